Background: an optimization exercise with open tools, aiming at small area. Do not read the settings as production practice. Where RTL was checked, it was by simulation tests only, not by an equivalence proof against the original. Runs are listed by start time; runs that overlapped did not see each other's results, and the first one shown may already differ from the original design. The series may have gaps, and a smaller design here may also do less where the tests do not look. Function not checked in runs 11 and 18: the RTL went through the layout flow alone. No driver is modelled on the clock port, so clocking that relies on it looks cheaper here than on a real chip.

===== design.v =====
module ALU(
	input logic[2:0] i_op,
	input logic[7:0] i_x,
	input logic[7:0] i_y,
	output logic[7:0] o_result
	);
	always_comb
	begin
		case(i_op)
			0: o_result = i_x + i_y;
			1: o_result = i_x - i_y;
			2: o_result = i_x & i_y;
			3: o_result = ~(i_x | i_y);
			4: o_result = i_x ^ i_y;
			5: o_result = i_x << i_y;
			6: o_result = i_x >> i_y;
			7: o_result = i_x >>> i_y;
		endcase
	end
endmodule
module debounce(
	input i_clk,
	input i_rst,
	input [WIDTH - 1:0] i_btn,
	output [WIDTH - 1:0] o_btn
	);
	parameter WIDTH = 1;
	parameter WAIT = 18;
	logic[WIDTH - 1:0] sync;
	logic[WIDTH - 1:0] cur_state;
	logic[WIDTH - 1:0] prev_state;
	logic[WAIT - 1:0] counter;
	logic[WIDTH - 1:0] debounced;
	always_ff @(posedge i_clk)
		if(i_rst)
			{prev_state, cur_state, sync} <= '0;
		else
			{prev_state, cur_state, sync} <= {cur_state, sync, i_btn};
	always_ff @(posedge i_clk)
		if(i_rst)
		begin
			debounced <= '0;
			counter <= '0;
		end else if(counter == 0)
		begin
			debounced <= cur_state;
			counter <= ~0;
		end else
			counter <= counter - 1'b1;
	assign o_btn = debounced;
endmodule
module top(
	input i_clk,
	input i_rst,
	input [10:0] i_btn,
	output [11:0] o_led
	);
	typedef enum logic[2:0] {S_OP, S_REG_SEL, S_REG_EDIT, S_X_REG_SEL, S_Y_REG_SEL, S_RES_REG_SEL, S_RES} states;
	states state;
	logic[2:0] op;
	logic[7:0] x;
	logic[7:0] y;
	logic[7:0] res;
	logic[2:0] x_reg;
	logic[2:0] y_reg;
	logic[2:0] res_reg;
	logic[2:0] sel_reg;
	logic[7:0] reg0;
	logic[7:0] reg1;
	logic[7:0] reg2;
	logic[7:0] reg3;
	logic[7:0] reg4;
	logic[7:0] reg5;
	logic[7:0] reg6;
	logic[7:0] reg7;
	logic[10:0] prev_btn;
	logic[10:0] button_events;
	wire[10:0] btn_debounced;
	logic[11:0] led_state;
	debounce #(11, 4) debouncer0(i_clk, i_rst, i_btn, btn_debounced);
	ALU alu0(op, x, y, res);
	always_comb begin
		case(x_reg)
			0: x = reg0;
			1: x = reg1;
			2: x = reg2;
			3: x = reg3;
			4: x = reg4;
			5: x = reg5;
			6: x = reg6;
			7: x = reg7;
		endcase
		case(y_reg)
			0: y = reg0;
			1: y = reg1;
			2: y = reg2;
			3: y = reg3;
			4: y = reg4;
			5: y = reg5;
			6: y = reg6;
			7: y = reg7;
		endcase
	end
	always_ff @(posedge i_clk) begin
		if(i_rst) begin
			button_events <= '0;
			prev_btn <= '0;
		end else begin
			button_events <= prev_btn & ~btn_debounced;
			prev_btn <= btn_debounced;
		end
	end
	always_ff @(posedge i_clk)
	begin
		if(i_rst) begin
			state <= S_OP;
			op <= '0;
			x_reg <= '0;
			y_reg <= '0;
			res_reg <= '0;
			sel_reg <= '0;
			{reg0, reg1, reg2, reg3, reg4, reg5, reg6, reg7} <= '0;
			led_state <= '0;
		end else
		case(state)
			S_OP: begin
				op <= op ^ button_events[2:0];
				led_state <= {9'b0, op};
				if(button_events[8])
					state <= S_REG_SEL;
			end
			S_REG_SEL: begin
				sel_reg <= sel_reg ^ button_events[2:0];
				led_state <= {9'b000100000, sel_reg};
				if(button_events[8])
					state <= S_X_REG_SEL;
				if(button_events[9])
					state <= S_REG_EDIT;
			end
			S_REG_EDIT: begin
				case(sel_reg)
					0: {led_state[7:0], reg0} <= {2{reg0 ^ button_events[7:0]}};
					1: {led_state[7:0], reg1} <= {2{reg1 ^ button_events[7:0]}};
					2: {led_state[7:0], reg2} <= {2{reg2 ^ button_events[7:0]}};
					3: {led_state[7:0], reg3} <= {2{reg3 ^ button_events[7:0]}};
					4: {led_state[7:0], reg4} <= {2{reg4 ^ button_events[7:0]}};
					5: {led_state[7:0], reg5} <= {2{reg5 ^ button_events[7:0]}};
					6: {led_state[7:0], reg6} <= {2{reg6 ^ button_events[7:0]}};
					7: {led_state[7:0], reg7} <= {2{reg7 ^ button_events[7:0]}};
				endcase
				led_state[11:8] <= 4'b0010;
				if(button_events[9])
					state <= S_REG_SEL;
			end
			S_X_REG_SEL: begin
				x_reg <= x_reg ^ button_events[2:0];
				led_state <= {9'b001100000, x_reg};
				if(button_events[8])
					state <= S_Y_REG_SEL;
			end
			S_Y_REG_SEL: begin
				y_reg <= y_reg ^ button_events[2:0];
				led_state <= {9'b010000000, y_reg};
				if(button_events[8])
					state <= S_RES_REG_SEL;
			end
			S_RES_REG_SEL: begin
				res_reg <= res_reg ^ button_events[2:0];
				led_state <= {9'b010100000, res_reg};
				if(button_events[8])
					state <= S_RES;
			end
			S_RES: begin
				led_state <= {4'b0110, res};
				if(button_events[10]) begin
					case(res_reg)
						0: reg0 <= res;
						1: reg1 <= res;
						2: reg2 <= res;
						3: reg3 <= res;
						4: reg4 <= res;
						5: reg5 <= res;
						6: reg6 <= res;
						7: reg7 <= res;
					endcase
				end
				if(button_events[8])
					state <= S_OP;
			end
		endcase
	end
	assign o_led = {led_state[11:8], ~led_state[7:0]};
endmodule

===== run.sh =====
#!/bin/bash
# synth_recipe.tcl (not shown) runs the flow's synth.tcl, then flattens the netlist and writes it again
# the make line also repeats each setting of config.mk as NAME=value (left out here)
make -C /OpenROAD-flow-scripts/flow DESIGN_CONFIG=/design/flow/config.mk WORK_HOME=/design/flow/orfs CLKGATE_MAP_FILE= SYNTH_SCRIPT=/design/flow/synth_recipe.tcl finish

===== config.mk =====
export PLATFORM = sky130hd
export DESIGN_NAME = top
export DESIGN_NICKNAME = top
export VERILOG_FILES = /design/flow/design.v
export SDC_FILE = /design/flow/constraint.sdc
export NUM_CORES = 4
export LEC_CHECK = 0
export CAP_MARGIN = 20
export CORE_MARGIN = 2
export CORE_UTILIZATION = 40
export SLEW_MARGIN = 20

===== constraint.sdc =====
create_clock -name core_clock -period 10.0 [get_ports {i_clk}]
set_input_delay 2.0000 -clock core_clock [delete_from_list [all_inputs] [get_ports {i_clk}]]
set_output_delay 2.0000 -clock core_clock [all_outputs]
set_load 0.01 [all_outputs]

==> results by group, run 1 <==
Worst setup path
  – CP max FO: 18
  – Req. time, crit path: 10.33 ns
  – Critical Path Stages: 16
  – CP bufs+invs: 3
  – Critical path class: flip-flop to flip-flop
  – CP Capture Type: flip-flop
  – Crit-path leading delay family: compound AO/OA/AOI/OAI gates
  – Crit-path cells: buf_4, inv_1, nand2_2, o22a_1, inv_2, ha_1, mux2i_1, fa_1, a21o_1, a21oi_1, o21bai_1, nand4_1, nand3_1, nor4_4, nor2_1, a221oi_2
  – CP arrival: 5.54 ns
  – Crit path largest cell delay: 0.71 ns
  – Crit start category: flip-flop
  – Worst R2R Path Depth: 16
  – Critical Path Slowest Stage Cell: o22a_1

Routing
  – Highest metal used: met4
  – M1 WL: 14.1 mm
  – Routed Antenna Nets: 0
  – Vias per Instance: 6.21
  – Drt total wl: 31.4 mm
  – Drc violations: 0
  – Met3 wire len: 2.35 mm
  – Routed length per instance: 20.8 um
  – Starting DRT DRC Count: 1211
  – Pre-antenna DRT Iters: 5
  – Metal2 WL: 13.9 mm
  – Vias: 9394

Synth
  – Main flop type after synthesis: dfxtp_1
  – Post-synth EDFFs: 0
  – Avg Cell Area, Syn: 8.47 sq um
  – Post-Syn Area: 10200 sq um
  – #FFs+latches synth: 152
  – Sequential share of the synthesized area: 29.8%
  – Yosys warnings: 3
  – Synth async-reset ratio: 0%
  – Post-synth cell types: 83
  – Post-synthesis net count: 1243
  – Syn Inst Count: 1204

Timing
  – Fmax: 0.192 GHz
  – Slew of the pin with the lowest slew margin: 1.13 ns
  – Final hold violation count: 0
  – RSZ-0062 raised after global routing: no
  – Max-slew headroom: 24.6%
  – # setup viols final: 0
  – Crit share post-route: 52.1%
  – Final Slew Violations: 0
  – Worst Skew: 0.00902 ns
  – Min setup slack post-route: 4.79 ns
  – Min Tclk post-route: 5.21 ns
  – Setup TNS: 0 ns

CTS
  – Clock tree buffer depth: 2
  – Clock transition at path regs: 0.06 ns
  – Total clock sinks: 152
  – CTS buffer count: 17
  – H-tree levels: 4
  – CTS tree: built
  – # hold bufs at CTS: 0
  – # Post-CTS Setup Buffers: 0
  – Clk latency of the worst-skew pair: 0.43 ns
  – Post_cts resized: 0
  – Clk Tree Root Cell: clkbuf_16

Global routing
  – Vias in the first global route: 8367
  – Largest net degree at the start of global routing: 96
  – Antenna violations before repair: 0
  – Total grt overflow: 0
  – Global-route wire length before repair: 49.2 mm
  – GRT Resource Usage Total: 23.6%

Placed design
  – Port bufs: 23
  – Dpl ws: 4.87 ns
  – Final HPWL DP: 21.6 mm
  – Placer Congestion: 0.933
  – Post-Place Cell Area: 10500 sq um

Floorplanning
  – Die ar.: 26800 sq um
  – I/O pin count: 25
  – Die W: 164 um
  – Die H: 164 um
  – Core area: 25100 sq um
  – Row count: 58
  – Starting Density: 40.6%

Layout
  – Final nets: 1210
  – Commonest non-fill, non-tap cells in the layout: dfxtp_1 (152), o21ai_0 (115), nor2_1 (96)
  – Area Overhead vs Synth: 9.38%
  – Antenna cell count: 0
  – Layout cell share with drive strength beyond 1: 9.30%
  – Post-layout util: 44.4%
  – Fillers: 2534
  – Most common cell after layout, fill and taps aside: dfxtp_1
  – Non-Filler Cell Area, Final: 11200 sq um

Run status
  – Status: complete, no violations

Job
  – Number of max-cap violations: 0

Hold path
  – Min-Delay Path Class: flip-flop to flip-flop
  – Hold Path Stages: 1
[synthesized netlist by cell type (all sizes together) (5+ instances only)]
cell / n / share of area (%)
o21a: 36 / 2.6
nand2b: 9 / 0.55
xnor2: 47 / 4.0
a31oi: 5 / 0.31
nor3: 26 / 1.3
o221ai: 9 / 0.83
mux2i: 66 / 6.5
clkbuf: 62 / 2.3
a22oi: 12 / 0.88
nand2: 51 / 2.0
mux4: 5 / 1.1
o31ai: 15 / 1.1
nor2: 98 / 3.7
nor3b: 20 / 1.5
dfxtp: 152 / 30
o22a: 7 / 0.60
a221oi: 44 / 4.9
buf: 32 / 2.2
nand3: 23 / 1.1
o31a: 16 / 1.4
a211oi: 20 / 1.6
o32ai: 23 / 2.9
o22ai: 35 / 2.3
o211ai: 5 / 0.50
o21ai: 119 / 5.9
nand3b: 5 / 0.37
xor2: 21 / 1.8
nand4: 7 / 0.58
inv: 46 / 1.7
a21oi: 58 / 3.1
ha: 25 / 3.1
nor2b: 53 / 3.3
[cells by family after synthesis]
family                   share of synthesized area, %
AO/OA/AOI/OAI                                    31.1
AND/OR/NAND/NOR                                  16.1
flip-flops                                       29.8
buffers and inverters                            6.29
multiplexers                                     7.58
XOR/XNOR                                         5.84
adder cells (fa/ha/maj)                          3.26
other                                          0.0368
[layer usage]
metal | vias to the layer above | global-route usage (%)
li1 | 4405 | -
met4 | 0 | 10.4
met3 | 90 | 2.92
met1 | 4471 | 33.8
met5 | - | 0
met2 | 428 | 35.4
[area by class of cell]
class,count,area [sq um],area share [%]
clock buffers,19,433,3.88
clock inverters,12,190,1.70
inverters,49,184,1.65
multi-input cells,909,6520,58.4
flip-flops and latches,152,3040,27.3
well taps,330,413,3.70
repair buffers,42,374,3.35
[worst reg2reg max path, stage by stage (launching register included)]
cell and delay, ns:
dfxtp_1 0.67, buf_4 0.32, inv_1 0.15, nand2_2 0.24
o22a_1 0.71, inv_2 0.30, ha_1 0.36, mux2i_1 0.10
fa_1 0.49, a21o_1 0.17, a21oi_1 0.21, o21bai_1 0.11
nand4_1 0.10, nand3_1 0.14, nor4_4 0.66, nor2_1 0.13
a221oi_2 0.23
[metrics by stage]
step | cells | hold WS [ns]
2_1_floorplan | 1204 | 0.412
3_3_place_gp | 1482 | 0.419
3_5_place_dp | 1482 | 0.420
4_1_cts | 1513 | 0.436
5_1_grt | 1513 | 0.452
6_report | 1513 | 0.433
[path summary, 6_finish.rpt]
path,start,to,slack (ns)
min,debouncer0.sync[1],debouncer0.cur_state[1],0.43
max reg2reg,y_reg[2],reg7[4],4.79
max,y_reg[2],reg7[4],4.79
min reg2reg,debouncer0.sync[1],debouncer0.cur_state[1],0.43
Power of run 1 is not shown: the default activity estimate is doubtful for this run.
==> run 2, diff against run 1 <==
==> design.v (replaced) <==
module ALU(
	input logic[2:0] i_op,
	input logic[7:0] i_x,
	input logic[7:0] i_y,
	output logic[7:0] o_result
	);
	always_comb
	begin
		case(i_op)
			0: o_result = i_x + i_y;
			1: o_result = i_x - i_y;
			2: o_result = i_x & i_y;
			3: o_result = ~(i_x | i_y);
			4: o_result = i_x ^ i_y;
			5: o_result = i_x << i_y;
			6: o_result = i_x >> i_y;
			7: o_result = i_x >> i_y;
		endcase
	end
endmodule
module debounce(
	input i_clk,
	input i_rst,
	input [WIDTH - 1:0] i_btn,
	output [WIDTH - 1:0] o_events,
	output o_pending
	);
	parameter WIDTH = 1;
	parameter WAIT = 4;
	logic[WAIT - 1:0] counter;
	logic[WIDTH - 1:0] debounced;
	logic[WIDTH - 1:0] events;
	always_ff @(posedge i_clk)
		if(i_rst)
		begin
			debounced <= '0;
			events <= '0;
			counter <= '0;
		end else
		begin
			if(counter == 2)
			begin
				debounced <= i_btn;
				events <= debounced & ~i_btn;
			end
			counter <= counter - 1'b1;
		end
	assign o_pending = counter == 13;
	assign o_events = events & {WIDTH{o_pending}};
endmodule
module top(
	input i_clk,
	input i_rst,
	input [10:0] i_btn,
	output [11:0] o_led
	);
	typedef enum logic[2:0] {S_OP, S_REG_SEL, S_REG_EDIT, S_X_REG_SEL, S_Y_REG_SEL, S_RES_REG_SEL, S_RES} states;
	states state;
	logic[2:0] op;
	logic[2:0] x_reg;
	logic[2:0] y_reg;
	logic[2:0] res_reg;
	logic[2:0] sel_reg;
	logic[7:0] regs[8];
	wire[10:0] ev;
	wire pending;
	logic edit;
	logic[2:0] alu_op;
	logic[7:0] x;
	logic[7:0] y;
	logic[7:0] res;
	logic[7:0] shown;
	debounce #(11, 4) debouncer0(i_clk, i_rst, i_btn, ev, pending);
	assign edit = state == S_REG_EDIT;
	assign alu_op = edit ? 3'd4 : op;
	assign x = regs[edit ? sel_reg : x_reg];
	assign y = edit ? ev[7:0] : regs[y_reg];
	ALU alu0(alu_op, x, y, res);
	always_ff @(posedge i_clk)
	begin
		if(i_rst) begin
			state <= S_OP;
			op <= '0;
			x_reg <= '0;
			y_reg <= '0;
			res_reg <= '0;
			sel_reg <= '0;
			for(int i = 0; i < 8; i++)
				regs[i] <= '0;
		end else
		case(state)
			S_OP: begin
				op <= op ^ ev[2:0];
				if(ev[8])
					state <= S_REG_SEL;
			end
			S_REG_SEL: begin
				sel_reg <= sel_reg ^ ev[2:0];
				if(ev[8])
					state <= S_X_REG_SEL;
				if(ev[9])
					state <= S_REG_EDIT;
			end
			S_REG_EDIT: begin
				regs[sel_reg] <= res;
				if(ev[9])
					state <= S_REG_SEL;
			end
			S_X_REG_SEL: begin
				x_reg <= x_reg ^ ev[2:0];
				if(ev[8])
					state <= S_Y_REG_SEL;
			end
			S_Y_REG_SEL: begin
				y_reg <= y_reg ^ ev[2:0];
				if(ev[8])
					state <= S_RES_REG_SEL;
			end
			S_RES_REG_SEL: begin
				res_reg <= res_reg ^ ev[2:0];
				if(ev[8])
					state <= S_RES;
			end
			default: begin
				if(ev[10])
					regs[res_reg] <= res;
				if(ev[8])
					state <= S_OP;
			end
		endcase
	end
	always_comb
		case(state)
			S_OP: shown = {5'b0, op};
			S_REG_SEL: shown = {5'b0, sel_reg};
			S_X_REG_SEL: shown = {5'b0, x_reg};
			S_Y_REG_SEL: shown = {5'b0, y_reg};
			S_RES_REG_SEL: shown = {5'b0, res_reg};
			default: shown = res;
		endcase
	assign o_led = {1'b0, state, ~shown};
endmodule
==> run 2 against run 1 <==
Clock skew shrank 0.0010 ns. First-iteration DRC count shrank 44%. Largest cell class unchanged. Non-clock buffer count down 12. Fmax is 35% lower. Core utilization shrank 0.33 points. Routed wire length down 29%. Hold slack improved by 0.024 ns. Register-to-register slack worse by 0.05 ns. Sequential share of layout area rose by 7.5 points. Die area down 25%. Flip-flop and latch count shrank 41. Via count shrank 32%.
==> results by group, run 2 <==
Run status
  – Status: complete, no violations

Global routing
  – Antenna violations before repair: 0 (unchanged)
  – Largest net degree at the start of global routing: 56 (-42%)
  – GRT Resource Usage Total: 22.4% (-1.3 points)
  – Global-route wire length before repair: 34.6 mm (-30%)
  – Total grt overflow: 0 (unchanged)
  – Vias in the first global route: 6003 (-28%)

Worst setup path
  – Crit start category: flip-flop
  – CP arrival: 5.95 ns (+0.41 ns)
  – Critical path class: flip-flop to output pin
  – CP Capture Type: output pin
  – CP max FO: 29 (+11)
  – Req. time, crit path: 8.00 ns (-2.33 ns)

Job
  – Number of max-cap violations: 0 (unchanged)

Synth
  – Avg Cell Area, Syn: 9.08 sq um (+7.1%)
  – Count leader, synth: nor2_1
  – Commonest cells in the netlist: nor2_1 (86), a21oi_1 (81), nand2_1 (76), edfxtp_1 (64), dfxtp_1 (47)
  – Top post-synthesis cells by area: edfxtp_1 (25%), dfxtp_1 (12%), mux2i_1 (5.7%), a21oi_1 (5.3%), ha_1 (4.4%)
  – Yosys top cell by area: edfxtp_1
  – Top-area cell type share of the netlist area: 25.3% (-4.5 points)
  – Yosys warnings: 3 (unchanged)
  – Post-synth cell types: 85 (+2.4%)
  – Synth async-reset ratio: 0% (unchanged)
  – Post-Syn Area: 7600 sq um (-26%)
  – #FFs+latches synth: 111 (-27%)
  – Post-synth EDFFs: 64 (+64)
  – Post-synthesis net count: 878 (-29%)
  – Main flop type after synthesis: edfxtp_1
  – Syn Inst Count: 837 (-30%)
  – Sequential share of the synthesized area: 37.7% (+7.9 points)

CTS
  – # Post-CTS Setup Buffers: 0 (unchanged)
  – Clock tree buffer depth: 2 (unchanged)
  – Clk latency of the worst-skew pair: 0.36 ns (-0.07 ns)
  – H-tree levels: 3 (-1)
  – Clk Tree Root Cell: clkbuf_16
  – Post_cts resized: 0 (unchanged)
  – CTS tree: built
  – Total clock sinks: 111 (-27%)
  – Clock transition at path regs: 0.08 ns (+0.02 ns)
  – # hold bufs at CTS: 0 (unchanged)
  – CTS buffer count: 9 (-8)

Timing
  – Min Hold Slack: 0.457 ns (+0.0237 ns)
  – RSZ-0062 raised after global routing: no
  – Max-slew headroom: 31.0% (+6.4 points)
  – Setup TNS: 0 ns (unchanged)
  – Final Slew Violations: 0 (unchanged)
  – Worst Skew: 0.00801 ns (-0.00101 ns)
  – Slew of the pin with the lowest slew margin: 1.03 ns (-0.0923 ns)
  – Final hold violation count: 0 (unchanged)
  – Min Tclk post-route: 7.95 ns (+2.74 ns)
  – Fmax: 0.126 GHz (-35%)
  – Crit share post-route: 79.5% (+27 points)
  – # setup viols final: 0 (unchanged)

Layout
  – Largest register by flop count: regs
  – Top Registers: regs: 64 flops, debouncer0.debounced: 11 flops, debouncer0.events: 11 flops
  – Largest register FFs: 64
  – Layout cell share with drive strength beyond 1: 7.93% (-1.4 points)
  – Antenna cell count: 0 (unchanged)
  – Area Overhead vs Synth: 8.24%
  – Most common cell after layout, fill and taps aside: nor2_1
  – Non-filler instance count after layout: 1054 (-30%)
  – Commonest non-fill, non-tap cells in the layout: nor2_1 (86), a21oi_1 (81), nand2_1 (76)
  – Final nets: 856 (-29%)

Placed design
  – Port bufs: 23 (unchanged)
  – Post-Place Cells: 1038 (-30%)
  – Placer Congestion: 0.918 (-1.6%)
  – Final HPWL DP: 15.9 mm (-26%)

Routing
  – Vias: 6352 (-32%)
  – Routed length per instance: 21.0 um (+1.2%)
  – Drt total wl: 22.1 mm (-29%)
  – Drc violations: 0 (unchanged)
  – Routed Antenna Nets: 0 (unchanged)
  – Pre-antenna DRT Iters: 5 (unchanged)
  – Starting DRT DRC Count: 674 (-44%)
  – Vias per Instance: 6.03 (-2.9%)

Hold path
  – Min-Delay Path Class: flip-flop to flip-flop

Floorplanning
  – Die H: 142 um (-13%)
  – Die ar.: 20100 sq um (-25%)
  – Starting Density: 40.7% (+0.12 points)
  – Core area: 18600 sq um (-26%)
  – Row count: 50 (-14%)
  – I/O pin count: 25 (unchanged)
  – Die W: 142 um (-13%)
==> run 2: cell count changes after synthesis, moves of 17 or more <==
| cell | previous run | this run |
|---|---|---|
| dfxtp_1 | 152 | 47 |
| o21ai_0 | 115 | 26 |
| edfxtp_1 | 0 | 64 |
| nor2b_1 | 53 | 6 |
| xnor2_1 | 47 | 14 |
| o22ai_1 | 33 | 1 |
| o21a_1 | 36 | 6 |
| nand2_1 | 48 | 76 |
| a21oi_1 | 54 | 81 |
| clkbuf_1 | 62 | 35 |
| a221oi_1 | 26 | 2 |
| mux2i_1 | 66 | 43 |
| a221oi_2 | 18 | 0 |
| xor2_1 | 21 | 4 |
==> run 2: layout make-up <==
type / count / area [sq um]
multi-input combinational: 629 / 4330
tap: 234 / 293
inverter: 34 / 133
clock buffer: 10 / 229
timing repair buffer: 30 / 278
sequential: 111 / 2860
clock inverter: 6 / 97.6
fill: 1860 / 10400
==> run 2: through the flow <==
| stage | setup WS [ns] | utilization, % | instance area (sq um) |
|---|---|---|---|
| 6_report | 2.05 | 44.1 | 8220 |
| 5_1_grt | 1.56 | 44.1 | 8220 |
| 4_1_cts | 1.82 | 44.1 | 8220 |
| 3_5_place_dp | 2.23 | 42.3 | 7890 |
| 3_3_place_gp | 2.31 | 42.3 | 7890 |
| 2_1_floorplan | 4.04 | - | 7600 |
==> run 2: cell families (layout without fill, tap and decap cells) <==
kind of cell	count (synthesis)	in the layout	synth area share, %
AO/OA/AOI/OAI	230	230	20.7
XOR/XNOR	18	18	2.08
adder cells (fa/ha/maj)	28	28	4.71
buffers and inverters	97	80	5.47
flip-flops	111	111	37.7
multiplexers	64	64	10.8
other	1	1	0.0494
AND/OR/NAND/NOR	288	288	18.5
==> run 2: final timing paths <==
| check | start | end | slack, ns | depth (start not counted) |
|---|---|---|---|---|
| worst min-delay path | debouncer0.debounced[7] | debouncer0.debounced[7] | 0.46 | 2 |
| worst max-delay path | state[1] | o_led[6] | 2.05 | 16 |
| worst max register to register | state[1] | regs[7][7] | 4.74 | 14 |
| worst min register to register | debouncer0.debounced[7] | debouncer0.debounced[7] | 0.46 | 2 |
==> run 2: per-layer routing <==
metal,vias up,GRT usage [%],routed length (um)
li1,3040,-,-
met1,3065,31.7,10400
met2,210,35.4,10100
met3,37,3.17,1150
met4,0,7.21,520
met5,-,0,0
==> run 2: critical path, stage by stage (launching register included) <==
cell and delay (ns):
dfxtp_1 0.87, or3b_1 0.41, buf_4 0.24, a21oi_1 0.16, a21o_1 0.62, inv_1 0.63
o21ai_0 0.37, xnor2_1 0.10, ha_1 0.36, a21oi_1 0.24, o21bai_1 0.09, a21oi_1 0.17
xnor2_1 0.08, a21oi_1 0.22, o221a_2 0.36, nand2b_1 0.13, clkdlybuf4s50_1 0.53
Power of run 2 is not shown: the default activity estimate is doubtful for this run.
==> run 3, diff against run 2 <==
==> design.v (replaced) <==
module ALU(
	input i_clk,
	input [3:0] i_cnt,
	input logic[2:0] i_op,
	input logic[1:0] i_x,
	input logic[1:0] i_y,
	output logic[7:0] o_result
	);
	logic c;
	logic[2:0] amount;
	logic[1:0] y;
	logic c1;
	logic c2;
	logic[1:0] r;
	wire first = i_cnt == 12;
	wire pass = i_cnt >= 9 && i_cnt <= 12;
	wire shifting = i_cnt >= 2 && i_cnt <= 8;
	wire shift_op = i_op[2] & (i_op[1] | i_op[0]);
	wire cin = first ? i_op[0] : c;
	always_comb begin
		y = i_y ^ {2{i_op[0]}};
		c1 = (i_x[0] & y[0]) | (cin & (i_x[0] ^ y[0]));
		c2 = (i_x[1] & y[1]) | (c1 & (i_x[1] ^ y[1]));
		case(i_op)
			0, 1: r = i_x ^ y ^ {c1, cin};
			2: r = i_x & i_y;
			3: r = ~(i_x | i_y);
			4: r = i_x ^ i_y;
			default: r = i_x;
		endcase
	end
	always_ff @(posedge i_clk)
		if(pass) begin
			o_result <= {r, o_result[7:2]};
			if(!shift_op)
				c <= c2;
			else if(first)
				c <= 1'b0;
			else if(i_cnt == 11)
				c <= i_y[1];
			else
				c <= c | i_y[1] | i_y[0];
			if(first)
				amount[1:0] <= i_y;
			if(i_cnt == 11)
				amount[2] <= i_y[0];
		end else if(shifting && shift_op) begin
			if(c)
				o_result <= '0;
			else if(amount != 0) begin
				o_result <= i_op[1] ? o_result >> 1 : o_result << 1;
				amount <= amount - 1'b1;
			end
		end
endmodule
module debounce(
	input i_clk,
	input i_rst,
	input [WIDTH - 1:0] i_btn,
	output [WIDTH - 1:0] o_events,
	output [WAIT - 1:0] o_counter
	);
	parameter WIDTH = 1;
	parameter WAIT = 4;
	logic[WAIT - 1:0] counter;
	logic[WIDTH - 1:0] debounced;
	logic[WIDTH - 1:0] events;
	always_ff @(posedge i_clk)
		if(i_rst)
		begin
			debounced <= '0;
			events <= '0;
			counter <= '0;
		end else
		begin
			if(counter == 2)
			begin
				debounced <= i_btn;
				events <= debounced & ~i_btn;
			end
			counter <= counter - 1'b1;
		end
	assign o_events = events;
	assign o_counter = counter;
endmodule
module top(
	input i_clk,
	input i_rst,
	input [10:0] i_btn,
	output [11:0] o_led
	);
	typedef enum logic[2:0] {S_OP, S_REG_SEL, S_REG_EDIT, S_X_REG_SEL, S_Y_REG_SEL, S_RES_REG_SEL, S_RES} states;
	states state;
	logic[2:0] op;
	logic[2:0] x_reg;
	logic[2:0] y_reg;
	logic[2:0] res_reg;
	logic[2:0] sel_reg;
	logic[7:0] rings[8];
	logic clearing;
	logic[7:0] shown_reg;
	logic[7:0] shown;
	wire[10:0] ev_held;
	wire[3:0] cnt;
	wire[7:0] alu_out;
	debounce #(11, 4) debouncer0(i_clk, i_rst, i_btn, ev_held, cnt);
	wire pending = cnt == 13;
	wire win = cnt == 13 || cnt == 14 || cnt == 15 || cnt == 0 || cnt == 1;
	wire[10:0] ev = ev_held & {11{pending}};
	wire[1:0] ph = {cnt[1] ^ cnt[0], cnt[0]};
	wire edit = state == S_REG_EDIT;
	wire in_res = state == S_RES;
	wire[7:0] edit_ev = edit ? ev[7:0] : 8'b0;
	wire[2:0] addr_x = state == S_REG_SEL ? sel_reg ^ ev_held[2:0] : x_reg;
	wire[1:0] tap_x = rings[addr_x][1:0];
	wire[1:0] tap_y = rings[y_reg][1:0];
	wire[1:0] shown_pair = shown_reg[2 * ph +: 2];
	wire[1:0] ev_pair = ev_held[2 * ph +: 2];
	wire[1:0] wdata = shown_pair ^ (edit ? ev_pair : 2'b0);
	wire we = win & (edit | (in_res & ev_held[10]));
	wire[2:0] waddr = edit ? sel_reg : res_reg;
	wire[1:0] alu_x = in_res && x_reg == res_reg ? shown_pair : tap_x;
	wire[1:0] alu_y = in_res && y_reg == res_reg ? shown_pair : tap_y;
	ALU alu0(i_clk, cnt, op, alu_x, alu_y, alu_out);
	always_ff @(posedge i_clk)
		for(int i = 0; i < 8; i++)
			rings[i] <= {clearing ? 2'b0 : we && waddr == i ? wdata : rings[i][1:0], rings[i][7:2]};
	always_ff @(posedge i_clk)
		if(i_rst)
			clearing <= 1'b1;
		else if(pending)
			clearing <= 1'b0;
	always_ff @(posedge i_clk)
		if(pending && (state == S_RES_REG_SEL || (in_res && ev_held[10])))
			shown_reg <= alu_out;
		else if(state == S_REG_SEL && win)
			shown_reg[2 * ph +: 2] <= tap_x;
		else
			shown_reg <= shown_reg ^ edit_ev;
	always_ff @(posedge i_clk)
	begin
		if(i_rst) begin
			state <= S_OP;
			op <= '0;
			x_reg <= '0;
			y_reg <= '0;
			res_reg <= '0;
			sel_reg <= '0;
		end else
		case(state)
			S_OP: begin
				op <= op ^ ev[2:0];
				if(ev[8])
					state <= S_REG_SEL;
			end
			S_REG_SEL: begin
				sel_reg <= sel_reg ^ ev[2:0];
				if(ev[8])
					state <= S_X_REG_SEL;
				if(ev[9])
					state <= S_REG_EDIT;
			end
			S_REG_EDIT: begin
				if(ev[9])
					state <= S_REG_SEL;
			end
			S_X_REG_SEL: begin
				x_reg <= x_reg ^ ev[2:0];
				if(ev[8])
					state <= S_Y_REG_SEL;
			end
			S_Y_REG_SEL: begin
				y_reg <= y_reg ^ ev[2:0];
				if(ev[8])
					state <= S_RES_REG_SEL;
			end
			S_RES_REG_SEL: begin
				res_reg <= res_reg ^ ev[2:0];
				if(ev[8])
					state <= S_RES;
			end
			default: begin
				if(ev[8])
					state <= S_OP;
			end
		endcase
	end
	always_comb
		case(state)
			S_OP: shown = {5'b0, op};
			S_REG_SEL: shown = {5'b0, sel_reg};
			S_X_REG_SEL: shown = {5'b0, x_reg};
			S_Y_REG_SEL: shown = {5'b0, y_reg};
			S_RES_REG_SEL: shown = {5'b0, res_reg};
			default: shown = shown_reg ^ edit_ev;
		endcase
	assign o_led = {1'b0, state, ~shown};
endmodule
==> run 3 against run 2 <==
Routed wire length shrank 28%. Via count decreased by 17%. Core utilization increased by 2.4 points. First-iteration DRC count decreased by 32%. Register-to-register slack better by 0.84 ns. Count of clock-buffer cells in the layout rose by 7. Hold slack worse by 0.14 ns. Clock skew up 0.0030 ns. Flip-flop and latch count increased by 18. Cell area decreased by 11%. Synthesized cell count fell by 12%. Area after synthesis down 15%. Critical path type unchanged.
==> results by group, run 3 <==
Run status
  – Status: complete, no violations

Global routing
  – Vias in the first global route: 4798 (-20%)
  – Global-route wire length before repair: 26.0 mm (-25%)
  – Largest net degree at the start of global routing: 50 (-11%)
  – GRT Resource Usage Total: 19.1% (-3.3 points)
  – Antenna violations before repair: 0 (unchanged)
  – Total grt overflow: 0 (unchanged)

CTS
  – CTS buffer count: 17 (+8)
  – CTS tree: built
  – Total clock sinks: 129 (+16%)
  – Clock tree buffer depth: 2 (unchanged)
  – Clock transition at path regs: 0.06 ns (-0.02 ns)
  – Clk Tree Root Cell: clkbuf_16
  – Post_cts resized: 0 (unchanged)
  – # Post-CTS Setup Buffers: 0 (unchanged)
  – Clk latency of the worst-skew pair: 0.43 ns (+0.07 ns)
  – # hold bufs at CTS: 0 (unchanged)
  – H-tree levels: 4 (+1)

Synth
  – Post-synthesis net count: 760 (-13%)
  – Commonest cells in the netlist: dfxtp_1 (117), nand2_1 (87), a21oi_1 (74), nor2_1 (56), mux2i_1 (32)
  – #FFs+latches synth: 129 (+16%)
  – Sequential share of the synthesized area: 41.8% (+4.1 points)
  – Post-synth EDFFs: 12 (-81%)
  – Post-synth cell types: 71 (-16%)
  – Syn Inst Count: 733 (-12%)
  – Avg Cell Area, Syn: 8.82 sq um (-2.8%)
  – Yosys top cell by area: dfxtp_1
  – Main flop type after synthesis: dfxtp_1
  – Synth async-reset ratio: 0% (unchanged)
  – Top post-synthesis cells by area: dfxtp_1 (36%), a21oi_1 (5.7%), edfxtp_1 (5.6%), nand2_1 (5.1%), mux2i_1 (5.0%)
  – Count leader, synth: dfxtp_1
  – Post-Syn Area: 6460 sq um (-15%)
  – Top-area cell type share of the netlist area: 36.2% (+11 points)
  – Yosys warnings: 4 (+1)

Layout
  – Antenna cell count: 0 (unchanged)
  – Largest register FFs: 64 (unchanged)
  – Most common cell after layout, fill and taps aside: dfxtp_1
  – Largest register by flop count: rings
  – Commonest non-fill, non-tap cells in the layout: dfxtp_1 (116), nand2_1 (87), a21oi_1 (74)
  – Final nets: 752 (-12%)
  – Non-filler instance count after layout: 953 (-9.6%)
  – Top Registers: rings: 64 flops, debouncer0.debounced: 11 flops, debouncer0.events: 11 flops
  – Layout cell share with drive strength beyond 1: 9.91% (+2.0 points)
  – Area Overhead vs Synth: 13.8%

Worst setup path
  – CP Capture Type: output pin
  – Req. time, crit path: 8.00 ns (about the same)
  – Critical path class: flip-flop to output pin
  – CP max FO: 17 (-41%)
  – Critical Path Slowest Stage Cell: dfxtp_1
  – CP arrival: 3.93 ns (-2.02 ns)
  – Crit-path cells: ha_1, and3_1, nand2_1, a21oi_1, o221ai_1, a222oi_1, clkdlybuf4s50_1
  – Crit start category: flip-flop
  – Crit path largest cell delay: 0.68 ns (-0.19 ns)

Timing
  – Final Slew Violations: 0 (unchanged)
  – RSZ-0062 raised after global routing: no
  – Setup TNS: 0 ns (unchanged)
  – Min setup slack post-route: 4.07 ns (+2.02 ns)
  – Max-slew headroom: 33.5% (+2.5 points)
  – Worst Skew: 0.0110 ns (+0.00301 ns)
  – Crit share post-route: 59.3% (-20 points)
  – Slew of the pin with the lowest slew margin: 0.998 ns (-0.0362 ns)
  – Fmax: 0.169 GHz (+34%)
  – Min Tclk post-route: 5.93 ns (-2.02 ns)
  – # setup viols final: 0 (unchanged)
  – Final hold violation count: 0 (unchanged)

Routing
  – Routed length per instance: 16.8 um (-20%)
  – Routed Antenna Nets: 0 (unchanged)
  – Vias per Instance: 5.54 (-8.1%)
  – Vias: 5277 (-17%)
  – Drt total wl: 16.0 mm (-28%)
  – Pre-antenna DRT Iters: 5 (unchanged)
  – Starting DRT DRC Count: 460 (-32%)
  – Drc violations: 0 (unchanged)

Floorplanning
  – Core area: 15800 sq um (-15%)
  – Die ar.: 17200 sq um (-15%)
  – Die W: 131 um (-7.5%)
  – I/O pin count: 25 (unchanged)
  – Die H: 131 um (-7.5%)
  – Starting Density: 40.8% (+0.093 points)
  – Row count: 46 (-8.0%)

Job
  – Number of max-cap violations: 0 (unchanged)

Placed design
  – Placer Congestion: 0.882 (-3.9%)
  – Post-Place Cells: 922 (-11%)
  – Final HPWL DP: 11.1 mm (-30%)
  – Dpl ws: 4.54 ns (+2.31 ns)
  – Port bufs: 23 (unchanged)

Hold path
  – Min-Delay Path Class: flip-flop to flip-flop
-- run 3: cell types whose count changed after synthesis, moves of 12 or more --
cell	delta
a211oi_1	-26
ha_1	-15
a22oi_1	-12
nor2_1	-30
edfxtp_1	-52
dfxtp_1	+70
-- run 3: layout make-up --
cell class,instances,area [sq um]
Tap cell,216,270
Timing Repair Buffer,27,260
Inverter,24,90.1
Fill cell,1490,8470
Sequential cell,129,2700
Clock inverter,14,184
Clock buffer,17,425
Multi-Input combinational cell,526,3420
-- run 3: cell families after synthesis --
logic type               Yosys count  share of synthesized area (%)
AND/OR/NAND/NOR                  277                           22.4
XOR/XNOR                          24                           3.60
buffers and inverters             78                           5.34
other                              1                         0.0580
AO/OA/AOI/OAI                    164                           15.5
multiplexers                      46                           8.29
flip-flops                       129                           41.8
adder cells (fa/ha/maj)           14                           2.94
-- run 3: critical path: cells and delay by family, from the launching register on --
family | cells | cell delay (ns)
buffers and inverters | 1 | 0.62
AND/OR/NAND/NOR | 2 | 1.02
AO/OA/AOI/OAI | 3 | 0.82
flip-flops | 1 | 0.68
adder cells (fa/ha/maj) | 1 | 0.35
-- run 3: final timing paths --
path,startpoint,endpoint,slack (ns),cells after the start
hold reg to reg,rings[1][3],rings[1][1],0.32,0
hold / removal,rings[1][3],rings[1][1],0.32,0
setup reg to reg,state[0],alu0.o_result[7],5.58,13
setup / recovery,debouncer0.counter[0],o_led[2],4.07,7
-- run 3: through the flow --
step                      hold slack (ns)  instance area [sq um]  util (%)
after floorplan                     0.310                   6460         -
after global placement              0.310                   6750      42.6
after detailed placement            0.312                   6750      42.6
after CTS                           0.319                   7360      46.5
after global routing                0.320                   7360      46.5
final                               0.320                   7360      46.5
-- run 3: metal layers --
layer	part of all wire (%)	up-vias	global-route usage [%]
li1	-	2590	-
met1	49	2531	26.8
met2	45	129	28.5
met3	3.8	27	3.90
met4	2.1	0	7.91
met5	0	-	0
Power of run 3 is not shown: the default activity estimate is doubtful for this run.
==> run 4, diff against run 3 <==
--- a/design.v
+++ b/design.v
@@ -3,54 +3,51 @@
 	input [3:0] i_cnt,
 	input logic[2:0] i_op,
 	input logic[1:0] i_x,
-	input logic[1:0] i_y,
 	output logic[7:0] o_result
 	);
 	logic c;
 	logic[2:0] amount;
+	logic[1:0] x;
 	logic[1:0] y;
 	logic c1;
 	logic c2;
 	logic[1:0] r;
-	wire first = i_cnt == 12;
-	wire pass = i_cnt >= 9 && i_cnt <= 12;
-	wire shifting = i_cnt >= 2 && i_cnt <= 8;
+	wire pass_y = i_cnt >= 9 && i_cnt <= 12;
+	wire pass_x = i_cnt >= 5 && i_cnt <= 8;
+	wire shifting = i_cnt <= 4 || i_cnt >= 14;
 	wire shift_op = i_op[2] & (i_op[1] | i_op[0]);
-	wire cin = first ? i_op[0] : c;
+	wire cin = i_cnt == 8 ? i_op[0] : c;
 	always_comb begin
-		y = i_y ^ {2{i_op[0]}};
-		c1 = (i_x[0] & y[0]) | (cin & (i_x[0] ^ y[0]));
-		c2 = (i_x[1] & y[1]) | (c1 & (i_x[1] ^ y[1]));
+		x = i_x;
+		y = o_result[1:0] ^ {2{i_op[0]}};
+		c1 = (x[0] & y[0]) | (cin & (x[0] ^ y[0]));
+		c2 = (x[1] & y[1]) | (c1 & (x[1] ^ y[1]));
 		case(i_op)
-			0, 1: r = i_x ^ y ^ {c1, cin};
-			2: r = i_x & i_y;
-			3: r = ~(i_x | i_y);
-			4: r = i_x ^ i_y;
-			default: r = i_x;
+			0, 1: r = x ^ y ^ {c1, cin};
+			2: r = x & o_result[1:0];
+			3: r = ~(x | o_result[1:0]);
+			4: r = x ^ o_result[1:0];
+			default: r = c ? 2'b00 : x;
 		endcase
 	end
 	always_ff @(posedge i_clk)
-		if(pass) begin
+		if(pass_y) begin
+			o_result <= {i_x, o_result[7:2]};
+			if(i_cnt == 12) begin
+				c <= 1'b0;
+				amount[1:0] <= i_x;
+			end else if(i_cnt == 11) begin
+				c <= i_x[1];
+				amount[2] <= i_x[0];
+			end else
+				c <= c | i_x[1] | i_x[0];
+		end else if(pass_x) begin
 			o_result <= {r, o_result[7:2]};
 			if(!shift_op)
 				c <= c2;
-			else if(first)
-				c <= 1'b0;
-			else if(i_cnt == 11)
-				c <= i_y[1];
-			else
-				c <= c | i_y[1] | i_y[0];
-			if(first)
-				amount[1:0] <= i_y;
-			if(i_cnt == 11)
-				amount[2] <= i_y[0];
-		end else if(shifting && shift_op) begin
-			if(c)
-				o_result <= '0;
-			else if(amount != 0) begin
-				o_result <= i_op[1] ? o_result >> 1 : o_result << 1;
-				amount <= amount - 1'b1;
-			end
+		end else if(shifting && shift_op && amount != 0) begin
+			o_result <= i_op[1] ? o_result >> 1 : o_result << 1;
+			amount <= amount - 1'b1;
 		end
 endmodule
 module debounce(
@@ -69,7 +66,6 @@
 		if(i_rst)
 		begin
 			debounced <= '0;
-			events <= '0;
 			counter <= '0;
 		end else
 		begin
@@ -104,37 +100,35 @@
 	wire[3:0] cnt;
 	wire[7:0] alu_out;
 	debounce #(11, 4) debouncer0(i_clk, i_rst, i_btn, ev_held, cnt);
-	wire pending = cnt == 13;
+	wire pending = cnt == 13 && !clearing;
 	wire win = cnt == 13 || cnt == 14 || cnt == 15 || cnt == 0 || cnt == 1;
 	wire[10:0] ev = ev_held & {11{pending}};
 	wire[1:0] ph = {cnt[1] ^ cnt[0], cnt[0]};
 	wire edit = state == S_REG_EDIT;
 	wire in_res = state == S_RES;
 	wire[7:0] edit_ev = edit ? ev[7:0] : 8'b0;
-	wire[2:0] addr_x = state == S_REG_SEL ? sel_reg ^ ev_held[2:0] : x_reg;
-	wire[1:0] tap_x = rings[addr_x][1:0];
-	wire[1:0] tap_y = rings[y_reg][1:0];
+	wire[2:0] addr = state == S_REG_SEL ? sel_reg ^ ev_held[2:0] :
+		cnt >= 9 && cnt <= 12 ? y_reg : x_reg;
 	wire[1:0] shown_pair = shown_reg[2 * ph +: 2];
 	wire[1:0] ev_pair = ev_held[2 * ph +: 2];
-	wire[1:0] wdata = shown_pair ^ (edit ? ev_pair : 2'b0);
+	wire[1:0] operand = in_res && addr == res_reg ? shown_pair : rings[addr][1:0];
+	ALU alu0(i_clk, cnt, op, operand, alu_out);
 	wire we = win & (edit | (in_res & ev_held[10]));
 	wire[2:0] waddr = edit ? sel_reg : res_reg;
-	wire[1:0] alu_x = in_res && x_reg == res_reg ? shown_pair : tap_x;
-	wire[1:0] alu_y = in_res && y_reg == res_reg ? shown_pair : tap_y;
-	ALU alu0(i_clk, cnt, op, alu_x, alu_y, alu_out);
+	wire[1:0] wdata = clearing ? 2'b00 : shown_pair ^ (edit ? ev_pair : 2'b0);
 	always_ff @(posedge i_clk)
 		for(int i = 0; i < 8; i++)
-			rings[i] <= {clearing ? 2'b0 : we && waddr == i ? wdata : rings[i][1:0], rings[i][7:2]};
+			rings[i] <= {clearing || (we && waddr == i) ? wdata : rings[i][1:0], rings[i][7:2]};
 	always_ff @(posedge i_clk)
 		if(i_rst)
 			clearing <= 1'b1;
-		else if(pending)
+		else if(cnt == 13)
 			clearing <= 1'b0;
 	always_ff @(posedge i_clk)
 		if(pending && (state == S_RES_REG_SEL || (in_res && ev_held[10])))
 			shown_reg <= alu_out;
-		else if(state == S_REG_SEL && win)
-			shown_reg[2 * ph +: 2] <= tap_x;
+		else if(state == S_REG_SEL && (cnt == 13 || cnt == 14 || cnt == 15 || cnt == 0))
+			shown_reg <= {rings[addr][1:0], shown_reg[7:2]};
 		else
 			shown_reg <= shown_reg ^ edit_ev;
 	always_ff @(posedge i_clk)
--- a/config.mk
+++ b/config.mk
@@ -8,4 +8,6 @@
 export CAP_MARGIN = 20
 export CORE_MARGIN = 2
 export CORE_UTILIZATION = 40
+export CTS_BUF_LIST = sky130_fd_sc_hd__clkbuf_4
+export CTS_CLUSTER_SIZE = 30
 export SLEW_MARGIN = 20
==> run 4 against run 3 <==
Setup slack improved by 0.27 ns. Cell area decreased by 15%. Flip-flop and latch count unchanged. Critical endpoint unchanged. Critical path type unchanged. Register-to-register slack got worse by 0.77 ns. Core utilization decreased by 1.4 points. Die area decreased by 13%. Fmax increased by 4.7%. Sequential share of layout area increased by 8.4 points. Cell count decreased by 20%. Non-clock buffer count decreased by 2. Global-route usage decreased by 0.81 points. Highest routed layer unchanged. Routed wire length decreased by 20%.
==> results by group, run 4 <==
Run status
  – Status: complete, no violations

Layout
  – Footprint of the multi-input gates: 2560 sq um (-25%)
  – Layout cell share with drive strength beyond 1: 9.88% (-0.024 points)
  – Area Overhead vs Synth: 10.9%
  – Commonest non-fill, non-tap cells in the layout: dfxtp_1 (106), nand2_1 (65), nor2_1 (49)
  – Largest register by flop count: rings
  – Post-layout util: 45.1% (-1.4 points)
  – FF+latch area: 2810 sq um (+4.0%)
  – Final nets: 599 (-20%)
  – Antenna cell count: 0 (unchanged)
  – Largest register FFs: 64 (unchanged)
  – Most common cell after layout, fill and taps aside: dfxtp_1
  – Fillers: 1306 (-12%)
  – Top Registers: rings: 64 flops, debouncer0.debounced: 11 flops, debouncer0.events: 11 flops

Synth
  – Syn Inst Count: 564 (-23%)
  – Post-synthesis simple-gate area fraction: 15.0% (-7.5 points)
  – Synth async-reset ratio: 0% (unchanged)
  – Top-area cell type share of the netlist area: 37.8% (+1.5 points)
  – Post-Syn Area: 5620 sq um (-13%)
  – Synth Area in Compound Gates: 11.7% (-3.8 points)
  – Post-synthesis adder-cell area fraction: 2.94% (-0.0031 points)
  – Avg Cell Area, Syn: 9.96 sq um (+13%)
  – Yosys top cell by area: dfxtp_1
  – Post-synth EDFFs: 23 (+11)
  – Post-synth cell types: 61 (-14%)
  – Yosys warnings: 4 (unchanged)
  – Main flop type after synthesis: dfxtp_1
  – Post-Synth XOR/XNOR Area: 4.99% (+1.4 points)
  – Sequential share of the synthesized area: 50.1% (+8.2 points)
  – Post-synthesis net count: 589 (-23%)
  – Mux share of post-synthesis cell area: 10.8% (+2.6 points)
  – #FFs+latches synth: 129 (unchanged)
  – Commonest cells in the netlist: dfxtp_1 (106), nand2_1 (65), nor2_1 (49), a21oi_1 (35), mux2i_1 (29)
  – Count leader, synth: dfxtp_1
  – Main combinational cell family by area after synthesis: simple AND/OR/NAND/NOR gates
  – Top post-synthesis cells by area: dfxtp_1 (38%), edfxtp_1 (12%), mux2i_1 (5.2%), nand2_1 (4.3%), nor2_1 (3.3%)

Timing
  – Final Slew Violations: 0 (unchanged)
  – Max-slew headroom: 26.4% (-7.1 points)
  – RSZ-0062 raised after global routing: no
  – Worst Skew: 0.0150 ns (+0.00393 ns)
  – Slew of the pin with the lowest slew margin: 1.10 ns (+0.0988 ns)
  – Setup TNS: 0 ns (unchanged)
  – Fmax: 0.177 GHz (+4.7%)
  – Final hold violation count: 0 (unchanged)
  – Min Tclk post-route: 5.66 ns (-0.268 ns)
  – # setup viols final: 0 (unchanged)
  – Crit share post-route: 56.6% (-2.7 points)

CTS
  – # hold bufs at CTS: 0 (unchanged)
  – Total clock sinks: 129 (unchanged)
  – Clk latency of the worst-skew pair: 0.55 ns (+0.12 ns)
  – # Post-CTS Setup Buffers: 0 (unchanged)
  – CTS buffer count: 17 (unchanged)
  – Post_cts resized: 0 (unchanged)
  – Clock transition at path regs: 0.12 ns (+0.06 ns)
  – CTS tree: built
  – Clock tree buffer depth: 2 (unchanged)
  – H-tree levels: 4 (unchanged)
  – Clk Tree Root Cell: clkbuf_4

Routing
  – Pre-antenna DRT Iters: 4 (-1)
  – Drc violations: 0 (unchanged)
  – Routed length per instance: 16.7 um (-0.83%)
  – Starting DRT DRC Count: 208 (-55%)
  – Drt total wl: 12.8 mm (-20%)
  – Vias: 3999 (-24%)
  – Routed Antenna Nets: 0 (unchanged)
  – Vias per Instance: 5.21 (-5.8%)

Global routing
  – Vias in the first global route: 3860 (-20%)
  – Antenna violations before repair: 0 (unchanged)
  – Global-route wire length before repair: 20.6 mm (-21%)
  – GRT Resource Usage Total: 18.2% (-0.81 points)
  – Total grt overflow: 0 (unchanged)
  – Largest net degree at the start of global routing: 36 (-28%)

Worst setup path
  – R2r startpoint: debouncer0.counter[0]
  – Critical path class: flip-flop to output pin
  – Crit path largest cell delay: 0.57 ns (-0.11 ns)
  – Cell mode on critical path: nor2_1
  – Crit-path cells: ha_1, nand3_1, nor2_1, and2_0, nand2_1, xnor2_1, nor2_1, a21oi_1, mux2i_1, clkdlybuf4s50_1
  – CP Capture Type: output pin
  – CP bufs+invs: 1 (unchanged)
  – CP max FO: 11 (-6)
  – Worst-case register-to-register setup slack: 4.81 ns (-0.77 ns)
  – Crit start category: flip-flop
  – Crit-path leading delay family: simple AND/OR/NAND/NOR gates
  – Worst R2R Path Depth: 17 (+4)
  – Reg2Reg Capture Point: alu0.o_result[7]
  – Req. time, crit path: 8.00 ns (about the same)
  – Critical Path Slowest Stage Cell: dfxtp_1
  – CP arrival: 3.66 ns (-0.27 ns)

Placed design
  – Placer Congestion: 0.857 (-2.7%)
  – Final HPWL DP: 9.11 mm (-18%)
  – Port bufs: 23 (unchanged)

Hold path
  – Min-Delay Path Class: flip-flop to flip-flop
  – Hold EP: rings[3][0]
  – Hold Path Stages: 0 (unchanged)
  – Hold path start: rings[3][2]

Floorplanning
  – Row count: 43 (-6.5%)
  – Die ar.: 15000 sq um (-13%)
  – Starting Density: 40.6% (-0.20 points)
  – Core area: 13800 sq um (-13%)
  – I/O pin count: 25 (unchanged)
  – Die W: 123 um (-6.6%)
  – Die H: 123 um (-6.6%)

Job
  – Number of max-cap violations: 0 (unchanged)
-- run 4: cell count changes in the layout (fill, tap and decap cells not counted), moves of 16 or more --
cell and delta:
o21ai_0 -16, nand3b_1 -16, nand2_1 -22, clkbuf_4 +17
a21oi_1 -39, nor3_1 -24, clkbuf_16 -17
-- run 4: final cells by class --
class / count / area share (%)
clock buffer: 17 / 2.05
clock inverter: 15 / 2.87
timing repair buffer: 25 / 3.93
inverter: 23 / 1.38
sequential: 129 / 45.1
tap: 180 / 3.61
multi-input combinational: 378 / 41.0
-- run 4: stage by stage --
stage	setup WS [ns]	hold WS [ns]	cell area (sq um)	cells
2_1_floorplan	5.47	0.310	5620	564
5_1_grt	3.99	0.332	6230	767
4_1_cts	4.30	0.337	6230	767
3_5_place_dp	4.82	0.312	5930	735
3_3_place_gp	5.02	0.310	5930	735
6_report	4.34	0.336	6230	767
-- run 4: worst max-delay path by stage --
stage / from / end / slack (ns) / cells after the start
final: debouncer0.counter[0] / o_led[2] / 4.34 / 10
after global routing: debouncer0.counter[0] / o_led[2] / 3.99 / 10
after global placement: debouncer0.counter[0] / alu0.o_result[7] / 5.02 / 17
after CTS: debouncer0.counter[0] / o_led[2] / 4.30 / 10
after detailed placement: debouncer0.counter[0] / alu0.o_result[7] / 4.82 / 17
after floorplan: debouncer0.counter[0] / alu0.o_result[7] / 5.47 / 20
-- run 4: kinds of logic (layout without fill, tap and decap cells) --
family / after synthesis / after routing
compound gates: 102 / 102
flops: 129 / 129
other cells: 1 / 1
mux: 51 / 51
simple gates: 180 / 180
xor+xnor: 32 / 32
fa+ha+maj: 12 / 12
buf+inv: 57 / 80
-- run 4: worst reg2reg max path, cell delays in order, from the launching register on --
cell	delay (ns)
dfxtp_1	0.44
inv_1	0.16
ha_1	0.29
or3b_1	0.49
a41o_1	0.28
o21ai_1	0.57
mux2i_1	0.16
o311a_1	0.40
a211o_1	0.28
a21boi_2	0.21
fa_1	0.47
fa_1	0.49
nor2b_1	0.12
a211oi_1	0.06
a31oi_1	0.17
nor2_1	0.05
a31oi_1	0.18
o22ai_1	0.11
-- run 4: metal layers --
layer	vias to the layer above	GRT usage (%)	wire (um)	part of all wire (%)
li1	1975	-	-	-
met1	1920	25.5	6300	49
met2	88	27.3	5660	44
met3	16	4.55	595	4.7
met4	0	6.68	215	1.7
met5	-	0	0	0
Power of run 4 is not shown: the default activity estimate is doubtful for this run.
==> run 5, diff against run 4 <==
--- a/config.mk
+++ b/config.mk
@@ -7,7 +7,8 @@
 export LEC_CHECK = 0
 export CAP_MARGIN = 20
 export CORE_MARGIN = 2
-export CORE_UTILIZATION = 40
-export CTS_BUF_LIST = sky130_fd_sc_hd__clkbuf_4
-export CTS_CLUSTER_SIZE = 30
+export CORE_UTILIZATION = 55
+export CTS_BUF_LIST = sky130_fd_sc_hd__clkbuf_8
+export CTS_CLUSTER_DIAMETER = 100
+export CTS_CLUSTER_SIZE = 50
 export SLEW_MARGIN = 20
==> run 5 against run 4 <==
Cell count decreased by 6.1%. Non-clock buffer count unchanged. Die area decreased by 26%. Critical path depth unchanged. Setup slack improved by 0.10 ns.
==> results by group, run 5 <==
Run status
  – Status: complete, no violations

Synth
  – Syn Inst Count: 564 (unchanged)
  – Post-Syn Area: 5620 sq um (unchanged)
  – Avg Cell Area, Syn: 9.96 sq um (unchanged)
  – Main flop type after synthesis: dfxtp_1
  – Commonest cells in the netlist: dfxtp_1 (106), nand2_1 (65), nor2_1 (49), a21oi_1 (35), mux2i_1 (29)
  – #FFs+latches synth: 129 (unchanged)
  – Synth async-reset ratio: 0% (unchanged)
  – Post-synth cell types: 61 (unchanged)
  – Top-area cell type share of the netlist area: 37.8% (unchanged)
  – Post-synthesis net count: 589 (unchanged)
  – Top post-synthesis cells by area: dfxtp_1 (38%), edfxtp_1 (12%), mux2i_1 (5.2%), nand2_1 (4.3%), nor2_1 (3.3%)
  – Yosys warnings: 4 (unchanged)
  – Post-synth EDFFs: 23 (unchanged)
  – Sequential share of the synthesized area: 50.1% (unchanged)
  – Yosys top cell by area: dfxtp_1
  – Count leader, synth: dfxtp_1

CTS
  – # hold bufs at CTS: 0 (unchanged)
  – Clock transition at path regs: 0.07 ns (-0.05 ns)
  – CTS tree: built
  – CTS buffer count: 17 (unchanged)
  – Total clock sinks: 129 (unchanged)
  – Post_cts resized: 0 (unchanged)
  – # Post-CTS Setup Buffers: 0 (unchanged)
  – Clock tree buffer depth: 2 (unchanged)
  – Clk Tree Root Cell: clkbuf_8
  – H-tree levels: 4 (unchanged)
  – Clk latency of the worst-skew pair: 0.45 ns (-0.10 ns)

Timing
  – Max-slew headroom: 28.0% (+1.6 points)
  – Worst Skew: 0.00707 ns (-0.00789 ns)
  – Crit share post-route: 55.6% (-1.0 points)
  – Final Slew Violations: 0 (unchanged)
  – Fmax: 0.180 GHz (+1.8%)
  – RSZ-0062 raised after global routing: no
  – Slew of the pin with the lowest slew margin: 1.07 ns (-0.0242 ns)
  – # setup viols final: 0 (unchanged)
  – Setup TNS: 0 ns (unchanged)
  – Final hold violation count: 0 (unchanged)
  – Min Tclk post-route: 5.56 ns (-0.0998 ns)

Placed design
  – Final HPWL DP: 9.14 mm (+0.34%)
  – Post-Place Cells: 688 (-6.4%)
  – Placer Congestion: 0.885 (+3.2%)
  – Port bufs: 23 (unchanged)

Worst setup path
  – Critical path class: flip-flop to output pin
  – CP arrival: 3.56 ns (-0.10 ns)
  – CP Capture Type: output pin
  – Req. time, crit path: 8.00 ns (about the same)
  – Crit start category: flip-flop
  – Critical Path Slowest Stage Cell: clkdlybuf4s50_1
  – Cell mode on critical path: nor2_1
  – Crit-path cells: ha_1, nand3_1, nor2_1, and2_0, nand2_1, xnor2_1, nor2_1, a21oi_1, mux2i_1, clkdlybuf4s50_1
  – CP max FO: 11 (unchanged)
  – Crit path largest cell delay: 0.57 ns (about the same)

Layout
  – Layout cell share with drive strength beyond 1: 10.1% (+0.17 points)
  – Largest register FFs: 64 (unchanged)
  – Most common cell after layout, fill and taps aside: dfxtp_1
  – Non-filler instance count after layout: 720 (-6.1%)
  – Final nets: 599 (unchanged)
  – Commonest non-fill, non-tap cells in the layout: dfxtp_1 (106), nand2_1 (65), nor2_1 (49)
  – Antenna cell count: 0 (unchanged)
  – Area Overhead vs Synth: 10.7%
  – Largest register by flop count: rings
  – Fillers: 814 (-38%)
  – Top Registers: rings: 64 flops, debouncer0.debounced: 11 flops, debouncer0.events: 11 flops

Floorplanning
  – Starting Density: 57.0% (+16 points)
  – Die W: 105 um (-14%)
  – Core area: 9860 sq um (-29%)
  – Die H: 105 um (-14%)
  – Row count: 36 (-16%)
  – Die ar.: 11000 sq um (-26%)
  – I/O pin count: 25 (unchanged)

Routing
  – Metal2 WL: 5.58 mm (-1.4%)
  – Drt total wl: 12.7 mm (-0.70%)
  – Routed length per instance: 17.6 um (+5.8%)
  – Highest metal used: met4
  – Starting DRT DRC Count: 252 (+21%)
  – Vias per Instance: 5.58 (+7.0%)
  – Pre-antenna DRT Iters: 5 (+1)
  – Drc violations: 0 (unchanged)
  – Met3 wire len: 650 um (+9.2%)
  – Routed Antenna Nets: 0 (unchanged)
  – Vias: 4018 (+0.48%)
  – M1 WL: 6.21 mm (-1.5%)

Global routing
  – Vias in the first global route: 3938 (+2.0%)
  – Global-route wire length before repair: 20.4 mm (-0.61%)
  – Total grt overflow: 0 (unchanged)
  – GRT Resource Usage Total: 24.4% (+6.2 points)
  – Largest net degree at the start of global routing: 36 (unchanged)
  – Antenna violations before repair: 0 (unchanged)

Hold path
  – Min-Delay Path Class: flip-flop to flip-flop

Job
  – Number of max-cap violations: 0 (unchanged)
-- run 5: cell counts after synthesis --
No cell type changed its count.
-- run 5: metrics by stage --
step / utilization, % / worst slack (ns) / hold WS (ns) / cell area, sq um
final: 63.1 / 4.44 / 0.325 / 6220
after global placement: 59.5 / 5.01 / 0.310 / 5870
after CTS: 63.1 / 4.41 / 0.327 / 6220
after global routing: 63.1 / 4.11 / 0.333 / 6220
after floorplan: - / 5.47 / 0.310 / 5620
after detailed placement: 59.5 / 4.83 / 0.312 / 5870
-- run 5: critical path, delay by kind of cell, from the launching register on --
kind / cells / cell delay (ns)
buf+inv: 1 / 0.57
compound gates: 1 / 0.05
fa+ha+maj: 1 / 0.31
simple gates: 5 / 1.24
flops: 1 / 0.56
xor+xnor: 1 / 0.19
mux: 1 / 0.18
-- run 5: area by class of cell --
type | count | area [sq um] | share of cell area (%)
inverters | 23 | 86.3 | 1.39
clock buffers | 17 | 234 | 3.76
flip-flops and latches | 129 | 2810 | 45.2
multi-input cells | 378 | 2560 | 41.1
well taps | 133 | 166 | 2.68
repair buffers | 25 | 245 | 3.94
clock inverters | 15 | 118 | 1.89
-- run 5: worst paths after layout --
| check | start | to | slack, ns | depth (start not counted) |
|---|---|---|---|---|
| hold reg to reg | rings[2][3] | rings[2][1] | 0.32 | 0 |
| hold / removal | rings[2][3] | rings[2][1] | 0.32 | 0 |
| setup reg to reg | debouncer0.counter[0] | alu0.o_result[7] | 4.82 | 17 |
| setup / recovery | debouncer0.counter[0] | o_led[2] | 4.44 | 10 |
-- run 5: layer usage --
layer  GRT usage (%)  vias to the layer above
met3            7.24                       23
met4            9.62                        0
met1            34.0                     1932
li1                -                     1970
met2            35.6                       93
met5               0                        -
-- run 5: cell families after synthesis --
kind of cell,after synthesis,synth area share (%)
buffers and inverters,57,4.43
other,1,0.0667
xor gates and xnor gates,32,4.99
muxes,51,10.8
DFF,129,50.1
AOI/OAI and AO/OA,102,11.7
adders and majority gates,12,2.94
and+or+nand+nor,180,15.0
Power of run 5 is not shown: the default activity estimate is doubtful for this run.
==> run 6, diff against run 5 <==
==> config.mk (replaced) <==
export PLATFORM = sky130hd
export DESIGN_NAME = top
export DESIGN_NICKNAME = top
export VERILOG_FILES = /design/flow/design.v
export SDC_FILE = /design/flow/constraint.sdc
export NUM_CORES = 4
export LEC_CHECK = 0
export ABC_AREA = 1
export CAP_MARGIN = 20
export CORE_MARGIN = 2
export CORE_UTILIZATION = 65
export CTS_BUF_LIST = sky130_fd_sc_hd__clkbuf_8
export SLEW_MARGIN = 20
==> run 6 against run 5 <==
Still clean. Area after synthesis down 1.6%. Flip-flop and latch count unchanged. Setup slack worse by 0.063 ns. Global-route usage up 6.1 points. Hold slack worse by 0.0018 ns. Register-to-register slack better by 0.62 ns. Synthesized cell count up 22%. First-iteration DRC count up 31%. Sequential share of layout area up 0.39 points. Critical path type unchanged. Largest cell class unchanged. Highest routed layer unchanged.
==> results by group, run 6 <==
Synth
  – Yosys warnings: 4 (unchanged)
  – Yosys top cell by area: dfxtp_1
  – Post-synthesis net count: 711 (+21%)
  – Count leader, synth: nand2_1
  – Sequential share of the synthesized area: 50.8% (+0.79 points)
  – Avg Cell Area, Syn: 8.06 sq um (-19%)
  – Main flop type after synthesis: dfxtp_1
  – Top-area cell type share of the netlist area: 38.4% (+0.60 points)
  – Top post-synthesis cells by area: dfxtp_1 (38%), edfxtp_1 (12%), nand2_1 (8.2%), inv_1 (6.0%), o21ai_0 (5.3%)
  – Post-Syn Area: 5530 sq um (-1.6%)
  – Syn Inst Count: 686 (+22%)
  – #FFs+latches synth: 129 (unchanged)
  – Synth async-reset ratio: 0% (unchanged)
  – Post-synth EDFFs: 23 (unchanged)
  – Post-synth cell types: 39 (-36%)
  – Commonest cells in the netlist: nand2_1 (121), dfxtp_1 (106), inv_1 (89), nor2_1 (69), o21ai_0 (59)

Floorplanning
  – Die ar.: 9260 sq um (-16%)
  – Core area: 8220 sq um (-17%)
  – Die W: 96.3 um (-8.4%)
  – Row count: 33 (-8.3%)
  – I/O pin count: 25 (unchanged)
  – Starting Density: 67.3% (+10 points)
  – Die H: 96.3 um (-8.4%)

Timing
  – Final hold violation count: 0 (unchanged)
  – Fmax: 0.178 GHz (-1.1%)
  – # setup viols final: 0 (unchanged)
  – Final Slew Violations: 0 (unchanged)
  – Crit share post-route: 56.3% (+0.63 points)
  – Max-slew headroom: 25.5% (-2.5 points)
  – Slew of the pin with the lowest slew margin: 1.11 ns (+0.0368 ns)
  – Setup TNS: 0 ns (unchanged)
  – Min Tclk post-route: 5.63 ns (+0.0631 ns)
  – RSZ-0062 raised after global routing: no
  – Worst Skew: 0.0103 ns (+0.00324 ns)

Hold path
  – Hold path start: rings[3][5]
  – Hold EP: rings[3][3]
  – Hold Path Stages: 0 (unchanged)
  – Min-Delay Path Class: flip-flop to flip-flop

Worst setup path
  – Crit-path cells: ha_1, inv_1, nor2_1, inv_1, nor2_2, inv_1, nor2_1, nand2_1, xor2_1, inv_1, o21ai_0, clkdlybuf4s50_1
  – CP Capture Type: output pin
  – Worst R2R Path Depth: 23 (+6)
  – Crit path largest cell delay: 0.59 ns (+0.02 ns)
  – Reg2Reg Capture Point: alu0.o_result[7]
  – Critical path class: flip-flop to output pin
  – Critical Path Slowest Stage Cell: clkdlybuf4s50_1
  – Cell mode on critical path: inv_1
  – CP arrival: 3.63 ns (+0.07 ns)
  – Worst-case register-to-register setup slack: 5.44 ns (+0.62 ns)
  – R2r startpoint: debouncer0.counter[0]
  – Crit start category: flip-flop
  – CP max FO: 12 (+1)
  – Req. time, crit path: 8.00 ns (about the same)

CTS
  – Clk latency of the worst-skew pair: 0.44 ns (about the same)
  – # Post-CTS Setup Buffers: 0 (unchanged)
  – H-tree levels: 4 (unchanged)
  – CTS tree: built
  – Clock transition at path regs: 0.08 ns (about the same)
  – Post_cts resized: 0 (unchanged)
  – Total clock sinks: 129 (unchanged)
  – CTS buffer count: 17 (unchanged)
  – # hold bufs at CTS: 0 (unchanged)
  – Clk Tree Root Cell: clkbuf_8
  – Clock tree buffer depth: 2 (unchanged)

Layout
  – Largest register by flop count: rings
  – Layout cell share with drive strength beyond 1: 7.89% (-2.2 points)
  – Final nets: 734 (+23%)
  – Commonest non-fill, non-tap cells in the layout: nand2_1 (121), dfxtp_1 (106), inv_1 (90)
  – Most common cell after layout, fill and taps aside: nand2_1
  – Antenna cell count: 0 (unchanged)
  – Top Registers: rings: 64 flops, debouncer0.debounced: 11 flops, debouncer0.events: 11 flops
  – Area Overhead vs Synth: 11.5%
  – Largest register FFs: 64 (unchanged)

Routing
  – Pre-antenna DRT Iters: 6 (+1)
  – Routed length per instance: 15.7 um (-11%)
  – Drc violations: 0 (unchanged)
  – Vias: 4669 (+16%)
  – Metal2 WL: 5.86 mm (+5.0%)
  – Starting DRT DRC Count: 329 (+31%)
  – Highest metal used: met4
  – M1 WL: 5.78 mm (-6.9%)
  – Met3 wire len: 1.05 mm (+61%)
  – Vias per Instance: 5.65 (+1.2%)
  – Routed Antenna Nets: 0 (unchanged)
  – Drt total wl: 13.0 mm (+2.5%)

Global routing
  – Total grt overflow: 0 (unchanged)
  – Antenna violations before repair: 0 (unchanged)
  – GRT Resource Usage Total: 30.5% (+6.1 points)
  – Global-route wire length before repair: 21.3 mm (+4.1%)
  – Largest net degree at the start of global routing: 30 (-17%)
  – Vias in the first global route: 4436 (+13%)

Placed design
  – Final HPWL DP: 9.51 mm (+4.1%)
  – Port bufs: 23 (unchanged)
  – Placer Congestion: 0.897 (+1.4%)

Run status
  – Status: complete, no violations

Job
  – Number of max-cap violations: 0 (unchanged)
run 6: cell types whose count changed after synthesis, sizes merged, moves of 13 or more:
cell	before	now
inv	23	95
nand2	65	130
mux2i	29	0
xnor2	20	2
o21ai	18	62
mux2	16	0
nor2	49	74
nand3	19	46
clkbuf	25	12
nor2b	19	0
a21oi	35	54
run 6: layout make-up:
type | count | area (sq um)
multi-input cells | 443 | 2270
flip-flops and latches | 129 | 2810
clock inverters | 15 | 134
fillers | 631 | 2050
inverters | 95 | 357
repair buffers | 23 | 230
well taps | 105 | 131
clock buffers | 17 | 234
run 6: routing by layer:
layer  up-vias  global-route usage [%]
met3        35                    6.34
met1      2132                    41.6
met4         0                    12.6
met5         -                       0
li1       2314                       -
met2       188                    47.2
run 6: worst max-delay path by stage:
stage	start	end	slack, ns	cells past startpoint
6_report	debouncer0.counter[0]	o_led[0]	4.37	12
5_1_grt	debouncer0.counter[0]	o_led[0]	4.02	12
4_1_cts	debouncer0.counter[0]	o_led[0]	4.42	12
3_5_place_dp	debouncer0.counter[0]	o_led[0]	4.89	12
3_3_place_gp	debouncer0.counter[0]	o_led[0]	4.94	12
2_1_floorplan	debouncer0.counter[0]	alu0.o_result[7]	6.18	24
run 6: logic make-up after synthesis:
group	share of synthesized area (%)
flops	50.8
other cells	0.0678
fa+ha+maj	2.99
simple gates	20.6
buf+inv	8.17
compound gates	15.3
xor+xnor	2.06
run 6: critical path, delay by kind of cell (launching register included):
kind                       cells  cell delay [ns]
and+or+nand+nor                4             1.12
adders and majority gates      1             0.25
xor gates and xnor gates       1             0.16
AOI/OAI and AO/OA              1             0.21
buffers and inverters          5             0.92
DFF                            1             0.53
run 6: metrics by stage:
stage / cell area (sq um) / cells / util, % / setup WS, ns / hold slack (ns)
after detailed placement: 5800 / 795 / 70.6 / 4.89 / 0.312
after global placement: 5800 / 795 / 70.6 / 4.94 / 0.310
after CTS: 6170 / 827 / 75.0 / 4.42 / 0.327
after floorplan: 5530 / 686 / - / 6.18 / 0.310
after global routing: 6170 / 827 / 75.0 / 4.02 / 0.332
final: 6170 / 827 / 75.0 / 4.37 / 0.323
Power of run 6 is not shown: the default activity estimate is doubtful for this run.
==> run 7, diff against run 6 <==
==> flow/run.sh (new file) <==
#!/bin/bash
# The standard layout, with the ports buffered by the smallest buffer and a
# clock tree of clkbuf_8 without dummy loads.
set -euo pipefail
export BUFFER_PORTS_ARGS="-buffer_cell sky130_fd_sc_hd__buf_1"
export CTS_ARGS="-sink_clustering_enable -repair_clock_nets -buf_list sky130_fd_sc_hd__clkbuf_8 -dont_use_dummy_load"
bash standard.sh > standard.log 2>&1
==> standard.sh (new file) <==
#!/bin/bash
# synth_recipe.tcl (not shown) runs the flow's synth.tcl, then flattens the netlist and writes it again
# the make line also repeats each setting of config.mk as NAME=value (left out here)
make -C /OpenROAD-flow-scripts/flow DESIGN_CONFIG=/design/flow/config.mk WORK_HOME=/design/flow/orfs CLKGATE_MAP_FILE= SYNTH_SCRIPT=/design/flow/synth_recipe.tcl "${@:-finish}"
==> config.mk (replaced) <==
export PLATFORM = sky130hd
export DESIGN_NAME = top
export DESIGN_NICKNAME = top
export VERILOG_FILES = /design/flow/design.v
export SDC_FILE = /design/flow/constraint.sdc
export NUM_CORES = 4
export LEC_CHECK = 0
export CAP_MARGIN = 20
export CORE_MARGIN = 2
export CORE_UTILIZATION = 55
export SLEW_MARGIN = 20
removed: run.sh
==> run 7 against run 6 <==
Core utilization is 15 points lower. Via count fell by 14%. Count of clock-buffer cells in the layout is the same. Critical path depth fell by 4. First-iteration DRC count shrank 36%. Non-clock buffer count increased by 2. Critical endpoint unchanged. Die area up 19%. Fmax increased by 6.6%. Cell area is 3.4% lower.
==> results by group, run 7 <==
Timing
  – Final Slew Violations: 0 (unchanged)
  – Min Tclk post-route: 5.28 ns (-0.348 ns)
  – # setup viols final: 0 (unchanged)
  – RSZ-0062 raised after global routing: no
  – Final hold violation count: 0 (unchanged)
  – Crit share post-route: 52.8% (-3.5 points)
  – Setup TNS: 0 ns (unchanged)
  – Slew of the pin with the lowest slew margin: 1.06 ns (-0.0502 ns)
  – Worst Skew: 0.0275 ns (+0.0172 ns)
  – Max-slew headroom: 28.9% (+3.4 points)
  – Min Hold Slack: 0.317 ns (-0.00524 ns)
  – Fmax: 0.189 GHz (+6.6%)

Layout
  – Largest register FFs: 64 (unchanged)
  – Final nets: 599 (-18%)
  – Non-Filler Cell Area, Final: 5960 sq um (-3.4%)
  – Area Overhead vs Synth: 6.03%
  – Most common cell after layout, fill and taps aside: dfxtp_1
  – Top Registers: rings: 64 flops, debouncer0.debounced: 11 flops, debouncer0.events: 11 flops
  – Antenna cell count: 0 (unchanged)
  – Largest register by flop count: rings
  – Commonest non-fill, non-tap cells in the layout: dfxtp_1 (106), nand2_1 (65), nor2_1 (49)
  – Layout cell share with drive strength beyond 1: 7.87% (-0.028 points)

Synth
  – Top post-synthesis cells by area: dfxtp_1 (38%), edfxtp_1 (12%), mux2i_1 (5.2%), nand2_1 (4.3%), nor2_1 (3.3%)
  – Post-synth EDFFs: 23 (unchanged)
  – Avg Cell Area, Syn: 9.96 sq um (+24%)
  – Syn Inst Count: 564 (-18%)
  – Post-synthesis net count: 589 (-17%)
  – Count leader, synth: dfxtp_1
  – Yosys warnings: 4 (unchanged)
  – Main flop type after synthesis: dfxtp_1
  – Synth async-reset ratio: 0% (unchanged)
  – #FFs+latches synth: 129 (unchanged)
  – Sequential share of the synthesized area: 50.1% (-0.79 points)
  – Yosys top cell by area: dfxtp_1
  – Post-Syn Area: 5620 sq um (+1.6%)
  – Top-area cell type share of the netlist area: 37.8% (-0.60 points)
  – Post-synth cell types: 61 (+56%)
  – Commonest cells in the netlist: dfxtp_1 (106), nand2_1 (65), nor2_1 (49), a21oi_1 (35), mux2i_1 (29)

Floorplanning
  – Die H: 105 um (+9.2%)
  – Row count: 36 (+9.1%)
  – Die ar.: 11000 sq um (+19%)
  – I/O pin count: 25 (unchanged)
  – Die W: 105 um (+9.2%)
  – Core area: 9860 sq um (+20%)
  – Starting Density: 57.0% (-10 points)

Global routing
  – Global-route wire length before repair: 20.1 mm (-5.7%)
  – Total grt overflow: 0 (unchanged)
  – GRT Resource Usage Total: 23.7% (-6.9 points)
  – Largest net degree at the start of global routing: 36 (+20%)
  – Vias in the first global route: 3820 (-14%)
  – Antenna violations before repair: 0 (unchanged)

Routing
  – Highest metal used: met4
  – Drc violations: 0 (unchanged)
  – Starting DRT DRC Count: 210 (-36%)
  – Vias per Instance: 5.69 (+0.85%)
  – Routed Antenna Nets: 0 (unchanged)
  – M1 WL: 6.01 mm (+4.0%)
  – Met3 wire len: 625 um (-40%)
  – Drt total wl: 12.2 mm (-6.1%)
  – Routed length per instance: 17.3 um (+10%)
  – Metal2 WL: 5.46 mm (-6.9%)
  – Vias: 4014 (-14%)
  – Pre-antenna DRT Iters: 5 (-1)

Worst setup path
  – CP Capture Type: output pin
  – CP arrival: 3.28 ns (-0.35 ns)
  – Req. time, crit path: 8.00 ns (about the same)
  – Crit-path leading delay family: simple AND/OR/NAND/NOR gates
  – Critical Path Slowest Stage Cell: dfxtp_1
  – Crit path largest cell delay: 0.57 ns (-0.02 ns)
  – Critical path class: flip-flop to output pin
  – CP bufs+invs: 1 (-4)
  – Crit start category: flip-flop
  – Worst-case register-to-register setup slack: 4.80 ns (-0.64 ns)
  – CP max FO: 11 (-1)
  – Crit-path cells: ha_1, nand3_1, nor2_1, and2_1, nand2_1, xnor2_1, o221ai_1, buf_1

CTS
  – Clk latency of the worst-skew pair: 0.44 ns (about the same)
  – # Post-CTS Setup Buffers: 0 (unchanged)
  – CTS buffer count: 17 (unchanged)
  – Post_cts resized: 0 (unchanged)
  – Total clock sinks: 129 (unchanged)
  – Clock transition at path regs: 0.06 ns (-0.02 ns)
  – H-tree levels: 4 (unchanged)
  – # hold bufs at CTS: 0 (unchanged)
  – Clk Tree Root Cell: clkbuf_8
  – CTS tree: built
  – Clock tree buffer depth: 2 (unchanged)

Run status
  – Status: complete, no violations

Placed design
  – Placer Congestion: 0.926 (+3.2%)
  – Final HPWL DP: 8.89 mm (-6.5%)
  – Port bufs: 23 (unchanged)
  – Post-Place Cell Area: 5720 sq um (-1.3%)

Hold path
  – Min-Delay Path Class: flip-flop to flip-flop

Job
  – Number of max-cap violations: 0 (unchanged)
[run 7: cell count changes in the layout (fill, tap and decap cells not counted), moves of 9 or more]
| cell | delta |
|---|---|
| nor2b_1 | +19 |
| clkdlybuf4s50_1 | -23 |
| nand3_1 | -25 |
| nor2_1 | -20 |
| nand2_2 | -9 |
| xnor2_1 | +18 |
| mux2i_1 | +29 |
| nand2_1 | -56 |
| o21ai_0 | -45 |
| inv_1 | -67 |
| a21oi_1 | -19 |
| buf_1 | +23 |
| mux2_2 | +15 |
[run 7: final cells by class]
type	count	area, sq um
clock buffer	17	234
fill	873	3910
inverter	23	86.3
multi-input combinational	378	2560
sequential	129	2810
tap	133	166
timing repair buffer	25	101
[run 7: worst paths after layout]
| kind | start | end | depth (start not counted) |
|---|---|---|---|
| worst max-delay path | debouncer0.counter[0] | o_led[0] | 8 |
| worst min-delay path | rings[0][4] | rings[0][2] | 0 |
| worst max register to register | debouncer0.counter[0] | alu0.o_result[7] | 17 |
| worst min register to register | rings[0][4] | rings[0][2] | 0 |
[run 7: logic make-up (layout without fill, tap and decap cells)]
| kind of cell | Yosys count | in the layout | share of synthesized area [%] |
|---|---|---|---|
| adder cells (fa/ha/maj) | 12 | 12 | 2.94 |
| flip-flops | 129 | 129 | 50.1 |
| other | 1 | 1 | 0.0667 |
| AND/OR/NAND/NOR | 180 | 180 | 15.0 |
| XOR/XNOR | 32 | 32 | 4.99 |
| AO/OA/AOI/OAI | 102 | 102 | 11.7 |
| multiplexers | 51 | 51 | 10.8 |
| buffers and inverters | 57 | 65 | 4.43 |
[run 7: routing by layer]
| layer | global-route usage (%) | vias to the layer above |
|---|---|---|
| li1 | - | 1955 |
| met1 | 33.9 | 1945 |
| met2 | 34.8 | 105 |
| met3 | 6.86 | 9 |
| met4 | 6.76 | 0 |
| met5 | 0 | - |
[run 7: through the flow]
stage | worst slack (ns) | cells | utilization, %
floorplan | 5.47 | 564 | -
global placement | 5.01 | 688 | 58.0
detailed placement | 4.85 | 688 | 58.0
CTS | 4.75 | 705 | 60.4
global route | 4.44 | 705 | 60.4
finish | 4.72 | 705 | 60.4
Power of run 7 is not shown: the default activity estimate is doubtful for this run.
==> run 8, diff against run 7 <==
--- a/config.mk
+++ b/config.mk
@@ -5,6 +5,7 @@
 export SDC_FILE = /design/flow/constraint.sdc
 export NUM_CORES = 4
 export LEC_CHECK = 0
+export ABC_AREA = 1
 export CAP_MARGIN = 20
 export CORE_MARGIN = 2
 export CORE_UTILIZATION = 55
==> run 8 against run 7 <==
Hold slack worse by 0.013 ns. Die area is 1.5% lower. Core utilization is 0.20 points higher. Critical path depth is 4 higher. Synthesized cell count is 22% higher. Non-clock buffer count is 2 lower. Clock skew is 0.0048 ns lower.
==> results by group, run 8 <==
Timing
  – Min Tclk post-route: 5.34 ns (+0.0611 ns)
  – Fmax: 0.187 GHz (-1.1%)
  – Crit share post-route: 53.4% (+0.61 points)
  – Slew of the pin with the lowest slew margin: 1.15 ns (+0.0942 ns)
  – Final hold violation count: 0 (unchanged)
  – Final Slew Violations: 0 (unchanged)
  – # setup viols final: 0 (unchanged)
  – Setup TNS: 0 ns (unchanged)
  – Worst Skew: 0.0227 ns (-0.00478 ns)
  – Max-slew headroom: 22.5% (-6.4 points)
  – RSZ-0062 raised after global routing: no

Routing
  – Drt total wl: 13.1 mm (+7.7%)
  – Routed Antenna Nets: 0 (unchanged)
  – Routed length per instance: 15.6 um (-9.6%)
  – Vias per Instance: 5.36 (-5.8%)
  – Pre-antenna DRT Iters: 5 (unchanged)
  – Starting DRT DRC Count: 278 (+32%)
  – Drc violations: 0 (unchanged)
  – Vias: 4503 (+12%)

Worst setup path
  – Worst R2R Path Depth: 23 (+6)
  – Critical Path Sink: o_led[0]
  – Crit start category: flip-flop
  – Worst-case register-to-register setup slack: 5.53 ns (+0.73 ns)
  – R2r startpoint: debouncer0.counter[0]
  – CP max FO: 12 (+1)
  – CP arrival: 3.34 ns (+0.06 ns)
  – Worst setup path start: debouncer0.counter[0]
  – Req. time, crit path: 8.00 ns (about the same)
  – Critical path class: flip-flop to output pin
  – Reg2Reg Capture Point: alu0.o_result[7]
  – CP Capture Type: output pin

CTS
  – Post_cts resized: 0 (unchanged)
  – H-tree levels: 4 (unchanged)
  – # hold bufs at CTS: 0 (unchanged)
  – Clk latency of the worst-skew pair: 0.46 ns (+0.02 ns)
  – Clock transition at path regs: 0.07 ns (about the same)
  – # Post-CTS Setup Buffers: 0 (unchanged)
  – Total clock sinks: 129 (unchanged)
  – Clk Tree Root Cell: clkbuf_8
  – CTS buffer count: 17 (unchanged)
  – CTS tree: built
  – Clock tree buffer depth: 2 (unchanged)

Layout
  – Largest register by flop count: rings
  – Final nets: 734 (+23%)
  – Fillers: 944 (+8.1%)
  – Top Registers: rings: 64 flops, debouncer0.debounced: 11 flops, debouncer0.events: 11 flops
  – Largest register FFs: 64 (unchanged)
  – Area Overhead vs Synth: 7.08%
  – Most common cell after layout, fill and taps aside: nand2_1
  – Commonest non-fill, non-tap cells in the layout: nand2_1 (121), dfxtp_1 (106), inv_1 (89)
  – Antenna cell count: 0 (unchanged)
  – Layout cell share with drive strength beyond 1: 6.08% (-1.8 points)

Floorplanning
  – Row count: 36 (unchanged)
  – Starting Density: 56.6% (-0.37 points)
  – Die W: 104 um (-0.75%)
  – Core area: 9770 sq um (-0.91%)
  – Die H: 104 um (-0.75%)
  – I/O pin count: 25 (unchanged)
  – Die ar.: 10900 sq um (-1.5%)

Synth
  – Syn Inst Count: 686 (+22%)
  – Post-synth cell types: 39 (-36%)
  – Top-area cell type share of the netlist area: 38.4% (+0.60 points)
  – Post-Syn Area: 5530 sq um (-1.6%)
  – Avg Cell Area, Syn: 8.06 sq um (-19%)
  – Main flop type after synthesis: dfxtp_1
  – Post-synthesis net count: 711 (+21%)
  – Count leader, synth: nand2_1
  – Yosys warnings: 4 (unchanged)
  – Synth async-reset ratio: 0% (unchanged)
  – Commonest cells in the netlist: nand2_1 (121), dfxtp_1 (106), inv_1 (89), nor2_1 (69), o21ai_0 (59)
  – Post-synth EDFFs: 23 (unchanged)
  – Yosys top cell by area: dfxtp_1
  – #FFs+latches synth: 129 (unchanged)
  – Top post-synthesis cells by area: dfxtp_1 (38%), edfxtp_1 (12%), nand2_1 (8.2%), inv_1 (6.0%), o21ai_0 (5.3%)
  – Sequential share of the synthesized area: 50.8% (+0.79 points)

Run status
  – Status: complete, no violations

Hold path
  – Hold path start: rings[0][5]
  – Min-Delay Path Class: flip-flop to flip-flop

Placed design
  – Final HPWL DP: 9.79 mm (+10%)
  – Port bufs: 23 (unchanged)
  – Placer Congestion: 0.915 (-1.2%)

Global routing
  – Total grt overflow: 0 (unchanged)
  – Vias in the first global route: 4273 (+12%)
  – Antenna violations before repair: 0 (unchanged)
  – GRT Resource Usage Total: 25.2% (+1.5 points)
  – Global-route wire length before repair: 21.0 mm (+4.7%)
  – Largest net degree at the start of global routing: 30 (-17%)

Job
  – Number of max-cap violations: 0 (unchanged)
## run 8: worst min path at each step
stage | end | slack (ns) | cells after the start
finish | rings[0][3] | 0.30 | 0
global route | rings[0][3] | 0.31 | 0
CTS | rings[0][3] | 0.30 | 0
detailed placement | rings[3][0] | 0.31 | 0
global placement | rings[7][3] | 0.31 | 0
floorplan | rings[0][0] | 0.31 | 0
## run 8: logic make-up (layout without fill, tap and decap cells)
group           Yosys count  after routing  synth area share [%]
compound gates          152            152                  15.3
flops                   129            129                  50.8
xor+xnor                 13             13                  2.06
buf+inv                 114            135                  8.17
fa+ha+maj                12             12                  2.99
simple gates            265            265                  20.6
other cells               1              1                0.0678
## run 8: final cells by class
class | count | area [sq um] | area share (%)
Clock buffer | 17 | 234 | 3.95
Inverter | 95 | 357 | 6.02
Multi-Input combinational cell | 443 | 2270 | 38.3
Sequential cell | 129 | 2810 | 47.5
Tap cell | 133 | 166 | 2.81
Timing Repair Buffer | 23 | 86.3 | 1.46
## run 8: through the flow
stage	hold WS [ns]	cells	setup slack [ns]	instance area [sq um]	util, %
floorplan	0.310	686	6.18	5530	-
global route	0.312	840	4.35	5920	60.6
global placement	0.310	823	5.27	5690	58.2
CTS	0.303	840	4.70	5920	60.6
detailed placement	0.312	823	5.18	5690	58.2
finish	0.305	840	4.66	5920	60.6
## run 8: critical path, cell delays in order (launching register included)
cell and delay, ns:
dfxtp_1 0.52, ha_1 0.25, inv_1 0.07, nor2_1 0.13
inv_1 0.06, nor2_2 0.35, inv_1 0.14, nor2_1 0.53
nand2_1 0.13, xor2_1 0.16, inv_1 0.07, o21ai_0 0.29
buf_1 0.19
## run 8: routing by layer
layer | track usage [%] | wire (um) | up-vias
li1 | - | - | 2281
met1 | 34.7 | 6470 | 2056
met2 | 35.9 | 5530 | 127
met3 | 7.27 | 694 | 39
met4 | 12.7 | 456 | 0
met5 | 0 | 0 | -
Power of run 8 is not shown: the default activity estimate is doubtful for this run.
==> run 9, diff against run 8 <==
--- a/design.v
+++ b/design.v
@@ -1,53 +1,76 @@
 module ALU(
 	input i_clk,
-	input [3:0] i_cnt,
+	input i_fetch,
+	input i_pass_y,
+	input i_first_y,
+	input i_second_y,
+	input [2:0] i_j,
+	input i_window,
 	input logic[2:0] i_op,
 	input logic[1:0] i_x,
 	output logic[7:0] o_result
 	);
 	logic c;
 	logic[2:0] amount;
-	logic[1:0] x;
+	logic xp;
 	logic[1:0] y;
 	logic c1;
 	logic c2;
 	logic[1:0] r;
-	wire pass_y = i_cnt >= 9 && i_cnt <= 12;
-	wire pass_x = i_cnt >= 5 && i_cnt <= 8;
-	wire shifting = i_cnt <= 4 || i_cnt >= 14;
+	logic[1:0] xs;
+	logic[7:0] left;
+	logic[7:0] right;
+	wire pass_x = i_window && !i_j[2];
 	wire shift_op = i_op[2] & (i_op[1] | i_op[0]);
-	wire cin = i_cnt == 8 ? i_op[0] : c;
+	wire cin = pass_x && i_j[1:0] == 0 ? i_op[0] : c;
+	wire[1:0] x = pass_x ? i_x : 2'b00;
 	always_comb begin
-		x = i_x;
 		y = o_result[1:0] ^ {2{i_op[0]}};
 		c1 = (x[0] & y[0]) | (cin & (x[0] ^ y[0]));
 		c2 = (x[1] & y[1]) | (c1 & (x[1] ^ y[1]));
+		xs = amount[0] ? {x[0], i_j == 0 ? 1'b0 : xp} : x;
 		case(i_op)
 			0, 1: r = x ^ y ^ {c1, cin};
 			2: r = x & o_result[1:0];
 			3: r = ~(x | o_result[1:0]);
 			4: r = x ^ o_result[1:0];
-			default: r = c ? 2'b00 : x;
+			default: r = c ? 2'b00 : xs;
+		endcase
+		case(amount[2:1])
+			0: left = 8'b00001111;
+			1: left = 8'b00000111;
+			2: left = 8'b00000011;
+			default: left = 8'b00000001;
+		endcase
+		case(amount)
+			0: right = 8'b00001111;
+			1, 2: right = 8'b00011110;
+			3, 4: right = 8'b00111100;
+			5, 6: right = 8'b01111000;
+			default: right = 8'b11110000;
 		endcase
 	end
-	always_ff @(posedge i_clk)
-		if(pass_y) begin
+	wire take = i_window && (shift_op ? (i_op[1] ? right[i_j] : left[i_j]) : !i_j[2]);
+	always_ff @(posedge i_clk)
+		xp <= x[1];
+	always_ff @(posedge i_clk)
+		if(i_fetch)
 			o_result <= {i_x, o_result[7:2]};
-			if(i_cnt == 12) begin
+		else if(i_pass_y) begin
+			o_result <= {shift_op ? 2'b00 : i_x, o_result[7:2]};
+			if(i_first_y) begin
 				c <= 1'b0;
 				amount[1:0] <= i_x;
-			end else if(i_cnt == 11) begin
+			end else if(i_second_y) begin
 				c <= i_x[1];
 				amount[2] <= i_x[0];
 			end else
 				c <= c | i_x[1] | i_x[0];
-		end else if(pass_x) begin
-			o_result <= {r, o_result[7:2]};
-			if(!shift_op)
+		end else begin
+			if(take)
+				o_result <= {r, o_result[7:2]};
+			if(pass_x && !shift_op)
 				c <= c2;
-		end else if(shifting && shift_op && amount != 0) begin
-			o_result <= i_op[1] ? o_result >> 1 : o_result << 1;
-			amount <= amount - 1'b1;
 		end
 endmodule
 module debounce(
@@ -101,21 +124,47 @@
 	wire[7:0] alu_out;
 	debounce #(11, 4) debouncer0(i_clk, i_rst, i_btn, ev_held, cnt);
 	wire pending = cnt == 13 && !clearing;
-	wire win = cnt == 13 || cnt == 14 || cnt == 15 || cnt == 0 || cnt == 1;
 	wire[10:0] ev = ev_held & {11{pending}};
-	wire[1:0] ph = {cnt[1] ^ cnt[0], cnt[0]};
+	wire[1:0] ph = 2'(2'd1 - cnt[1:0]);
+	logic ahead;
+	logic behind;
+	logic pass_y;
+	logic window;
+	logic[2:0] j;
+	always_comb begin
+		ahead = 1'b0;
+		behind = 1'b0;
+		pass_y = 1'b0;
+		window = 1'b1;
+		j = 3'(4'd5 - cnt);
+		case(cnt)
+			1, 0, 15, 14: ahead = 1'b1;
+			12, 11, 10, 9: behind = 1'b1;
+			default: ;
+		endcase
+		case(cnt)
+			9, 8, 7, 6: pass_y = 1'b1;
+			default: ;
+		endcase
+		case(cnt)
+			13, 12, 11, 10, 9, 8, 7, 6: window = 1'b0;
+			default: ;
+		endcase
+	end
 	wire edit = state == S_REG_EDIT;
 	wire in_res = state == S_RES;
 	wire[7:0] edit_ev = edit ? ev[7:0] : 8'b0;
-	wire[2:0] addr = state == S_REG_SEL ? sel_reg ^ ev_held[2:0] :
-		cnt >= 9 && cnt <= 12 ? y_reg : x_reg;
+	wire store = in_res & ev_held[10];
+	wire selecting = state == S_OP || state == S_REG_SEL;
+	wire[2:0] addr = selecting ? sel_reg ^ (state == S_REG_SEL ? ev_held[2:0] : 3'b0) :
+		pass_y ? y_reg : x_reg;
 	wire[1:0] shown_pair = shown_reg[2 * ph +: 2];
-	wire[1:0] ev_pair = ev_held[2 * ph +: 2];
-	wire[1:0] operand = in_res && addr == res_reg ? shown_pair : rings[addr][1:0];
-	ALU alu0(i_clk, cnt, op, operand, alu_out);
-	wire we = win & (edit | (in_res & ev_held[10]));
-	wire[2:0] waddr = edit ? sel_reg : res_reg;
-	wire[1:0] wdata = clearing ? 2'b00 : shown_pair ^ (edit ? ev_pair : 2'b0);
+	wire[1:0] tap = rings[addr][1:0];
+	wire[1:0] operand = in_res && addr == res_reg ? shown_pair : tap;
+	ALU alu0(i_clk, selecting && ahead, pass_y, cnt == 9, cnt == 8, j, window, op, operand, alu_out);
+	wire we = (ahead & store) | (behind & (edit | state == S_REG_SEL));
+	wire[2:0] waddr = in_res ? res_reg : sel_reg;
+	wire[1:0] wdata = clearing ? 2'b00 : shown_pair;
 	always_ff @(posedge i_clk)
 		for(int i = 0; i < 8; i++)
 			rings[i] <= {clearing || (we && waddr == i) ? wdata : rings[i][1:0], rings[i][7:2]};
@@ -125,10 +174,8 @@
 		else if(cnt == 13)
 			clearing <= 1'b0;
 	always_ff @(posedge i_clk)
-		if(pending && (state == S_RES_REG_SEL || (in_res && ev_held[10])))
+		if(pending && (selecting || state == S_RES_REG_SEL || store))
 			shown_reg <= alu_out;
-		else if(state == S_REG_SEL && (cnt == 13 || cnt == 14 || cnt == 15 || cnt == 0))
-			shown_reg <= {rings[addr][1:0], shown_reg[7:2]};
 		else
 			shown_reg <= shown_reg ^ edit_ev;
 	always_ff @(posedge i_clk)
==> run 9 against run 8 <==
Register-to-register slack is essentially flat. Sequential share of layout area is 1.5 points higher. Area after synthesis is 0.93% lower. Synthesized cell count fell by 4.8%. Setup slack better by 0.082 ns. Largest cell class unchanged.
==> results by group, run 9 <==
Run status
  – Status: complete, no violations

Synth
  – #FFs+latches synth: 133 (+3.1%)
  – Top-area cell type share of the netlist area: 40.2% (+1.8 points)
  – Top post-synthesis cells by area: dfxtp_1 (40%), edfxtp_1 (13%), nand2_1 (8.4%), o21ai_0 (6.0%), inv_1 (5.2%)
  – Synth async-reset ratio: 0% (unchanged)
  – Commonest cells in the netlist: nand2_1 (123), dfxtp_1 (110), inv_1 (76), o21ai_0 (66), nor2_1 (56)
  – Yosys warnings: 4 (unchanged)
  – Avg Cell Area, Syn: 8.39 sq um (+4.1%)
  – Syn Inst Count: 653 (-4.8%)
  – Yosys top cell by area: dfxtp_1
  – Post-Syn Area: 5480 sq um (-0.93%)
  – Post-synthesis net count: 678 (-4.6%)
  – Post-synth cell types: 40 (+2.6%)
  – Count leader, synth: nand2_1
  – Sequential share of the synthesized area: 52.8% (+1.9 points)
  – Main flop type after synthesis: dfxtp_1
  – Post-synth EDFFs: 23 (unchanged)

Timing
  – Min Tclk post-route: 5.26 ns (-0.0824 ns)
  – Final Slew Violations: 0 (unchanged)
  – Slew of the pin with the lowest slew margin: 0.858 ns (-0.295 ns)
  – Crit share post-route: 52.6% (-0.82 points)
  – Setup TNS: 0 ns (unchanged)
  – Max-slew headroom: 42.6% (+20 points)
  – # setup viols final: 0 (unchanged)
  – Worst Skew: 0.0247 ns (+0.00198 ns)
  – Final hold violation count: 0 (unchanged)
  – Min Hold Slack: 0.310 ns (+0.00483 ns)
  – Fmax: 0.190 GHz (+1.6%)
  – Min setup slack post-route: 4.74 ns (+0.0824 ns)
  – RSZ-0062 raised after global routing: no

Floorplanning
  – I/O pin count: 25 (unchanged)
  – Die W: 104 um (-0.45%)
  – Die H: 104 um (-0.45%)
  – Core area: 9730 sq um (-0.46%)
  – Die ar.: 10800 sq um (-0.89%)
  – Row count: 36 (unchanged)
  – Starting Density: 56.3% (-0.27 points)

Placed design
  – Final HPWL DP: 9.03 mm (-7.7%)
  – Port bufs: 23 (unchanged)
  – Placer Congestion: 0.957 (+4.6%)
  – Dpl ws: 5.19 ns (+0.00956 ns)

Worst setup path
  – Critical path class: flip-flop to output pin
  – CP max FO: 12 (unchanged)
  – Reg2Reg Capture Point: alu0.o_result[7]
  – Cell mode on critical path: nor2_1
  – Crit path largest cell delay: 0.63 ns (+0.10 ns)
  – CP arrival: 3.26 ns (-0.08 ns)
  – CP Capture Type: output pin
  – Crit start category: flip-flop
  – R2r startpoint: debouncer0.counter[0]
  – Worst R2R Path Depth: 21 (-8.7%)
  – Critical Path Slowest Stage Cell: nor2_1
  – Req. time, crit path: 8.00 ns (about the same)
  – Crit-path cells: ha_1, nand3_1, nor2_1, inv_1, nor2_1, nand2_1, xnor2_1, o21ai_0, buf_1
  – Worst-case register-to-register setup slack: 5.53 ns (about the same)

CTS
  – # Post-CTS Setup Buffers: 0 (unchanged)
  – CTS tree: built
  – Total clock sinks: 133 (+3.1%)
  – Post_cts resized: 0 (unchanged)
  – Clock tree buffer depth: 2 (unchanged)
  – Clk latency of the worst-skew pair: 0.44 ns (-0.02 ns)
  – # hold bufs at CTS: 0 (unchanged)
  – H-tree levels: 4 (unchanged)
  – CTS buffer count: 17 (unchanged)
  – Clk Tree Root Cell: clkbuf_8
  – Clock transition at path regs: 0.08 ns (about the same)

Global routing
  – Vias in the first global route: 4088 (-4.3%)
  – Total grt overflow: 0 (unchanged)
  – Antenna violations before repair: 0 (unchanged)
  – GRT Resource Usage Total: 24.5% (-0.66 points)
  – Largest net degree at the start of global routing: 24 (-20%)
  – Global-route wire length before repair: 20.6 mm (-2.2%)

Hold path
  – Hold path start: rings[2][7]
  – Hold Path Stages: 0 (unchanged)
  – Hold EP: rings[2][5]
  – Min-Delay Path Class: flip-flop to flip-flop

Layout
  – Final nets: 708 (-3.5%)
  – Area Overhead vs Synth: 7.72%
  – Largest register FFs: 64 (unchanged)
  – Commonest non-fill, non-tap cells in the layout: nand2_1 (123), dfxtp_1 (110), inv_1 (76)
  – Post-layout util: 60.7% (+0.075 points)
  – Most common cell after layout, fill and taps aside: nand2_1
  – Layout cell share with drive strength beyond 1: 7.64% (+1.6 points)
  – Top Registers: rings: 64 flops, debouncer0.debounced: 11 flops, debouncer0.events: 11 flops
  – Antenna cell count: 0 (unchanged)
  – Largest register by flop count: rings

Routing
  – Drt total wl: 12.3 mm (-6.5%)
  – Routed Antenna Nets: 0 (unchanged)
  – Routed length per instance: 15.1 um (-3.5%)
  – Vias per Instance: 5.36 (about the same)
  – Pre-antenna DRT Iters: 8 (+3)
  – Vias: 4363 (-3.1%)
  – Drc violations: 0 (unchanged)
  – Starting DRT DRC Count: 351 (+26%)

Job
  – Number of max-cap violations: 0 (unchanged)
-- run 9: logic make-up after synthesis --
group	Yosys count	share of synthesized area [%]
multiplexers	6	1.23
AND/OR/NAND/NOR	270	22.0
AO/OA/AOI/OAI	125	12.4
other	1	0.0684
flip-flops	133	52.8
buffers and inverters	96	6.92
XOR/XNOR	10	1.60
adder cells (fa/ha/maj)	12	3.01
-- run 9: through the flow --
stage,cell area (sq um),std cells
floorplan,5480,653
global placement,5670,797
detailed placement,5670,797
CTS,5900,814
global route,5900,814
finish,5900,814
-- run 9: cell type report --
class	count	area, sq um
fillers	890	3830
flip-flops and latches	133	2890
multi-input cells	424	2210
inverters	84	315
clock buffers	17	234
well taps	133	166
repair buffers	23	86.3
-- run 9: worst max path at each step --
stage	endpoint	slack, ns	cells past startpoint	start
6_report	o_led[2]	4.74	9	debouncer0.counter[0]
5_1_grt	o_led[2]	4.36	9	debouncer0.counter[0]
4_1_cts	o_led[2]	4.73	9	debouncer0.counter[0]
3_5_place_dp	o_led[2]	5.19	9	debouncer0.counter[0]
3_3_place_gp	o_led[2]	5.34	9	debouncer0.counter[0]
2_1_floorplan	o_led[2]	6.20	9	debouncer0.counter[1]
-- run 9: metal layers --
| layer | global-route usage [%] | part of all wire [%] | vias to the layer above |
|---|---|---|---|
| met4 | 10.8 | 2.4 | 0 |
| met1 | 35.7 | 49 | 2020 |
| li1 | - | - | 2192 |
| met2 | 34.2 | 42 | 131 |
| met3 | 6.42 | 6.2 | 20 |
| met5 | 0 | 0 | - |
-- run 9: worst max-delay path: cells and delay by family (launching register included) --
family,cells,cell delay (ns)
AO/OA/AOI/OAI,1,0.23
XOR/XNOR,1,0.17
AND/OR/NAND/NOR,4,1.20
flip-flops,1,0.52
buffers and inverters,2,0.35
adder cells (fa/ha/maj),1,0.36
Power of run 9 is not shown: the default activity estimate is doubtful for this run.
==> run 10, diff against run 9 <==
==> design.v: back to that of run 4 <==
==> flow/run.sh (replaced) <==
#!/bin/bash
# The standard layout, with the ports buffered by the smallest buffer and the
# registers' clock pins split into eight groups by position, each behind a
# clkbuf_8 (flow/cluster_clock.tcl); CTS builds the tree above them, without
# dummy loads.
set -euo pipefail
export BUFFER_PORTS_ARGS="-buffer_cell sky130_fd_sc_hd__buf_1"
export PRE_CTS_TCL="$PWD/flow/cluster_clock.tcl"
export CTS_ARGS="-clk_nets i_clk -sink_clustering_enable -repair_clock_nets -buf_list sky130_fd_sc_hd__clkbuf_8 -dont_use_dummy_load"
bash standard.sh > standard.log 2>&1
==> flow/cluster_clock.tcl (new file) <==
# Sourced by ORFS's cts.tcl before clock_tree_synthesis (PRE_CTS_TCL).
# Splits the clock's register sinks into equal groups by position (recursive
# bisection along the longer side) and puts each group behind a clock buffer
# at the group's centre; CTS then builds the tree from the clock port to
# these buffers, and detailed placement legalizes them.
proc my_cluster_clock { nclusters bufname } {
  set block [ord::get_db_block]
  set master [[ord::get_db] findMaster $bufname]
  set clk [$block findNet i_clk]
  set sinks {}
  foreach it [$clk getITerms] {
    if { [$it isInputSignal] } {
      set loc [[$it getInst] getLocation]
      lappend sinks [list $it [lindex $loc 0] [lindex $loc 1]]
    }
  }
  set groups [list [list $nclusters $sinks]]
  set done {}
  while { [llength $groups] > 0 } {
    set item [lindex $groups 0]
    set groups [lrange $groups 1 end]
    set n [lindex $item 0]
    set g [lindex $item 1]
    if { $n <= 1 } {
      lappend done $g
      continue
    }
    set xs {}
    set ys {}
    foreach s $g {
      lappend xs [lindex $s 1]
      lappend ys [lindex $s 2]
    }
    set xs [lsort -integer $xs]
    set ys [lsort -integer $ys]
    set dx [expr {[lindex $xs end] - [lindex $xs 0]}]
    set dy [expr {[lindex $ys end] - [lindex $ys 0]}]
    set k [expr {$dx >= $dy ? 1 : 2}]
    set g [lsort -integer -index $k $g]
    set n1 [expr {$n / 2}]
    set h [expr {[llength $g] * $n1 / $n}]
    lappend groups [list $n1 [lrange $g 0 [expr {$h - 1}]]]
    lappend groups [list [expr {$n - $n1}] [lrange $g $h end]]
  }
  set i 0
  foreach g $done {
    set sx 0
    set sy 0
    foreach s $g {
      set sx [expr {$sx + [lindex $s 1]}]
      set sy [expr {$sy + [lindex $s 2]}]
    }
    set inst [odb::dbInst_create $block $master "clkbuf_cluster_$i"]
    set net [odb::dbNet_create $block "clknet_cluster_$i"]
    $net setSigType CLOCK
    foreach s $g {
      set it [lindex $s 0]
      $it disconnect
      $it connect $net
    }
    [$inst findITerm A] connect $clk
    [$inst findITerm X] connect $net
    $inst setLocation [expr {$sx / [llength $g]}] [expr {$sy / [llength $g]}]
    $inst setPlacementStatus PLACED
    incr i
  }
  puts "my_cluster_clock: [llength $sinks] sinks in $i groups behind $bufname"
}

my_cluster_clock 8 sky130_fd_sc_hd__clkbuf_8
==> run 10 against run 9 <==
Cell area fell by 1.1%. Routed wire length up 5.3%. Die area increased by 0.90%. Via count increased by 1.8%. Flip-flop and latch count decreased by 4. Register-to-register slack lost 0.02 ns. Largest cell class unchanged.
==> results by group, run 10 <==
Timing
  – Max-slew headroom: 25.1% (-17 points)
  – Slew of the pin with the lowest slew margin: 1.11 ns (+0.257 ns)
  – Min Tclk post-route: 5.36 ns (+0.104 ns)
  – Setup TNS: 0 ns (unchanged)
  – Final hold violation count: 0 (unchanged)
  – Final Slew Violations: 0 (unchanged)
  – RSZ-0062 raised after global routing: no
  – # setup viols final: 0 (unchanged)
  – Crit share post-route: 53.6% (+1.0 points)
  – Fmax: 0.187 GHz (-1.9%)
  – Worst Skew: 0.0211 ns (-0.00357 ns)

Synth
  – Avg Cell Area, Syn: 8.06 sq um (-3.9%)
  – Top post-synthesis cells by area: dfxtp_1 (38%), edfxtp_1 (12%), nand2_1 (8.2%), inv_1 (6.0%), o21ai_0 (5.3%)
  – Sequential share of the synthesized area: 50.8% (-1.9 points)
  – Top-area cell type share of the netlist area: 38.4% (-1.8 points)
  – Count leader, synth: nand2_1
  – Syn Inst Count: 686 (+5.1%)
  – Commonest cells in the netlist: nand2_1 (121), dfxtp_1 (106), inv_1 (89), nor2_1 (69), o21ai_0 (59)
  – Post-synth cell types: 39 (-2.5%)
  – Post-Syn Area: 5530 sq um (+0.94%)
  – Yosys warnings: 4 (unchanged)
  – #FFs+latches synth: 129 (-3.0%)
  – Post-synth EDFFs: 23 (unchanged)
  – Synth async-reset ratio: 0% (unchanged)
  – Main flop type after synthesis: dfxtp_1
  – Yosys top cell by area: dfxtp_1
  – Post-synthesis net count: 711 (+4.9%)

Worst setup path
  – Worst R2R Path Depth: 23 (+9.5%)
  – CP max FO: 12 (unchanged)
  – Crit start category: flip-flop
  – CP arrival: 3.36 ns (+0.10 ns)
  – Req. time, crit path: 8.00 ns (about the same)
  – Critical path class: flip-flop to output pin
  – Worst-case register-to-register setup slack: 5.51 ns (-0.02 ns)
  – Reg2Reg Capture Point: alu0.o_result[7]
  – CP Capture Type: output pin
  – R2r startpoint: debouncer0.counter[0]

Routing
  – Routed Antenna Nets: 0 (unchanged)
  – Vias per Instance: 5.32 (-0.68%)
  – Starting DRT DRC Count: 248 (-29%)
  – Vias: 4440 (+1.8%)
  – Drc violations: 0 (unchanged)
  – Pre-antenna DRT Iters: 5 (-3)
  – Routed length per instance: 15.5 um (+2.8%)
  – Drt total wl: 12.9 mm (+5.3%)

CTS
  – Clock transition at path regs: 0.10 ns (+0.02 ns)
  – CTS buffer count: 3 (-14)
  – # Post-CTS Setup Buffers: 0 (unchanged)
  – Post_cts resized: 0 (unchanged)
  – # hold bufs at CTS: 0 (unchanged)
  – Clk latency of the worst-skew pair: 0.45 ns (about the same)
  – CTS tree: built

Placed design
  – Placer Congestion: 0.915 (-4.4%)
  – Port bufs: 23 (unchanged)
  – Final HPWL DP: 9.79 mm (+8.4%)

Layout
  – Layout cell share with drive strength beyond 1: 5.28% (-2.4 points)
  – Area Overhead vs Synth: 5.59%
  – Commonest non-fill, non-tap cells in the layout: nand2_1 (121), dfxtp_1 (106), inv_1 (89)
  – Largest register FFs: 64 (unchanged)
  – Largest register by flop count: rings
  – Final nets: 728 (+2.8%)
  – Top Registers: rings: 64 flops, debouncer0.debounced: 11 flops, debouncer0.events: 11 flops
  – Antenna cell count: 0 (unchanged)
  – Most common cell after layout, fill and taps aside: nand2_1

Floorplanning
  – Row count: 36 (unchanged)
  – Die W: 104 um (+0.45%)
  – I/O pin count: 25 (unchanged)
  – Starting Density: 56.6% (+0.27 points)
  – Core area: 9770 sq um (+0.46%)
  – Die ar.: 10900 sq um (+0.90%)
  – Die H: 104 um (+0.45%)

Hold path
  – Min-Delay Path Class: flip-flop to flip-flop
  – Hold path start: rings[7][5]
  – Hold Path Stages: 0 (unchanged)
  – Hold EP: rings[7][3]

Global routing
  – Global-route wire length before repair: 20.8 mm (+0.97%)
  – Vias in the first global route: 4207 (+2.9%)
  – GRT Resource Usage Total: 23.6% (-0.90 points)
  – Antenna violations before repair: 0 (unchanged)
  – Total grt overflow: 0 (unchanged)
  – Largest net degree at the start of global routing: 30 (+25%)

Run status
  – Status: complete, no violations

Job
  – Number of max-cap violations: 0 (unchanged)
## run 10: metrics by stage
stage / util [%] / instance area [sq um] / instances / worst slack, ns / hold WS [ns]
after global placement: 58.2 / 5690 / 823 / 5.27 / 0.310
after detailed placement: 58.2 / 5690 / 823 / 5.18 / 0.312
after CTS: 59.8 / 5840 / 834 / 4.68 / 0.327
after floorplan: - / 5530 / 686 / 6.18 / 0.310
final: 59.8 / 5840 / 834 / 4.64 / 0.316
after global routing: 59.8 / 5840 / 834 / 4.33 / 0.337
## run 10: cell type report, clock buffers not listed
| cell class | instances | area [sq um] |
|---|---|---|
| Buffer | 8 | 110 |
| Fill cell | 946 | 3930 |
| Inverter | 95 | 357 |
| Multi-Input combinational cell | 443 | 2270 |
| Sequential cell | 129 | 2810 |
| Tap cell | 133 | 166 |
| Timing Repair Buffer | 23 | 86.3 |
## run 10: worst max-delay path by stage
stage                                startpoint          endpoint  slack (ns)
after global routing      debouncer0.counter[0]          o_led[0]        4.33
after global placement    debouncer0.counter[0]          o_led[0]        5.27
after detailed placement  debouncer0.counter[0]          o_led[0]        5.18
after floorplan           debouncer0.counter[0]  alu0.o_result[7]        6.18
final                     debouncer0.counter[0]          o_led[0]        4.64
after CTS                 debouncer0.counter[0]          o_led[0]        4.68
## run 10: cell families (layout without fill, tap and decap cells)
group,after synthesis,count (layout),synth area share [%]
simple gates,265,265,20.6
buf+inv,114,129,8.17
flops,129,129,50.8
compound gates,152,152,15.3
fa+ha+maj,12,12,2.99
other cells,1,1,0.0678
xor+xnor,13,13,2.06
## run 10: routing by layer
layer,track usage (%),up-vias,part of all wire [%]
met5,0,-,0
met4,9.65,0,3.8
met3,3.76,41,4.2
met2,34.7,105,41
met1,34.6,2028,51
li1,-,2266,-
## run 10: critical path, cell delays in order, from the launching register on
cell	delay (ns)
dfxtp_1	0.53
ha_1	0.25
inv_1	0.07
nor2_1	0.14
inv_1	0.07
nor2_2	0.34
inv_1	0.13
nor2_1	0.53
nand2_1	0.14
xor2_1	0.16
inv_1	0.07
o21ai_0	0.29
buf_1	0.19
Power of run 10 is not shown: the default activity estimate is doubtful for this run.
==> run 11, diff against run 10 <==
==> design.v (replaced) <==
module ALU(
	input i_clk,
	input i_fetch,
	input i_pass_y,
	input i_first_y,
	input i_second_y,
	input [2:0] i_j,
	input i_window,
	input logic[2:0] i_op,
	input logic[1:0] i_x,
	output logic[7:0] o_result
	);
	logic c;
	logic[2:0] amount;
	logic xp;
	logic[1:0] y;
	logic c1;
	logic c2;
	logic[1:0] r;
	logic[1:0] xs;
	logic[7:0] left;
	logic[7:0] right;
	wire pass_x = i_window && !i_j[2];
	wire shift_op = i_op[2] & (i_op[1] | i_op[0]);
	wire cin = pass_x && i_j[1:0] == 0 ? i_op[0] : c;
	wire[1:0] x = pass_x ? i_x : 2'b00;
	always_comb begin
		y = o_result[1:0] ^ {2{i_op[0]}};
		c1 = (x[0] & y[0]) | (cin & (x[0] ^ y[0]));
		c2 = (x[1] & y[1]) | (c1 & (x[1] ^ y[1]));
		xs = amount[0] ? {x[0], i_j == 0 ? 1'b0 : xp} : x;
		case(i_op)
			0, 1: r = x ^ y ^ {c1, cin};
			2: r = x & o_result[1:0];
			3: r = ~(x | o_result[1:0]);
			4: r = x ^ o_result[1:0];
			default: r = c ? 2'b00 : xs;
		endcase
		case(amount[2:1])
			0: left = 8'b00001111;
			1: left = 8'b00000111;
			2: left = 8'b00000011;
			default: left = 8'b00000001;
		endcase
		case(amount)
			0: right = 8'b00001111;
			1, 2: right = 8'b00011110;
			3, 4: right = 8'b00111100;
			5, 6: right = 8'b01111000;
			default: right = 8'b11110000;
		endcase
	end
	wire take = i_window && (shift_op ? (i_op[1] ? right[i_j] : left[i_j]) : !i_j[2]);
	always_ff @(posedge i_clk)
		xp <= x[1];
	always_ff @(posedge i_clk)
		if(i_fetch)
			o_result <= {i_x, o_result[7:2]};
		else if(i_pass_y) begin
			o_result <= {shift_op ? 2'b00 : i_x, o_result[7:2]};
			if(i_first_y) begin
				c <= 1'b0;
				amount[1:0] <= i_x;
			end else if(i_second_y) begin
				c <= i_x[1];
				amount[2] <= i_x[0];
			end else
				c <= c | i_x[1] | i_x[0];
		end else begin
			if(take)
				o_result <= {r, o_result[7:2]};
			if(pass_x && !shift_op)
				c <= c2;
		end
endmodule
module debounce(
	input i_clk,
	input i_rst,
	input [WIDTH - 1:0] i_btn,
	input i_edit,
	output [8:0] o_events,
	output [WAIT - 1:0] o_counter
	);
	parameter WIDTH = 1;
	parameter WAIT = 4;
	logic[WAIT - 1:0] counter;
	logic[WIDTH - 1:0] debounced;
	logic[8:0] events;
	wire[WIDTH - 1:0] released = debounced & ~i_btn;
	always_ff @(posedge i_clk)
		if(counter == 2) begin
			debounced <= i_btn;
			events <= {released[9], released[7:5],
				i_edit ? released[4:3] : {released[10], released[8]}, released[2:0]};
		end
	always_ff @(posedge i_clk)
		if(i_rst)
			counter <= '0;
		else
			counter <= counter - 1'b1;
	assign o_events = events;
	assign o_counter = counter;
endmodule
module top(
	input i_clk,
	input i_rst,
	input [10:0] i_btn,
	output [11:0] o_led
	);
	typedef enum logic[2:0] {S_OP, S_REG_SEL, S_REG_EDIT, S_X_REG_SEL, S_Y_REG_SEL, S_RES_REG_SEL, S_RES} states;
	states state;
	logic[2:0] op;
	logic[2:0] x_reg;
	logic[2:0] y_reg;
	logic[2:0] res_reg;
	logic[2:0] sel_reg;
	logic[7:0] rings[8];
	logic clearing;
	logic[7:0] shown_reg;
	logic[7:0] shown;
	wire[8:0] ev_held;
	logic first;
	wire[3:0] cnt;
	wire[7:0] alu_out;
	wire edit = state == S_REG_EDIT;
	debounce #(11, 4) debouncer0(i_clk, i_rst, i_btn, edit, ev_held, cnt);
	wire pending = cnt == 13 && !first;
	wire[8:0] ev_p = ev_held & {9{pending}};
	wire[10:0] ev = {ev_p[4], ev_p[8], ev_p[3], ev_p[7:0]};
	wire[1:0] ph = 2'(2'd1 - cnt[1:0]);
	logic ahead;
	logic behind;
	logic pass_y;
	logic window;
	logic[2:0] j;
	always_comb begin
		ahead = 1'b0;
		behind = 1'b0;
		pass_y = 1'b0;
		window = 1'b1;
		j = 3'(4'd5 - cnt);
		case(cnt)
			1, 0, 15, 14: ahead = 1'b1;
			12, 11, 10, 9: behind = 1'b1;
			default: ;
		endcase
		case(cnt)
			9, 8, 7, 6: pass_y = 1'b1;
			default: ;
		endcase
		case(cnt)
			13, 12, 11, 10, 9, 8, 7, 6: window = 1'b0;
			default: ;
		endcase
	end
	wire in_res = state == S_RES;
	wire[7:0] edit_ev = edit ? ev_p[7:0] : 8'b0;
	wire store = in_res & ev_held[4];
	wire selecting = state == S_OP || state == S_REG_SEL;
	wire[2:0] addr = selecting ? sel_reg ^ (state == S_REG_SEL ? ev_held[2:0] : 3'b0) :
		pass_y ? y_reg : x_reg;
	wire[1:0] shown_pair = shown_reg[2 * ph +: 2];
	wire[1:0] tap = rings[addr][1:0];
	wire[1:0] operand = in_res && addr == res_reg ? shown_pair : tap;
	ALU alu0(i_clk, selecting && ahead, pass_y, cnt == 9, cnt == 8, j, window, op, operand, alu_out);
	wire we = (ahead & store) | (behind & (edit | state == S_REG_SEL));
	wire[2:0] waddr = in_res ? res_reg : sel_reg;
	wire[1:0] wdata = clearing ? 2'b00 : shown_pair;
	always_ff @(posedge i_clk)
		for(int i = 0; i < 8; i++)
			rings[i] <= {clearing || (we && waddr == i) ? wdata : rings[i][1:0], rings[i][7:2]};
	always_ff @(posedge i_clk)
		if(i_rst) begin
			clearing <= 1'b1;
			first <= 1'b1;
		end else if(cnt == 13) begin
			clearing <= 1'b0;
			first <= clearing;
		end
	always_ff @(posedge i_clk)
		if(pending && (selecting || state == S_RES_REG_SEL || store))
			shown_reg <= alu_out;
		else
			shown_reg <= shown_reg ^ edit_ev;
	always_ff @(posedge i_clk)
	begin
		if(i_rst) begin
			state <= S_OP;
			op <= '0;
			x_reg <= '0;
			y_reg <= '0;
			res_reg <= '0;
			sel_reg <= '0;
		end else
		case(state)
			S_OP: begin
				op <= op ^ ev[2:0];
				if(ev[8])
					state <= S_REG_SEL;
			end
			S_REG_SEL: begin
				sel_reg <= sel_reg ^ ev[2:0];
				if(ev[8])
					state <= S_X_REG_SEL;
				if(ev[9])
					state <= S_REG_EDIT;
			end
			S_REG_EDIT: begin
				if(ev[9])
					state <= S_REG_SEL;
			end
			S_X_REG_SEL: begin
				x_reg <= x_reg ^ ev[2:0];
				if(ev[8])
					state <= S_Y_REG_SEL;
			end
			S_Y_REG_SEL: begin
				y_reg <= y_reg ^ ev[2:0];
				if(ev[8])
					state <= S_RES_REG_SEL;
			end
			S_RES_REG_SEL: begin
				res_reg <= res_reg ^ ev[2:0];
				if(ev[8])
					state <= S_RES;
			end
			default: begin
				if(ev[8])
					state <= S_OP;
			end
		endcase
	end
	always_comb
		case(state)
			S_OP: shown = {5'b0, op};
			S_REG_SEL: shown = {5'b0, sel_reg};
			S_X_REG_SEL: shown = {5'b0, x_reg};
			S_Y_REG_SEL: shown = {5'b0, y_reg};
			S_RES_REG_SEL: shown = {5'b0, res_reg};
			default: shown = shown_reg ^ edit_ev;
		endcase
	assign o_led = {1'b0, state, ~shown};
endmodule
==> run 11 against run 10 <==
Setup slack lost 0.11 ns. Fmax shrank 2.0%. Sequential share of layout area grew 2.1 points. Clock skew grew 0.0025 ns. Routed wire length shrank 2.9%. Highest routed layer unchanged. Cell count shrank 4.8%. Cell area grew 1.0%. Largest cell class unchanged. Flip-flop and latch count grew 3.
==> results by group, run 11 <==
Timing
  – Fmax: 0.183 GHz (-2.0%)
  – Final hold violation count: 0 (unchanged)
  – Crit share post-route: 54.7% (+1.1 points)
  – Final Slew Violations: 0 (unchanged)
  – # setup viols final: 0 (unchanged)
  – Worst Skew: 0.0236 ns (+0.00253 ns)
  – Slew of the pin with the lowest slew margin: 0.868 ns (-0.247 ns)
  – RSZ-0062 raised after global routing: no
  – Min Tclk post-route: 5.47 ns (+0.108 ns)
  – Setup TNS: 0 ns (unchanged)
  – Max-slew headroom: 41.9% (+17 points)

Worst setup path
  – Worst-case register-to-register setup slack: 5.63 ns (+0.12 ns)
  – CP bufs+invs: 3 (-2)
  – Critical path class: flip-flop to output pin
  – CP arrival: 3.47 ns (+0.11 ns)
  – R2r startpoint: debouncer0.counter[0]
  – CP max FO: 11 (-1)
  – Crit-path leading delay family: simple AND/OR/NAND/NOR gates
  – Crit path largest cell delay: 0.70 ns (+0.17 ns)
  – Critical Path Slowest Stage Cell: nor2_1
  – Crit-path cells: inv_1, ha_1, nand3_1, nor2_1, inv_1, nor2_1, nand2_1, xor2_1, o22ai_1, buf_1
  – CP Capture Type: output pin
  – Crit start category: flip-flop
  – Reg2Reg Capture Point: alu0.o_result[7]
  – Req. time, crit path: 8.00 ns (about the same)
  – Worst R2R Path Depth: 20 (-13%)

Routing
  – Routed Antenna Nets: 0 (unchanged)
  – Routed length per instance: 15.8 um (+2.0%)
  – Vias: 4251 (-4.3%)
  – Starting DRT DRC Count: 308 (+24%)
  – Drc violations: 0 (unchanged)
  – Drt total wl: 12.6 mm (-2.9%)
  – Pre-antenna DRT Iters: 5 (unchanged)
  – Vias per Instance: 5.35 (+0.57%)

Hold path
  – Hold EP: rings[2][1]
  – Hold Path Stages: 0 (unchanged)
  – Min-Delay Path Class: flip-flop to flip-flop
  – Hold path start: rings[2][3]

Synth
  – Yosys warnings: 4 (unchanged)
  – Count leader, synth: nand2_1
  – Top post-synthesis cells by area: dfxtp_1 (36%), edfxtp_1 (17%), nand2_1 (9.3%), inv_1 (5.0%), o21ai_0 (4.8%)
  – #FFs+latches synth: 132 (+2.3%)
  – Main flop type after synthesis: dfxtp_1
  – Post-synth cell types: 42 (+7.7%)
  – Top-area cell type share of the netlist area: 36.2% (-2.1 points)
  – Post-Syn Area: 5530 sq um (about the same)
  – Post-synthesis net count: 659 (-7.3%)
  – Synth async-reset ratio: 0% (unchanged)
  – Yosys top cell by area: dfxtp_1
  – Commonest cells in the netlist: nand2_1 (137), dfxtp_1 (100), inv_1 (73), o21ai_0 (53), nor2_1 (49)
  – Post-synth EDFFs: 32 (+39%)
  – Syn Inst Count: 634 (-7.6%)
  – Sequential share of the synthesized area: 53.6% (+2.8 points)
  – Avg Cell Area, Syn: 8.72 sq um (+8.1%)

Run status
  – Status: complete, no violations

Placed design
  – Final HPWL DP: 9.53 mm (-2.6%)
  – Placer Congestion: 0.908 (-0.77%)
  – Post-Place Cells: 783 (-4.9%)
  – Post-Place Cell Area: 5750 sq um (+1.1%)
  – Port bufs: 23 (unchanged)

Layout
  – Antenna cell count: 0 (unchanged)
  – Largest register FFs: 64 (unchanged)
  – Footprint of the multi-input gates: 2230 sq um (-1.8%)
  – Post-layout util: 60.4% (+0.61 points)
  – Most common cell after layout, fill and taps aside: nand2_1
  – Largest register by flop count: rings
  – Area Overhead vs Synth: 6.77%
  – FF+latch area: 2960 sq um (+5.3%)
  – Top Registers: rings: 64 flops, debouncer0.debounced: 11 flops, debouncer0.events: 9 flops
  – Fillers: 913 (-3.5%)
  – Non-filler instance count after layout: 794 (-4.8%)
  – Final nets: 688 (-5.5%)
  – Commonest non-fill, non-tap cells in the layout: nand2_1 (137), dfxtp_1 (100), inv_1 (73)
  – Non-Filler Cell Area, Final: 5900 sq um (+1.0%)
  – Layout cell share with drive strength beyond 1: 8.77% (+3.5 points)

Global routing
  – Largest net degree at the start of global routing: 21 (-30%)
  – Most used routing layer: met2
  – Total grt overflow: 0 (unchanged)
  – Global-route wire length before repair: 21.1 mm (+1.4%)
  – Antenna violations before repair: 0 (unchanged)
  – Met3 Use GR: 2.88% (-0.88 points)
  – Grt met1 use: 34.2% (-0.43 points)
  – Vias in the first global route: 4162 (-1.1%)
  – Met2 Track Usage GR: 39.9% (+5.2 points)
  – GRT Resource Usage Total: 24.2% (+0.63 points)

CTS
  – CTS buffer count: 3 (unchanged)
  – Clk latency of the worst-skew pair: 0.45 ns (about the same)
  – CTS tree: built
  – # hold bufs at CTS: 0 (unchanged)
  – Clock transition at path regs: 0.11 ns (about the same)
  – # Post-CTS Setup Buffers: 0 (unchanged)
  – Post_cts resized: 0 (unchanged)

Floorplanning
  – Starting Density: 56.5% (about the same)
  – Die H: 104 um (about the same)
  – Core area: 9770 sq um (unchanged)
  – I/O pin count: 25 (unchanged)
  – Die W: 104 um (about the same)
  – Row count: 36 (unchanged)
  – Die ar.: 10900 sq um (about the same)

Job
  – Number of max-cap violations: 0 (unchanged)
run 11: metrics by stage:
stage / setup WS (ns) / hold slack [ns]
finish: 4.53 / 0.319
floorplan: 6.01 / 0.310
global route: 4.13 / 0.323
detailed placement: 5.04 / 0.312
global placement: 5.12 / 0.310
CTS: 4.55 / 0.318
run 11: cell families after synthesis:
group	count (synthesis)	share of synthesized area (%)
AOI/OAI and AO/OA	100	10.0
buffers and inverters	87	6.18
xor gates and xnor gates	11	1.74
adders and majority gates	12	2.99
DFF	132	53.6
and+or+nand+nor	285	24.2
other	1	0.0679
muxes	6	1.22
run 11: worst max-delay path by stage:
stage / start / endpoint / depth (start not counted)
CTS: debouncer0.counter[1] / o_led[1] / 10
global route: debouncer0.counter[1] / o_led[0] / 10
finish: debouncer0.counter[1] / o_led[1] / 10
detailed placement: debouncer0.counter[1] / o_led[1] / 10
global placement: debouncer0.counter[1] / o_led[1] / 10
floorplan: debouncer0.counter[1] / o_led[1] / 10
run 11: worst reg2reg max path, cell delays in order, from the launching register on:
cell and delay, ns:
dfxtp_1 0.55, inv_1 0.20, ha_1 0.29, o21ai_2 0.34, nand2_4 0.16, nand2_1 0.12
nand3_2 0.09, nand2_4 0.13, o21ai_0 0.09, nor2_1 0.25, and2_4 0.20, nand2_2 0.06
nand2_4 0.11, nand2_2 0.11, fa_1 0.47, fa_1 0.50, nor3_1 0.04, a211oi_1 0.25
nand2_1 0.08, nand2_1 0.06, nand2_1 0.05
run 11: cell type report, clock buffers not listed:
type	instances	share of cell area, %
multi-input combinational	415	37.7
sequential	132	50.2
tap	133	2.82
timing repair buffer	24	1.59
buffer	8	1.87
inverter	79	5.07
run 11: routing by layer:
metal	wire length (um)	vias up
met5	0	-
met4	311	0
met3	473	22
met2	5740	113
met1	6040	1978
li1	-	2138
Power of run 11 is not shown: the default activity estimate is doubtful for this run.
==> run 12, diff against run 11 <==
==> design.v: back to that of run 9 <==
==> run 12 against run 11 <==
Still clean. First-iteration DRC count grew 14%. Global-route usage shrank 1.2 points. Register-to-register slack lost 0.06 ns. Flip-flop and latch count grew 1. Fmax grew 3.9%. Area after synthesis shrank 0.84%. Critical endpoint is now o_led[2]. Largest cell class unchanged.
==> results by group, run 12 <==
Routing
  – Drt total wl: 12.1 mm (-3.9%)
  – Starting DRT DRC Count: 352 (+14%)
  – Routed length per instance: 14.9 um (-5.6%)
  – Pre-antenna DRT Iters: 6 (+1)
  – Routed Antenna Nets: 0 (unchanged)
  – Drc violations: 0 (unchanged)
  – Vias per Instance: 5.38 (+0.53%)
  – Vias: 4349 (+2.3%)

CTS
  – # Post-CTS Setup Buffers: 0 (unchanged)
  – CTS buffer count: 3 (unchanged)
  – # hold bufs at CTS: 0 (unchanged)
  – Clk latency of the worst-skew pair: 0.44 ns (about the same)
  – CTS tree: built
  – Clock transition at path regs: 0.11 ns (about the same)
  – Post_cts resized: 0 (unchanged)

Placed design
  – Placer Congestion: 0.957 (+5.4%)
  – Port bufs: 23 (unchanged)
  – Dpl ws: 5.19 ns (+0.153 ns)
  – Post-Place Cells: 797 (+1.8%)
  – Final HPWL DP: 9.03 mm (-5.2%)

Synth
  – Top-area cell type share of the netlist area: 40.2% (+4.0 points)
  – Post-synthesis adder-cell area fraction: 3.01% (+0.025 points)
  – Syn Inst Count: 653 (+3.0%)
  – Synth Area in Compound Gates: 12.4% (+2.4 points)
  – Post-Synth XOR/XNOR Area: 1.60% (-0.15 points)
  – Commonest cells in the netlist: nand2_1 (123), dfxtp_1 (110), inv_1 (76), o21ai_0 (66), nor2_1 (56)
  – Post-synth EDFFs: 23 (-28%)
  – Yosys top cell by area: dfxtp_1
  – Post-Syn Area: 5480 sq um (-0.84%)
  – Synth async-reset ratio: 0% (unchanged)
  – #FFs+latches synth: 133 (+0.76%)
  – Post-synthesis net count: 678 (+2.9%)
  – Sequential share of the synthesized area: 52.8% (-0.83 points)
  – Post-synth cell types: 40 (-4.8%)
  – Post-synthesis simple-gate area fraction: 22.0% (-2.2 points)
  – Main combinational cell family by area after synthesis: simple AND/OR/NAND/NOR gates
  – Count leader, synth: nand2_1
  – Yosys warnings: 4 (unchanged)
  – Avg Cell Area, Syn: 8.39 sq um (-3.7%)
  – Top post-synthesis cells by area: dfxtp_1 (40%), edfxtp_1 (13%), nand2_1 (8.4%), o21ai_0 (6.0%), inv_1 (5.2%)
  – Main flop type after synthesis: dfxtp_1
  – Mux share of post-synthesis cell area: 1.23% (+0.010 points)

Layout
  – Final nets: 702 (+2.0%)
  – Top Registers: rings: 64 flops, debouncer0.debounced: 11 flops, debouncer0.events: 11 flops
  – Area Overhead vs Synth: 6.21%
  – Largest register by flop count: rings
  – Non-filler instance count after layout: 808 (+1.8%)
  – Largest register FFs: 64 (unchanged)
  – Layout cell share with drive strength beyond 1: 6.81% (-2.0 points)
  – Fillers: 897 (-1.8%)
  – Antenna cell count: 0 (unchanged)
  – Commonest non-fill, non-tap cells in the layout: nand2_1 (123), dfxtp_1 (110), inv_1 (76)
  – Most common cell after layout, fill and taps aside: nand2_1

Floorplanning
  – Die ar.: 10800 sq um (-0.80%)
  – Core area: 9730 sq um (-0.46%)
  – Starting Density: 56.3% (-0.21 points)
  – Die W: 104 um (-0.40%)
  – Die H: 104 um (-0.40%)
  – Row count: 36 (unchanged)
  – I/O pin count: 25 (unchanged)

Worst setup path
  – CP arrival: 3.26 ns (-0.21 ns)
  – Critical Path Slowest Stage Cell: nor2_1
  – Crit path largest cell delay: 0.62 ns (-0.08 ns)
  – Crit-path cells: ha_1, nand3_1, nor2_1, inv_1, nor2_1, nand2_1, xnor2_1, o21ai_0, buf_1
  – Req. time, crit path: 8.00 ns (about the same)
  – CP Capture Type: output pin
  – Worst-case register-to-register setup slack: 5.57 ns (-0.06 ns)
  – CP max FO: 12 (+1)
  – Cell mode on critical path: nor2_1
  – Crit start category: flip-flop
  – Critical path class: flip-flop to output pin

Timing
  – RSZ-0062 raised after global routing: no
  – Final hold violation count: 0 (unchanged)
  – Final Slew Violations: 0 (unchanged)
  – Min Tclk post-route: 5.26 ns (-0.206 ns)
  – Slew of the pin with the lowest slew margin: 0.852 ns (-0.0160 ns)
  – Max-slew headroom: 43.0% (+1.1 points)
  – Worst Skew: 0.0199 ns (-0.00371 ns)
  – Min setup slack post-route: 4.74 ns (+0.206 ns)
  – Min Hold Slack: 0.310 ns (-0.00914 ns)
  – Setup TNS: 0 ns (unchanged)
  – # setup viols final: 0 (unchanged)
  – Fmax: 0.190 GHz (+3.9%)
  – Crit share post-route: 52.6% (-2.1 points)

Global routing
  – Total grt overflow: 0 (unchanged)
  – Largest net degree at the start of global routing: 24 (+14%)
  – Global-route wire length before repair: 20.2 mm (-3.9%)
  – Vias in the first global route: 3993 (-4.1%)
  – Antenna violations before repair: 0 (unchanged)
  – GRT Resource Usage Total: 23.0% (-1.2 points)

Run status
  – Status: complete, no violations

Hold path
  – Min-Delay Path Class: flip-flop to flip-flop

Job
  – Number of max-cap violations: 0 (unchanged)
-- run 12: cell types whose count changed after synthesis, sizes merged, moves of 9 or more --
cell	delta
nand2	-18
a21oi	+10
o21ai	+14
dfxtp	+10
edfxtp	-9
-- run 12: cell families (layout without fill, tap and decap cells) --
family          count (synthesis)  in the layout
xor+xnor                       10             10
fa+ha+maj                      12             12
buf+inv                        96            118
other cells                     1              1
compound gates                125            125
mux                             6              6
simple gates                  270            270
flops                         133            133
-- run 12: layout make-up, clock buffers not listed --
type / count / area [sq um] / area share [%]
inverters: 84 / 315 / 5.42
multi-input cells: 424 / 2210 / 37.9
repair buffers: 23 / 86.3 / 1.48
plain buffers: 8 / 110 / 1.89
flip-flops and latches: 133 / 2890 / 49.7
well taps: 133 / 166 / 2.86
-- run 12: final timing paths --
path                                             from          endpoint  depth (start not counted)
worst min register to register            rings[0][5]       rings[0][3]                          0
worst min-delay path                      rings[0][5]       rings[0][3]                          0
worst max register to register  debouncer0.counter[0]  alu0.o_result[7]                         23
worst max-delay path            debouncer0.counter[0]          o_led[2]                          9
-- run 12: routing by layer --
| metal | vias up | part of all wire [%] | track usage [%] |
|---|---|---|---|
| li1 | 2179 | - | - |
| met1 | 2008 | 51 | 36.0 |
| met2 | 137 | 42 | 33.6 |
| met3 | 25 | 5.1 | 3.15 |
| met4 | 0 | 2.4 | 5.79 |
| met5 | - | 0 | 0 |
-- run 12: metrics by stage --
step	util, %	instance area [sq um]
after floorplan	-	5480
after global placement	58.3	5670
after detailed placement	58.3	5670
after CTS	59.8	5820
after global routing	59.8	5820
final	59.8	5820
-- run 12: critical path: cells and delay by family, from the launching register on --
family	cells	cell delay, ns
adder cells (fa/ha/maj)	1	0.36
buffers and inverters	2	0.35
AND/OR/NAND/NOR	4	1.19
flip-flops	1	0.54
XOR/XNOR	1	0.16
AO/OA/AOI/OAI	1	0.22
Power of run 12 is not shown: the default activity estimate is doubtful for this run.
==> run 13, diff against run 12 <==
--- a/design.v
+++ b/design.v
@@ -110,15 +110,11 @@
 	);
 	typedef enum logic[2:0] {S_OP, S_REG_SEL, S_REG_EDIT, S_X_REG_SEL, S_Y_REG_SEL, S_RES_REG_SEL, S_RES} states;
 	states state;
-	logic[2:0] op;
-	logic[2:0] x_reg;
-	logic[2:0] y_reg;
-	logic[2:0] res_reg;
-	logic[2:0] sel_reg;
+	logic[2:0] slot[5];
 	logic[7:0] rings[8];
 	logic clearing;
 	logic[7:0] shown_reg;
-	logic[7:0] shown;
+	wire[7:0] shown;
 	wire[10:0] ev_held;
 	wire[3:0] cnt;
 	wire[7:0] alu_out;
@@ -156,14 +152,14 @@
 	wire[7:0] edit_ev = edit ? ev[7:0] : 8'b0;
 	wire store = in_res & ev_held[10];
 	wire selecting = state == S_OP || state == S_REG_SEL;
-	wire[2:0] addr = selecting ? sel_reg ^ (state == S_REG_SEL ? ev_held[2:0] : 3'b0) :
-		pass_y ? y_reg : x_reg;
+	wire[2:0] addr = state == S_OP ? slot[1] : state == S_REG_SEL ? slot[0] ^ ev_held[2:0] :
+		pass_y ? slot[4] : slot[3];
 	wire[1:0] shown_pair = shown_reg[2 * ph +: 2];
 	wire[1:0] tap = rings[addr][1:0];
-	wire[1:0] operand = in_res && addr == res_reg ? shown_pair : tap;
-	ALU alu0(i_clk, selecting && ahead, pass_y, cnt == 9, cnt == 8, j, window, op, operand, alu_out);
+	wire[1:0] operand = in_res && addr == slot[0] ? shown_pair : tap;
+	ALU alu0(i_clk, selecting && ahead, pass_y, cnt == 9, cnt == 8, j, window, slot[1], operand, alu_out);
 	wire we = (ahead & store) | (behind & (edit | state == S_REG_SEL));
-	wire[2:0] waddr = in_res ? res_reg : sel_reg;
+	wire[2:0] waddr = slot[0];
 	wire[1:0] wdata = clearing ? 2'b00 : shown_pair;
 	always_ff @(posedge i_clk)
 		for(int i = 0; i < 8; i++)
@@ -178,24 +174,31 @@
 			shown_reg <= alu_out;
 		else
 			shown_reg <= shown_reg ^ edit_ev;
+	wire toggling = pending && state != S_REG_EDIT && state != S_RES;
+	wire[2:0] field = slot[0] ^ (toggling ? ev[2:0] : 3'b0);
+	wire rotate = pending && ev[8] && state != S_REG_EDIT && state != S_RES_REG_SEL &&
+		!(state == S_REG_SEL && ev[9]);
+	always_ff @(posedge i_clk)
+		if(i_rst)
+			for(int i = 0; i < 5; i++)
+				slot[i] <= '0;
+		else if(rotate) begin
+			for(int i = 0; i < 4; i++)
+				slot[i] <= slot[i + 1];
+			slot[4] <= field;
+		end else
+			slot[0] <= field;
 	always_ff @(posedge i_clk)
 	begin
-		if(i_rst) begin
+		if(i_rst)
 			state <= S_OP;
-			op <= '0;
-			x_reg <= '0;
-			y_reg <= '0;
-			res_reg <= '0;
-			sel_reg <= '0;
-		end else
+		else
 		case(state)
 			S_OP: begin
-				op <= op ^ ev[2:0];
 				if(ev[8])
 					state <= S_REG_SEL;
 			end
 			S_REG_SEL: begin
-				sel_reg <= sel_reg ^ ev[2:0];
 				if(ev[8])
 					state <= S_X_REG_SEL;
 				if(ev[9])
@@ -206,17 +209,14 @@
 					state <= S_REG_SEL;
 			end
 			S_X_REG_SEL: begin
-				x_reg <= x_reg ^ ev[2:0];
 				if(ev[8])
 					state <= S_Y_REG_SEL;
 			end
 			S_Y_REG_SEL: begin
-				y_reg <= y_reg ^ ev[2:0];
 				if(ev[8])
 					state <= S_RES_REG_SEL;
 			end
 			S_RES_REG_SEL: begin
-				res_reg <= res_reg ^ ev[2:0];
 				if(ev[8])
 					state <= S_RES;
 			end
@@ -226,14 +226,6 @@
 			end
 		endcase
 	end
-	always_comb
-		case(state)
-			S_OP: shown = {5'b0, op};
-			S_REG_SEL: shown = {5'b0, sel_reg};
-			S_X_REG_SEL: shown = {5'b0, x_reg};
-			S_Y_REG_SEL: shown = {5'b0, y_reg};
-			S_RES_REG_SEL: shown = {5'b0, res_reg};
-			default: shown = shown_reg ^ edit_ev;
-		endcase
+	assign shown = state == S_REG_EDIT || state == S_RES ? shown_reg ^ edit_ev : {5'b0, slot[0]};
 	assign o_led = {1'b0, state, ~shown};
 endmodule
==> run 13 against run 12 <==
Sequential share of layout area rose by 1.4 points. Critical path depth fell by 1. Register-to-register slack improved by 0.15 ns. Highest routed layer unchanged.
==> results by group, run 13 <==
Routing
  – Routed Antenna Nets: 0 (unchanged)
  – Pre-antenna DRT Iters: 5 (-1)
  – Vias: 3910 (-10%)
  – Vias per Instance: 5.16 (-4.2%)
  – Starting DRT DRC Count: 226 (-36%)
  – Drc violations: 0 (unchanged)
  – Drt total wl: 11.2 mm (-7.6%)
  – Routed length per instance: 14.7 um (-1.5%)

Worst setup path
  – Crit-path cells: inv_1, ha_1, nand3_1, nor2_1, nand3_1, xnor2_1, o21ai_0, buf_1
  – CP bufs+invs: 2 (unchanged)
  – Critical Path Slowest Stage Cell: nor2_1
  – R2r startpoint: debouncer0.counter[0]
  – Critical path class: flip-flop to output pin
  – CP Capture Type: output pin
  – Worst setup path start: debouncer0.counter[1]
  – CP arrival: 3.04 ns (-0.22 ns)
  – Worst-case register-to-register setup slack: 5.72 ns (+0.15 ns)
  – Reg2Reg Capture Point: alu0.o_result[7]
  – CP max FO: 14 (+2)
  – Worst R2R Path Depth: 23 (unchanged)
  – Req. time, crit path: 8.00 ns (about the same)
  – Crit path largest cell delay: 0.74 ns (+0.12 ns)
  – Crit start category: flip-flop
  – Cell mode on critical path: nand3_1
  – Crit-path leading delay family: simple AND/OR/NAND/NOR gates

CTS
  – # Post-CTS Setup Buffers: 0 (unchanged)
  – CTS buffer count: 3 (unchanged)
  – Clock transition at path regs: 0.10 ns (about the same)
  – Post_cts resized: 0 (unchanged)
  – CTS tree: built
  – Clk latency of the worst-skew pair: 0.44 ns (about the same)
  – # hold bufs at CTS: 0 (unchanged)

Timing
  – Fmax: 0.198 GHz (+4.5%)
  – RSZ-0062 raised after global routing: no
  – Min Tclk post-route: 5.04 ns (-0.224 ns)
  – Slew of the pin with the lowest slew margin: 0.949 ns (+0.0971 ns)
  – Final Slew Violations: 0 (unchanged)
  – Max-slew headroom: 36.5% (-6.5 points)
  – Crit share post-route: 50.4% (-2.2 points)
  – Setup TNS: 0 ns (unchanged)
  – Final hold violation count: 0 (unchanged)
  – Worst Skew: 0.0190 ns (-0.000967 ns)
  – # setup viols final: 0 (unchanged)

Layout
  – Layout cell share with drive strength beyond 1: 8.43% (+1.6 points)
  – Area Overhead vs Synth: 6.35%
  – Fillers: 897 (unchanged)
  – Top Registers: rings: 64 flops, slot: 15 flops
  – Antenna cell count: 0 (unchanged)
  – FF+latch area: 2890 sq um (unchanged)
  – Commonest non-fill, non-tap cells in the layout: dfxtp_1 (110), nand2_1 (103), inv_1 (70)
  – Largest register by flop count: rings
  – Largest register FFs: 64 (unchanged)
  – Final nets: 656 (-6.6%)
  – Footprint of the multi-input gates: 2080 sq um (-5.8%)
  – Most common cell after layout, fill and taps aside: dfxtp_1

Synth
  – Post-synth EDFFs: 23 (unchanged)
  – Sequential share of the synthesized area: 54.3% (+1.6 points)
  – Post-synth cell types: 41 (+2.5%)
  – Synth async-reset ratio: 0% (unchanged)
  – Yosys warnings: 7 (+3)
  – Top post-synthesis cells by area: dfxtp_1 (41%), edfxtp_1 (13%), nand2_1 (7.3%), o21ai_0 (5.5%), inv_1 (4.9%)
  – Commonest cells in the netlist: dfxtp_1 (110), nand2_1 (103), inv_1 (70), o21ai_0 (59), nor2_1 (51)
  – Avg Cell Area, Syn: 8.73 sq um (+4.0%)
  – #FFs+latches synth: 133 (unchanged)
  – Yosys top cell by area: dfxtp_1
  – Post-Syn Area: 5320 sq um (-2.9%)
  – Main flop type after synthesis: dfxtp_1
  – Post-synthesis net count: 635 (-6.3%)
  – Count leader, synth: dfxtp_1
  – Top-area cell type share of the netlist area: 41.4% (+1.2 points)
  – Syn Inst Count: 610 (-6.6%)

Floorplanning
  – Core area: 9330 sq um (-4.1%)
  – I/O pin count: 25 (unchanged)
  – Starting Density: 57.1% (+0.75 points)
  – Die ar.: 10500 sq um (-2.7%)
  – Die H: 102 um (-1.4%)
  – Row count: 35 (-2.8%)
  – Die W: 102 um (-1.4%)

Hold path
  – Min-Delay Path Class: flip-flop to flip-flop
  – Hold EP: rings[5][2]
  – Hold Path Stages: 0 (unchanged)
  – Hold path start: rings[5][4]

Placed design
  – Final HPWL DP: 8.41 mm (-6.9%)
  – Port bufs: 23 (unchanged)
  – Placer Congestion: 0.901 (-5.9%)

Global routing
  – Antenna violations before repair: 0 (unchanged)
  – Global-route wire length before repair: 18.5 mm (-8.5%)
  – Largest net degree at the start of global routing: 31 (+29%)
  – Total grt overflow: 0 (unchanged)
  – Vias in the first global route: 3706 (-7.2%)
  – GRT Resource Usage Total: 22.7% (-0.36 points)

Job
  – Number of max-cap violations: 0 (unchanged)

Run status
  – Status: complete, no violations
## run 13: cell types whose count changed after synthesis, moves of 3 or more
| cell | before | now |
|---|---|---|
| o21ai_0 | 66 | 59 |
| nand2_1 | 123 | 103 |
| nand3_1 | 44 | 41 |
| a221oi_1 | 3 | 0 |
| a21oi_1 | 34 | 39 |
| nor3_1 | 12 | 5 |
| inv_1 | 76 | 70 |
| nor3b_1 | 7 | 0 |
| nand3_2 | 0 | 3 |
| nand2_2 | 11 | 8 |
| nor2_1 | 56 | 51 |
| xor2_1 | 4 | 10 |
## run 13: how the worst max path moves through the flow
stage	slack (ns)	to	cells after the start
CTS	4.98	o_led[1]	8
global placement	5.56	o_led[1]	8
detailed placement	5.46	o_led[1]	8
global route	4.67	o_led[1]	8
floorplan	6.04	o_led[1]	8
finish	4.96	o_led[2]	8
## run 13: worst reg2reg max path, stage by stage (launching register included)
cell and delay [ns]:
dfxtp_1 0.52, inv_1 0.22, ha_1 0.32, o21ai_2 0.29, nand2_2 0.16, nand2_1 0.10, nand3_2 0.10, a21oi_4 0.28
nand2_1 0.09, nand2_1 0.06, nor2_1 0.04, nand2_1 0.07, inv_2 0.05, nor2_2 0.08, nand2_2 0.07, nand2_4 0.08
nand2_2 0.11, fa_1 0.45, fa_1 0.49, nor3_1 0.04, a211oi_1 0.22, nand2_1 0.09, nand2_1 0.06, nand2_1 0.06
## run 13: area by class of cell, clock buffers not listed
type                       instances  share of cell area, %
timing repair buffer              23                   1.52
multi-input combinational        385                   36.8
buffer                             8                   1.94
sequential                       133                   51.1
tap                              129                   2.85
inverter                          77                   5.10
## run 13: cells by family after synthesis
group	Yosys count	synth area share, %
DFF	133	54.3
adders and majority gates	12	3.10
and+or+nand+nor	229	19.3
muxes	6	1.27
xor gates and xnor gates	17	2.80
buffers and inverters	92	6.58
other	1	0.0704
AOI/OAI and AO/OA	120	12.6
## run 13: metrics by stage
step	setup WS, ns	util [%]	hold slack [ns]	instances	cell area, sq um
floorplan	6.04	-	0.310	610	5320
global placement	5.56	59.1	0.310	747	5510
detailed placement	5.46	59.1	0.312	747	5510
CTS	4.98	60.7	0.328	758	5660
global route	4.67	60.7	0.326	758	5660
finish	4.96	60.7	0.324	758	5660
## run 13: layer usage
metal / global-route usage, % / part of all wire, %
met1: 34.6 / 51
met2: 35.4 / 43
met3: 2.80 / 5.4
met4: 3.69 / 1.4
met5: 0 / 0
Power of run 13 is not shown: the default activity estimate is doubtful for this run.
==> run 14, diff against run 13 <==
--- a/config.mk
+++ b/config.mk
@@ -5,7 +5,6 @@
 export SDC_FILE = /design/flow/constraint.sdc
 export NUM_CORES = 4
 export LEC_CHECK = 0
-export ABC_AREA = 1
 export CAP_MARGIN = 20
 export CORE_MARGIN = 2
 export CORE_UTILIZATION = 55
==> run 14 against run 13 <==
Cell count is 11% lower. Register-to-register slack worse by 0.38 ns. Hold slack worse by 0.00061 ns. Sequential share of layout area is 0.14 points lower. Fmax is 0.94% higher. Via count is 8.2% lower. Highest routed layer unchanged.
==> results by group, run 14 <==
Hold path
  – Min-Delay Path Class: flip-flop to flip-flop
  – Hold Path Stages: 0 (unchanged)
  – Hold EP: rings[1][1]
  – Hold path start: rings[1][3]

Synth
  – Sequential share of the synthesized area: 54.0% (-0.34 points)
  – Post-synth EDFFs: 23 (unchanged)
  – Top-area cell type share of the netlist area: 41.1% (-0.26 points)
  – #FFs+latches synth: 133 (unchanged)
  – Top post-synthesis cells by area: dfxtp_1 (41%), edfxtp_1 (13%), nand2_1 (5.9%), a21oi_1 (3.7%), mux2i_1 (3.7%)
  – Post-synthesis net count: 556 (-12%)
  – Yosys warnings: 7 (unchanged)
  – Post-synth cell types: 64 (+56%)
  – Yosys top cell by area: dfxtp_1
  – Post-Syn Area: 5360 sq um (+0.63%)
  – Synth async-reset ratio: 0% (unchanged)
  – Syn Inst Count: 531 (-13%)
  – Avg Cell Area, Syn: 10.1 sq um (+16%)
  – Main flop type after synthesis: dfxtp_1
  – Commonest cells in the netlist: dfxtp_1 (110), nand2_1 (84), nor2_1 (43), a21oi_1 (40), edfxtp_1 (23)
  – Count leader, synth: dfxtp_1

Floorplanning
  – Die W: 103 um (+0.30%)
  – Die H: 103 um (+0.30%)
  – Row count: 36 (+2.9%)
  – Die ar.: 10500 sq um (+0.61%)
  – Core area: 9590 sq um (+2.9%)
  – I/O pin count: 25 (unchanged)
  – Starting Density: 55.8% (-1.2 points)

Global routing
  – Global-route wire length before repair: 16.6 mm (-10%)
  – GRT Resource Usage Total: 20.4% (-2.3 points)
  – Antenna violations before repair: 0 (unchanged)
  – Largest net degree at the start of global routing: 39 (+26%)
  – Vias in the first global route: 3296 (-11%)
  – Total grt overflow: 0 (unchanged)

CTS
  – # Post-CTS Setup Buffers: 0 (unchanged)
  – CTS tree: built
  – Post_cts resized: 0 (unchanged)
  – Clock transition at path regs: 0.12 ns (+0.02 ns)
  – # hold bufs at CTS: 0 (unchanged)
  – CTS buffer count: 3 (unchanged)
  – Clk latency of the worst-skew pair: 0.45 ns (about the same)

Placed design
  – Post-Place Cells: 663 (-11%)
  – Placer Congestion: 0.842 (-6.6%)
  – Port bufs: 23 (unchanged)
  – Final HPWL DP: 7.77 mm (-7.6%)
  – Post-Place Cell Area: 5520 sq um (+0.16%)

Timing
  – Fmax: 0.200 GHz (+0.94%)
  – Slew of the pin with the lowest slew margin: 1.01 ns (+0.0616 ns)
  – Min Tclk post-route: 4.99 ns (-0.0467 ns)
  – RSZ-0062 raised after global routing: no
  – Crit share post-route: 49.9% (-0.47 points)
  – Final Slew Violations: 0 (unchanged)
  – Worst Skew: 0.0300 ns (+0.0111 ns)
  – Setup TNS: 0 ns (unchanged)
  – Final hold violation count: 0 (unchanged)
  – Max-slew headroom: 32.5% (-4.0 points)
  – Min Hold Slack: 0.324 ns (-0.000605 ns)
  – # setup viols final: 0 (unchanged)

Layout
  – Fillers: 867 (-3.3%)
  – Non-Filler Cell Area, Final: 5680 sq um (+0.27%)
  – Most common cell after layout, fill and taps aside: dfxtp_1
  – Antenna cell count: 0 (unchanged)
  – Area Overhead vs Synth: 5.96%
  – Commonest non-fill, non-tap cells in the layout: dfxtp_1 (110), nand2_1 (84), nor2_1 (43)
  – Final nets: 568 (-13%)
  – Layout cell share with drive strength beyond 1: 8.32% (-0.11 points)
  – Largest register by flop count: rings
  – Non-filler instance count after layout: 674 (-11%)
  – Largest register FFs: 64 (unchanged)
  – Top Registers: rings: 64 flops, slot: 15 flops

Worst setup path
  – Reg2Reg Capture Point: alu0.o_result[7]
  – Crit start category: flip-flop
  – CP max FO: 12 (-2)
  – Req. time, crit path: 8.00 ns (about the same)
  – Critical path class: flip-flop to output pin
  – CP arrival: 2.99 ns (-0.05 ns)
  – CP Capture Type: output pin
  – R2r startpoint: debouncer0.counter[0]
  – Worst R2R Path Depth: 17 (-26%)
  – Worst-case register-to-register setup slack: 5.34 ns (-0.38 ns)

Routing
  – Routed length per instance: 15.7 um (+6.5%)
  – Highest metal used: met4
  – Drc violations: 0 (unchanged)
  – Pre-antenna DRT Iters: 4 (-1)
  – Routed Antenna Nets: 0 (unchanged)
  – Metal2 WL: 4.60 mm (-3.3%)
  – M1 WL: 5.36 mm (-5.0%)
  – Drt total wl: 10.6 mm (-5.3%)
  – Vias per Instance: 5.32 (+3.2%)
  – Vias: 3589 (-8.2%)
  – Starting DRT DRC Count: 168 (-26%)
  – Met3 wire len: 420 um (-30%)

Run status
  – Status: complete, no violations

Job
  – Number of max-cap violations: 0 (unchanged)
==> run 14: critical path, cell delays in order (launching register included) <==
cell     delay [ns]
dfxtp_1        0.64
ha_1           0.37
nand3_1        0.17
nor2_1         0.35
and3_1         0.37
nand2_1        0.14
xnor2_1        0.16
mux2i_1        0.16
buf_1          0.17
==> run 14: routing by layer <==
layer | global-route usage, % | up-vias
met3 | 2.71 | 13
met2 | 31.1 | 71
met4 | 4.82 | 0
met5 | 0 | -
met1 | 31.0 | 1659
li1 | - | 1846
==> run 14: worst max-delay path by stage <==
| stage | depth (start not counted) | start | slack [ns] | end |
|---|---|---|---|---|
| floorplan | 18 | debouncer0.counter[0] | 5.74 | alu0.o_result[7] |
| global placement | 6 | state[1] | 5.55 | o_led[1] |
| detailed placement | 17 | debouncer0.counter[0] | 5.37 | alu0.o_result[7] |
| CTS | 8 | debouncer0.counter[0] | 5.02 | o_led[1] |
| global route | 8 | debouncer0.counter[0] | 4.77 | o_led[0] |
| finish | 8 | debouncer0.counter[0] | 5.01 | o_led[1] |
==> run 14: kinds of logic (layout without fill, tap and decap cells) <==
kind of cell               Yosys count  after routing  share of synthesized area, %
buffers and inverters               33             43                          2.41
other                                1              1                        0.0700
and+or+nand+nor                    198            198                          17.4
adders and majority gates           13             13                          3.27
muxes                               36             36                          7.68
AOI/OAI and AO/OA                   94             94                          11.4
xor gates and xnor gates            23             23                          3.76
DFF                                133            133                          54.0
==> run 14: final cells by class, clock buffers not listed <==
type / instances / area [sq um] / share of cell area, %
buffer: 8 / 110 / 1.94
tap: 133 / 166 / 2.93
multi-input combinational: 365 / 2340 / 41.3
inverter: 8 / 30.0 / 0.529
timing repair buffer: 24 / 93.8 / 1.65
sequential: 133 / 2890 / 51.0
==> run 14: per-stage QoR <==
step / utilization [%] / worst slack, ns
floorplan: - / 5.74
global placement: 57.5 / 5.55
detailed placement: 57.5 / 5.37
CTS: 59.1 / 5.02
global route: 59.2 / 4.77
finish: 59.2 / 5.01
Power of run 14 is not shown: the default activity estimate is doubtful for this run.
==> run 15, diff against run 14 <==
--- a/config.mk
+++ b/config.mk
@@ -5,7 +5,8 @@
 export SDC_FILE = /design/flow/constraint.sdc
 export NUM_CORES = 4
 export LEC_CHECK = 0
+export ABC_AREA = 1
 export CAP_MARGIN = 20
 export CORE_MARGIN = 2
-export CORE_UTILIZATION = 55
+export CORE_UTILIZATION = 70
 export SLEW_MARGIN = 20
==> run 15 against run 14 <==
First-iteration DRC count up 110%. Critical endpoint is now o_led[2]. Flip-flop and latch count did not move. Area after synthesis down 0.63%. Die area shrank 21%. Synthesized cell count is 15% higher. Cell count is 8.0% higher. Sequential share of layout area rose by 0.48 points. Clock skew shrank 0.0061 ns. Critical path depth unchanged. Register-to-register slack better by 0.29 ns. Routed wire length grew 7.9%.
==> results by group, run 15 <==
Run status
  – Status: complete, no violations

Hold path
  – Min-Delay Path Class: flip-flop to flip-flop

CTS
  – Clk latency of the worst-skew pair: 0.46 ns (about the same)
  – # hold bufs at CTS: 0 (unchanged)
  – CTS buffer count: 3 (unchanged)
  – CTS tree: built
  – # Post-CTS Setup Buffers: 0 (unchanged)
  – Post_cts resized: 0 (unchanged)
  – Clock transition at path regs: 0.12 ns (about the same)

Synth
  – Post-synthesis net count: 635 (+14%)
  – Syn Inst Count: 610 (+15%)
  – Post-synth EDFFs: 23 (unchanged)
  – Yosys warnings: 7 (unchanged)
  – Sequential share of the synthesized area: 54.3% (+0.34 points)
  – Main flop type after synthesis: dfxtp_1
  – Commonest cells in the netlist: dfxtp_1 (110), nand2_1 (103), inv_1 (70), o21ai_0 (59), nor2_1 (51)
  – Count leader, synth: dfxtp_1
  – Top post-synthesis cells by area: dfxtp_1 (41%), edfxtp_1 (13%), nand2_1 (7.3%), o21ai_0 (5.5%), inv_1 (4.9%)
  – Synth async-reset ratio: 0% (unchanged)
  – Avg Cell Area, Syn: 8.73 sq um (-13%)
  – #FFs+latches synth: 133 (unchanged)
  – Post-Syn Area: 5320 sq um (-0.63%)
  – Yosys top cell by area: dfxtp_1
  – Top-area cell type share of the netlist area: 41.4% (+0.26 points)
  – Post-synth cell types: 41 (-36%)

Routing
  – Starting DRT DRC Count: 349 (+110%)
  – Vias per Instance: 5.62 (+5.5%)
  – Routed Antenna Nets: 0 (unchanged)
  – Drc violations: 0 (unchanged)
  – Pre-antenna DRT Iters: 7 (+3)
  – Vias: 4089 (+14%)
  – Routed length per instance: 15.6 um (-0.14%)
  – Drt total wl: 11.4 mm (+7.9%)

Worst setup path
  – CP arrival: 3.04 ns (+0.05 ns)
  – Req. time, crit path: 8.00 ns (about the same)
  – Critical path class: flip-flop to output pin
  – CP max FO: 14 (+2)
  – CP Capture Type: output pin
  – Crit start category: flip-flop

Global routing
  – Largest net degree at the start of global routing: 31 (-21%)
  – Global-route wire length before repair: 18.9 mm (+14%)
  – Antenna violations before repair: 0 (unchanged)
  – GRT Resource Usage Total: 28.9% (+8.5 points)
  – Vias in the first global route: 3890 (+18%)
  – Total grt overflow: 0 (unchanged)

Layout
  – Most common cell after layout, fill and taps aside: dfxtp_1
  – Area Overhead vs Synth: 5.64%
  – Largest register by flop count: rings
  – Non-filler instance count after layout: 728 (+8.0%)
  – Final nets: 656 (+15%)
  – Top Registers: rings: 64 flops, slot: 15 flops
  – Layout cell share with drive strength beyond 1: 8.43% (+0.11 points)
  – Commonest non-fill, non-tap cells in the layout: dfxtp_1 (110), nand2_1 (103), inv_1 (70)
  – Largest register FFs: 64 (unchanged)
  – Post-layout util: 77.1% (+18 points)
  – Fillers: 565 (-35%)
  – Antenna cell count: 0 (unchanged)
  – Non-Filler Cell Area, Final: 5620 sq um (-0.93%)

Floorplanning
  – Die W: 91.2 um (-11%)
  – Die H: 91.2 um (-11%)
  – I/O pin count: 25 (unchanged)
  – Row count: 31 (-14%)
  – Core area: 7290 sq um (-24%)
  – Starting Density: 73.0% (+17 points)
  – Die ar.: 8320 sq um (-21%)

Timing
  – Setup TNS: 0 ns (unchanged)
  – Slew of the pin with the lowest slew margin: 0.944 ns (-0.0673 ns)
  – # setup viols final: 0 (unchanged)
  – Crit share post-route: 50.4% (+0.48 points)
  – Final Slew Violations: 0 (unchanged)
  – Max-slew headroom: 36.9% (+4.4 points)
  – Worst Skew: 0.0240 ns (-0.00606 ns)
  – Fmax: 0.198 GHz (-0.95%)
  – RSZ-0062 raised after global routing: no
  – Final hold violation count: 0 (unchanged)
  – Min Tclk post-route: 5.04 ns (+0.0478 ns)

Placed design
  – Port bufs: 23 (unchanged)
  – Placer Congestion: 0.889 (+5.6%)
  – Post-Place Cells: 717 (+8.1%)
  – Final HPWL DP: 8.54 mm (+9.9%)
  – Post-Place Cell Area: 5470 sq um (-0.84%)

Job
  – Number of max-cap violations: 0 (unchanged)
==> run 15: area by class of cell, clock buffers not listed <==
| class | instances | area (sq um) | share of cell area, % |
|---|---|---|---|
| tap | 99 | 124 | 2.20 |
| buffer | 8 | 110 | 1.96 |
| inverter | 77 | 289 | 5.14 |
| sequential | 133 | 2890 | 51.4 |
| timing repair buffer | 23 | 86.3 | 1.54 |
| multi-input combinational | 385 | 2080 | 37.0 |
==> run 15: path summary, 6_finish.rpt <==
check / cells past startpoint / from / to / slack (ns)
worst min-delay path: 0 / rings[5][2] / rings[5][0] / 0.33
worst min register to register: 0 / rings[5][2] / rings[5][0] / 0.33
worst max-delay path: 8 / debouncer0.counter[1] / o_led[2] / 4.96
worst max register to register: 23 / debouncer0.counter[0] / alu0.o_result[7] / 5.63
==> run 15: cell families after synthesis <==
group                    Yosys count  share of synthesized area [%]
AO/OA/AOI/OAI                    120                           12.6
XOR/XNOR                          17                           2.80
adder cells (fa/ha/maj)           12                           3.10
buffers and inverters             92                           6.58
flip-flops                       133                           54.3
multiplexers                       6                           1.27
other                              1                         0.0704
AND/OR/NAND/NOR                  229                           19.3
==> run 15: critical path: stages (launching register included) <==
cell and delay [ns]:
dfxtp_1 0.39, inv_1 0.25, ha_1 0.34, nand3_1 0.13
nor2_1 0.73, nand3_1 0.20, xnor2_1 0.20, o21ai_0 0.17
buf_1 0.17
==> run 15: routing by layer <==
metal  vias to the layer above  wire length, um  track usage [%]
met3                        35              696             3.73
li1                       2020                -                -
met5                         -                0                0
met2                       149             5260             46.4
met1                      1885             5040             39.7
met4                         0              399             12.1
==> run 15: stage by stage <==
step | worst slack, ns | hold slack, ns
after global routing | 4.71 | 0.338
after CTS | 4.99 | 0.326
final | 4.96 | 0.328
after floorplan | 6.04 | 0.310
after global placement | 5.63 | 0.310
after detailed placement | 5.50 | 0.312
Power of run 15 is not shown: the default activity estimate is doubtful for this run.
==> run 16, diff against run 15 <==
--- a/config.mk
+++ b/config.mk
@@ -8,5 +8,5 @@
 export ABC_AREA = 1
 export CAP_MARGIN = 20
 export CORE_MARGIN = 2
-export CORE_UTILIZATION = 70
+export CORE_UTILIZATION = 45
 export SLEW_MARGIN = 20
==> run 16 against run 15 <==
Area after synthesis unchanged. Global-route usage down 11 points. Cell count up 6.0%. Die area up 53%. Sequential share of layout area down 0.50 points. Critical path depth unchanged. Via count down 4.1%. Still clean. Hold slack worse by 0.018 ns.
==> results by group, run 16 <==
Run status
  – Status: complete, no violations

Routing
  – Routed length per instance: 14.6 um (-6.8%)
  – Pre-antenna DRT Iters: 6 (-1)
  – Vias per Instance: 5.08 (-9.6%)
  – Drt total wl: 11.3 mm (-1.2%)
  – Starting DRT DRC Count: 289 (-17%)
  – Routed Antenna Nets: 0 (unchanged)
  – Vias: 3922 (-4.1%)
  – Drc violations: 0 (unchanged)

Synth
  – Top post-synthesis cells by area: dfxtp_1 (41%), edfxtp_1 (13%), nand2_1 (7.3%), o21ai_0 (5.5%), inv_1 (4.9%)
  – Synth Area in Compound Gates: 12.6% (unchanged)
  – Post-Synth XOR/XNOR Area: 2.80% (unchanged)
  – Post-synthesis simple-gate area fraction: 19.3% (unchanged)
  – Sequential share of the synthesized area: 54.3% (unchanged)
  – Post-Syn Area: 5320 sq um (unchanged)
  – #FFs+latches synth: 133 (unchanged)
  – Main flop type after synthesis: dfxtp_1
  – Count leader, synth: dfxtp_1
  – Mux share of post-synthesis cell area: 1.27% (unchanged)
  – Syn Inst Count: 610 (unchanged)
  – Commonest cells in the netlist: dfxtp_1 (110), nand2_1 (103), inv_1 (70), o21ai_0 (59), nor2_1 (51)
  – Post-synthesis adder-cell area fraction: 3.10% (unchanged)
  – Post-synth EDFFs: 23 (unchanged)
  – Post-synthesis net count: 635 (unchanged)
  – Synth async-reset ratio: 0% (unchanged)
  – Yosys top cell by area: dfxtp_1
  – Post-synth cell types: 41 (unchanged)
  – Main combinational cell family by area after synthesis: simple AND/OR/NAND/NOR gates
  – Yosys warnings: 7 (unchanged)
  – Top-area cell type share of the netlist area: 41.4% (unchanged)
  – Avg Cell Area, Syn: 8.73 sq um (unchanged)

Layout
  – Non-filler instance count after layout: 772 (+6.0%)
  – Antenna cell count: 0 (unchanged)
  – Largest register by flop count: rings
  – Final nets: 656 (unchanged)
  – Top Registers: rings: 64 flops, slot: 15 flops
  – Area Overhead vs Synth: 6.67%
  – Non-Filler Cell Area, Final: 5680 sq um (+0.98%)
  – Largest register FFs: 64 (unchanged)
  – Layout cell share with drive strength beyond 1: 8.43% (unchanged)
  – Most common cell after layout, fill and taps aside: dfxtp_1
  – Commonest non-fill, non-tap cells in the layout: dfxtp_1 (110), nand2_1 (103), inv_1 (70)

Floorplanning
  – Core area: 11500 sq um (+57%)
  – Die ar.: 12700 sq um (+53%)
  – Row count: 39 (+26%)
  – Starting Density: 46.4% (-27 points)
  – Die W: 113 um (+24%)
  – Die H: 113 um (+24%)
  – I/O pin count: 25 (unchanged)

Placed design
  – Final HPWL DP: 8.35 mm (-2.2%)
  – Port bufs: 23 (unchanged)
  – Placer Congestion: 0.866 (-2.5%)
  – Dpl ws: 5.39 ns (-0.109 ns)
  – Post-Place Cells: 761 (+6.1%)
  – Post-Place Cell Area: 5530 sq um (+1.0%)

Global routing
  – Total grt overflow: 0 (unchanged)
  – Vias in the first global route: 3735 (-4.0%)
  – Global-route wire length before repair: 18.4 mm (-2.6%)
  – Met3 Use GR: 2.79% (-0.95 points)
  – Most used routing layer: met2
  – Antenna violations before repair: 0 (unchanged)
  – Met2 Track Usage GR: 27.9% (-18 points)
  – GRT Resource Usage Total: 18.0% (-11 points)
  – Grt met1 use: 26.4% (-13 points)
  – Largest net degree at the start of global routing: 31 (unchanged)

Job
  – Number of max-cap violations: 0 (unchanged)

Worst setup path
  – Crit start category: flip-flop
  – CP max FO: 14 (unchanged)
  – CP arrival: 3.10 ns (+0.06 ns)
  – Req. time, crit path: 8.00 ns (about the same)
  – CP Capture Type: output pin
  – Critical path class: flip-flop to output pin

Timing
  – Worst Skew: 0.0381 ns (+0.0142 ns)
  – Fmax: 0.196 GHz (-1.1%)
  – Final Slew Violations: 0 (unchanged)
  – Setup TNS: 0 ns (unchanged)
  – # setup viols final: 0 (unchanged)
  – Max-slew headroom: 33.3% (-3.6 points)
  – Min setup slack post-route: 4.90 ns (-0.0565 ns)
  – Slew of the pin with the lowest slew margin: 0.997 ns (+0.0536 ns)
  – RSZ-0062 raised after global routing: no
  – Final hold violation count: 0 (unchanged)
  – Min Tclk post-route: 5.10 ns (+0.0565 ns)
  – Crit share post-route: 51.0% (+0.56 points)

CTS
  – CTS tree: built
  – Clock transition at path regs: 0.12 ns (about the same)
  – CTS buffer count: 3 (unchanged)
  – Clk latency of the worst-skew pair: 0.46 ns (about the same)
  – # Post-CTS Setup Buffers: 0 (unchanged)
  – # hold bufs at CTS: 0 (unchanged)
  – Post_cts resized: 0 (unchanged)

Hold path
  – Min-Delay Path Class: flip-flop to flip-flop
[run 16: cell counts after synthesis]
Identical to the previous run, type by type.
[run 16: layout make-up, clock buffers not listed]
class / instances / area [sq um]
buffer: 8 / 110
fill: 1080 / 5790
inverter: 77 / 289
multi-input combinational: 385 / 2080
sequential: 133 / 2890
tap: 143 / 179
timing repair buffer: 23 / 86.3
[run 16: logic make-up (layout without fill, tap and decap cells)]
| family | Yosys count | count (layout) |
|---|---|---|
| xor gates and xnor gates | 17 | 17 |
| AOI/OAI and AO/OA | 120 | 120 |
| and+or+nand+nor | 229 | 229 |
| muxes | 6 | 6 |
| adders and majority gates | 12 | 12 |
| buffers and inverters | 92 | 111 |
| other | 1 | 1 |
| DFF | 133 | 133 |
[run 16: worst max-delay path, stage by stage, from the launching register on]
cell	delay, ns
dfxtp_1	0.37
inv_1	0.24
ha_1	0.34
nand3_1	0.13
nor2_1	0.77
nand3_1	0.24
xor2_1	0.23
o21ai_0	0.15
buf_1	0.18
[run 16: path summary, 6_finish.rpt]
path | start | endpoint | slack (ns) | cells past startpoint
worst min register to register | rings[0][3] | rings[0][1] | 0.31 | 0
worst max register to register | debouncer0.counter[0] | alu0.o_result[7] | 5.71 | 23
worst min-delay path | rings[0][3] | rings[0][1] | 0.31 | 0
worst max-delay path | debouncer0.counter[1] | o_led[1] | 4.90 | 8
[run 16: per-stage QoR]
stage	hold slack, ns	utilization, %
2_1_floorplan	0.310	-
3_3_place_gp	0.310	48.2
3_5_place_dp	0.312	48.2
4_1_cts	0.320	49.5
5_1_grt	0.328	49.5
6_report	0.310	49.5
[run 16: layer usage]
layer | wire, um | vias up
li1 | - | 2017
met3 | 583 | 17
met1 | 5650 | 1798
met5 | 0 | -
met2 | 4820 | 90
met4 | 207 | 0
Power of run 16 is not shown: the default activity estimate is doubtful for this run.
==> run 17, diff against run 16 <==
--- a/flow/run.sh
+++ b/flow/run.sh
@@ -1,8 +1,8 @@
 #!/bin/bash
 # The standard layout, with the ports buffered by the smallest buffer and the
 # registers' clock pins split into eight groups by position, each behind a
-# clkbuf_8 (flow/cluster_clock.tcl); CTS builds the tree above them, without
-# dummy loads.
+# clkbuf_8, and these behind one clkbuf_4 (flow/cluster_clock.tcl), which
+# leaves CTS nothing to build (no dummy loads either).
 set -euo pipefail
 export BUFFER_PORTS_ARGS="-buffer_cell sky130_fd_sc_hd__buf_1"
 export PRE_CTS_TCL="$PWD/flow/cluster_clock.tcl"
--- a/flow/cluster_clock.tcl
+++ b/flow/cluster_clock.tcl
@@ -1,8 +1,9 @@
 # Sourced by ORFS's cts.tcl before clock_tree_synthesis (PRE_CTS_TCL).
 # Splits the clock's register sinks into equal groups by position (recursive
 # bisection along the longer side) and puts each group behind a clock buffer
-# at the group's centre; CTS then builds the tree from the clock port to
-# these buffers, and detailed placement legalizes them.
+# at the group's centre, then drives these buffers from one root buffer at
+# their centre, the only load of the clock port. CTS then has nothing left
+# to build, and detailed placement legalizes the buffers.
 proc my_cluster_clock { nclusters bufname } {
   set block [ord::get_db_block]
   set master [[ord::get_db] findMaster $bufname]
@@ -67,4 +68,32 @@
   puts "my_cluster_clock: [llength $sinks] sinks in $i groups behind $bufname"
 }
 
+proc my_root_buffer { bufname } {
+  set block [ord::get_db_block]
+  set master [[ord::get_db] findMaster $bufname]
+  set clk [$block findNet i_clk]
+  set inst [odb::dbInst_create $block $master "clkbuf_root"]
+  set net [odb::dbNet_create $block "clknet_root"]
+  $net setSigType CLOCK
+  set sx 0
+  set sy 0
+  set n 0
+  foreach it [$clk getITerms] {
+    if { [$it isInputSignal] } {
+      set loc [[$it getInst] getLocation]
+      set sx [expr {$sx + [lindex $loc 0]}]
+      set sy [expr {$sy + [lindex $loc 1]}]
+      incr n
+      $it disconnect
+      $it connect $net
+    }
+  }
+  [$inst findITerm A] connect $clk
+  [$inst findITerm X] connect $net
+  $inst setLocation [expr {$sx / $n}] [expr {$sy / $n}]
+  $inst setPlacementStatus PLACED
+  puts "my_root_buffer: $n loads behind $bufname"
+}
+
 my_cluster_clock 8 sky130_fd_sc_hd__clkbuf_8
+my_root_buffer sky130_fd_sc_hd__clkbuf_4
--- a/config.mk
+++ b/config.mk
@@ -8,5 +8,5 @@
 export ABC_AREA = 1
 export CAP_MARGIN = 20
 export CORE_MARGIN = 2
-export CORE_UTILIZATION = 45
+export CORE_UTILIZATION = 55
 export SLEW_MARGIN = 20
==> run 17 against run 16 <==
Critical path depth did not move. First-iteration DRC count shrank 30%. Global-route usage grew 4.2 points. Cell area is 0.90% lower. Sequential share of layout area up 0.46 points. Critical endpoint is now o_led[0]. Still clean. Register-to-register slack about the same. Synthesized cell count unchanged. Clock skew is 0.023 ns lower. Fmax is 0.29% higher. Die area down 18%.
==> results by group, run 17 <==
Synth
  – Synth Area in Compound Gates: 12.6% (unchanged)
  – Post-synthesis adder-cell area fraction: 3.10% (unchanged)
  – Top post-synthesis cells by area: dfxtp_1 (41%), edfxtp_1 (13%), nand2_1 (7.3%), o21ai_0 (5.5%), inv_1 (4.9%)
  – Yosys top cell by area: dfxtp_1
  – Avg Cell Area, Syn: 8.73 sq um (unchanged)
  – Commonest cells in the netlist: dfxtp_1 (110), nand2_1 (103), inv_1 (70), o21ai_0 (59), nor2_1 (51)
  – Main combinational cell family by area after synthesis: simple AND/OR/NAND/NOR gates
  – Sequential share of the synthesized area: 54.3% (unchanged)
  – Top-area cell type share of the netlist area: 41.4% (unchanged)
  – Post-synthesis simple-gate area fraction: 19.3% (unchanged)
  – Post-Synth XOR/XNOR Area: 2.80% (unchanged)
  – Syn Inst Count: 610 (unchanged)
  – Post-Syn Area: 5320 sq um (unchanged)
  – Yosys warnings: 7 (unchanged)
  – #FFs+latches synth: 133 (unchanged)
  – Count leader, synth: dfxtp_1
  – Synth async-reset ratio: 0% (unchanged)
  – Post-synth EDFFs: 23 (unchanged)
  – Main flop type after synthesis: dfxtp_1
  – Mux share of post-synthesis cell area: 1.27% (unchanged)
  – Post-synth cell types: 41 (unchanged)
  – Post-synthesis net count: 635 (unchanged)

Run status
  – Status: complete, no violations

Floorplanning
  – Die H: 102 um (-9.2%)
  – Die W: 102 um (-9.2%)
  – Core area: 9330 sq um (-19%)
  – Die ar.: 10500 sq um (-18%)
  – Row count: 35 (-10%)
  – I/O pin count: 25 (unchanged)
  – Starting Density: 57.1% (+11 points)

Timing
  – RSZ-0062 raised after global routing: no
  – Final Slew Violations: 0 (unchanged)
  – Final hold violation count: 0 (unchanged)
  – # setup viols final: 0 (unchanged)
  – Min Tclk post-route: 5.08 ns (-0.0145 ns)
  – Setup TNS: 0 ns (unchanged)
  – Crit share post-route: 50.8% (-0.14 points)
  – Worst Skew: 0.0147 ns (-0.0234 ns)
  – Slew of the pin with the lowest slew margin: 0.946 ns (-0.0510 ns)
  – Fmax: 0.197 GHz (+0.29%)
  – Max-slew headroom: 36.7% (+3.4 points)
  – Min setup slack post-route: 4.92 ns (+0.0145 ns)

Layout
  – Area Overhead vs Synth: 5.71%
  – Commonest non-fill, non-tap cells in the layout: dfxtp_1 (110), nand2_1 (103), inv_1 (70)
  – Most common cell after layout, fill and taps aside: dfxtp_1
  – Largest register by flop count: rings
  – Final nets: 654 (-0.30%)
  – Top Registers: rings: 64 flops, slot: 15 flops
  – Antenna cell count: 0 (unchanged)
  – Largest register FFs: 64 (unchanged)
  – Post-layout util: 60.3% (+11 points)
  – Layout cell share with drive strength beyond 1: 8.13% (-0.29 points)

CTS
  – Post_cts resized: 0 (unchanged)
  – Clock transition at path regs: 0.10 ns (-0.02 ns)
  – # Post-CTS Setup Buffers: 0 (unchanged)
  – # hold bufs at CTS: 0 (unchanged)
  – Clk latency of the worst-skew pair: 0.48 ns (+0.02 ns)

Worst setup path
  – Crit-path cells: inv_1, ha_1, nand3_1, nor2_1, nand3_1, xnor2_1, o21ai_0, buf_1
  – CP arrival: 3.08 ns (-0.02 ns)
  – Req. time, crit path: 8.00 ns (about the same)
  – CP bufs+invs: 2 (unchanged)
  – Critical Path Slowest Stage Cell: nor2_1
  – Crit-path leading delay family: simple AND/OR/NAND/NOR gates
  – Crit start category: flip-flop
  – Crit path largest cell delay: 0.74 ns (-0.03 ns)
  – CP max FO: 14 (unchanged)
  – Cell mode on critical path: nand3_1
  – CP Capture Type: output pin
  – Critical path class: flip-flop to output pin

Global routing
  – Total grt overflow: 0 (unchanged)
  – GRT Resource Usage Total: 22.3% (+4.2 points)
  – Antenna violations before repair: 0 (unchanged)
  – Largest net degree at the start of global routing: 31 (unchanged)
  – Vias in the first global route: 3694 (-1.1%)
  – Global-route wire length before repair: 18.5 mm (+0.34%)

Placed design
  – Placer Congestion: 0.901 (+4.0%)
  – Final HPWL DP: 8.41 mm (+0.69%)
  – Dpl ws: 5.46 ns (+0.0663 ns)
  – Port bufs: 23 (unchanged)

Routing
  – Vias per Instance: 5.14 (+1.2%)
  – Routed Antenna Nets: 0 (unchanged)
  – Drc violations: 0 (unchanged)
  – Starting DRT DRC Count: 203 (-30%)
  – Vias: 3886 (-0.92%)
  – Pre-antenna DRT Iters: 5 (-1)
  – Routed length per instance: 14.7 um (+0.54%)
  – Drt total wl: 11.1 mm (-1.5%)

Job
  – Number of max-cap violations: 0 (unchanged)

Hold path
  – Min-Delay Path Class: flip-flop to flip-flop
==> run 17: cell counts after synthesis <==
Identical to the previous run, type by type.
==> run 17: final timing paths <==
check | end | startpoint | slack, ns | depth (start not counted)
min | rings[5][2] | rings[5][4] | 0.33 | 0
max reg2reg | alu0.o_result[7] | debouncer0.counter[0] | 5.72 | 23
max | o_led[0] | debouncer0.counter[1] | 4.92 | 8
min reg2reg | rings[5][2] | rings[5][4] | 0.33 | 0
==> run 17: routing by layer <==
metal,vias up,part of all wire [%],GRT usage [%]
li1,2007,-,-
met1,1789,51,34.6
met2,79,43,35.3
met3,11,4.4,1.57
met4,0,1.3,2.67
met5,-,0,0
==> run 17: cell families (layout without fill, tap and decap cells) <==
kind of cell | after synthesis | in the layout
compound gates | 120 | 120
xor+xnor | 17 | 17
fa+ha+maj | 12 | 12
buf+inv | 92 | 109
flops | 133 | 133
mux | 6 | 6
other cells | 1 | 1
simple gates | 229 | 229
==> run 17: through the flow <==
step | std cells | hold slack, ns | area, sq um
floorplan | 610 | 0.310 | 5320
global placement | 747 | 0.310 | 5510
detailed placement | 747 | 0.312 | 5510
CTS | 756 | 0.312 | 5630
global route | 756 | 0.332 | 5630
finish | 756 | 0.326 | 5630
==> run 17: cell type report <==
type	instances	area, sq um
timing repair buffer	23	86.3
buffer	9	118
fill	902	3700
tap	129	161
inverter	77	289
sequential	133	2890
multi-input combinational	385	2080
Power of run 17 is not shown: the default activity estimate is doubtful for this run.
==> run 18, diff against run 17 <==
--- a/design.v
+++ b/design.v
@@ -123,19 +123,16 @@
 	wire[10:0] ev = ev_held & {11{pending}};
 	wire[1:0] ph = 2'(2'd1 - cnt[1:0]);
 	logic ahead;
-	logic behind;
 	logic pass_y;
 	logic window;
 	logic[2:0] j;
 	always_comb begin
 		ahead = 1'b0;
-		behind = 1'b0;
 		pass_y = 1'b0;
 		window = 1'b1;
 		j = 3'(4'd5 - cnt);
 		case(cnt)
 			1, 0, 15, 14: ahead = 1'b1;
-			12, 11, 10, 9: behind = 1'b1;
 			default: ;
 		endcase
 		case(cnt)
@@ -149,18 +146,18 @@
 	end
 	wire edit = state == S_REG_EDIT;
 	wire in_res = state == S_RES;
-	wire[7:0] edit_ev = edit ? ev[7:0] : 8'b0;
 	wire store = in_res & ev_held[10];
-	wire selecting = state == S_OP || state == S_REG_SEL;
-	wire[2:0] addr = state == S_OP ? slot[1] : state == S_REG_SEL ? slot[0] ^ ev_held[2:0] :
+	wire fetching = state == S_REG_SEL || edit;
+	wire[2:0] addr = fetching ? slot[0] ^ (edit ? 3'b0 : ev_held[2:0]) :
 		pass_y ? slot[4] : slot[3];
 	wire[1:0] shown_pair = shown_reg[2 * ph +: 2];
-	wire[1:0] tap = rings[addr][1:0];
-	wire[1:0] operand = in_res && addr == slot[0] ? shown_pair : tap;
-	ALU alu0(i_clk, selecting && ahead, pass_y, cnt == 9, cnt == 8, j, window, slot[1], operand, alu_out);
-	wire we = (ahead & store) | (behind & (edit | state == S_REG_SEL));
+	wire[1:0] ev_pair = ev_held[2 * ph +: 2];
+	wire[1:0] fetched = rings[addr][1:0] ^ (edit ? ev_pair : 2'b00);
+	wire[1:0] operand = in_res && addr == slot[0] ? shown_pair : fetched;
+	ALU alu0(i_clk, fetching && ahead, pass_y, cnt == 9, cnt == 8, j, window, slot[1], operand, alu_out);
+	wire we = ahead & (store | edit);
 	wire[2:0] waddr = slot[0];
-	wire[1:0] wdata = clearing ? 2'b00 : shown_pair;
+	wire[1:0] wdata = clearing ? 2'b00 : edit ? fetched : shown_pair;
 	always_ff @(posedge i_clk)
 		for(int i = 0; i < 8; i++)
 			rings[i] <= {clearing || (we && waddr == i) ? wdata : rings[i][1:0], rings[i][7:2]};
@@ -170,10 +167,8 @@
 		else if(cnt == 13)
 			clearing <= 1'b0;
 	always_ff @(posedge i_clk)
-		if(pending && (selecting || state == S_RES_REG_SEL || store))
+		if(pending && (fetching || state == S_RES_REG_SEL || store))
 			shown_reg <= alu_out;
-		else
-			shown_reg <= shown_reg ^ edit_ev;
 	wire toggling = pending && state != S_REG_EDIT && state != S_RES;
 	wire[2:0] field = slot[0] ^ (toggling ? ev[2:0] : 3'b0);
 	wire rotate = pending && ev[8] && state != S_REG_EDIT && state != S_RES_REG_SEL &&
@@ -226,6 +221,6 @@
 			end
 		endcase
 	end
-	assign shown = state == S_REG_EDIT || state == S_RES ? shown_reg ^ edit_ev : {5'b0, slot[0]};
+	assign shown = edit && pending ? alu_out : edit || in_res ? shown_reg : {5'b0, slot[0]};
 	assign o_led = {1'b0, state, ~shown};
 endmodule
==> run 18 against run 17 <==
Still clean. Via count grew 3.8%. Die area is 0.54% higher. Synthesized cell count is 0.49% higher. Setup slack gained 0.35 ns. Flip-flop and latch count shrank 2. Fmax is 7.3% higher. Area after synthesis grew 0.56%. Core utilization fell by 1.5 points. Hold slack worse by 0.0056 ns. Sequential share of layout area grew 0.55 points. Critical endpoint is now o_led[5].
==> results by group, run 18 <==
Run status
  – Status: complete, no violations

Layout
  – Antenna cell count: 0 (unchanged)
  – Layout cell share with drive strength beyond 1: 6.68% (-1.5 points)
  – Most common cell after layout, fill and taps aside: nand2_1
  – Largest register by flop count: rings
  – Top Registers: rings: 64 flops, slot: 15 flops
  – Area Overhead vs Synth: 5.45%
  – Commonest non-fill, non-tap cells in the layout: nand2_1 (106), dfxtp_1 (100), o21ai_0 (71)
  – Final nets: 656 (+0.31%)
  – Largest register FFs: 64 (unchanged)

Worst setup path
  – CP max FO: 16 (+2)
  – CP Capture Type: output pin
  – R2r startpoint: debouncer0.counter[0]
  – Reg2Reg Capture Point: alu0.o_result[7]
  – Worst R2R Path Depth: 25 (+8.7%)
  – Critical path class: flip-flop to output pin
  – Req. time, crit path: 8.00 ns (about the same)
  – Crit start category: flip-flop
  – CP arrival: 2.73 ns (-0.35 ns)
  – Worst-case register-to-register setup slack: 5.46 ns (-0.26 ns)

Synth
  – Post-synth EDFFs: 31 (+35%)
  – Syn Inst Count: 613 (+0.49%)
  – Post-synth cell types: 38 (-7.3%)
  – Top post-synthesis cells by area: dfxtp_1 (37%), edfxtp_1 (17%), nand2_1 (7.4%), o21ai_0 (6.6%), inv_1 (4.4%)
  – Top-area cell type share of the netlist area: 37.4% (-4.0 points)
  – Avg Cell Area, Syn: 8.73 sq um (about the same)
  – Synth async-reset ratio: 0% (unchanged)
  – Post-Syn Area: 5350 sq um (+0.56%)
  – Sequential share of the synthesized area: 54.8% (+0.44 points)
  – Main flop type after synthesis: dfxtp_1
  – Yosys warnings: 7 (unchanged)
  – Commonest cells in the netlist: nand2_1 (106), dfxtp_1 (100), o21ai_0 (71), inv_1 (63), nor2_1 (60)
  – Yosys top cell by area: dfxtp_1
  – Post-synthesis net count: 638 (+0.47%)
  – #FFs+latches synth: 131 (-1.5%)
  – Count leader, synth: nand2_1

Timing
  – Slew of the pin with the lowest slew margin: 0.857 ns (-0.0895 ns)
  – Crit share post-route: 47.3% (-3.5 points)
  – Fmax: 0.211 GHz (+7.3%)
  – # setup viols final: 0 (unchanged)
  – Min Tclk post-route: 4.73 ns (-0.347 ns)
  – Final Slew Violations: 0 (unchanged)
  – Worst Skew: 0.0309 ns (+0.0162 ns)
  – Final hold violation count: 0 (unchanged)
  – Setup TNS: 0 ns (unchanged)
  – RSZ-0062 raised after global routing: no
  – Max-slew headroom: 42.9% (+6.2 points)

Floorplanning
  – Die ar.: 10500 sq um (+0.54%)
  – Row count: 36 (+2.9%)
  – I/O pin count: 25 (unchanged)
  – Die H: 103 um (+0.27%)
  – Core area: 9590 sq um (+2.9%)
  – Starting Density: 55.8% (-1.3 points)
  – Die W: 103 um (+0.27%)

Routing
  – Routed Antenna Nets: 0 (unchanged)
  – Drt total wl: 11.4 mm (+2.7%)
  – Drc violations: 0 (unchanged)
  – Pre-antenna DRT Iters: 5 (unchanged)
  – Vias per Instance: 5.29 (+3.0%)
  – Routed length per instance: 14.9 um (+1.9%)
  – Vias: 4033 (+3.8%)
  – Starting DRT DRC Count: 253 (+25%)

Global routing
  – Total grt overflow: 0 (unchanged)
  – Antenna violations before repair: 0 (unchanged)
  – GRT Resource Usage Total: 21.7% (-0.61 points)
  – Global-route wire length before repair: 17.9 mm (-3.2%)
  – Largest net degree at the start of global routing: 30 (-3.2%)
  – Vias in the first global route: 3543 (-4.1%)

Hold path
  – Hold EP: rings[0][0]
  – Min-Delay Path Class: flip-flop to flip-flop
  – Hold path start: rings[0][2]
  – Hold Path Stages: 0 (unchanged)

CTS
  – Clock transition at path regs: 0.12 ns (+0.02 ns)
  – Post_cts resized: 0 (unchanged)
  – # hold bufs at CTS: 0 (unchanged)
  – Clk latency of the worst-skew pair: 0.51 ns (+0.03 ns)
  – # Post-CTS Setup Buffers: 0 (unchanged)

Job
  – Number of max-cap violations: 0 (unchanged)

Placed design
  – Placer Congestion: 0.906 (+0.50%)
  – Port bufs: 23 (unchanged)
  – Final HPWL DP: 8.53 mm (+1.4%)
==> run 18: cell types whose count changed after synthesis, moves of 6 or more <==
cell	before	now
nand3_1	41	28
nand4_1	4	17
o21ai_0	59	71
dfxtp_1	110	100
nor2_1	51	60
edfxtp_1	23	31
inv_1	70	63
mux2_2	6	0
==> run 18: logic make-up (layout without fill, tap and decap cells) <==
| kind of cell | count (synthesis) | count (layout) | share of synthesized area [%] |
|---|---|---|---|
| multiplexers | 1 | 1 | 0.187 |
| buffers and inverters | 88 | 104 | 6.52 |
| adder cells (fa/ha/maj) | 12 | 12 | 3.08 |
| flip-flops | 131 | 131 | 54.8 |
| AO/OA/AOI/OAI | 130 | 130 | 13.3 |
| AND/OR/NAND/NOR | 243 | 243 | 20.9 |
| other | 1 | 1 | 0.0700 |
| XOR/XNOR | 7 | 7 | 1.15 |
==> run 18: how the worst max path moves through the flow <==
stage | startpoint | endpoint | slack, ns | depth (start not counted)
after floorplan | debouncer0.counter[1] | o_led[0] | 6.23 | 9
after global placement | debouncer0.counter[0] | alu0.o_result[7] | 5.61 | 22
after detailed placement | debouncer0.counter[0] | alu0.o_result[7] | 5.51 | 23
after CTS | debouncer0.counter[0] | alu0.o_result[7] | 5.51 | 23
after global routing | debouncer0.counter[0] | alu0.o_result[7] | 5.05 | 25
final | debouncer0.counter[1] | o_led[5] | 5.27 | 9
==> run 18: worst max-delay path: stages (launching register included) <==
cell and delay (ns):
dfxtp_1 0.40, inv_1 0.28, ha_1 0.25, inv_1 0.09
nor3_1 0.19, nand2_1 0.13, inv_1 0.12, nand2_1 0.28
o21ai_0 0.30, buf_1 0.18
==> run 18: area by class of cell <==
cell class	instances	area, sq um
buffer	9	118
timing repair buffer	23	86.3
sequential	131	2930
fill	881	3950
inverter	72	270
multi-input combinational	394	2070
tap	133	166
==> run 18: layer usage <==
layer	GRT usage, %	wire (um)
met2	36.6	5250
met5	0	0
met1	30.8	5350
met4	3.79	163
met3	2.10	611
==> run 18: stage by stage <==
stage | instance area, sq um | hold slack (ns) | util (%) | cells | setup WS [ns]
floorplan | 5350 | 0.310 | - | 613 | 6.23
global placement | 5530 | 0.310 | 57.6 | 753 | 5.61
detailed placement | 5530 | 0.312 | 57.6 | 753 | 5.51
CTS | 5650 | 0.312 | 58.8 | 762 | 5.51
global route | 5650 | 0.328 | 58.8 | 762 | 5.05
finish | 5650 | 0.320 | 58.8 | 762 | 5.27
Power of run 18 is not shown: the default activity estimate is doubtful for this run.
==> run 19, diff against run 18 <==
--- a/design.v
+++ b/design.v
@@ -78,29 +78,29 @@
 	input i_rst,
 	input [WIDTH - 1:0] i_btn,
 	output [WIDTH - 1:0] o_events,
-	output [WAIT - 1:0] o_counter
+	output [WAIT - 1:0] o_phase
 	);
 	parameter WIDTH = 1;
 	parameter WAIT = 4;
-	logic[WAIT - 1:0] counter;
+	logic[WAIT - 1:0] phase;
 	logic[WIDTH - 1:0] debounced;
 	logic[WIDTH - 1:0] events;
 	always_ff @(posedge i_clk)
 		if(i_rst)
 		begin
 			debounced <= '0;
-			counter <= '0;
+			phase <= 1;
 		end else
 		begin
-			if(counter == 2)
+			if(phase == 15)
 			begin
 				debounced <= i_btn;
 				events <= debounced & ~i_btn;
 			end
-			counter <= counter - 1'b1;
+			phase <= phase + 1'b1;
 		end
 	assign o_events = events;
-	assign o_counter = counter;
+	assign o_phase = phase;
 endmodule
 module top(
 	input i_clk,
@@ -116,59 +116,43 @@
 	logic[7:0] shown_reg;
 	wire[7:0] shown;
 	wire[10:0] ev_held;
-	wire[3:0] cnt;
+	wire[3:0] phase;
 	wire[7:0] alu_out;
-	debounce #(11, 4) debouncer0(i_clk, i_rst, i_btn, ev_held, cnt);
-	wire pending = cnt == 13 && !clearing;
+	debounce #(11, 4) debouncer0(i_clk, i_rst, i_btn, ev_held, phase);
+	wire pending = phase == 4 && !clearing;
 	wire[10:0] ev = ev_held & {11{pending}};
-	wire[1:0] ph = 2'(2'd1 - cnt[1:0]);
-	logic ahead;
-	logic pass_y;
-	logic window;
-	logic[2:0] j;
-	always_comb begin
-		ahead = 1'b0;
-		pass_y = 1'b0;
-		window = 1'b1;
-		j = 3'(4'd5 - cnt);
-		case(cnt)
-			1, 0, 15, 14: ahead = 1'b1;
-			default: ;
-		endcase
-		case(cnt)
-			9, 8, 7, 6: pass_y = 1'b1;
-			default: ;
-		endcase
-		case(cnt)
-			13, 12, 11, 10, 9, 8, 7, 6: window = 1'b0;
-			default: ;
-		endcase
-	end
+	wire[1:0] ph = phase[1:0];
+	wire ahead = phase[3:2] == 2'b00;
+	wire pass_y = phase[3:2] == 2'b10;
+	wire window = phase[3] == phase[2];
+	wire[2:0] j = {~phase[2], phase[1:0]};
 	wire edit = state == S_REG_EDIT;
 	wire in_res = state == S_RES;
+	wire[7:0] edit_ev = edit ? ev[7:0] : 8'b0;
 	wire store = in_res & ev_held[10];
-	wire fetching = state == S_REG_SEL || edit;
-	wire[2:0] addr = fetching ? slot[0] ^ (edit ? 3'b0 : ev_held[2:0]) :
+	wire selecting = state == S_OP || state == S_REG_SEL;
+	wire[2:0] addr = state == S_OP ? slot[1] : state == S_REG_SEL ? slot[0] ^ ev_held[2:0] :
 		pass_y ? slot[4] : slot[3];
 	wire[1:0] shown_pair = shown_reg[2 * ph +: 2];
-	wire[1:0] ev_pair = ev_held[2 * ph +: 2];
-	wire[1:0] fetched = rings[addr][1:0] ^ (edit ? ev_pair : 2'b00);
-	wire[1:0] operand = in_res && addr == slot[0] ? shown_pair : fetched;
-	ALU alu0(i_clk, fetching && ahead, pass_y, cnt == 9, cnt == 8, j, window, slot[1], operand, alu_out);
-	wire we = ahead & (store | edit);
+	wire[1:0] tap = rings[addr][1:0];
+	wire[1:0] operand = in_res && addr == slot[0] ? shown_pair : tap;
+	ALU alu0(i_clk, selecting && ahead, pass_y, phase == 8, phase == 9, j, window, slot[1], operand, alu_out);
+	wire we = (ahead & store) | (pass_y & (edit | state == S_REG_SEL));
 	wire[2:0] waddr = slot[0];
-	wire[1:0] wdata = clearing ? 2'b00 : edit ? fetched : shown_pair;
+	wire[1:0] wdata = clearing ? 2'b00 : shown_pair;
 	always_ff @(posedge i_clk)
 		for(int i = 0; i < 8; i++)
 			rings[i] <= {clearing || (we && waddr == i) ? wdata : rings[i][1:0], rings[i][7:2]};
 	always_ff @(posedge i_clk)
 		if(i_rst)
 			clearing <= 1'b1;
-		else if(cnt == 13)
+		else if(phase == 4)
 			clearing <= 1'b0;
 	always_ff @(posedge i_clk)
-		if(pending && (fetching || state == S_RES_REG_SEL || store))
+		if(pending && (selecting || state == S_RES_REG_SEL || store))
 			shown_reg <= alu_out;
+		else
+			shown_reg <= shown_reg ^ edit_ev;
 	wire toggling = pending && state != S_REG_EDIT && state != S_RES;
 	wire[2:0] field = slot[0] ^ (toggling ? ev[2:0] : 3'b0);
 	wire rotate = pending && ev[8] && state != S_REG_EDIT && state != S_RES_REG_SEL &&
@@ -221,6 +205,6 @@
 			end
 		endcase
 	end
-	assign shown = edit && pending ? alu_out : edit || in_res ? shown_reg : {5'b0, slot[0]};
+	assign shown = state == S_REG_EDIT || state == S_RES ? shown_reg ^ edit_ev : {5'b0, slot[0]};
 	assign o_led = {1'b0, state, ~shown};
 endmodule
==> run 19 against run 18 <==
Fmax fell by 1.5%. Routed wire length fell by 0.49%. Cell area is 1.8% lower. Critical path depth decreased by 1. Clock skew shrank 0.019 ns. Flip-flop and latch count shrank 1.
==> results by group, run 19 <==
Run status
  – Status: complete, no violations

Layout
  – Most common cell after layout, fill and taps aside: nand2_1
  – Layout cell share with drive strength beyond 1: 6.02% (-0.66 points)
  – Non-Filler Cell Area, Final: 5540 sq um (-1.8%)
  – Fillers: 861 (-2.3%)
  – Top Registers: rings: 64 flops, slot: 15 flops
  – Final nets: 661 (+0.76%)
  – Area Overhead vs Synth: 5.33%
  – Largest register FFs: 64 (unchanged)
  – Commonest non-fill, non-tap cells in the layout: nand2_1 (136), dfxtp_1 (107), inv_1 (63)
  – Largest register by flop count: rings
  – Antenna cell count: 0 (unchanged)

Worst setup path
  – Critical Path Slowest Stage Cell: nor2_1
  – Req. time, crit path: 8.00 ns (about the same)
  – CP Capture Type: output pin
  – Cell mode on critical path: nor2_1
  – Crit path largest cell delay: 0.54 ns (+0.14 ns)
  – Crit-path cells: inv_2, nor2_1, inv_1, nor2_1, nand2_1, xor2_1, o21ai_0, buf_1
  – CP arrival: 2.81 ns (+0.08 ns)
  – CP max FO: 11 (-5)
  – Critical path class: flip-flop to output pin
  – Crit start category: flip-flop

Timing
  – Min Hold Slack: 0.326 ns (+0.00515 ns)
  – RSZ-0062 raised after global routing: no
  – # setup viols final: 0 (unchanged)
  – Max-slew headroom: 42.2% (-0.72 points)
  – Final Slew Violations: 0 (unchanged)
  – Final hold violation count: 0 (unchanged)
  – Setup TNS: 0 ns (unchanged)
  – Min Tclk post-route: 4.81 ns (+0.0731 ns)
  – Slew of the pin with the lowest slew margin: 0.864 ns (+0.00759 ns)
  – Crit share post-route: 48.1% (+0.73 points)
  – Fmax: 0.208 GHz (-1.5%)
  – Worst Skew: 0.0116 ns (-0.0193 ns)

Global routing
  – Largest net degree at the start of global routing: 32 (+6.7%)
  – Total grt overflow: 0 (unchanged)
  – Vias in the first global route: 3751 (+5.9%)
  – GRT Resource Usage Total: 22.6% (+0.97 points)
  – Global-route wire length before repair: 18.7 mm (+4.2%)
  – Antenna violations before repair: 0 (unchanged)

Routing
  – Pre-antenna DRT Iters: 5 (unchanged)
  – Vias per Instance: 5.22 (-1.4%)
  – Routed Antenna Nets: 0 (unchanged)
  – Starting DRT DRC Count: 207 (-18%)
  – Vias: 3968 (-1.6%)
  – Routed length per instance: 14.9 um (-0.23%)
  – Drt total wl: 11.3 mm (-0.49%)
  – Drc violations: 0 (unchanged)

Synth
  – Commonest cells in the netlist: nand2_1 (136), dfxtp_1 (107), inv_1 (63), o21ai_0 (62), nor2_1 (45)
  – Post-synth cell types: 39 (+2.6%)
  – Sequential share of the synthesized area: 53.8% (-0.94 points)
  – Top post-synthesis cells by area: dfxtp_1 (41%), edfxtp_1 (13%), nand2_1 (9.7%), o21ai_0 (5.9%), inv_1 (4.5%)
  – Syn Inst Count: 616 (+0.49%)
  – Top-area cell type share of the netlist area: 40.7% (+3.3 points)
  – Post-synth EDFFs: 23 (-26%)
  – Yosys warnings: 7 (unchanged)
  – Post-synthesis net count: 644 (+0.94%)
  – Yosys top cell by area: dfxtp_1
  – Synth async-reset ratio: 0% (unchanged)
  – Avg Cell Area, Syn: 8.54 sq um (-2.2%)
  – Post-Syn Area: 5260 sq um (-1.7%)
  – Count leader, synth: nand2_1
  – #FFs+latches synth: 130 (-0.76%)
  – Main flop type after synthesis: dfxtp_1

Floorplanning
  – Die H: 102 um (-0.83%)
  – Die W: 102 um (-0.83%)
  – Starting Density: 56.9% (+1.1 points)
  – Row count: 35 (-2.8%)
  – Core area: 9240 sq um (-3.7%)
  – Die ar.: 10400 sq um (-1.7%)
  – I/O pin count: 25 (unchanged)

CTS
  – Clk latency of the worst-skew pair: 0.50 ns (about the same)
  – Clock transition at path regs: 0.10 ns (-0.02 ns)
  – # hold bufs at CTS: 0 (unchanged)
  – Post_cts resized: 0 (unchanged)
  – # Post-CTS Setup Buffers: 0 (unchanged)

Placed design
  – Placer Congestion: 0.933 (+3.1%)
  – Final HPWL DP: 8.56 mm (+0.37%)
  – Post-Place Cell Area: 5420 sq um (-1.9%)
  – Port bufs: 23 (unchanged)

Job
  – Number of max-cap violations: 0 (unchanged)

Hold path
  – Min-Delay Path Class: flip-flop to flip-flop
[run 19: changes by cell type after synthesis, moves of 6 or more]
cell | before | now
o21ai_0 | 71 | 62
nand3_1 | 28 | 36
mux2_2 | 0 | 6
dfxtp_1 | 100 | 107
edfxtp_1 | 31 | 23
nand4_1 | 17 | 3
nor2_1 | 60 | 45
a21oi_1 | 37 | 43
nand2_1 | 106 | 136
[run 19: area by class of cell]
cell class                      count  area, sq um  share of cell area, %
Tap cell                          129          161                   2.91
Sequential cell                   130         2830                   51.1
Multi-Input combinational cell    400         2080                   37.5
Buffer                              9          118                   2.12
Timing Repair Buffer               24         93.8                   1.69
Inverter                           68          255                   4.61
[run 19: through the flow]
stage | utilization [%] | std cells | worst slack [ns]
2_1_floorplan | - | 616 | 5.95
3_3_place_gp | 58.7 | 751 | 5.78
3_5_place_dp | 58.7 | 751 | 5.73
4_1_cts | 60.0 | 760 | 5.71
5_1_grt | 60.0 | 760 | 4.90
6_report | 60.0 | 760 | 5.19
[run 19: final timing paths]
path | start | end | slack [ns] | cells after the start
max reg2reg | debouncer0.phase[2] | alu0.o_result[7] | 5.91 | 22
min | rings[4][7] | rings[4][5] | 0.33 | 0
min reg2reg | rings[4][7] | rings[4][5] | 0.33 | 0
max | state[1] | o_led[1] | 5.19 | 8
[run 19: logic make-up (layout without fill, tap and decap cells)]
| kind of cell | Yosys count | after routing | share of synthesized area, % |
|---|---|---|---|
| simple gates | 243 | 243 | 19.9 |
| flops | 130 | 130 | 53.8 |
| compound gates | 121 | 121 | 12.1 |
| buf+inv | 86 | 101 | 6.61 |
| fa+ha+maj | 15 | 15 | 3.85 |
| xor+xnor | 14 | 14 | 2.33 |
| mux | 6 | 6 | 1.28 |
| other cells | 1 | 1 | 0.0713 |
[run 19: critical path: cells and delay by family, from the launching register on]
kind                      cells  cell delay (ns)
AOI/OAI and AO/OA             1             0.22
buffers and inverters         3             0.52
xor gates and xnor gates      1             0.18
and+or+nand+nor               3             0.98
DFF                           1             0.40
[run 19: metal layers]
layer | up-vias | wire, um | track usage, %
li1 | 2030 | - | -
met1 | 1805 | 5550 | 32.9
met5 | - | 0 | 0
met4 | 0 | 276 | 5.61
met2 | 110 | 4890 | 36.2
met3 | 23 | 608 | 2.55
Power of run 19 is not shown: the default activity estimate is doubtful for this run.

## port drivers added, routing unchanged
In the flow no input, the clock included, has a driving cell. The finished layouts below were timed again as built, in two steps. Step 1, drivers: a clkbuf_16 drives i_clk and a buf_2 each remaining input, both assumed. Step 2 moves the port delays by t, midway between the first and last clock arrival at a register: inputs arrive t later, outputs are due t later. That takes back most of the time a late clock gives input paths. Slacks: no drivers / after step 1 / after step 2; pairs: no drivers / after step 1.
| run | t (ns) | setup slack, ns | hold WS [ns] | worst slew at a driven data input, ns |
|---|---|---|---|---|
| run 1 | 0.469 | 4.793 / 4.793 / 4.793 | 0.433 / 0.433 / 0.433 | 0.04 |
| run 2 | 0.398 | 2.050 / 2.008 / 2.406 | 0.457 / 0.457 / 0.457 | 0.03 |
| run 3 | 0.468 | 4.069 / 4.026 / 4.494 | 0.320 / 0.320 / 0.320 | 0.04 |
| run 4 | 0.575 | 4.337 / 4.303 / 4.809 | 0.336 / 0.336 / 0.336 | 0.03 |
| run 5 | 0.479 | 4.437 / 4.402 / 4.816 | 0.325 / 0.325 / 0.325 | 0.03 |
| run 6 | 0.463 | 4.374 / 4.341 / 4.804 | 0.323 / 0.323 / 0.323 | 0.03 |
| run 7 | 0.460 | 4.722 / 4.688 / 4.805 | 0.317 / 0.317 / 0.317 | 0.03 |
| run 8 | 0.481 | 4.661 / 4.628 / 5.109 | 0.305 / 0.305 / 0.305 | 0.03 |
| run 9 | 0.463 | 4.744 / 4.708 / 5.171 | 0.310 / 0.310 / 0.310 | 0.03 |
| run 10 | 0.474 | 4.640 / 4.608 / 5.082 | 0.316 / 0.316 / 0.316 | 0.03 |
| run 11 | 0.472 | 4.532 / 4.499 / 4.971 | 0.319 / 0.319 / 0.319 | 0.03 |
| run 12 | 0.469 | 4.737 / 4.703 / 5.171 | 0.310 / 0.310 / 0.310 | 0.03 |
| run 13 | 0.463 | 4.962 / 4.932 / 5.395 | 0.324 / 0.324 / 0.324 | 0.03 |
| run 14 | 0.468 | 5.009 / 4.978 / 5.344 | 0.324 / 0.324 / 0.324 | 0.03 |
| run 15 | 0.480 | 4.961 / 4.926 / 5.406 | 0.328 / 0.328 / 0.328 | 0.04 |
| run 16 | 0.480 | 4.904 / 4.869 / 5.349 | 0.310 / 0.310 / 0.310 | 0.03 |
| run 17 | 0.504 | 4.919 / 4.892 / 5.396 | 0.326 / 0.326 / 0.326 | 0.04 |
| run 18 | 0.522 | 5.265 / 5.238 / 5.460 | 0.320 / 0.320 / 0.320 | 0.03 |
| run 19 | 0.525 | 5.192 / 5.163 / 5.688 | 0.325 / 0.326 / 0.326 | 0.03 |
After both steps setup and hold are still met in every run listed.
